From an optimization exercise on the open Yosys and OpenROAD flow, aimed at small area, a short achievable clock period and few clock cycles; shortcuts taken in it are not production practice. Where RTL was checked, it was by simulation tests only, not by an equivalence proof against the original. Order is by start time. A run may have started before the one above it ended, and the first run may already hold edits. Some runs may be left out. An edit can pass the tests and still lose a function that they never use. The RTL of runs 4, 7 to 12, 21 and 24 was laid out without a check of its function.

**flow/run.sh**
```bash
#!/bin/bash
# synth_recipe.tcl (not shown) runs the flow's synth.tcl, then flattens the netlist and writes it again
# the make line also repeats each setting of config.mk as NAME=value (left out here)
make -C /OpenROAD-flow-scripts/flow DESIGN_CONFIG=/design/flow/config.mk WORK_HOME=/design/flow/orfs CLKGATE_MAP_FILE= SYNTH_SCRIPT=/design/flow/synth_recipe.tcl finish
```
**flow/config.mk**
```make
export PLATFORM = sky130hd
export DESIGN_NAME = TriSolve4x4
export DESIGN_NICKNAME = TriSolve4x4
export VERILOG_FILES = /design/flow/design.v
export SDC_FILE = /design/flow/constraint.sdc
export NUM_CORES = 8
export LEC_CHECK = 0
export CAP_MARGIN = 20
export CORE_MARGIN = 2
export CORE_UTILIZATION = 40
export SLEW_MARGIN = 20
```
**flow/constraint.sdc**
```tcl
create_clock -name core_clock -period 150.0 [get_ports {clk}]
set_input_delay 30.0000 -clock core_clock [delete_from_list [all_inputs] [get_ports {clk}]]
set_output_delay 30.0000 -clock core_clock [all_outputs]
set_load 0.01 [all_outputs]
```
**flow/design.v**
```verilog
`timescale 1ns/1ps
module ForwardSub4x4(
    input              clk,
    input              rst,
    input              start,
    input      [511:0] L_in,  
    input      [127:0] b_in,
    output reg         done,
    output reg [127:0] y_out
);
  reg signed [31:0] L [0:15];
  reg signed [31:0] b [0:3];
  reg signed [31:0] y [0:3];
  reg [1:0] i;
  integer j;
  localparam IDLE  = 3'd0,
             LOAD  = 3'd1,
             CALC  = 3'd2,
             DONE  = 3'd3;
  reg [2:0] state;
  reg signed [31:0] sum;
  integer idx;
  always @(posedge clk) begin
    if(rst) begin
      state <= IDLE;
      done  <= 0;
    end else begin
      case(state)
        IDLE: begin
          done <= 0;
          if(start)
            state <= LOAD;
        end
        LOAD: begin
          for(idx=0; idx<16; idx=idx+1) begin
            if(idx/4 >= idx%4)
              L[idx] <= L_in[idx*32 +: 32];
          end
          for(idx=0; idx<4; idx=idx+1) begin
            b[idx] <= b_in[idx*32 +: 32];
          end
          i <= 0;   
          state <= CALC;
        end
        CALC: begin
          sum = b[i];
          for(j=0; j<3; j=j+1) begin
            if(j < i)
              sum = sum - (L[{i, j[1:0]}] * y[j]);
          end
          if(sum == 32'sh80000000 && L[{i, i}] == -32'sd1)
            y[i] <= 32'sh80000000;
          else if(L[{i, i}] != 0)
            y[i] <= sum / L[{i, i}];
          else
            y[i] <= 0;  
          if(i<3) begin
            i <= i+1;
          end else begin
            state <= DONE;
          end
        end
        DONE: begin
          done <= 1;
          for(idx=0; idx<4; idx=idx+1) begin
            y_out[idx*32 +: 32] <= y[idx];
          end
          if(start) begin
            done  <= 0;
            state <= LOAD;
          end
        end
      endcase
    end
  end
endmodule
`timescale 1ns/1ps
module BackwardSub4x4(
    input              clk,
    input              rst,
    input              start,
    input      [511:0] U_in,
    input      [127:0] y_in,
    output reg         done,
    output reg [127:0] x_out
);
  reg signed [31:0] U [0:15];
  reg signed [31:0] y [0:3];
  reg signed [31:0] x [0:3];
  reg [1:0] i;
  integer j;
  localparam IDLE  = 3'd0,
             LOAD  = 3'd1,
             CALC  = 3'd2,
             DONE  = 3'd3;
  reg [2:0] state;
  reg signed [31:0] sum;
  integer idx;
  always @(posedge clk) begin
    if(rst) begin
      state <= IDLE;
      done <= 0;
    end else begin
      case(state)
        IDLE: begin
          done <= 0;
          if(start)
            state <= LOAD;
        end
        LOAD: begin
          for(idx=0; idx<16; idx=idx+1) begin
            if(idx%4 >= idx/4)
              U[idx] <= U_in[idx*32 +: 32];
          end
          for(idx=0; idx<4; idx=idx+1) begin
            y[idx] <= y_in[idx*32 +: 32];
          end
          i <= 3;  
          state <= CALC;
        end
        CALC: begin
          sum = y[i];
          for(j=3; j>0; j=j-1) begin
            if(j > i)
              sum = sum - (U[{i, j[1:0]}] * x[j]);
          end
          if(sum == 32'sh80000000 && U[{i, i}] == -32'sd1)
            x[i] <= 32'sh80000000;
          else if(U[{i, i}] != 0)
            x[i] <= sum / U[{i, i}];
          else
            x[i] <= 0;  
          if(i>0) begin
            i <= i - 1;
          end else begin
            state <= DONE;
          end
        end
        DONE: begin
          done <= 1;
          for(idx=0; idx<4; idx=idx+1) begin
            x_out[idx*32 +: 32] <= x[idx];
          end
          if(start) begin
            done  <= 0;
            state <= LOAD;
          end
        end
      endcase
    end
  end
endmodule
`timescale 1ns/1ps
module TriSolve4x4(
    input              clk,
    input              rst,
    input              start,
    input      [511:0] L_in,
    input      [511:0] U_in,
    input      [127:0] b_in,
    output reg         done,
    output     [127:0] x_out
);
  wire         fdone;
  wire         bdone;
  wire [127:0] y;
  reg          fdone_q;
  reg          bdone_q;
  ForwardSub4x4 fwd (
    .clk(clk), .rst(rst), .start(start),
    .L_in(L_in), .b_in(b_in),
    .done(fdone), .y_out(y)
  );
  wire bstart = fdone & ~fdone_q;
  BackwardSub4x4 bwd (
    .clk(clk), .rst(rst), .start(bstart),
    .U_in(U_in), .y_in(y),
    .done(bdone), .x_out(x_out)
  );
  always @(posedge clk) begin
    if (rst) begin
      fdone_q <= 1'b0;
      bdone_q <= 1'b0;
      done    <= 1'b0;
    end else begin
      fdone_q <= fdone;
      bdone_q <= bdone;
      if (start)
        done <= 1'b0;
      else if (bdone & ~bdone_q)
        done <= 1'b1;
    end
  end
endmodule
```
==> results.tsv, run 1 <==
stage	metric	value	unit
global_routing	vias in the first global route	172100	
logic_synthesis	top cell type by total area after synthesis	fa_1	
sta	Tcrit/Tclk final	86.74	%
logic_synthesis	Yosys reg bits	1421	
placed_design	hpwl dp	661800	um
clock_tree	CTS tree	built	
worst_setup_path	crit-path max FO	43	
die	Die Width	723.7	um
cells_and_area	nets@finish	28720	
sta	RSZ-0062 raised after global routing	no	
logic_synthesis	Post-synth top flop	edfxtp_1	
worst_setup_path	CP peak stage delay	920	ps
clock_tree	CTS Sinks	1421	
worst_setup_path	Crit. Startpoint	fwd.i[1]$_SDFFCE_PN0P_	
die	I/O pin count	1284	
worst_setup_path	Req. time, crit path	150530	ps
worst_setup_path	R2R Path Start	fwd.i[1]$_SDFFCE_PN0P_	
worst_hold_path	Hold Path Origin	fwd.y_out[35]$_DFFE_PP_	
cells_and_area	post-route insts no fill	29990	
worst_setup_path	kind of critical path	flop to flop	
logic_synthesis	post-synthesis sequential area ratio	20.55	%
placed_design	Cells after DPL	29620	
worst_setup_path	Worst path most repeated cell	o21a_1	
logic_synthesis	async set or reset register ratio after synthesis	0	%
sta	min Tclk post-route	130110	ps
die	row count	264	
logic_synthesis	EDFF count, synth	1412	
worst_setup_path	Crit path max-delay family	compound AO/OA/AOI/OAI gates	
worst_setup_path	Reg2Reg Depth	478	
run_status	outcome	finished clean	
worst_hold_path	Hold Path End	bwd.y[1][3]$_DFFE_PP_	
global_routing	pin count of the biggest net entering global routing	157	
cells_and_area	area grow syn2layout	11.77	%
die	core area	516300	um^2
clock_tree	clock latency on the worst-skew pair	930	ps
worst_setup_path	Worst Path Arrival	130640	ps
worst_hold_path	WHS Path Cells	0	
die	Die Height	723.7	um
die	Die Area	523800	um^2
worst_hold_path	Min-Delay Path Class	flop to flop	
clock_tree	post-CTS resize count	0	
global_routing	gr ovfl total	0	
logic_synthesis	post-synthesis area per instance	9.304	um^2
sta	Slew HR	13.21	%
global_routing	GRT Total Usage	30.89	%
clock_tree	Clock Tree Buf Depth	4	
logic_synthesis	Post-Syn Area	207200	um^2
drt	Via density	5.732	
worst_setup_path	Reg2Reg Capture Point	fwd.y[3][29]$_DFFE_PP_	
drt	wire per inst	27.24	um
clock_tree	clk slew on worst S/H paths	60	ps
drt	routed wire length	817000	um
worst_setup_path	Crit-path slowest cell	a2111oi_0	
cells_and_area	Filler cells	49600	
clock_tree	Post-CTS Setup Bufs	0	
global_routing	initial antenna violation count	79	
sta	fmax	0.007686	GHz
placed_design	# port buffers	899	
drt	Antenna Nets Post-Route	0	
logic_synthesis	top area cells in the synthesized netlist	fa_1 (26%), edfxtp_1 (20%), ha_1 (12%), nand2_1 (6.9%), inv_1 (4.6%)	
job	Max-Cap Viols	0	
sta	Hold Fails Final Rpt	0	
worst_setup_path	Buf/Inv on CP	42	
clock_tree	hold buffers post-CTS	0	
sta	final max-slew violation count	0	
clock_tree	CTS Root Cell	clkbuf_16	
logic_synthesis	Syn Inst Count	22270	
die	Starting Density	40.13	%
worst_setup_path	R2R setup slack	19890	ps
logic_synthesis	Synth top area share	25.51	%
sta	Setup Skew	62.44	ps
sta	post-route setup TNS	0	ps
drt	Residual DRC	0	
logic_synthesis	Syn. warnings	391	
clock_tree	CTS Buf Count	169	
sta	Tightest Pin Transition	1302	ps
clock_tree	CTS H-Tree Depth	4	
global_routing	first-pass GRT wire length	1187000	um
worst_setup_path	CP Capture Type	flop	
cells_and_area	share of post-route cells with drive strength above 1	6.342	%
logic_synthesis	library cells used by synthesis	121	
drt	drt first pass iters	9	
drt	DRC violation total after the first TritonRoute iteration	15620	
placed_design	Routability Congestion	1.010	
sta	Setup violations, final	0	
drt	routed via count	171900	
logic_synthesis	Synth Net Count	28110	
worst_setup_path	Worst setup SP type	flop	
## placed cells by master (no fill, tap or decap), types with 57 or more instances in the layout
master	n
o31ai_1	107
nor2b_1	220
mux2i_1	85
a21boi_0	57
xor2_1	338
fa_1	2640
nor2_1	1232
a211oi_1	96
nand4_1	76
a21oi_1	1004
o21a_1	445
clkbuf_16	169
xnor2_1	753
nor3_1	452
or2_2	105
nand2b_1	146
and2_1	454
a31oi_1	141
mux2_2	283
o21bai_1	61
a21o_1	345
clkdlybuf4s50_1	898
nand2_1	3798
ha_1	2038
or3_1	136
and3_1	72
inv_1	2538
nand3_1	206
edfxtp_1	1412
a22oi_1	124
a222oi_1	116
o21ai_0	648
buf_4	519
diode_2	71
o211ai_1	78
## flip-flops by register name (all words and copies together) (netlist names)
| name | count |
|---|---|
| bwd.y | 128 |
| fwd.b | 128 |
| bwd.x_out | 128 |
| fdone_q | 1 |
| fwd.y | 128 |
| bwd.U | 320 |
| bwd.i | 2 |
| done | 1 |
| fwd.y_out | 128 |
| fwd.done | 1 |
| bwd.done | 1 |
| bwd.x | 128 |
| fwd.i | 2 |
| bwd.state | 2 |
| fwd.L | 320 |
| bdone_q | 1 |
| fwd.state | 2 |
## per-layer routing
metal	wire length, um	GRT usage [%]
met2	353700	47.09
met3	78060	7.556
met1	321300	39.12
met4	63650	20.09
met5	325	0.07327
## Yosys cell counts, drive strengths merged (29+ instances only)
cell type / instances
buf: 238
and3: 72
a211oi: 102
o22ai: 45
o31ai: 111
mux2: 284
edfxtp: 1412
nor2b: 230
or3: 136
a41oi: 32
a21o: 345
a31o: 32
xor2: 346
a221oi: 31
o21a: 445
nor4: 53
o21bai: 62
nor2: 1268
o21ai: 685
mux2i: 87
o2111ai: 33
a31oi: 143
or2: 110
a221o: 31
a21boi: 61
a21oi: 1066
o31a: 30
xnor2: 781
nand3: 207
xnor3: 30
o211ai: 79
nand4: 76
a222oi: 116
a22o: 46
a211o: 29
nor3: 461
and2: 455
fa: 2640
ha: 2047
inv: 2545
nand2: 3799
a22oi: 124
clkbuf: 746
nand2b: 148
nor3b: 35
## metrics by stage
stage                     setup WS [ps]  util [%]  instance area [um^2]  hold WS, ps
after floorplan                   44450         -                207200        400.3
after global placement            23370     43.76                225900        400.7
after global routing              12160     44.83                231500        416.1
final                             19890     44.86                231600        409.0
after CTS                         22570     44.81                231400        411.7
after detailed placement          23150     43.76                225900        404.5
## worst max-delay path by stage
stage                                        end  cells after the start  slack (ps)
final                     fwd.y[3][29]$_DFFE_PP_                    478       19890
after global routing      fwd.y[3][29]$_DFFE_PP_                    487       12160
after CTS                 fwd.y[3][29]$_DFFE_PP_                    479       22570
after detailed placement  fwd.y[2][29]$_DFFE_PP_                    478       23150
after global placement    fwd.y[2][27]$_DFFE_PP_                    476       23370
after floorplan           bwd.x[0][24]$_DFFE_PP_                    526       44450
## logic make-up (layout without fill, tap and decap cells)
group           count (synthesis)  after routing  synth area share (%)
flops                        1421           1421                 20.55
other cells                     0             71                     0
mux                           371            371                 1.966
buf+inv                      3530           4266                 6.519
compound gates               3938           3938                 12.69
simple gates                 7163           7163                 15.29
fa+ha+maj                    4687           4687                 37.87
xor+xnor                     1159           1159                 5.117
## area by class of cell
class / count / area, um^2 / share of cell area [%]
Multi-Input combinational cell: 17320 / 152200 / 65.72
Clock inverter: 97 / 1072 / 0.4630
Clock buffer: 198 / 4338 / 1.873
Antenna cell: 71 / 177.7 / 0.07672
Tap cell: 6916 / 8653 / 3.736
Inverter: 2546 / 9563 / 4.129
Timing Repair Buffer: 1425 / 12990 / 5.610
Sequential cell: 1421 / 42580 / 18.39
Testbench counts, summed over its fixed seeds: cycles 4,800.
Power of run 1 is left out: the tool's default activity adds up to more than one toggle a clock period on the data nets, which glitch-free logic cannot reach.
==> inputs of run 2 (changes only) <==
--- a/flow/design.v
+++ b/flow/design.v
@@ -161,34 +161,187 @@
     output reg         done,
     output     [127:0] x_out
 );
-  wire         fdone;
-  wire         bdone;
-  wire [127:0] y;
-  reg          fdone_q;
-  reg          bdone_q;
-  ForwardSub4x4 fwd (
-    .clk(clk), .rst(rst), .start(start),
-    .L_in(L_in), .b_in(b_in),
-    .done(fdone), .y_out(y)
-  );
-  wire bstart = fdone & ~fdone_q;
-  BackwardSub4x4 bwd (
-    .clk(clk), .rst(rst), .start(bstart),
-    .U_in(U_in), .y_in(y),
-    .done(bdone), .x_out(x_out)
-  );
+  localparam W = 8;      
+  reg  [31:0] slot [0:3];
+  assign x_out = {slot[3], slot[2], slot[1], slot[0]};
+  reg         busy;
+  reg  [4:0]  pc;        
+  reg  [1:0]  ph;        
+  reg  [31:0] op;        
+  reg  [31:0] rr;        
+  reg  [31:0] nq;        
+  reg  [5:0]  sc;        
+  reg         sgn;       
+  reg         wide;      
+  function [5:0] opdec;    
+    input [4:0] p;
+    case (p)
+      5'd0:  opdec = {1'b1, 2'd0, 2'd0, 1'b0};
+      5'd1:  opdec = {1'b0, 2'd1, 2'd0, 1'b0};
+      5'd2:  opdec = {1'b1, 2'd1, 2'd1, 1'b0};
+      5'd3:  opdec = {1'b0, 2'd2, 2'd0, 1'b0};
+      5'd4:  opdec = {1'b0, 2'd2, 2'd1, 1'b0};
+      5'd5:  opdec = {1'b1, 2'd2, 2'd2, 1'b0};
+      5'd6:  opdec = {1'b0, 2'd3, 2'd0, 1'b0};
+      5'd7:  opdec = {1'b0, 2'd3, 2'd1, 1'b0};
+      5'd8:  opdec = {1'b0, 2'd3, 2'd2, 1'b0};
+      5'd9:  opdec = {1'b1, 2'd3, 2'd3, 1'b0};
+      5'd10: opdec = {1'b1, 2'd3, 2'd3, 1'b1};
+      5'd11: opdec = {1'b0, 2'd2, 2'd3, 1'b1};
+      5'd12: opdec = {1'b1, 2'd2, 2'd2, 1'b1};
+      5'd13: opdec = {1'b0, 2'd1, 2'd3, 1'b1};
+      5'd14: opdec = {1'b0, 2'd1, 2'd2, 1'b1};
+      5'd15: opdec = {1'b1, 2'd1, 2'd1, 1'b1};
+      5'd16: opdec = {1'b0, 2'd0, 2'd3, 1'b1};
+      5'd17: opdec = {1'b0, 2'd0, 2'd2, 1'b1};
+      5'd18: opdec = {1'b0, 2'd0, 2'd1, 1'b1};
+      default: opdec = {1'b1, 2'd0, 2'd0, 1'b1};
+    endcase
+  endfunction
+  wire [5:0] cur = opdec(pc);
+  wire       isdiv = cur[5];
+  wire [1:0] ti = cur[4:3];
+  wire [1:0] sj = cur[2:1];
+  wire [4:0] pcn = busy ? pc + 5'd1 : 5'd0;
+  wire [5:0] nxt = opdec(pcn);
+  wire [3:0] widx = {nxt[4:3], nxt[2:1]};
+  wire [31:0] opn = nxt[0] ? U_in[widx*32 +: 32] : L_in[widx*32 +: 32];
+  wire [31:0] acc = slot[ti];
+  wire [31:0] mj  = slot[sj];
+  wire        fits = (&op[31:11]) | ~(|op[31:11]);
+  reg  signed [11:0] digit;
+  reg  signed [31:0] mcand;
+  always @* begin
+    if (fits) begin
+      digit = op[11:0];
+      mcand = mj;
+    end else begin
+      case (ph)
+        2'd0: begin digit = {1'b0, op[10:0]};  mcand = mj; end
+        2'd1: begin digit = {1'b0, op[21:11]}; mcand = {mj[20:0], 11'd0}; end
+        default: begin digit = {{2{op[31]}}, op[31:22]}; mcand = {mj[9:0], 22'd0}; end
+      endcase
+    end
+  end
+  wire signed [31:0] prod = digit * mcand;
+  wire [31:0] macres = acc - prod;
+  wire [31:0] dabs = op[31] ? -op : op;
+  wire        dzero = ~(|op);
+  wire        done1 = (dabs == 32'd1);
+  wire [31:0] negin = (ph == 2'd0) ? acc : nq;
+  wire        negs  = (ph == 2'd0) ? (done1 ? op[31] : acc[31]) : sgn;
+  wire [31:0] negout = negs ? -negin : negin;    
+  function [5:0] blen;
+    input [31:0] v;
+    integer k;
+    begin
+      blen = 0;
+      for (k = 0; k < 32; k = k + 1)
+        if (v[k]) blen = k + 1;
+    end
+  endfunction
+  wire [5:0] bln = blen(negout);
+  wire [5:0] bld = blen(dabs);
+  wire [7:0] rdiff = {2'b0, bln} - {2'b0, bld} + 8'd8;
+  wire [2:0] ngrp = rdiff[7] ? 3'd0 : rdiff[5:3];
+  reg [31:0] rinit, ninit;
+  always @* begin
+    case (ngrp)
+      3'd0: begin rinit = 32'd0; ninit = 32'd0; end
+      3'd1: begin rinit = negout >> 8;  ninit = {negout[7:0], 24'd0}; end
+      3'd2: begin rinit = negout >> 16; ninit = {negout[15:0], 16'd0}; end
+      3'd3: begin rinit = negout >> 24; ninit = {negout[23:0], 8'd0}; end
+      default: begin rinit = 32'd0; ninit = negout; end
+    endcase
+  end
+  reg [W-1:0] nr;
+  reg [31:0]  nn;
+  reg [W:0]   nt;
+  integer s;
+  always @* begin
+    nr = rr[W-1:0];
+    nn = nq;
+    for (s = 0; s < 8; s = s + 1) begin
+      nt = {nr, nn[31]} - {1'b0, op[W-1:0]};
+      if (!nt[W]) nr = nt[W-1:0];
+      else        nr = {nr[W-2:0], nn[31]};
+      nn = {nn[30:0], ~nt[W]};
+    end
+  end
+  wire [31:0] wx = {rr[30:0], nq[31]};
+  wire [32:0] wt = {1'b0, wx} - {1'b0, op};
+  wire        wq = ~wt[32];
+  integer t;
+  wire last_cyc = (!isdiv) ? (fits || ph == 2'd2)
+                 : (ph == 2'd0) ? (dzero || done1) : (ph == 2'd2);
   always @(posedge clk) begin
     if (rst) begin
-      fdone_q <= 1'b0;
-      bdone_q <= 1'b0;
-      done    <= 1'b0;
+      busy <= 1'b0;
+      done <= 1'b0;
+    end else if (!busy) begin
+      if (start) begin
+        busy <= 1'b1;
+        done <= 1'b0;
+      end
+    end else if (last_cyc && pc == 5'd19) begin
+      busy <= 1'b0;
+      done <= 1'b1;
+    end
+  end
+  always @(posedge clk) begin
+    if (!busy) begin
+      if (start) begin
+        pc   <= 5'd0;
+        ph   <= 2'd0;
+        op   <= opn;
+        for (t = 0; t < 4; t = t + 1)
+          slot[t] <= b_in[t*32 +: 32];
+      end
+    end else if (!isdiv) begin
+      slot[ti] <= macres;
+      if (fits || ph == 2'd2) begin
+        ph <= 2'd0;
+        pc <= pcn;
+        op <= opn;
+      end else
+        ph <= ph + 2'd1;
     end else begin
-      fdone_q <= fdone;
-      bdone_q <= bdone;
-      if (start)
-        done <= 1'b0;
-      else if (bdone & ~bdone_q)
-        done <= 1'b1;
+      case (ph)
+        2'd0: begin
+          if (dzero || done1) begin
+            slot[ti] <= dzero ? 32'd0 : negout;
+            pc <= pcn;
+            op <= opn;
+              end else begin
+            op   <= dabs;
+            sgn  <= acc[31] ^ op[31];
+            wide <= |dabs[31:W];
+            rr   <= rinit;
+            nq   <= ninit;
+            sc   <= {ngrp, 3'd0};
+            ph   <= (ngrp == 3'd0) ? 2'd2 : 2'd1;
+          end
+        end
+        2'd1: begin
+          if (!wide) begin
+            rr <= {{(32-W){1'b0}}, nr};
+            nq <= nn;
+            sc <= sc - 6'd8;
+            if (sc == 6'd8) ph <= 2'd2;
+          end else begin
+            rr <= wq ? wt[31:0] : wx;
+            nq <= {nq[30:0], wq};
+            sc <= sc - 6'd1;
+            if (sc == 6'd1) ph <= 2'd2;
+          end
+        end
+        default: begin
+          slot[ti] <= negout;
+          ph <= 2'd0;
+          pc <= pcn;
+          op <= opn;
+          end
+      endcase
     end
   end
 endmodule
==> run 2 against run 1 <==
The flow now stops in I/O pin placement (3_2_place_iop). Synthesized cell count decreased by 76%. Area after synthesis decreased by 79%.
==> results.tsv, run 2 <==
stage	metric	value	unit	change
run_status	Error	[ERROR PPL-0024] Number of IO pins (1284) exceeds maximum number of available positions (1198). Increase the die perimeter from 1327.60um to 1746.24um.		
logic_synthesis	post-synthesis area per instance	7.958	um^2	-14%
run_status	outcome	stopped before the end		
logic_synthesis	Yosys reg bits	245		-83%
logic_synthesis	async set or reset register ratio after synthesis	0	%	unchanged
run_status	Stopped at	I/O pin placement (3_2_place_iop)		
logic_synthesis	Syn Inst Count	5404		-76%
die	Die Width	331.9	um	-54%
die	row count	120		-55%
logic_synthesis	library cells used by synthesis	101		-17%
logic_synthesis	Post-synth top flop	edfxtp_1		
logic_synthesis	Synth Net Count	7025		-75%
die	Starting Density	40.23	%	+0.098 points
die	Die Height	331.9	um	-54%
logic_synthesis	top area cells in the synthesized netlist	edfxtp_1 (17%), fa_1 (13%), a211oi_1 (7.6%), nand2_1 (6.9%), ha_1 (5.6%)		
logic_synthesis	synth cell count leaders	nand2_1 (791), nor2_1 (460), a211oi_1 (433)		
logic_synthesis	EDFF count, synth	238		-83%
logic_synthesis	Post-Syn Area	43010	um^2	-79%
logic_synthesis	Syn. warnings	1		-99.7%
logic_synthesis	Synth top area share	16.62	%	-8.9 points
logic_synthesis	top cell type by total area after synthesis	edfxtp_1		
logic_synthesis	post-synthesis sequential area ratio	16.94	%	-3.6 points
logic_synthesis	top-count cell post-synth	nand2_1		
## run 2: cell families after synthesis
kind of cell	Yosys count	share of synthesized area [%]
AND/OR/NAND/NOR	1898	20.37
multiplexers	287	8.882
adder cells (fa/ha/maj)	466	18.32
XOR/XNOR	196	4.024
AO/OA/AOI/OAI	1508	24.32
buffers and inverters	804	7.142
flip-flops	245	16.94
Testbench counts for the RTL of run 2, summed over its fixed seeds: cycles 12,032.
==> inputs of run 3 (changes only) <==
==> flow/design.v (replaced) <==
`timescale 1ns/1ps
module ForwardSub4x4(
    input              clk,
    input              rst,
    input              start,
    input      [511:0] L_in,  
    input      [127:0] b_in,
    output reg         done,
    output reg [127:0] y_out
);
  reg signed [31:0] L [0:15];
  reg signed [31:0] b [0:3];
  reg signed [31:0] y [0:3];
  reg [1:0] i;
  integer j;
  localparam IDLE  = 3'd0,
             LOAD  = 3'd1,
             CALC  = 3'd2,
             DONE  = 3'd3;
  reg [2:0] state;
  reg signed [31:0] sum;
  integer idx;
  always @(posedge clk) begin
    if(rst) begin
      state <= IDLE;
      done  <= 0;
    end else begin
      case(state)
        IDLE: begin
          done <= 0;
          if(start)
            state <= LOAD;
        end
        LOAD: begin
          for(idx=0; idx<16; idx=idx+1) begin
            if(idx/4 >= idx%4)
              L[idx] <= L_in[idx*32 +: 32];
          end
          for(idx=0; idx<4; idx=idx+1) begin
            b[idx] <= b_in[idx*32 +: 32];
          end
          i <= 0;   
          state <= CALC;
        end
        CALC: begin
          sum = b[i];
          for(j=0; j<3; j=j+1) begin
            if(j < i)
              sum = sum - (L[{i, j[1:0]}] * y[j]);
          end
          if(sum == 32'sh80000000 && L[{i, i}] == -32'sd1)
            y[i] <= 32'sh80000000;
          else if(L[{i, i}] != 0)
            y[i] <= sum / L[{i, i}];
          else
            y[i] <= 0;  
          if(i<3) begin
            i <= i+1;
          end else begin
            state <= DONE;
          end
        end
        DONE: begin
          done <= 1;
          for(idx=0; idx<4; idx=idx+1) begin
            y_out[idx*32 +: 32] <= y[idx];
          end
          if(start) begin
            done  <= 0;
            state <= LOAD;
          end
        end
      endcase
    end
  end
endmodule
`timescale 1ns/1ps
module BackwardSub4x4(
    input              clk,
    input              rst,
    input              start,
    input      [511:0] U_in,
    input      [127:0] y_in,
    output reg         done,
    output reg [127:0] x_out
);
  reg signed [31:0] U [0:15];
  reg signed [31:0] y [0:3];
  reg signed [31:0] x [0:3];
  reg [1:0] i;
  integer j;
  localparam IDLE  = 3'd0,
             LOAD  = 3'd1,
             CALC  = 3'd2,
             DONE  = 3'd3;
  reg [2:0] state;
  reg signed [31:0] sum;
  integer idx;
  always @(posedge clk) begin
    if(rst) begin
      state <= IDLE;
      done <= 0;
    end else begin
      case(state)
        IDLE: begin
          done <= 0;
          if(start)
            state <= LOAD;
        end
        LOAD: begin
          for(idx=0; idx<16; idx=idx+1) begin
            if(idx%4 >= idx/4)
              U[idx] <= U_in[idx*32 +: 32];
          end
          for(idx=0; idx<4; idx=idx+1) begin
            y[idx] <= y_in[idx*32 +: 32];
          end
          i <= 3;  
          state <= CALC;
        end
        CALC: begin
          sum = y[i];
          for(j=3; j>0; j=j-1) begin
            if(j > i)
              sum = sum - (U[{i, j[1:0]}] * x[j]);
          end
          if(sum == 32'sh80000000 && U[{i, i}] == -32'sd1)
            x[i] <= 32'sh80000000;
          else if(U[{i, i}] != 0)
            x[i] <= sum / U[{i, i}];
          else
            x[i] <= 0;  
          if(i>0) begin
            i <= i - 1;
          end else begin
            state <= DONE;
          end
        end
        DONE: begin
          done <= 1;
          for(idx=0; idx<4; idx=idx+1) begin
            x_out[idx*32 +: 32] <= x[idx];
          end
          if(start) begin
            done  <= 0;
            state <= LOAD;
          end
        end
      endcase
    end
  end
endmodule
`timescale 1ns/1ps
module TriSolve4x4(
    input              clk,
    input              rst,
    input              start,
    input      [511:0] L_in,
    input      [511:0] U_in,
    input      [127:0] b_in,
    output reg         done,
    output     [127:0] x_out
);
  localparam W = 8;
  reg  [31:0] slot0, slot1, slot2, slot3;
  assign x_out = {slot3, slot2, slot1, slot0};
  reg  [3:0]  sg;        
  reg  [3:0]  ff;        
  reg  [3:0]  ydn;       
  reg  [3:0]  xdn;       
  reg         busy;
  reg         fix;       
  wire [31:0] mw0  = L_in[(4*1+0)*32 +: 32];
  wire [31:0] mw1  = L_in[(4*2+0)*32 +: 32];
  wire [31:0] mw2  = L_in[(4*3+0)*32 +: 32];
  wire [31:0] mw3  = L_in[(4*2+1)*32 +: 32];
  wire [31:0] mw4  = L_in[(4*3+1)*32 +: 32];
  wire [31:0] mw5  = L_in[(4*3+2)*32 +: 32];
  wire [31:0] mw6  = U_in[(4*2+3)*32 +: 32];
  wire [31:0] mw7  = U_in[(4*1+3)*32 +: 32];
  wire [31:0] mw8  = U_in[(4*1+2)*32 +: 32];
  wire [31:0] mw9  = U_in[(4*0+3)*32 +: 32];
  wire [31:0] mw10 = U_in[(4*0+2)*32 +: 32];
  wire [31:0] mw11 = U_in[(4*0+1)*32 +: 32];
  wire [31:0] dw0 = L_in[(4*0+0)*32 +: 32];
  wire [31:0] dw1 = L_in[(4*1+1)*32 +: 32];
  wire [31:0] dw2 = L_in[(4*2+2)*32 +: 32];
  wire [31:0] dw3 = L_in[(4*3+3)*32 +: 32];
  wire [31:0] dw4 = U_in[(4*3+3)*32 +: 32];
  wire [31:0] dw5 = U_in[(4*2+2)*32 +: 32];
  wire [31:0] dw6 = U_in[(4*1+1)*32 +: 32];
  wire [31:0] dw7 = U_in[(4*0+0)*32 +: 32];
  reg  [11:0] mnx;       
  reg  [7:0]  dnx;       
  wire [31:0] opbn = ({32{mnx[0]}} & mw0) | ({32{mnx[1]}} & mw1) | ({32{mnx[2]}} & mw2)
                   | ({32{mnx[3]}} & mw3) | ({32{mnx[4]}} & mw4) | ({32{mnx[5]}} & mw5)
                   | ({32{mnx[6]}} & mw6) | ({32{mnx[7]}} & mw7) | ({32{mnx[8]}} & mw8)
                   | ({32{mnx[9]}} & mw9) | ({32{mnx[10]}} & mw10) | ({32{mnx[11]}} & mw11);
  wire [31:0] drn  = ({32{dnx[0]}} & dw0) | ({32{dnx[1]}} & dw1) | ({32{dnx[2]}} & dw2)
                   | ({32{dnx[3]}} & dw3) | ({32{dnx[4]}} & dw4) | ({32{dnx[5]}} & dw5)
                   | ({32{dnx[6]}} & dw6) | ({32{dnx[7]}} & dw7);
  reg  [3:0]  mp;        
  reg  [1:0]  ch;        
  reg  [31:0] opb;       
  wire [1:0] mi = (mp == 4'd0) ? 2'd1 : (mp == 4'd1 || mp == 4'd3 || mp == 4'd6) ? 2'd2 :
                  (mp == 4'd2 || mp == 4'd4 || mp == 4'd5) ? 2'd3 :
                  (mp == 4'd7 || mp == 4'd8) ? 2'd1 : 2'd0;
  wire [1:0] mj = (mp <= 4'd2) ? 2'd0 : (mp == 4'd3 || mp == 4'd4 || mp == 4'd11) ? 2'd1 :
                  (mp == 4'd5 || mp == 4'd8 || mp == 4'd10) ? 2'd2 : 2'd3;
  wire       mbwd = (mp >= 4'd6);
  wire       mdone = (mp == 4'd12);
  wire [3:0] rowdone_f = {mp > 4'd5, mp > 4'd3, mp > 4'd0, 1'b1};
  wire [3:0] yrdy = ydn | (ff & rowdone_f);
  wire       srcrdy = mbwd ? xdn[mj] : yrdy[mj];
  function [31:0] sel4;
    input [1:0] k;
    input [31:0] a0, a1, a2, a3;
    sel4 = k[1] ? (k[0] ? a3 : a2) : (k[0] ? a1 : a0);
  endfunction
  reg  [3:0]  dp;        
  reg  [31:0] dr;        
  reg         dbusy;
  reg  [W-1:0] rr;       
  reg  [31:0] nq;        
  reg  [5:0]  sc;        
  reg         qsg;       
  reg         dwide;     
  wire [1:0]  drow = dp[2] ? ~dp[1:0] : dp[1:0];
  wire        dfwd = ~dp[2];
  wire        wstep = dbusy & dwide;
  wire [31:0] sa = sel4(mi, slot0, slot1, slot2, slot3);
  wire [31:0] sb = sel4(mj, slot0, slot1, slot2, slot3);
  wire [31:0] sd = sel4(drow, slot0, slot1, slot2, slot3);
  wire        fits = (&opb[31:11]) | ~(|opb[31:11]);
  reg  [11:0] dg;
  reg  [31:0] mc;
  always @* begin
    if (wstep) begin
      dg = 12'd1;
      mc = dr;
    end else if (fits) begin
      dg = opb[11:0];
      mc = sb;
    end else if (ch == 2'd0) begin
      dg = {1'b0, opb[10:0]};
      mc = sb;
    end else if (ch == 2'd1) begin
      dg = {1'b0, opb[21:11]};
      mc = {sb[20:0], 11'd0};
    end else begin
      dg = {{2{opb[31]}}, opb[31:22]};
      mc = {sb[9:0], 22'd0};
    end
  end
  wire        flip = wstep ? dr[31] : (sg[mj] ^ (mbwd & sg[mi]));
  wire [31:0] wx   = {sd[30:0], nq[31]};
  wire [31:0] acc  = wstep ? wx : sa;
  wire [12:0] dge = {dg, 1'b0};
  reg  [31:0] row0, row1, row2, row3, row4, row5;
  reg  [31:0] negs;
  reg  [31:0] sel;
  reg         one, two, neg;
  reg  [2:0]  bt;
  integer k, b;
  always @* begin
    negs = 32'd0;
    row0 = 0; row1 = 0; row2 = 0; row3 = 0; row4 = 0; row5 = 0;
    for (k = 0; k < 6; k = k + 1) begin
      bt  = dge[2*k +: 3];
      one = bt[1] ^ bt[0];
      two = (bt == 3'b011) | (bt == 3'b100);
      neg = (one | two) & (bt[2] ^ ~flip);
      for (b = 0; b < 32; b = b + 1)
        sel[b] = (one & mc[b]) | (two & (b > 0 ? mc[b-1] : 1'b0));
      sel = (sel ^ {32{neg}}) << (2*k);
      negs[2*k] = neg;
      case (k)
        0: row0 = sel;
        1: row1 = sel;
        2: row2 = sel;
        3: row3 = sel;
        4: row4 = sel;
        default: row5 = sel;
      endcase
    end
  end
  wire [31:0] macres = acc + row0 + row1 + row2 + row3 + row4 + row5 + negs;
  wire        mlast = fits | (ch == 2'd2);
  wire        mfire = busy & ~fix & ~mdone & srcrdy & ~wstep;
  wire        mfin = mfire & mlast;
  wire        d_one  = (dr == 32'd1);
  wire        d_mone = (dr == 32'hffffffff);
  wire        d_zero = (dr == 32'd0);
  wire        dleft  = busy & ~fix & ~dp[3] & ~dbusy;
  wire        prefold = dleft & dfwd & (d_one | d_mone);
  wire [3:0]  lastmac = (dp[2:0] == 3'd1) ? 4'd0 : (dp[2:0] == 3'd2) ? 4'd3 :
                        (dp[2:0] == 3'd3 || dp[2:0] == 3'd4) ? 4'd5 :
                        (dp[2:0] == 3'd5) ? 4'd6 : (dp[2:0] == 3'd6) ? 4'd8 : 4'd11;
  wire        row_ok  = (dp[2:0] == 3'd0) | (mp > lastmac);      
  wire        merge   = mfin & (mp == lastmac) & (dp[2:0] != 3'd0);
  wire        setup   = dleft & ~prefold & (row_ok | merge);
  wire [31:0] nv  = merge ? macres : sd;
  wire        nsg = sg[drow];
  wire [31:0] nneg = -nv;
  wire [31:0] nabs = nv[31] ? nneg : nv;
  wire        nsign = nsg ? nneg[31] : nv[31];
  wire        dnar = dr[31] ? ((&dr[31:W]) & (|dr[W-1:0])) : ~(|dr[31:W]);
  wire [W-1:0] d8 = dr[31] ? -dr[W-1:0] : dr[W-1:0];
  wire [W+1:0] d8x3 = {2'b0, d8} + {1'b0, d8, 1'b0};
  wire [W-1:0] dsm = {1'b0, d8[W-1:1] | {1'b0, d8[W-1:2]} | {2'b0, d8[W-1:3]} | {3'b0, d8[W-1:4]}
                     | {4'b0, d8[W-1:5]} | {5'b0, d8[W-1:6]} | {6'b0, d8[W-1:7]}};
  wire       qzero = dnar & ~(|nabs[31:W]) & ~(|(nabs[W-1:0] & ~dsm));
  wire       grp2 = ~dnar | (|nabs[31:16+W]) | (|(nabs[16 +: W] & ~dsm));
  wire       s_res = d_one | d_mone;                   
  wire       s_zero = d_zero | qzero;                  
  wire       s_div = setup & ~s_res & ~s_zero;
  reg  [W-1:0] sr;
  reg  [31:0]  sn;
  reg  [W+1:0] sx;
  reg  [W+2:0] t1, t2, t3;
  integer s;
  always @* begin
    sr = rr;
    sn = nq;
    for (s = 0; s < 8; s = s + 1) begin
      sx = {sr, sn[31:30]};
      t1 = {1'b0, sx} - {3'b0, dr[W-1:0]};
      t2 = {1'b0, sx} - {2'b0, dr[W-1:0], 1'b0};
      t3 = {1'b0, sx} - {1'b0, dr[W+W+1:W]};
      if (!t3[W+2])      begin sr = t3[W-1:0]; sn = {sn[29:0], 2'd3}; end
      else if (!t2[W+2]) begin sr = t2[W-1:0]; sn = {sn[29:0], 2'd2}; end
      else if (!t1[W+2]) begin sr = t1[W-1:0]; sn = {sn[29:0], 2'd1}; end
      else               begin sr = sx[W-1:0]; sn = {sn[29:0], 2'd0}; end
    end
  end
  wire        wq = ~macres[31];                        
  wire [31:0] qn = dwide ? {nq[30:0], wq} : sn;
  wire        dfin = dbusy & (sc == 6'd1);
  wire [1:0]  fixrow = sg[0] ? 2'd0 : sg[1] ? 2'd1 : sg[2] ? 2'd2 : 2'd3;
  wire [31:0] sf = sel4(fixrow, slot0, slot1, slot2, slot3);
  wire [31:0] dwin = fix ? sf : qn;
  wire        dwneg = fix | qsg;
  wire [31:0] dwv = dwneg ? -dwin : dwin;
  wire        szw = setup & ((s_zero & ~s_res) | (s_div & ~dnar));
  wire        dwr = dfin | fix | szw;
  wire [1:0]  dwrow = fix ? fixrow : drow;
  wire [31:0] dwdata = szw ? 32'd0 : dwv;
  wire [31:0] wrem = wq ? macres : wx;
  wire        dadv = prefold | dfin | (setup & (s_res | s_zero));
  reg [3:0] sg_n;
  always @* begin
    sg_n = sg;
    if (prefold) sg_n[drow] = d_mone;
    if (setup & s_res) sg_n[drow] = nsg ^ d_mone;
    if ((setup & s_zero & ~s_res) | dfin) sg_n[drow] = 1'b0;
    if (fix) sg_n[fixrow] = 1'b0;
  end
  wire all_end = (dadv & (dp == 4'd7)) | fix;
  always @(posedge clk) begin
    if (rst) begin
      busy <= 1'b0;
      done <= 1'b0;
    end else if (!busy) begin
      if (start) begin
        busy <= 1'b1;
        done <= 1'b0;
      end
    end else if (all_end && sg_n == 4'd0) begin
      busy <= 1'b0;
      done <= 1'b1;
    end
  end
  wire        mwr = mfire | wstep;
  wire [1:0]  mwrow = wstep ? drow : mi;
  wire [31:0] mwdata = wstep ? wrem : macres;
  wire [3:0]  dsel = {4{dwr}} & (4'b0001 << dwrow);
  wire [3:0]  msel = {4{mwr}} & (4'b0001 << mwrow) & ~dsel;
  always @(posedge clk) begin
    if (!busy) begin
      if (start) begin
        slot0 <= b_in[31:0];
        slot1 <= b_in[63:32];
        slot2 <= b_in[95:64];
        slot3 <= b_in[127:96];
      end
    end else begin
      if (dsel[0]) slot0 <= dwdata; else if (msel[0]) slot0 <= mwdata;
      if (dsel[1]) slot1 <= dwdata; else if (msel[1]) slot1 <= mwdata;
      if (dsel[2]) slot2 <= dwdata; else if (msel[2]) slot2 <= mwdata;
      if (dsel[3]) slot3 <= dwdata; else if (msel[3]) slot3 <= mwdata;
    end
  end
  always @(posedge clk) begin
    if (!busy) begin
      if (start) begin
        mp    <= 4'd0;
        ch    <= 2'd0;
        opb   <= mw0;
        mnx   <= 12'd2;
        dp    <= 4'd0;
        dr    <= dw0;
        dnx   <= 8'd2;
        sg    <= {3'b0, dw0 == 32'hffffffff};
        ff    <= {3'b0, (dw0[31:1] == 31'd0 && dw0[0]) || (dw0 == 32'hffffffff)};
        ydn   <= 4'd0;
        xdn   <= 4'd0;
        dbusy <= 1'b0;
        fix   <= 1'b0;
      end
    end else begin
      sg <= sg_n;
      if (all_end && sg_n != 4'd0) fix <= 1'b1;
      if (mfire) begin
        if (mlast) begin
          mp  <= mp + 4'd1;
          ch  <= 2'd0;
          opb <= opbn;
          mnx <= {mnx[10:0], 1'b0};
        end else
          ch <= ch + 2'd1;
      end
      if (prefold)
        ff[drow] <= 1'b1;
      if (setup && (s_res || s_zero)) begin
        if (!dfwd) xdn[drow] <= 1'b1;
        else       ydn[drow] <= 1'b1;
      end
      if (s_div) begin
        dbusy <= 1'b1;
        qsg   <= nsign ^ dr[31];
        dwide <= ~dnar;
        if (dnar) begin
          dr[W-1:0]     <= d8;
          dr[2*W+1:W]   <= d8x3;
        end
        rr    <= grp2 ? {W{1'b0}} : nabs[16 +: W];
        nq    <= grp2 ? nabs : {nabs[15:0], 16'd0};
        sc    <= ~dnar ? 6'd32 : (grp2 ? 6'd2 : 6'd1);
      end
      if (dbusy) begin
        nq <= qn;
        rr <= sr;
        sc <= sc - 6'd1;
        if (dfin) begin
          dbusy <= 1'b0;
          if (!dfwd) xdn[drow] <= 1'b1;
          else       ydn[drow] <= 1'b1;
        end
      end
      if (dadv) begin
        dp  <= dp + 4'd1;
        dr  <= drn;
        dnx <= {dnx[6:0], 1'b0};
      end
    end
  end
endmodule
--- a/flow/config.mk
+++ b/flow/config.mk
@@ -6,6 +6,6 @@
 export NUM_CORES = 8
 export LEC_CHECK = 0
 export CAP_MARGIN = 20
-export CORE_MARGIN = 2
-export CORE_UTILIZATION = 40
+export CORE_AREA = 3 3 447 447
+export DIE_AREA = 0 0 450 450
 export SLEW_MARGIN = 20
==> run 3 against run 2 <==
Now clean on timing, DRC and antenna. Area after synthesis increased by 4.8%. Synthesized cell count increased by 2.4%.
==> results.tsv, run 3 <==
stage	metric	value	unit	change
worst_setup_path	R2R setup slack	123680	ps	
cells_and_area	commonest non-fill, non-tap cell in the layout	clkdlybuf4s50_1		
global_routing	GRT Total Usage	28.76	%	
clock_tree	clk slew on worst S/H paths	60	ps	
global_routing	first-pass GRT wire length	412700	um	
worst_setup_path	Req. time, crit path	120000	ps	
logic_synthesis	Syn Inst Count	5534		+2.4%
clock_tree	post-CTS resize count	0		
clock_tree	CTS Root Cell	clkbuf_16		
logic_synthesis	synth cell count leaders	nand2_1 (550), o21ai_0 (432), nor2_1 (350)		
logic_synthesis	Yosys reg bits	288		+18%
sta	fmax	0.03097	GHz	
clock_tree	Clock Tree Buf Depth	3		
clock_tree	CTS Sinks	288		
logic_synthesis	EDFF count, synth	286		+20%
sta	Setup violations, final	0		
worst_setup_path	Crit path max-delay family	buffers and inverters		
worst_setup_path	Worst setup SP type	flop		
die	I/O pin count	1284		
sta	min Tclk post-route	32290	ps	
worst_hold_path	Hold Path Origin	done$_SDFFE_PP0P_		
logic_synthesis	post-synthesis area per instance	8.146	um^2	+2.4%
global_routing	initial antenna violation count	106		
global_routing	gr ovfl total	0		
die	core area	195400	um^2	
cells_and_area	share of post-route cells with drive strength above 1	7.360	%	
drt	met2 wire length	130300	um	
sta	Setup Skew	78.21	ps	
worst_hold_path	WHS Path Cells	2		
sta	Slew HR	16.72	%	
worst_setup_path	Reg2Reg Depth	100		
drt	wire length on met3	35600	um	
drt	Via density	5.949		
drt	Residual DRC	0		
clock_tree	CTS tree	built		
logic_synthesis	library cells used by synthesis	118		+17%
worst_setup_path	crit-path cells	clkdlybuf4s50_1		
cells_and_area	commonest non-fill, non-tap cells in the layout	clkdlybuf4s50_1 (899), nand2_1 (549), o21ai_0 (425), nor2_1 (344), a21oi_1 (333)		
worst_setup_path	crit-path max FO	5		
global_routing	pin count of the biggest net entering global routing	110		
worst_setup_path	Worst Path Arrival	2290	ps	
clock_tree	CTS H-Tree Depth	2		
drt	Metal-1 WL	119800	um	
logic_synthesis	top-count cell post-synth	nand2_1		
global_routing	vias in the first global route	49730		
run_status	outcome	finished clean		
logic_synthesis	top area cells in the synthesized netlist	edfxtp_1 (19%), ha_1 (9.0%), fa_1 (6.8%), o21ai_0 (4.8%), nand2_1 (4.6%)		
drt	wire per inst	34.39	um	
drt	Antenna Nets Post-Route	0		
drt	max layer used	met5		
logic_synthesis	Syn. warnings	1		unchanged
clock_tree	hold buffers post-CTS	0		
sta	final max-slew violation count	0		
drt	drt first pass iters	9		
logic_synthesis	Post-synth top flop	edfxtp_1		
worst_setup_path	Buf/Inv on CP	1		
die	Die Height	450	um	+36%
placed_design	# port buffers	899		
clock_tree	clock latency on the worst-skew pair	650	ps	
worst_hold_path	Min-Delay Path Class	flop to flop		
cells_and_area	area grow syn2layout	30.01	%	
clock_tree	Post-CTS Setup Bufs	0		
die	Starting Density	23.07	%	-17 points
cells_and_area	Filler cells	20900		
worst_setup_path	Reg2Reg Capture Point	slot1[26]$_DFFE_PP_		
worst_setup_path	Crit-path slowest cell	clkdlybuf4s50_1		
logic_synthesis	post-synthesis sequential area ratio	19.14	%	+2.2 points
sta	post-route setup TNS	0	ps	
placed_design	Routability Congestion	1.012		
job	Max-Cap Viols	0		
logic_synthesis	Post-Syn Area	45080	um^2	+4.8%
drt	DRC violation total after the first TritonRoute iteration	7712		
sta	Hold Fails Final Rpt	0		
sta	Tightest Pin Transition	1236	ps	
logic_synthesis	Synth Net Count	7166		+2.0%
worst_setup_path	kind of critical path	flop to primary output		
drt	routed wire length	307700	um	
logic_synthesis	async set or reset register ratio after synthesis	0	%	unchanged
placed_design	hpwl dp	249600	um	
logic_synthesis	top cell type by total area after synthesis	edfxtp_1		
sta	RSZ-0062 raised after global routing	no		
worst_setup_path	CP Capture Type	primary output		
clock_tree	CTS Buf Count	39		
sta	Tcrit/Tclk final	21.53	%	
worst_setup_path	R2R Path Start	dr[13]$_DFFE_PP_		
die	Die Width	450	um	+36%
logic_synthesis	Synth top area share	19.05	%	+2.4 points
worst_hold_path	Hold Path End	done$_SDFFE_PP0P_		
cells_and_area	nets@finish	7879		
drt	routed via count	53240		
die	row count	162		+35%
die	Die Area	202500	um^2	
worst_setup_path	CP peak stage delay	910	ps	
==> run 3: worst max-delay path by stage <==
stage	endpoint	startpoint	cells after the start	slack, ps
final	x_out[73]	slot2[9]$_DFFE_PP_	1	117710
after global routing	x_out[41]	slot1[9]$_DFFE_PP_	1	117690
after CTS	x_out[73]	slot2[9]$_DFFE_PP_	1	117820
after detailed placement	mnx[11]$_SDFFCE_PN0P_	start	5	117360
after global placement	mnx[11]$_SDFFCE_PN0P_	start	5	117390
after floorplan	mnx[10]$_SDFFCE_PN0P_	start	3	115760
==> run 3: per-layer routing <==
layer	vias up	track usage, %
li1	22510	-
met5	-	0
met1	25990	36.34
met4	40	16.97
met2	3875	43.35
met3	824	8.308
==> run 3: final cells by class <==
cell class | instances | area (um^2) | share of cell area [%]
timing repair buffer | 1048 | 10120 | 17.28
sequential | 288 | 8632 | 14.73
inverter | 314 | 1181 | 2.015
multi-input combinational | 4556 | 34000 | 58.00
tap | 2624 | 3283 | 5.602
antenna | 47 | 117.6 | 0.2007
clock inverter | 24 | 257.7 | 0.4398
clock buffer | 47 | 1016 | 1.734
==> run 3: through the flow <==
| stage | worst slack (ps) | utilization, % | std cells | area [um^2] | hold slack, ps |
|---|---|---|---|---|---|
| 4_1_cts | 117820 | 29.93 | 8900 | 58470 | 469.1 |
| 6_report | 117710 | 29.99 | 8948 | 58610 | 475.6 |
| 3_5_place_dp | 117360 | 29.27 | 8829 | 57200 | 460.4 |
| 2_1_floorplan | 115760 | - | 5534 | 45080 | 406.4 |
| 5_1_grt | 117690 | 29.98 | 8935 | 58570 | 496.4 |
| 3_3_place_gp | 117390 | 29.27 | 8828 | 57190 | 447.1 |
==> run 3: logic make-up (layout without fill, tap and decap cells) <==
logic type | count (synthesis) | after routing | share of synthesized area, %
AOI/OAI and AO/OA | 2051 | 2051 | 31.29
and+or+nand+nor | 1523 | 1523 | 16.03
buffers and inverters | 690 | 1433 | 6.009
adders and majority gates | 477 | 477 | 15.77
DFF | 288 | 288 | 19.14
xor gates and xnor gates | 260 | 260 | 5.210
muxes | 245 | 245 | 6.553
other | 0 | 47 | 0
Testbench counts for the RTL of run 3, summed over its fixed seeds: cycles 5,520.
Power of run 3 is left out for the same reason.
==> inputs of run 4 (changes only) <==
--- a/flow/design.v
+++ b/flow/design.v
@@ -190,8 +190,12 @@
   wire [31:0] dw5 = U_in[(4*2+2)*32 +: 32];
   wire [31:0] dw6 = U_in[(4*1+1)*32 +: 32];
   wire [31:0] dw7 = U_in[(4*0+0)*32 +: 32];
-  reg  [11:0] mnx;       
-  reg  [7:0]  dnx;       
+  reg  [3:0]  mp;        
+  reg  [3:0]  dp;        
+  wire [3:0]  mpn = mp + 4'd1;
+  wire [3:0]  dpn = dp + 4'd1;
+  wire [11:0] mnx = 12'd1 << mpn;    
+  wire [7:0]  dnx = 8'd1 << dpn[2:0];   
   wire [31:0] opbn = ({32{mnx[0]}} & mw0) | ({32{mnx[1]}} & mw1) | ({32{mnx[2]}} & mw2)
                    | ({32{mnx[3]}} & mw3) | ({32{mnx[4]}} & mw4) | ({32{mnx[5]}} & mw5)
                    | ({32{mnx[6]}} & mw6) | ({32{mnx[7]}} & mw7) | ({32{mnx[8]}} & mw8)
@@ -199,7 +203,6 @@
   wire [31:0] drn  = ({32{dnx[0]}} & dw0) | ({32{dnx[1]}} & dw1) | ({32{dnx[2]}} & dw2)
                    | ({32{dnx[3]}} & dw3) | ({32{dnx[4]}} & dw4) | ({32{dnx[5]}} & dw5)
                    | ({32{dnx[6]}} & dw6) | ({32{dnx[7]}} & dw7);
-  reg  [3:0]  mp;        
   reg  [1:0]  ch;        
   reg  [31:0] opb;       
   wire [1:0] mi = (mp == 4'd0) ? 2'd1 : (mp == 4'd1 || mp == 4'd3 || mp == 4'd6) ? 2'd2 :
@@ -217,7 +220,6 @@
     input [31:0] a0, a1, a2, a3;
     sel4 = k[1] ? (k[0] ? a3 : a2) : (k[0] ? a1 : a0);
   endfunction
-  reg  [3:0]  dp;        
   reg  [31:0] dr;        
   reg         dbusy;
   reg  [W-1:0] rr;       
@@ -228,9 +230,21 @@
   wire [1:0]  drow = dp[2] ? ~dp[1:0] : dp[1:0];
   wire        dfwd = ~dp[2];
   wire        wstep = dbusy & dwide;
-  wire [31:0] sa = sel4(mi, slot0, slot1, slot2, slot3);
+  wire        dleft  = busy & ~fix & ~dp[3] & ~dbusy;
+  wire        d_one  = (dr == 32'd1);
+  wire        d_mone = (dr == 32'hffffffff);
+  wire        d_zero = (dr == 32'd0);
+  wire        prefold = dleft & dfwd & (d_one | d_mone);
+  wire [3:0]  lastmac = (dp[2:0] == 3'd1) ? 4'd0 : (dp[2:0] == 3'd2) ? 4'd3 :
+                        (dp[2:0] == 3'd3 || dp[2:0] == 3'd4) ? 4'd5 :
+                        (dp[2:0] == 3'd5) ? 4'd6 : (dp[2:0] == 3'd6) ? 4'd8 : 4'd11;
+  wire        row_ok  = (dp[2:0] == 3'd0) | (mp > lastmac);
+  wire        alone   = dleft & ~prefold & row_ok;    
+  wire [1:0]  fixrow = sg[0] ? 2'd0 : sg[1] ? 2'd1 : sg[2] ? 2'd2 : 2'd3;
+  wire [1:0]  ridx = fix ? fixrow : (alone | wstep) ? drow : mi;
+  wire [31:0] sa = sel4(ridx, slot0, slot1, slot2, slot3);
   wire [31:0] sb = sel4(mj, slot0, slot1, slot2, slot3);
-  wire [31:0] sd = sel4(drow, slot0, slot1, slot2, slot3);
+  wire [31:0] sd = sa;
   wire        fits = (&opb[31:11]) | ~(|opb[31:11]);
   reg  [11:0] dg;
   reg  [31:0] mc;
@@ -284,24 +298,36 @@
       endcase
     end
   end
-  wire [31:0] macres = acc + row0 + row1 + row2 + row3 + row4 + row5 + negs;
+  wire [31:0] s1 = acc ^ row0 ^ row1;
+  wire [31:0] c1 = ((acc & row0) | (acc & row1) | (row0 & row1)) << 1;
+  wire [31:0] s2 = row2 ^ row3 ^ row4;
+  wire [31:0] c2 = ((row2 & row3) | (row2 & row4) | (row3 & row4)) << 1;
+  wire [31:0] s3 = s1 ^ c1 ^ s2;
+  wire [31:0] c3 = ((s1 & c1) | (s1 & s2) | (c1 & s2)) << 1;
+  wire [31:0] s4 = c2 ^ row5 ^ negs;
+  wire [31:0] c4 = ((c2 & row5) | (c2 & negs) | (row5 & negs)) << 1;
+  wire [31:0] s5 = s3 ^ c3 ^ s4;
+  wire [31:0] c5 = ((s3 & c3) | (s3 & s4) | (c3 & s4)) << 1;
+  wire [31:0] s6 = s5 ^ c5 ^ c4;
+  wire [31:0] c6 = ((s5 & c5) | (s5 & c4) | (c5 & c4)) << 1;
+  reg  [31:0] macres;
+  reg         rc;
+  integer m;
+  always @* begin
+    rc = 1'b0;
+    for (m = 0; m < 32; m = m + 1) begin
+      macres[m] = s6[m] ^ c6[m] ^ rc;
+      rc = (s6[m] & c6[m]) | (rc & (s6[m] ^ c6[m]));
+    end
+  end
   wire        mlast = fits | (ch == 2'd2);
-  wire        mfire = busy & ~fix & ~mdone & srcrdy & ~wstep;
+  wire        mfire = busy & ~fix & ~mdone & srcrdy & ~wstep & ~alone;
   wire        mfin = mfire & mlast;
-  wire        d_one  = (dr == 32'd1);
-  wire        d_mone = (dr == 32'hffffffff);
-  wire        d_zero = (dr == 32'd0);
-  wire        dleft  = busy & ~fix & ~dp[3] & ~dbusy;
-  wire        prefold = dleft & dfwd & (d_one | d_mone);
-  wire [3:0]  lastmac = (dp[2:0] == 3'd1) ? 4'd0 : (dp[2:0] == 3'd2) ? 4'd3 :
-                        (dp[2:0] == 3'd3 || dp[2:0] == 3'd4) ? 4'd5 :
-                        (dp[2:0] == 3'd5) ? 4'd6 : (dp[2:0] == 3'd6) ? 4'd8 : 4'd11;
-  wire        row_ok  = (dp[2:0] == 3'd0) | (mp > lastmac);      
-  wire        merge   = mfin & (mp == lastmac) & (dp[2:0] != 3'd0);
-  wire        setup   = dleft & ~prefold & (row_ok | merge);
+  wire        merge   = dleft & ~prefold & mfin & (mp == lastmac) & (dp[2:0] != 3'd0);
+  wire        setup   = alone | merge;
   wire [31:0] nv  = merge ? macres : sd;
   wire        nsg = sg[drow];
-  wire [31:0] nneg = -nv;
+  wire [31:0] nneg = ngo;
   wire [31:0] nabs = nv[31] ? nneg : nv;
   wire        nsign = nsg ? nneg[31] : nv[31];
   wire        dnar = dr[31] ? ((&dr[31:W]) & (|dr[W-1:0])) : ~(|dr[31:W]);
@@ -314,6 +340,8 @@
   wire       s_res = d_one | d_mone;                   
   wire       s_zero = d_zero | qzero;                  
   wire       s_div = setup & ~s_res & ~s_zero;
+  wire [31:0] ngi = (dbusy | fix) ? dwin : nv;
+  wire [31:0] ngo = -ngi;
   reg  [W-1:0] sr;
   reg  [31:0]  sn;
   reg  [W+1:0] sx;
@@ -336,11 +364,9 @@
   wire        wq = ~macres[31];                        
   wire [31:0] qn = dwide ? {nq[30:0], wq} : sn;
   wire        dfin = dbusy & (sc == 6'd1);
-  wire [1:0]  fixrow = sg[0] ? 2'd0 : sg[1] ? 2'd1 : sg[2] ? 2'd2 : 2'd3;
-  wire [31:0] sf = sel4(fixrow, slot0, slot1, slot2, slot3);
-  wire [31:0] dwin = fix ? sf : qn;
+  wire [31:0] dwin = fix ? sa : qn;
   wire        dwneg = fix | qsg;
-  wire [31:0] dwv = dwneg ? -dwin : dwin;
+  wire [31:0] dwv = dwneg ? ngo : dwin;
   wire        szw = setup & ((s_zero & ~s_res) | (s_div & ~dnar));
   wire        dwr = dfin | fix | szw;
   wire [1:0]  dwrow = fix ? fixrow : drow;
@@ -396,10 +422,8 @@
         mp    <= 4'd0;
         ch    <= 2'd0;
         opb   <= mw0;
-        mnx   <= 12'd2;
         dp    <= 4'd0;
         dr    <= dw0;
-        dnx   <= 8'd2;
         sg    <= {3'b0, dw0 == 32'hffffffff};
         ff    <= {3'b0, (dw0[31:1] == 31'd0 && dw0[0]) || (dw0 == 32'hffffffff)};
         ydn   <= 4'd0;
@@ -412,10 +436,9 @@
       if (all_end && sg_n != 4'd0) fix <= 1'b1;
       if (mfire) begin
         if (mlast) begin
-          mp  <= mp + 4'd1;
+          mp  <= mpn;
           ch  <= 2'd0;
           opb <= opbn;
-          mnx <= {mnx[10:0], 1'b0};
         end else
           ch <= ch + 2'd1;
       end
@@ -448,9 +471,8 @@
         end
       end
       if (dadv) begin
-        dp  <= dp + 4'd1;
+        dp  <= dpn;
         dr  <= drn;
-        dnx <= {dnx[6:0], 1'b0};
       end
     end
   end
==> flow/flow/run.sh (new file) <==
#!/bin/bash
# The standard layout (standard.sh: the standard flow's synthesis and ORFS flow), except
# that the port buffers are plain buf_1 cells instead of the default choice.
# Every input and output port still gets its own buffer.
set -euo pipefail
bash standard.sh "BUFFER_PORTS_ARGS=-buffer_cell sky130_fd_sc_hd__buf_1" finish > standard_flow.log 2>&1
==> flow/standard.sh (new file) <==
#!/bin/bash
# synth_recipe.tcl (not shown) runs the flow's synth.tcl, then flattens the netlist and writes it again
# the make line also repeats each setting of config.mk as NAME=value (left out here)
make -C /OpenROAD-flow-scripts/flow DESIGN_CONFIG=/design/flow/config.mk WORK_HOME=/design/flow/orfs CLKGATE_MAP_FILE= SYNTH_SCRIPT=/design/flow/synth_recipe.tcl "${@:-finish}"
removed: flow/run.sh
==> run 4 against run 3 <==
Still clean. First-iteration DRC count fell by 15%. Non-clock buffer count rose by 38. Design area down 11%. Critical endpoint is now slot3[25]$_DFFE_PP_.
==> results.tsv, run 4 <==
stage	metric	value	unit	change
worst_setup_path	Worst setup SP type	flop		
worst_setup_path	kind of critical path	flop to flop		
logic_synthesis	post-synthesis area per instance	8.053	um^2	-1.1%
sta	Setup violations, final	0		unchanged
global_routing	gr ovfl total	0		unchanged
logic_synthesis	Post-Syn Area	44000	um^2	-2.4%
logic_synthesis	async set or reset register ratio after synthesis	0	%	unchanged
die	Starting Density	22.52	%	-0.55 points
worst_hold_path	Hold Path Origin	xdn[2]$_SDFFCE_PN0P_		
worst_setup_path	Crit-path slowest cell	a211oi_1		
worst_setup_path	Worst path most repeated cell	a21oi_1		
drt	Residual DRC	0		unchanged
global_routing	GRT Total Usage	29.01	%	+0.26 points
cells_and_area	Filler cells	21610		+3.4%
die	Die Height	450	um	unchanged
worst_hold_path	Min-Delay Path Class	flop to flop		
worst_hold_path	WHS Path Cells	2		unchanged
worst_setup_path	CP peak stage delay	900	ps	about the same
worst_setup_path	crit-path max FO	32		+27
logic_synthesis	Syn Inst Count	5464		-1.3%
cells_and_area	commonest non-fill, non-tap cells in the layout	buf_1 (899), nand2_1 (606), a21oi_1 (420), nor2_1 (406), inv_1 (313)		
logic_synthesis	Yosys reg bits	270		-6.3%
drt	Via density	5.814		-2.3%
worst_setup_path	Critical Path Sink	slot3[25]$_DFFE_PP_		
drt	routed wire length	309000	um	+0.42%
worst_setup_path	Reg2Reg Depth	117		+17%
clock_tree	clock latency on the worst-skew pair	650	ps	about the same
logic_synthesis	multiplexer share of the synthesized area	5.218	%	-1.3 points
logic_synthesis	top area cells in the synthesized netlist	edfxtp_1 (18%), ha_1 (8.6%), fa_1 (8.1%), nand2_1 (5.2%), a21oi_1 (4.9%)		
drt	drt first pass iters	8		-1
cells_and_area	share of post-route cells with drive strength above 1	7.435	%	+0.075 points
worst_setup_path	R2R setup slack	117600	ps	-6080 ps
logic_synthesis	Syn. warnings	1		unchanged
worst_setup_path	Req. time, crit path	150250	ps	+30250 ps
clock_tree	CTS Root Cell	clkbuf_16		
cells_and_area	area occupied by registers	8092	um^2	-6.3%
global_routing	vias in the first global route	48900		-1.7%
drt	wire per inst	34.69	um	+0.87%
worst_setup_path	Reg2Reg Capture Point	slot3[25]$_DFFE_PP_		
run_status	outcome	finished clean		
logic_synthesis	library cells used by synthesis	124		+5.1%
logic_synthesis	top cell type by total area after synthesis	edfxtp_1		
worst_setup_path	CP Capture Type	flop		
sta	Hold Fails Final Rpt	0		unchanged
drt	routed via count	51790		-2.7%
clock_tree	post-CTS resize count	0		unchanged
die	I/O pin count	1284		unchanged
worst_setup_path	Worst Path Arrival	32650	ps	+30360 ps
sta	Setup Skew	51.88	ps	-26.34 ps
drt	Antenna Nets Post-Route	0		unchanged
die	row count	162		unchanged
cells_and_area	Final Util	26.76	%	-3.2 points
sta	RSZ-0062 raised after global routing	no		
clock_tree	CTS Sinks	270		-6.3%
logic_synthesis	Post-synth top flop	edfxtp_1		
placed_design	Routability Congestion	1.047		+3.5%
cells_and_area	area grow syn2layout	18.85	%	
clock_tree	CTS Buf Count	38		-2.6%
logic_synthesis	Post-Synth Adder-Cell Area	16.79	%	+1.0 points
placed_design	# port buffers	899		unchanged
logic_synthesis	Synth Net Count	7102		-0.89%
sta	fmax	0.03086	GHz	-0.35%
sta	Slew HR	16.55	%	-0.17 points
global_routing	pin count of the biggest net entering global routing	86		-22%
clock_tree	hold buffers post-CTS	0		unchanged
worst_setup_path	R2R Path Start	dr[9]$_DFFE_PP_		
die	Die Width	450	um	unchanged
logic_synthesis	Synth top area share	18.29	%	-0.76 points
logic_synthesis	top-count cell post-synth	nand2_1		
sta	Tightest Pin Transition	1241	ps	+4.480 ps
logic_synthesis	synth cell count leaders	nand2_1 (607), a21oi_1 (431), nor2_1 (408)		
placed_design	hpwl dp	250300	um	+0.26%
clock_tree	CTS H-Tree Depth	2		unchanged
die	Die Area	202500	um^2	unchanged
logic_synthesis	post-synthesis sequential area ratio	18.38	%	-0.76 points
drt	DRC violation total after the first TritonRoute iteration	6535		-15%
clock_tree	Clock Tree Buf Depth	3		unchanged
cells_and_area	area occupied by multi-input gates	33540	um^2	-1.3%
sta	post-route setup TNS	0	ps	unchanged
die	core area	195400	um^2	unchanged
placed_design	Cells after DPL	8794		-0.40%
logic_synthesis	largest family of logic cells by synthesized area	compound AO/OA/AOI/OAI gates		
clock_tree	CTS tree	built		
global_routing	initial antenna violation count	110		+3.8%
logic_synthesis	post-synthesis xor/xnor area fraction	5.369	%	+0.16 points
cells_and_area	commonest non-fill, non-tap cell in the layout	buf_1		
logic_synthesis	post-synthesis compound-gate area fraction	31.68	%	+0.39 points
sta	min Tclk post-route	32400	ps	+112.0 ps
clock_tree	Post-CTS Setup Bufs	0		unchanged
cells_and_area	post-route insts no fill	8908		-0.45%
cells_and_area	nets@finish	7850		-0.37%
logic_synthesis	post-synthesis simple-gate area fraction	16.35	%	+0.32 points
clock_tree	clk slew on worst S/H paths	60	ps	about the same
worst_setup_path	Crit. Startpoint	dr[9]$_DFFE_PP_		
sta	Tcrit/Tclk final	21.60	%	+0.075 points
global_routing	first-pass GRT wire length	411600	um	-0.28%
logic_synthesis	EDFF count, synth	268		-6.3%
sta	final max-slew violation count	0		unchanged
job	Max-Cap Viols	0		unchanged
==> run 4: cell families after synthesis <==
logic type | after synthesis
adders and majority gates | 483
xor gates and xnor gates | 265
and+or+nand+nor | 1558
muxes | 220
buffers and inverters | 698
AOI/OAI and AO/OA | 1970
DFF | 270
==> run 4: critical path: cells and delay by family, from the launching register on <==
kind            cells  cell delay (ps)
compound gates     62            17480
mux                 2              540
xor+xnor            1              170
simple gates       33             7450
flops               1              320
buf+inv            10             2380
fa+ha+maj           9             3440
==> run 4: metal layers <==
layer  vias up  global-route usage (%)  routed length [um]
met4        74                   18.21               23610
met1     25360                   34.72              117400
li1      21940                       -                   -
met3       838                   10.48               36250
met5         -                       0                 429
met2      3583                   44.02              131300
==> run 4: stage by stage <==
step	hold WS (ps)	area [um^2]	setup slack (ps)
3_3_place_gp	555.3	50870	117860
6_report	573.2	52300	117600
5_1_grt	617.9	52230	115840
4_1_cts	576.8	52160	118080
2_1_floorplan	406.4	44000	117640
3_5_place_dp	562.9	50870	117830
==> run 4: final cells by class <==
class,count,share of cell area [%]
tap,2624,6.278
inverter,320,2.311
clock buffer,40,1.873
multi-input combinational,4496,64.14
clock inverter,29,0.5886
antenna,43,0.2058
sequential,270,15.47
timing repair buffer,1086,9.132
==> run 4: worst min path at each step <==
stage	slack [ps]	endpoint
after floorplan	410	fix$_DFFE_PP_
after global placement	560	xdn[2]$_SDFFCE_PN0P_
after detailed placement	560	ydn[1]$_SDFFCE_PN0P_
after CTS	580	ydn[1]$_SDFFCE_PN0P_
after global routing	620	xdn[3]$_SDFFCE_PN0P_
final	570	xdn[2]$_SDFFCE_PN0P_
Power of run 4 is left out for the same reason.
==> inputs of run 5 (changes only) <==
--- a/flow/design.v
+++ b/flow/design.v
@@ -335,10 +335,9 @@
   wire [W+1:0] d8x3 = {2'b0, d8} + {1'b0, d8, 1'b0};
   wire [W-1:0] dsm = {1'b0, d8[W-1:1] | {1'b0, d8[W-1:2]} | {2'b0, d8[W-1:3]} | {3'b0, d8[W-1:4]}
                      | {4'b0, d8[W-1:5]} | {5'b0, d8[W-1:6]} | {6'b0, d8[W-1:7]}};
-  wire       qzero = dnar & ~(|nabs[31:W]) & ~(|(nabs[W-1:0] & ~dsm));
   wire       grp2 = ~dnar | (|nabs[31:16+W]) | (|(nabs[16 +: W] & ~dsm));
   wire       s_res = d_one | d_mone;                   
-  wire       s_zero = d_zero | qzero;                  
+  wire       s_zero = d_zero;                          
   wire       s_div = setup & ~s_res & ~s_zero;
   wire [31:0] ngi = (dbusy | fix) ? dwin : nv;
   wire [31:0] ngo = -ngi;
--- a/flow/config.mk
+++ b/flow/config.mk
@@ -5,6 +5,7 @@
 export SDC_FILE = /design/flow/constraint.sdc
 export NUM_CORES = 8
 export LEC_CHECK = 0
+export ABC_AREA = 1
 export CAP_MARGIN = 20
 export CORE_AREA = 3 3 447 447
 export DIE_AREA = 0 0 450 450
==> run 5 against run 4 <==
Sequential cell count did not move. Worst setup slack improved by 410 ps. Largest cell class unchanged. Design area decreased by 3.9%. Highest routed layer unchanged. Wire length fell by 7.1%. Non-clock buffer count down 39. Critical path depth fell by 109. Clock skew down 11 ps. Critical path type is now input pin to flop. Worst hold slack got worse by 78 ps.
==> results.tsv, run 5 <==
stage	metric	value	unit	change
worst_setup_path	Crit-path slowest cell	a21oi_1		
drt	Residual DRC	0		unchanged
sta	RSZ-0062 raised after global routing	no		
clock_tree	Clock Tree Buf Depth	3		unchanged
logic_synthesis	EDFF count, synth	268		unchanged
global_routing	vias in the first global route	48310		-1.2%
logic_synthesis	top-count cell post-synth	nand2_1		
clock_tree	CTS Buf Count	37		-2.6%
cells_and_area	area occupied by multi-input gates	30490	um^2	-9.1%
clock_tree	clk slew on worst S/H paths	60	ps	about the same
drt	DRC violation total after the first TritonRoute iteration	6679		+2.2%
clock_tree	CTS tree	built		
clock_tree	CTS Sinks	270		unchanged
worst_setup_path	kind of critical path	input pin to flop		
sta	Setup violations, final	0		unchanged
worst_hold_path	WHS Path Cells	2		unchanged
sta	Tcrit/Tclk final	21.33	%	-0.27 points
worst_hold_path	Min-Delay Path Class	flop to flop		
clock_tree	Post-CTS Setup Bufs	0		unchanged
worst_setup_path	Worst setup SP type	input pin		
drt	drt first pass iters	6		-2
global_routing	first-pass GRT wire length	386300	um	-6.1%
cells_and_area	commonest non-fill, non-tap cell in the layout	nand2_1		
logic_synthesis	Post-Syn Area	42260	um^2	-4.0%
logic_synthesis	post-synthesis sequential area ratio	19.14	%	+0.76 points
drt	Antenna Nets Post-Route	0		unchanged
sta	Setup Skew	41.08	ps	-10.80 ps
placed_design	# port buffers	899		unchanged
job	Max-Cap Viols	0		unchanged
worst_setup_path	CP Capture Type	flop		
global_routing	GRT Total Usage	26.96	%	-2.1 points
cells_and_area	area grow syn2layout	18.97	%	about the same
worst_setup_path	Worst Path Arrival	32330	ps	-320 ps
worst_setup_path	Req. time, crit path	150340	ps	+90 ps
sta	Hold Slack	495.7	ps	-77.51 ps
sta	min Tclk post-route	32000	ps	-409.0 ps
global_routing	gr ovfl total	0		unchanged
logic_synthesis	top cell type by total area after synthesis	edfxtp_1		
worst_setup_path	Crit path max-delay family	compound AO/OA/AOI/OAI gates		
sta	post-route setup TNS	0	ps	unchanged
placed_design	pre-CTS setup slack	117370	ps	-463.0 ps
logic_synthesis	synth cell count leaders	nand2_1 (1255), inv_1 (674), a21oi_1 (450)		
placed_design	Routability Congestion	1.034		-1.2%
cells_and_area	commonest non-fill, non-tap cells in the layout	nand2_1 (1253), buf_1 (899), inv_1 (667), a21oi_1 (445), o21ai_0 (389)		
worst_setup_path	Buf/Inv on CP	1		-9
sta	Hold Fails Final Rpt	0		unchanged
die	Starting Density	21.63	%	-0.89 points
cells_and_area	area occupied by registers	8092	um^2	unchanged
drt	routed via count	50940		-1.6%
clock_tree	clock latency on the worst-skew pair	640	ps	about the same
placed_design	hpwl dp	235100	um	-6.1%
logic_synthesis	Syn. warnings	1		unchanged
global_routing	met3 usage	8.378	%	-2.1 points
drt	routed wire length	286900	um	-7.1%
global_routing	initial antenna violation count	77		-30%
clock_tree	post-CTS resize count	0		unchanged
sta	setup ws final	118010	ps	+409.0 ps
logic_synthesis	async set or reset register ratio after synthesis	0	%	unchanged
worst_setup_path	CP peak stage delay	620	ps	-280 ps
sta	Slew HR	14.63	%	-1.9 points
cells_and_area	share of post-route cells with drive strength above 1	5.659	%	-1.8 points
sta	fmax	0.03126	GHz	+1.3%
die	Die Width	450	um	unchanged
global_routing	GR Util met1	33.58	%	-1.1 points
global_routing	met2 Use GR	40.20	%	-3.8 points
worst_setup_path	WP depth	8		-93%
logic_synthesis	Post-synth top flop	edfxtp_1		
die	I/O pin count	1284		unchanged
die	row count	162		unchanged
drt	Via density	5.414		-6.9%
logic_synthesis	Synth top area share	19.04	%	+0.75 points
cells_and_area	nets@finish	8362		+6.5%
worst_setup_path	crit-path max FO	1		-97%
worst_setup_path	crit-path cells	buf_1, a22o_1, a21oi_1, o2111ai_1, a221oi_1, a21oi_1, o21ai_0, o21ai_0		
clock_tree	hold buffers post-CTS	0		unchanged
logic_synthesis	top area cells in the synthesized netlist	edfxtp_1 (19%), nand2_1 (11%), ha_1 (9.1%), fa_1 (8.5%), inv_1 (6.0%)		
run_status	outcome	finished clean		
die	Die Height	450	um	unchanged
logic_synthesis	Syn Inst Count	5970		+9.3%
global_routing	Top Usage Layer GRT	met2		
logic_synthesis	post-synthesis area per instance	7.079	um^2	-12%
sta	Tightest Pin Transition	1267	ps	+26.45 ps
die	core area	195400	um^2	unchanged
clock_tree	CTS H-Tree Depth	2		unchanged
cells_and_area	Filler cells	21970		+1.7%
logic_synthesis	Yosys reg bits	270		unchanged
clock_tree	CTS Root Cell	clkbuf_16		
die	Die Area	202500	um^2	unchanged
logic_synthesis	library cells used by synthesis	77		-38%
drt	wire per inst	30.50	um	-12%
worst_setup_path	Reg2Reg Depth	83		-29%
sta	final max-slew violation count	0		unchanged
global_routing	pin count of the biggest net entering global routing	102		+19%
logic_synthesis	Synth Net Count	7610		+7.2%
## run 5: changes by cell type after synthesis, sizes merged, moves of 103 or more
cell,delta
nand2,+672
a22oi,-103
nand3,+221
o22ai,+116
mux2i,-147
o21ai,+133
inv,+379
a21o,-133
## run 5: worst min-delay path, stage by stage (launching register included)
cell	delay, ps
dfxtp_1	320
nand2_1	70
a21oi_1	60
## run 5: logic make-up (layout without fill, tap and decap cells)
| family | after synthesis | after routing | synth area share, % |
|---|---|---|---|
| flip-flops | 270 | 270 | 19.14 |
| adder cells (fa/ha/maj) | 485 | 485 | 17.54 |
| AND/OR/NAND/NOR | 2180 | 2180 | 22.18 |
| other | 0 | 35 | 0 |
| multiplexers | 7 | 7 | 0.1658 |
| XOR/XNOR | 308 | 308 | 6.383 |
| AO/OA/AOI/OAI | 1681 | 1681 | 25.18 |
| buffers and inverters | 1039 | 1819 | 9.415 |
## run 5: through the flow
step | area, um^2 | instances | utilization [%]
CTS | 50160 | 9371 | 25.67
detailed placement | 48980 | 9304 | 25.07
floorplan | 42260 | 5970 | -
global route | 50240 | 9394 | 25.71
finish | 50280 | 9409 | 25.73
global placement | 48980 | 9304 | 25.07
## run 5: layout make-up
cell class	instances	share of cell area, %
Antenna cell	35	0.1742
Clock buffer	45	1.901
Clock inverter	22	0.4529
Inverter	705	5.288
Multi-Input combinational cell	4661	60.64
Sequential cell	270	16.09
Tap cell	2624	6.530
Timing Repair Buffer	1047	8.921
## run 5: path summary, 6_finish.rpt
path                            start                 to  slack [ps]
hold reg to reg     done$_SDFFE_PP0P_  done$_SDFFE_PP0P_         500
setup reg to reg  mp[0]$_SDFFCE_PN0P_   nq[13]$_DFFE_PP_      126410
hold / removal      done$_SDFFE_PP0P_  done$_SDFFE_PP0P_         500
setup / recovery              U_in[4]    dr[4]$_DFFE_PP_      118010
## run 5: routing by layer
metal,part of all wire (%),wire (um),up-vias
met5,0.066,190,-
met4,7.4,21240,30
met3,12,33200,712
met2,42,121200,3374
met1,39,111100,24540
li1,-,-,22280
Testbench counts for the RTL of run 5, summed over its fixed seeds: cycles 5,520.
Power of run 5 is left out for the same reason.
==> inputs of run 6 (changes only) <==
--- a/flow/config.mk
+++ b/flow/config.mk
@@ -7,6 +7,6 @@
 export LEC_CHECK = 0
 export ABC_AREA = 1
 export CAP_MARGIN = 20
-export CORE_AREA = 3 3 447 447
-export DIE_AREA = 0 0 450 450
+export CORE_AREA = 3 3 997 77
+export DIE_AREA = 0 0 1000 80
 export SLEW_MARGIN = 20
==> run 6 against run 5 <==
The run now fails in global routing (5_1_grt). Synthesized cell count stayed put. Area after synthesis is the same.
==> results.tsv, run 6 <==
stage	metric	value	unit	change
clock_tree	CTS Root Cell	clkbuf_16		
logic_synthesis	library cells used by synthesis	77		unchanged
clock_tree	CTS Sinks	270		unchanged
die	I/O pin count	1284		unchanged
run_status	outcome	stopped before the end		
run_status	Stopped at	global routing (5_1_grt)		
global_routing	first-pass GRT wire length	409900	um	
die	Die Height	80	um	-82%
clock_tree	CTS Buf Count	21		-43%
global_routing	vias in the first global route	54400		
global_routing	GRT Total Usage	72.33	%	
global_routing	gr ovfl total	486		
logic_synthesis	async set or reset register ratio after synthesis	0	%	unchanged
logic_synthesis	top-count cell post-synth	nand2_1		
clock_tree	hold buffers post-CTS	0		unchanged
die	Starting Density	60.14	%	+39 points
global_routing	pin count of the biggest net entering global routing	121		
die	Die Width	1000	um	+120%
logic_synthesis	Synth Net Count	7610		unchanged
logic_synthesis	top area cells in the synthesized netlist	edfxtp_1 (19%), nand2_1 (11%), ha_1 (9.1%), fa_1 (8.5%), inv_1 (6.0%)		
placed_design	# port buffers	899		unchanged
logic_synthesis	Synth top area share	19.04	%	unchanged
logic_synthesis	EDFF count, synth	268		unchanged
logic_synthesis	Syn. warnings	1		unchanged
logic_synthesis	Syn Inst Count	5970		unchanged
clock_tree	Post-CTS Setup Bufs	0		unchanged
run_status	Error	[ERROR GRT-0116] Global routing finished with congestion. Check the congestion regions in the DRC Viewer.		
placed_design	Routability Congestion	1.468		+42%
logic_synthesis	synth cell count leaders	nand2_1 (1255), inv_1 (674), a21oi_1 (450)		
clock_tree	CTS H-Tree Depth	1		-1
logic_synthesis	post-synthesis area per instance	7.079	um^2	unchanged
logic_synthesis	post-synthesis sequential area ratio	19.14	%	unchanged
placed_design	hpwl dp	229000	um	-2.6%
die	row count	26		-84%
logic_synthesis	Post-Syn Area	42260	um^2	unchanged
clock_tree	post-CTS resize count	0		unchanged
clock_tree	Clock Tree Buf Depth	3		unchanged
logic_synthesis	Post-synth top flop	edfxtp_1		
logic_synthesis	Yosys reg bits	270		unchanged
logic_synthesis	top cell type by total area after synthesis	edfxtp_1		
## run 6: through the flow
step / util (%) / hold slack (ps) / instances / area, um^2 / setup WS (ps)
after detailed placement: 67.21 / 467.8 / 7713 / 47230 / 117670
after CTS: 68.15 / 479.8 / 7750 / 47890 / 118330
after global placement: 67.18 / 457.1 / 7713 / 47210 / 117670
after floorplan: - / 483.9 / 5970 / 42260 / 117890
## run 6: logic make-up after synthesis
| logic type | Yosys count | synth area share [%] |
|---|---|---|
| multiplexers | 7 | 0.1658 |
| adder cells (fa/ha/maj) | 485 | 17.54 |
| flip-flops | 270 | 19.14 |
| XOR/XNOR | 308 | 6.383 |
| buffers and inverters | 1039 | 9.415 |
| AO/OA/AOI/OAI | 1681 | 25.18 |
| AND/OR/NAND/NOR | 2180 | 22.18 |
## run 6: how the worst max path moves through the flow
stage / start / endpoint / slack (ps) / depth (start not counted)
global placement: L_in[149] / opb[21]$_DFFE_PP_ / 117670 / 9
detailed placement: L_in[149] / opb[21]$_DFFE_PP_ / 117670 / 9
floorplan: start / slot0[0]$_DFFE_PP_ / 117890 / 2
CTS: L_in[149] / opb[21]$_DFFE_PP_ / 118330 / 9
## run 6: routing by layer
metal,global-route usage [%],overflow
met5,59.06,16
met4,36.20,14
met3,68.35,244
met2,78.61,41
met1,83.50,171
==> inputs of run 7 (changes only) <==
--- a/flow/design.v
+++ b/flow/design.v
@@ -194,8 +194,8 @@
   reg  [3:0]  dp;        
   wire [3:0]  mpn = mp + 4'd1;
   wire [3:0]  dpn = dp + 4'd1;
-  wire [11:0] mnx = 12'd1 << mpn;    
-  wire [7:0]  dnx = 8'd1 << dpn[2:0];   
+  wire [11:0] mnx = busy ? (12'd1 << mpn) : 12'd1;
+  wire [7:0]  dnx = busy ? (8'd1 << dpn[2:0]) : 8'd1;
   wire [31:0] opbn = ({32{mnx[0]}} & mw0) | ({32{mnx[1]}} & mw1) | ({32{mnx[2]}} & mw2)
                    | ({32{mnx[3]}} & mw3) | ({32{mnx[4]}} & mw4) | ({32{mnx[5]}} & mw5)
                    | ({32{mnx[6]}} & mw6) | ({32{mnx[7]}} & mw7) | ({32{mnx[8]}} & mw8)
@@ -310,16 +310,7 @@
   wire [31:0] c5 = ((s3 & c3) | (s3 & s4) | (c3 & s4)) << 1;
   wire [31:0] s6 = s5 ^ c5 ^ c4;
   wire [31:0] c6 = ((s5 & c5) | (s5 & c4) | (c5 & c4)) << 1;
-  reg  [31:0] macres;
-  reg         rc;
-  integer m;
-  always @* begin
-    rc = 1'b0;
-    for (m = 0; m < 32; m = m + 1) begin
-      macres[m] = s6[m] ^ c6[m] ^ rc;
-      rc = (s6[m] & c6[m]) | (rc & (s6[m] ^ c6[m]));
-    end
-  end
+  wire [31:0] macres = s6 + c6;
   wire        mlast = fits | (ch == 2'd2);
   wire        mfire = busy & ~fix & ~mdone & srcrdy & ~wstep & ~alone;
   wire        mfin = mfire & mlast;
@@ -335,25 +326,31 @@
   wire [W+1:0] d8x3 = {2'b0, d8} + {1'b0, d8, 1'b0};
   wire [W-1:0] dsm = {1'b0, d8[W-1:1] | {1'b0, d8[W-1:2]} | {2'b0, d8[W-1:3]} | {3'b0, d8[W-1:4]}
                      | {4'b0, d8[W-1:5]} | {5'b0, d8[W-1:6]} | {6'b0, d8[W-1:7]}};
-  wire       grp2 = ~dnar | (|nabs[31:16+W]) | (|(nabs[16 +: W] & ~dsm));
+  wire       c_a = dnar & ~(|nabs[31:12+W]) & ~(|(nabs[12 +: W] & ~dsm));
+  wire       c_b = dnar & ~c_a & ~(|(nabs[31:28] & ~dsm[3:0]));
   wire       s_res = d_one | d_mone;                   
   wire       s_zero = d_zero;                          
   wire       s_div = setup & ~s_res & ~s_zero;
-  wire [31:0] ngi = (dbusy | fix) ? dwin : nv;
-  wire [31:0] ngo = -ngi;
-  reg  [W-1:0] sr;
-  reg  [31:0]  sn;
+  wire       s_fin = s_div & c_a;                     
+  wire [31:0] ngo = -nv;
+  wire [W-1:0] ci_r = dbusy ? rr : (c_a ? nabs[12 +: W] : {4'b0, nabs[31:28]});
+  wire [31:0]  ci_n = dbusy ? nq : (c_a ? {nabs[11:0], 20'd0} : {nabs[27:0], 4'd0});
+  reg  [W-1:0] sr, r6;
+  reg  [31:0]  sn, n6;
   reg  [W+1:0] sx;
   reg  [W+2:0] t1, t2, t3;
   integer s;
   always @* begin
-    sr = rr;
-    sn = nq;
+    sr = ci_r;
+    sn = ci_n;
+    r6 = 0;
+    n6 = 0;
     for (s = 0; s < 8; s = s + 1) begin
+      if (s == 6) begin r6 = sr; n6 = sn; end
       sx = {sr, sn[31:30]};
-      t1 = {1'b0, sx} - {3'b0, dr[W-1:0]};
-      t2 = {1'b0, sx} - {2'b0, dr[W-1:0], 1'b0};
-      t3 = {1'b0, sx} - {1'b0, dr[W+W+1:W]};
+      t1 = {1'b0, sx} - {3'b0, d8};
+      t2 = {1'b0, sx} - {2'b0, d8, 1'b0};
+      t3 = {1'b0, sx} - {1'b0, d8x3};
       if (!t3[W+2])      begin sr = t3[W-1:0]; sn = {sn[29:0], 2'd3}; end
       else if (!t2[W+2]) begin sr = t2[W-1:0]; sn = {sn[29:0], 2'd2}; end
       else if (!t1[W+2]) begin sr = t1[W-1:0]; sn = {sn[29:0], 2'd1}; end
@@ -363,21 +360,22 @@
   wire        wq = ~macres[31];                        
   wire [31:0] qn = dwide ? {nq[30:0], wq} : sn;
   wire        dfin = dbusy & (sc == 6'd1);
-  wire [31:0] dwin = fix ? sa : qn;
-  wire        dwneg = fix | qsg;
-  wire [31:0] dwv = dwneg ? ngo : dwin;
+  wire [31:0] dwin = fix ? sa : dbusy ? qn : n6;
+  wire        dwneg = fix | (dbusy ? qsg : (nsign ^ dr[31]));
+  wire [31:0] dwo = -dwin;
+  wire [31:0] dwv = dwneg ? dwo : dwin;
   wire        szw = setup & ((s_zero & ~s_res) | (s_div & ~dnar));
-  wire        dwr = dfin | fix | szw;
+  wire        dwr = dfin | fix | szw | s_fin;
   wire [1:0]  dwrow = fix ? fixrow : drow;
   wire [31:0] dwdata = szw ? 32'd0 : dwv;
   wire [31:0] wrem = wq ? macres : wx;
-  wire        dadv = prefold | dfin | (setup & (s_res | s_zero));
+  wire        dadv = prefold | dfin | (setup & (s_res | s_zero)) | s_fin;
   reg [3:0] sg_n;
   always @* begin
     sg_n = sg;
     if (prefold) sg_n[drow] = d_mone;
     if (setup & s_res) sg_n[drow] = nsg ^ d_mone;
-    if ((setup & s_zero & ~s_res) | dfin) sg_n[drow] = 1'b0;
+    if ((setup & s_zero & ~s_res) | dfin | s_fin) sg_n[drow] = 1'b0;
     if (fix) sg_n[fixrow] = 1'b0;
   end
   wire all_end = (dadv & (dp == 4'd7)) | fix;
@@ -417,12 +415,12 @@
   end
   always @(posedge clk) begin
     if (!busy) begin
+      opb <= opbn;
+      dr  <= drn;
       if (start) begin
         mp    <= 4'd0;
         ch    <= 2'd0;
-        opb   <= mw0;
         dp    <= 4'd0;
-        dr    <= dw0;
         sg    <= {3'b0, dw0 == 32'hffffffff};
         ff    <= {3'b0, (dw0[31:1] == 31'd0 && dw0[0]) || (dw0 == 32'hffffffff)};
         ydn   <= 4'd0;
@@ -443,21 +441,17 @@
       end
       if (prefold)
         ff[drow] <= 1'b1;
-      if (setup && (s_res || s_zero)) begin
+      if (setup && (s_res || s_zero || s_fin)) begin
         if (!dfwd) xdn[drow] <= 1'b1;
         else       ydn[drow] <= 1'b1;
       end
-      if (s_div) begin
+      if (s_div && !c_a) begin
         dbusy <= 1'b1;
         qsg   <= nsign ^ dr[31];
         dwide <= ~dnar;
-        if (dnar) begin
-          dr[W-1:0]     <= d8;
-          dr[2*W+1:W]   <= d8x3;
-        end
-        rr    <= grp2 ? {W{1'b0}} : nabs[16 +: W];
-        nq    <= grp2 ? nabs : {nabs[15:0], 16'd0};
-        sc    <= ~dnar ? 6'd32 : (grp2 ? 6'd2 : 6'd1);
+        rr    <= c_b ? r6 : {W{1'b0}};
+        nq    <= c_b ? n6 : nabs;
+        sc    <= ~dnar ? 6'd32 : (c_b ? 6'd1 : 6'd2);
       end
       if (dbusy) begin
         nq <= qn;
--- a/flow/config.mk
+++ b/flow/config.mk
@@ -7,6 +7,6 @@
 export LEC_CHECK = 0
 export ABC_AREA = 1
 export CAP_MARGIN = 20
-export CORE_AREA = 3 3 997 77
-export DIE_AREA = 0 0 1000 80
+export CORE_AREA = 3 3 447 447
+export DIE_AREA = 0 0 450 450
 export SLEW_MARGIN = 20
==> run 7 against run 6 <==
Now clean on timing, DRC and antenna. Synthesized cell count is 15% higher. Area after synthesis is 7.7% higher.
==> results.tsv, run 7 <==
stage	metric	value	unit	change
sta	final max-slew violation count	0		
worst_setup_path	Crit-path slowest cell	o21ai_0		
worst_setup_path	Worst Path Arrival	39110	ps	
job	Max-Cap Viols	0		
sta	Tcrit/Tclk final	25.85	%	
logic_synthesis	top-count cell post-synth	nand2_1		
drt	wire per inst	33.03	um	
worst_setup_path	kind of critical path	flop to flop		
drt	routed via count	56080		
logic_synthesis	Post-synth top flop	edfxtp_1		
worst_setup_path	Worst setup SP type	flop		
clock_tree	post-CTS resize count	0		unchanged
logic_synthesis	post-synthesis sequential area ratio	17.77	%	-1.4 points
sta	post-route setup TNS	0	ps	
cells_and_area	area occupied by multi-input gates	32580	um^2	
logic_synthesis	top area cells in the synthesized netlist	edfxtp_1 (18%), nand2_1 (14%), ha_1 (9.0%), inv_1 (7.4%), nand3_1 (6.9%)		
global_routing	gr ovfl total	0		
cells_and_area	area grow syn2layout	17.10	%	
sta	Setup violations, final	0		
logic_synthesis	post-synthesis compound-gate area fraction	19.89	%	-5.3 points
clock_tree	CTS Root Cell	clkbuf_16		
global_routing	initial antenna violation count	139		
clock_tree	Clock Tree Buf Depth	3		unchanged
cells_and_area	Final Util	27.28	%	
logic_synthesis	EDFF count, synth	268		unchanged
sta	RSZ-0062 raised after global routing	no		
die	Die Area	202500	um^2	
drt	routed wire length	341500	um	
logic_synthesis	library cells used by synthesis	78		+1.3%
clock_tree	hold buffers post-CTS	0		unchanged
cells_and_area	share of post-route cells with drive strength above 1	5.855	%	
logic_synthesis	async set or reset register ratio after synthesis	0	%	unchanged
drt	Residual DRC	0		
sta	fmax	0.02579	GHz	
clock_tree	CTS Sinks	270		unchanged
logic_synthesis	post-synthesis area per instance	6.623	um^2	-6.4%
logic_synthesis	Syn Inst Count	6872		+15%
logic_synthesis	Synth Net Count	8505		+12%
clock_tree	clk slew on worst S/H paths	70	ps	
die	Die Width	450	um	-55%
cells_and_area	Filler cells	22300		
logic_synthesis	largest family of logic cells by synthesized area	simple AND/OR/NAND/NOR gates		
sta	Tightest Pin Transition	1180	ps	
die	Starting Density	23.29	%	-37 points
worst_setup_path	Worst path most repeated cell	nand2_1		
global_routing	GRT Total Usage	32.22	%	
worst_setup_path	Req. time, crit path	150330	ps	
sta	Hold Fails Final Rpt	0		
cells_and_area	final instance area	53300	um^2	
placed_design	Cell Area, Placed	51880	um^2	+9.9%
run_status	outcome	finished clean		
logic_synthesis	top cell type by total area after synthesis	edfxtp_1		
logic_synthesis	post-synthesis xor/xnor area fraction	6.023	%	-0.36 points
global_routing	vias in the first global route	52540		
logic_synthesis	multiplexer share of the synthesized area	0.1100	%	-0.056 points
placed_design	Routability Congestion	1.088		-26%
worst_setup_path	CP Capture Type	flop		
clock_tree	Post-CTS Setup Bufs	0		unchanged
worst_setup_path	crit-path max FO	85		
drt	DRC violation total after the first TritonRoute iteration	7083		
logic_synthesis	synth cell count leaders	nand2_1 (1653), inv_1 (900), nand3_1 (630)		
drt	Antenna Nets Post-Route	0		
die	core area	195400	um^2	
cells_and_area	commonest non-fill, non-tap cell in the layout	nand2_1		
placed_design	pre-CTS setup slack	112290	ps	-5378 ps
global_routing	pin count of the biggest net entering global routing	107		
placed_design	hpwl dp	287800	um	+26%
cells_and_area	nets@finish	9240		
clock_tree	CTS H-Tree Depth	2		+1
die	Die Height	450	um	+460%
global_routing	first-pass GRT wire length	450400	um	
placed_design	# port buffers	899		unchanged
cells_and_area	commonest non-fill, non-tap cells in the layout	nand2_1 (1651), buf_1 (899), inv_1 (895), nand3_1 (625), a21oi_1 (438)		
clock_tree	clock latency on the worst-skew pair	590	ps	
worst_hold_path	Min-Delay Path Class	flop to flop		
sta	Slew HR	20.77	%	
logic_synthesis	Post-Synth Adder-Cell Area	15.65	%	-1.9 points
die	I/O pin count	1284		unchanged
sta	min Tclk post-route	38780	ps	
die	row count	162		+520%
drt	Via density	5.425		
logic_synthesis	Synth top area share	17.68	%	-1.4 points
logic_synthesis	Yosys reg bits	270		unchanged
cells_and_area	area occupied by registers	8088	um^2	
logic_synthesis	post-synthesis simple-gate area fraction	29.30	%	+7.1 points
clock_tree	CTS tree	built		
logic_synthesis	Syn. warnings	1		unchanged
clock_tree	CTS Buf Count	36		+71%
drt	drt first pass iters	9		
logic_synthesis	Post-Syn Area	45510	um^2	+7.7%
worst_setup_path	CP peak stage delay	790	ps	
sta	Setup Skew	41.93	ps	
sta	setup ws final	111220	ps	
==> run 7: stage by stage <==
stage               hold slack [ps]  instances
floorplan                     409.5       6872
global placement              546.3      10190
detailed placement            550.3      10190
CTS                           560.0      10260
global route                  558.4      10290
finish                        546.6      10340
==> run 7: cell type report <==
cell class / count / share of cell area (%)
multi-input cells: 5316 / 61.12
flip-flops and latches: 270 / 15.17
repair buffers: 1033 / 8.226
inverters: 950 / 6.716
well taps: 2624 / 6.160
clock buffers: 44 / 1.784
clock inverters: 22 / 0.4507
diodes: 78 / 0.3662
==> run 7: cell families after synthesis <==
kind of cell             count (synthesis)
AO/OA/AOI/OAI                         1474
XOR/XNOR                               313
adder cells (fa/ha/maj)                478
buffers and inverters                 1286
flip-flops                             270
multiplexers                             5
AND/OR/NAND/NOR                       3046
==> run 7: worst paths after layout <==
check	startpoint	endpoint	slack [ps]	cells past startpoint
min	done$_SDFFE_PP0P_	done$_SDFFE_PP0P_	550	2
max	dp[2]$_SDFFCE_PN0P_	slot1[14]$_DFFE_PP_	111220	167
max reg2reg	dp[2]$_SDFFCE_PN0P_	slot1[14]$_DFFE_PP_	111220	167
min reg2reg	done$_SDFFE_PP0P_	done$_SDFFE_PP0P_	550	2
==> run 7: critical path: cells and delay by family (launching register included) <==
kind                       cells  cell delay, ps
AOI/OAI and AO/OA             51           13630
xor gates and xnor gates       1             290
adders and majority gates     16            6520
buffers and inverters         18            2560
DFF                            1             720
muxes                          3            1860
and+or+nand+nor               78           12720
==> run 7: per-layer routing <==
layer	part of all wire (%)	vias to the layer above	track usage (%)
met3	11	737	9.832
li1	-	24810	-
met4	8.6	52	22.77
met2	42	3293	47.92
met1	39	27190	39.49
met5	0.091	-	0
Power of run 7 is left out for the same reason.
==> inputs of run 8 (changes only) <==
--- a/flow/design.v
+++ b/flow/design.v
@@ -310,7 +310,16 @@
   wire [31:0] c5 = ((s3 & c3) | (s3 & s4) | (c3 & s4)) << 1;
   wire [31:0] s6 = s5 ^ c5 ^ c4;
   wire [31:0] c6 = ((s5 & c5) | (s5 & c4) | (c5 & c4)) << 1;
-  wire [31:0] macres = s6 + c6;
+  reg  [31:0] macres;
+  reg         rc;
+  integer m;
+  always @* begin
+    rc = 1'b0;
+    for (m = 0; m < 32; m = m + 1) begin
+      macres[m] = s6[m] ^ c6[m] ^ rc;
+      rc = (s6[m] & c6[m]) | (rc & (s6[m] ^ c6[m]));
+    end
+  end
   wire        mlast = fits | (ch == 2'd2);
   wire        mfire = busy & ~fix & ~mdone & srcrdy & ~wstep & ~alone;
   wire        mfin = mfire & mlast;
@@ -326,27 +335,21 @@
   wire [W+1:0] d8x3 = {2'b0, d8} + {1'b0, d8, 1'b0};
   wire [W-1:0] dsm = {1'b0, d8[W-1:1] | {1'b0, d8[W-1:2]} | {2'b0, d8[W-1:3]} | {3'b0, d8[W-1:4]}
                      | {4'b0, d8[W-1:5]} | {5'b0, d8[W-1:6]} | {6'b0, d8[W-1:7]}};
-  wire       c_a = dnar & ~(|nabs[31:12+W]) & ~(|(nabs[12 +: W] & ~dsm));
-  wire       c_b = dnar & ~c_a & ~(|(nabs[31:28] & ~dsm[3:0]));
+  wire       grp2 = ~dnar | (|nabs[31:16+W]) | (|(nabs[16 +: W] & ~dsm));
   wire       s_res = d_one | d_mone;                   
   wire       s_zero = d_zero;                          
   wire       s_div = setup & ~s_res & ~s_zero;
-  wire       s_fin = s_div & c_a;                     
-  wire [31:0] ngo = -nv;
-  wire [W-1:0] ci_r = dbusy ? rr : (c_a ? nabs[12 +: W] : {4'b0, nabs[31:28]});
-  wire [31:0]  ci_n = dbusy ? nq : (c_a ? {nabs[11:0], 20'd0} : {nabs[27:0], 4'd0});
-  reg  [W-1:0] sr, r6;
-  reg  [31:0]  sn, n6;
+  wire [31:0] ngi = (dbusy | fix) ? dwin : nv;
+  wire [31:0] ngo = -ngi;
+  reg  [W-1:0] sr;
+  reg  [31:0]  sn;
   reg  [W+1:0] sx;
   reg  [W+2:0] t1, t2, t3;
   integer s;
   always @* begin
-    sr = ci_r;
-    sn = ci_n;
-    r6 = 0;
-    n6 = 0;
+    sr = rr;
+    sn = nq;
     for (s = 0; s < 8; s = s + 1) begin
-      if (s == 6) begin r6 = sr; n6 = sn; end
       sx = {sr, sn[31:30]};
       t1 = {1'b0, sx} - {3'b0, d8};
       t2 = {1'b0, sx} - {2'b0, d8, 1'b0};
@@ -360,22 +363,21 @@
   wire        wq = ~macres[31];                        
   wire [31:0] qn = dwide ? {nq[30:0], wq} : sn;
   wire        dfin = dbusy & (sc == 6'd1);
-  wire [31:0] dwin = fix ? sa : dbusy ? qn : n6;
-  wire        dwneg = fix | (dbusy ? qsg : (nsign ^ dr[31]));
-  wire [31:0] dwo = -dwin;
-  wire [31:0] dwv = dwneg ? dwo : dwin;
+  wire [31:0] dwin = fix ? sa : qn;
+  wire        dwneg = fix | qsg;
+  wire [31:0] dwv = dwneg ? ngo : dwin;
   wire        szw = setup & ((s_zero & ~s_res) | (s_div & ~dnar));
-  wire        dwr = dfin | fix | szw | s_fin;
+  wire        dwr = dfin | fix | szw;
   wire [1:0]  dwrow = fix ? fixrow : drow;
   wire [31:0] dwdata = szw ? 32'd0 : dwv;
   wire [31:0] wrem = wq ? macres : wx;
-  wire        dadv = prefold | dfin | (setup & (s_res | s_zero)) | s_fin;
+  wire        dadv = prefold | dfin | (setup & (s_res | s_zero));
   reg [3:0] sg_n;
   always @* begin
     sg_n = sg;
     if (prefold) sg_n[drow] = d_mone;
     if (setup & s_res) sg_n[drow] = nsg ^ d_mone;
-    if ((setup & s_zero & ~s_res) | dfin | s_fin) sg_n[drow] = 1'b0;
+    if ((setup & s_zero & ~s_res) | dfin) sg_n[drow] = 1'b0;
     if (fix) sg_n[fixrow] = 1'b0;
   end
   wire all_end = (dadv & (dp == 4'd7)) | fix;
@@ -441,17 +443,17 @@
       end
       if (prefold)
         ff[drow] <= 1'b1;
-      if (setup && (s_res || s_zero || s_fin)) begin
+      if (setup && (s_res || s_zero)) begin
         if (!dfwd) xdn[drow] <= 1'b1;
         else       ydn[drow] <= 1'b1;
       end
-      if (s_div && !c_a) begin
+      if (s_div) begin
         dbusy <= 1'b1;
         qsg   <= nsign ^ dr[31];
         dwide <= ~dnar;
-        rr    <= c_b ? r6 : {W{1'b0}};
-        nq    <= c_b ? n6 : nabs;
-        sc    <= ~dnar ? 6'd32 : (c_b ? 6'd1 : 6'd2);
+        rr    <= grp2 ? {W{1'b0}} : nabs[16 +: W];
+        nq    <= grp2 ? nabs : {nabs[15:0], 16'd0};
+        sc    <= ~dnar ? 6'd32 : (grp2 ? 6'd2 : 6'd1);
       end
       if (dbusy) begin
         nq <= qn;
==> run 8 against run 7 <==
Still clean on timing, DRC and antenna. Via count shrank 11%. Worst setup slack gained 7000 ps. Worst hold slack lost 6.3 ps. Non-clock buffer count grew 16. Global-route usage shrank 6.3 points. Sequential share of layout area grew 0.83 points. Clock skew grew 4.3 ps. Utilization shrank 1.4 points. First-iteration DRC count shrank 18%. Register-to-register slack gained 12000 ps. Critical path depth shrank 160. Critical path type is now input pin to flop. Highest routed layer unchanged.
==> results.tsv, run 8 <==
stage	metric	value	unit	change
worst_setup_path	Worst setup SP type	input pin		
drt	Via density	5.247		-3.3%
clock_tree	CTS H-Tree Depth	2		unchanged
clock_tree	CTS tree	built		
logic_synthesis	top cell type by total area after synthesis	edfxtp_1		
drt	drt first pass iters	9		unchanged
worst_setup_path	Crit-path slowest cell	nor4_1		
clock_tree	Post-CTS Setup Bufs	0		unchanged
sta	Tightest Pin Transition	1311	ps	+130.9 ps
clock_tree	CTS Buf Count	35		-2.8%
logic_synthesis	Yosys reg bits	270		unchanged
logic_synthesis	Syn. warnings	1		unchanged
clock_tree	post-CTS resize count	0		unchanged
die	Die Width	450	um	unchanged
die	Starting Density	21.95	%	-1.3 points
clock_tree	CTS Root Cell	clkbuf_16		
logic_synthesis	EDFF count, synth	268		unchanged
global_routing	GRT Total Usage	25.90	%	-6.3 points
clock_tree	clock latency on the worst-skew pair	610	ps	+20 ps
placed_design	hpwl dp	229900	um	-20%
drt	DRC violation total after the first TritonRoute iteration	5786		-18%
worst_setup_path	CP Capture Type	flop		
logic_synthesis	post-synthesis xor/xnor area fraction	6.327	%	+0.30 points
logic_synthesis	Synth Net Count	7673		-9.8%
sta	final max-slew violation count	0		unchanged
logic_synthesis	Post-Syn Area	42890	um^2	-5.8%
clock_tree	CTS Sinks	270		unchanged
logic_synthesis	Syn Inst Count	6069		-12%
logic_synthesis	async set or reset register ratio after synthesis	0	%	unchanged
logic_synthesis	Post-Synth Adder-Cell Area	16.23	%	+0.58 points
clock_tree	Clock Tree Buf Depth	3		unchanged
die	Die Height	450	um	unchanged
worst_setup_path	crit-path cells	buf_1, nand4_1, nor4_1, nand2_1, nand2_1, a41oi_1, a31oi_1		
sta	min Tclk post-route	31790	ps	-6993 ps
die	core area	195400	um^2	unchanged
cells_and_area	area occupied by registers	8088	um^2	unchanged
drt	Residual DRC	0		unchanged
global_routing	vias in the first global route	47190		-10%
worst_setup_path	kind of critical path	input pin to flop		
placed_design	Routability Congestion	1.077		-1.0%
sta	Setup violations, final	0		unchanged
logic_synthesis	post-synthesis compound-gate area fraction	23.69	%	+3.8 points
logic_synthesis	synth cell count leaders	nand2_1 (1090), inv_1 (790), o21ai_0 (530)		
clock_tree	clk slew on worst S/H paths	60	ps	about the same
drt	Antenna Nets Post-Route	0		unchanged
cells_and_area	share of post-route cells with drive strength above 1	7.792	%	+1.9 points
sta	Hold Fails Final Rpt	0		unchanged
placed_design	# port buffers	899		unchanged
worst_setup_path	Req. time, crit path	150400	ps	+70 ps
drt	routed via count	49780		-11%
worst_setup_path	Worst path most repeated cell	nand2_1		
cells_and_area	nets@finish	8420		-8.9%
logic_synthesis	multiplexer share of the synthesized area	0.1634	%	+0.053 points
sta	Slew HR	11.65	%	-9.1 points
sta	Setup Skew	46.26	ps	+4.330 ps
logic_synthesis	Synth top area share	18.76	%	+1.1 points
worst_hold_path	Min-Delay Path Class	flop to flop		
sta	post-route setup TNS	0	ps	unchanged
global_routing	first-pass GRT wire length	373100	um	-17%
cells_and_area	area occupied by multi-input gates	30390	um^2	-6.7%
clock_tree	hold buffers post-CTS	0		unchanged
worst_setup_path	crit-path max FO	3		-96%
die	Die Area	202500	um^2	unchanged
worst_setup_path	Worst Path Arrival	32190	ps	-6920 ps
logic_synthesis	post-synthesis simple-gate area fraction	23.70	%	-5.6 points
global_routing	pin count of the biggest net entering global routing	97		-9.3%
global_routing	gr ovfl total	0		unchanged
logic_synthesis	post-synthesis area per instance	7.067	um^2	+6.7%
logic_synthesis	top-count cell post-synth	nand2_1		
global_routing	initial antenna violation count	53		-62%
cells_and_area	area grow syn2layout	17.84	%	
run_status	outcome	finished clean		
logic_synthesis	Post-synth top flop	edfxtp_1		
logic_synthesis	library cells used by synthesis	89		+14%
drt	wire per inst	28.99	um	-12%
logic_synthesis	top area cells in the synthesized netlist	edfxtp_1 (19%), nand2_1 (9.5%), fa_1 (8.4%), ha_1 (7.9%), inv_1 (6.9%)		
die	row count	162		unchanged
die	I/O pin count	1284		unchanged
cells_and_area	Filler cells	22010		-1.3%
drt	routed wire length	275100	um	-19%
job	Max-Cap Viols	0		unchanged
logic_synthesis	largest family of logic cells by synthesized area	simple AND/OR/NAND/NOR gates		
worst_setup_path	CP peak stage delay	490	ps	-300 ps
logic_synthesis	post-synthesis sequential area ratio	18.86	%	+1.1 points
sta	Tcrit/Tclk final	21.19	%	-4.7 points
cells_and_area	commonest non-fill, non-tap cells in the layout	nand2_1 (1088), buf_1 (899), inv_1 (788), o21ai_0 (520), a21oi_1 (406)		
cells_and_area	commonest non-fill, non-tap cell in the layout	nand2_1		
sta	RSZ-0062 raised after global routing	no		
sta	fmax	0.03146	GHz	+22%
==> run 8: changes by cell type after synthesis, sizes merged, moves of 43 or more <==
| cell | previous run | this run |
|---|---|---|
| buf | 110 | 67 |
| clkbuf | 219 | 271 |
| ha | 326 | 270 |
| inv | 933 | 815 |
| nand2 | 1701 | 1213 |
| nand3 | 658 | 387 |
| o211ai | 91 | 44 |
| o21ai | 387 | 582 |
| o22ai | 169 | 215 |
| xnor2 | 91 | 153 |
| xor2 | 222 | 156 |
==> run 8: area by class of cell <==
class / instances / area share, %
flip-flops and latches: 270 / 16.00
repair buffers: 1049 / 8.905
multi-input cells: 4632 / 60.13
inverters: 828 / 6.271
clock buffers: 45 / 1.807
well taps: 2624 / 6.496
clock inverters: 16 / 0.2698
diodes: 24 / 0.1188
==> run 8: through the flow <==
stage	utilization, %	cell area (um^2)	cells	setup WS (ps)	hold slack [ps]
2_1_floorplan	-	42890	6069	117880	406.4
3_5_place_dp	25.29	49410	9402	117700	517.7
5_1_grt	25.85	50510	9475	118290	542.2
6_report	25.87	50540	9488	118210	540.4
4_1_cts	25.83	50460	9463	118300	527.7
3_3_place_gp	25.29	49410	9401	117680	506.7
==> run 8: logic make-up (layout without fill, tap and decap cells) <==
group / after synthesis / count (layout)
AOI/OAI and AO/OA: 1665 / 1665
buffers and inverters: 1167 / 1938
muxes: 7 / 7
adders and majority gates: 449 / 449
xor gates and xnor gates: 309 / 309
other: 0 / 24
and+or+nand+nor: 2202 / 2202
DFF: 270 / 270
==> run 8: final timing paths <==
path / cells past startpoint / end / slack (ps) / from
max reg2reg: 141 / nq[14]$_DFFE_PP_ / 123420 / dr[0]$_DFFE_PP_
max: 7 / ff[0]$_DFFE_PP_ / 118210 / L_in[29]
min reg2reg: 2 / done$_SDFFE_PP0P_ / 540 / done$_SDFFE_PP0P_
min: 2 / done$_SDFFE_PP0P_ / 540 / done$_SDFFE_PP0P_
==> run 8: critical path: cells and delay by family <==
family	cells	cell delay [ps]
and+or+nand+nor	4	1150
buffers and inverters	1	340
AOI/OAI and AO/OA	2	680
==> run 8: metal layers <==
metal	GRT usage, %	share of wire, %	routed length (um)	vias to the layer above
met4	13.44	6.2	17050	10
met2	42.75	46	126900	2998
met1	32.19	39	107400	23970
li1	-	-	-	22300
met5	0	0.026	72	-
met3	4.571	8.6	23690	508
Power of run 8 is left out for the same reason.
==> inputs of run 9 (changes only) <==
--- a/flow/config.mk
+++ b/flow/config.mk
@@ -9,4 +9,5 @@
 export CAP_MARGIN = 20
 export CORE_AREA = 3 3 447 447
 export DIE_AREA = 0 0 450 450
+export GPL_TIMING_DRIVEN = 0
 export SLEW_MARGIN = 20
==> run 9 against run 8 <==
Design area is 2.0% higher. Global-route usage is 3.5 points higher. Register-to-register slack lost 110 ps. Critical path type unchanged. Highest routed layer unchanged.
==> results.tsv, run 9 <==
stage	metric	value	unit	change
logic_synthesis	library cells used by synthesis	89		unchanged
global_routing	gr ovfl total	0		unchanged
worst_hold_path	Min-Delay Path Class	flop to flop		
logic_synthesis	Post-synth top flop	edfxtp_1		
logic_synthesis	Post-Synth Adder-Cell Area	16.23	%	unchanged
drt	wire per inst	32.38	um	+12%
logic_synthesis	Syn Inst Count	6069		unchanged
drt	Antenna Nets Post-Route	0		unchanged
cells_and_area	Filler cells	22040		+0.14%
logic_synthesis	post-synthesis sequential area ratio	18.86	%	unchanged
worst_setup_path	Worst Path Arrival	31790	ps	-400 ps
clock_tree	Clock Tree Buf Depth	3		unchanged
clock_tree	CTS H-Tree Depth	2		unchanged
drt	drt first pass iters	8		-1
cells_and_area	nets@finish	8639		+2.6%
clock_tree	CTS Buf Count	38		+8.6%
logic_synthesis	post-synthesis xor/xnor area fraction	6.327	%	unchanged
sta	fmax	0.03169	GHz	+0.73%
logic_synthesis	top area cells in the synthesized netlist	edfxtp_1 (19%), nand2_1 (9.5%), fa_1 (8.4%), ha_1 (7.9%), inv_1 (6.9%)		
clock_tree	hold buffers post-CTS	0		unchanged
sta	Hold Fails Final Rpt	0		unchanged
clock_tree	CTS Root Cell	clkbuf_16		
sta	Tcrit/Tclk final	21.04	%	-0.15 points
sta	min Tclk post-route	31560	ps	-231.0 ps
clock_tree	CTS Sinks	270		unchanged
clock_tree	clock latency on the worst-skew pair	620	ps	about the same
clock_tree	clk slew on worst S/H paths	60	ps	about the same
placed_design	# port buffers	899		unchanged
sta	Slew HR	14.49	%	+2.8 points
logic_synthesis	EDFF count, synth	268		unchanged
die	core area	195400	um^2	unchanged
worst_setup_path	crit-path max FO	1		-2
die	Die Width	450	um	unchanged
sta	Setup violations, final	0		unchanged
logic_synthesis	top-count cell post-synth	nand2_1		
logic_synthesis	Synth top area share	18.76	%	unchanged
logic_synthesis	top cell type by total area after synthesis	edfxtp_1		
logic_synthesis	post-synthesis simple-gate area fraction	23.70	%	unchanged
logic_synthesis	multiplexer share of the synthesized area	0.1634	%	unchanged
global_routing	first-pass GRT wire length	414700	um	+11%
clock_tree	CTS tree	built		
sta	Setup Skew	50.59	ps	+4.326 ps
die	Die Height	450	um	unchanged
drt	Residual DRC	0		unchanged
worst_setup_path	CP Capture Type	flop		
drt	DRC violation total after the first TritonRoute iteration	6626		+15%
die	Die Area	202500	um^2	unchanged
global_routing	initial antenna violation count	83		+57%
logic_synthesis	Syn. warnings	1		unchanged
drt	Via density	5.365		+2.3%
sta	RSZ-0062 raised after global routing	no		
worst_setup_path	R2R setup slack	123310	ps	-110 ps
logic_synthesis	largest family of logic cells by synthesized area	simple AND/OR/NAND/NOR gates		
worst_setup_path	Worst setup SP type	input pin		
global_routing	pin count of the biggest net entering global routing	33		-66%
die	Starting Density	21.95	%	unchanged
worst_setup_path	Req. time, crit path	150240	ps	-160 ps
sta	final max-slew violation count	0		unchanged
job	Max-Cap Viols	0		unchanged
cells_and_area	commonest non-fill, non-tap cell in the layout	nand2_1		
logic_synthesis	Synth Net Count	7673		unchanged
global_routing	vias in the first global route	49310		+4.5%
logic_synthesis	Yosys reg bits	270		unchanged
run_status	outcome	finished clean		
clock_tree	Post-CTS Setup Bufs	0		unchanged
logic_synthesis	async set or reset register ratio after synthesis	0	%	unchanged
global_routing	GRT Total Usage	29.44	%	+3.5 points
cells_and_area	area grow syn2layout	20.20	%	
drt	routed via count	52080		+4.6%
cells_and_area	commonest non-fill, non-tap cells in the layout	nand2_1 (1089), buf_1 (941), inv_1 (788), o21ai_0 (519), a21oi_1 (408)		
logic_synthesis	synth cell count leaders	nand2_1 (1090), inv_1 (790), o21ai_0 (530)		
placed_design	hpwl dp	275100	um	+20%
sta	Tightest Pin Transition	1269	ps	-42.14 ps
drt	routed wire length	314300	um	+14%
logic_synthesis	post-synthesis area per instance	7.067	um^2	unchanged
die	I/O pin count	1284		unchanged
logic_synthesis	post-synthesis compound-gate area fraction	23.69	%	unchanged
placed_design	Routability Congestion	1.093		+1.5%
logic_synthesis	Post-Syn Area	42890	um^2	unchanged
sta	post-route setup TNS	0	ps	unchanged
die	row count	162		unchanged
cells_and_area	share of post-route cells with drive strength above 1	6.343	%	-1.4 points
clock_tree	post-CTS resize count	0		unchanged
worst_setup_path	kind of critical path	input pin to flop		
[run 9: layout make-up]
cell class                 count  area (um^2)  area share [%]
clock buffer                  44        973.4           1.888
sequential                   270         8088           15.69
tap                         2624         3283           6.368
multi-input combinational   4632        30260           58.69
clock inverter                24        371.6          0.7208
buffer                       339         1577           3.058
timing repair buffer         926         3787           7.347
inverter                     828         3162           6.133
antenna                       21        52.55          0.1019
[run 9: cell families after synthesis]
logic type                 Yosys count
AOI/OAI and AO/OA                 1665
xor gates and xnor gates           309
adders and majority gates          449
buffers and inverters             1167
DFF                                270
muxes                                7
and+or+nand+nor                   2202
[run 9: through the flow]
stage / instance area [um^2] / setup WS, ps / cells / utilization [%] / hold WS (ps)
2_1_floorplan: 42890 / 117880 / 6069 / - / 406.4
3_3_place_gp: 49550 / 115110 / 9592 / 25.36 / 421.5
3_5_place_dp: 50130 / 117830 / 9619 / 25.65 / 425.4
4_1_cts: 51470 / 118440 / 9687 / 26.34 / 449.2
5_1_grt: 51520 / 118430 / 9694 / 26.37 / 472.2
6_report: 51550 / 118440 / 9708 / 26.38 / 452.6
[run 9: path summary, 6_finish.rpt]
check / startpoint / end / cells after the start
max reg2reg: dr[0]$_DFFE_PP_ / nq[28]$_DFFE_PP_ / 148
max: U_in[45] / opb[13]$_DFFE_PP_ / 4
min: busy$_SDFF_PP0_ / fix$_DFFE_PP_ / 0
min reg2reg: busy$_SDFF_PP0_ / fix$_DFFE_PP_ / 0
[run 9: metal layers]
metal	part of all wire (%)	routed length, um	GRT usage, %	up-vias
li1	-	-	-	22740
met2	46	146000	49.25	3230
met3	8.5	26870	5.807	636
met4	6.0	18970	14.34	44
met1	39	122200	36.04	25430
met5	0.088	277	0	-
[run 9: critical path, stage by stage]
cell and delay [ps]:
buf_1 100, a22o_1 430, a2111oi_0 970, nand3_1 270
Power of run 9 is left out for the same reason.
==> inputs of run 10 (changes only) <==
--- a/flow/config.mk
+++ b/flow/config.mk
@@ -8,6 +8,6 @@
 export ABC_AREA = 1
 export CAP_MARGIN = 20
 export CORE_AREA = 3 3 447 447
+export CTS_BUF_LIST = sky130_fd_sc_hd__clkbuf_8 sky130_fd_sc_hd__clkbuf_4
 export DIE_AREA = 0 0 450 450
-export GPL_TIMING_DRIVEN = 0
 export SLEW_MARGIN = 20
==> run 10 against run 9 <==
Still clean. Sequential share of layout area grew 0.33 points. Clock skew rose by 7.6 ps. Final cell count decreased by 2.0%. Fmax down 0.24%. Critical endpoint is now x_out[80]. Highest routed layer unchanged.
==> results.tsv, run 10 <==
stage	metric	value	unit	change
run_status	outcome	finished clean		
worst_setup_path	Reg2Reg Capture Point	nq[14]$_DFFE_PP_		
sta	Tcrit/Tclk final	21.09	%	+0.051 points
worst_setup_path	Reg2Reg Depth	141		-4.7%
clock_tree	clock latency on the worst-skew pair	730	ps	+110 ps
logic_synthesis	post-synthesis area per instance	7.067	um^2	unchanged
die	Die Area	202500	um^2	unchanged
clock_tree	Clock Tree Buf Depth	3		unchanged
logic_synthesis	Yosys reg bits	270		unchanged
drt	routed via count	49820		-4.3%
sta	fmax	0.03161	GHz	-0.24%
global_routing	pin count of the biggest net entering global routing	97		+190%
global_routing	initial antenna violation count	58		-30%
drt	wire per inst	28.98	um	-10%
cells_and_area	share of post-route cells with drive strength above 1	8.271	%	+1.9 points
logic_synthesis	EDFF count, synth	268		unchanged
sta	post-route setup TNS	0	ps	unchanged
cells_and_area	commonest non-fill, non-tap cells in the layout	nand2_1 (1088), buf_1 (899), inv_1 (788), o21ai_0 (519), a21oi_1 (406)		
logic_synthesis	library cells used by synthesis	89		unchanged
global_routing	gr ovfl total	0		unchanged
logic_synthesis	async set or reset register ratio after synthesis	0	%	unchanged
die	I/O pin count	1284		unchanged
global_routing	GRT Total Usage	25.97	%	-3.5 points
global_routing	vias in the first global route	47270		-4.1%
worst_setup_path	R2R setup slack	123560	ps	+250 ps
placed_design	# port buffers	899		unchanged
cells_and_area	nets@finish	8434		-2.4%
die	Die Height	450	um	unchanged
logic_synthesis	top-count cell post-synth	nand2_1		
clock_tree	post-CTS resize count	0		unchanged
logic_synthesis	Synth top area share	18.76	%	unchanged
worst_setup_path	WP depth	1		-3
sta	min Tclk post-route	31630	ps	+76.00 ps
die	core area	195400	um^2	unchanged
drt	DRC violation total after the first TritonRoute iteration	5697		-14%
logic_synthesis	top area cells in the synthesized netlist	edfxtp_1 (19%), nand2_1 (9.5%), fa_1 (8.4%), ha_1 (7.9%), inv_1 (6.9%)		
worst_setup_path	Req. time, crit path	120000	ps	-30240 ps
drt	routed wire length	275800	um	-12%
sta	Hold Fails Final Rpt	0		unchanged
sta	final max-slew violation count	0		unchanged
clock_tree	clk slew on worst S/H paths	60	ps	about the same
worst_hold_path	WHS Path Cells	2		+2
drt	Antenna Nets Post-Route	0		unchanged
sta	Setup Skew	58.14	ps	+7.550 ps
die	Die Width	450	um	unchanged
clock_tree	CTS Sinks	270		unchanged
worst_setup_path	Buf/Inv on CP	1		unchanged
worst_setup_path	CP Capture Type	primary output		
logic_synthesis	Synth Net Count	7673		unchanged
clock_tree	hold buffers post-CTS	0		unchanged
clock_tree	CTS Root Cell	clkbuf_8		
clock_tree	CTS H-Tree Depth	2		unchanged
cells_and_area	area grow syn2layout	17.72	%	
drt	drt first pass iters	6		-2
worst_setup_path	Crit-path slowest cell	buf_1		
drt	Via density	5.236		-2.4%
worst_setup_path	R2R Path Start	dr[0]$_DFFE_PP_		
sta	Setup violations, final	0		unchanged
global_routing	first-pass GRT wire length	374100	um	-9.8%
logic_synthesis	Syn Inst Count	6069		unchanged
logic_synthesis	Syn. warnings	1		unchanged
worst_setup_path	crit-path max FO	3		+2
worst_setup_path	crit-path cells	buf_1		
sta	Slew HR	14.53	%	+0.037 points
logic_synthesis	synth cell count leaders	nand2_1 (1090), inv_1 (790), o21ai_0 (530)		
die	row count	162		unchanged
logic_synthesis	Post-Syn Area	42890	um^2	unchanged
sta	RSZ-0062 raised after global routing	no		
worst_setup_path	Worst Path Arrival	1630	ps	-30160 ps
logic_synthesis	post-synthesis sequential area ratio	18.86	%	unchanged
worst_setup_path	Crit path max-delay family	buffers and inverters		
logic_synthesis	top cell type by total area after synthesis	edfxtp_1		
worst_setup_path	Worst setup SP type	flop		
cells_and_area	commonest non-fill, non-tap cell in the layout	nand2_1		
placed_design	hpwl dp	229900	um	-16%
worst_setup_path	kind of critical path	flop to primary output		
worst_setup_path	CP peak stage delay	490	ps	-480 ps
die	Starting Density	21.95	%	unchanged
logic_synthesis	Post-synth top flop	edfxtp_1		
placed_design	Routability Congestion	1.077		-1.5%
job	Max-Cap Viols	0		unchanged
clock_tree	Post-CTS Setup Bufs	0		unchanged
clock_tree	CTS Buf Count	49		+29%
worst_setup_path	Critical Path Sink	x_out[80]		
sta	Tightest Pin Transition	1282	ps	+12.86 ps
clock_tree	CTS tree	built		
worst_hold_path	Min-Delay Path Class	flop to flop		
worst_setup_path	Crit. Startpoint	slot2[16]$_DFFE_PP_		
drt	Residual DRC	0		unchanged
-- run 10: tightest hold or removal path: stages (launching register included) --
cell and delay, ps:
dfxtp_1 350, nand2_1 80, a21oi_1 60
-- run 10: logic make-up (layout without fill, tap and decap cells) --
| family | Yosys count | count (layout) | synth area share (%) |
|---|---|---|---|
| and+or+nand+nor | 2202 | 2202 | 23.70 |
| AOI/OAI and AO/OA | 1665 | 1665 | 23.69 |
| buffers and inverters | 1167 | 1965 | 11.03 |
| adders and majority gates | 449 | 449 | 16.23 |
| xor gates and xnor gates | 309 | 309 | 6.328 |
| DFF | 270 | 270 | 18.86 |
| muxes | 7 | 7 | 0.1634 |
| other | 0 | 24 | 0 |
-- run 10: final cells by class --
| type | count | area (um^2) |
|---|---|---|
| Sequential cell | 270 | 8088 |
| Inverter | 828 | 3169 |
| Clock inverter | 31 | 264.0 |
| Antenna cell | 24 | 60.06 |
| Fill cell | 22020 | 144900 |
| Clock buffer | 57 | 734.5 |
| Multi-Input combinational cell | 4632 | 30390 |
| Timing Repair Buffer | 1049 | 4501 |
| Tap cell | 2624 | 3283 |
-- run 10: worst min-delay path by stage --
stage,from,to
floorplan,busy$_SDFF_PP0_,fix$_DFFE_PP_
global placement,done$_SDFFE_PP0P_,done$_SDFFE_PP0P_
detailed placement,done$_SDFFE_PP0P_,done$_SDFFE_PP0P_
CTS,done$_SDFFE_PP0P_,done$_SDFFE_PP0P_
global route,done$_SDFFE_PP0P_,done$_SDFFE_PP0P_
finish,done$_SDFFE_PP0P_,done$_SDFFE_PP0P_
-- run 10: metrics by stage --
stage / area, um^2 / util [%] / setup WS [ps] / hold slack (ps) / instances
finish: 50490 / 25.84 / 118370 / 538.6 / 9515
global route: 50460 / 25.82 / 118300 / 540.1 / 9504
CTS: 50410 / 25.80 / 118360 / 525.5 / 9490
detailed placement: 49410 / 25.29 / 117700 / 517.7 / 9402
global placement: 49410 / 25.29 / 117680 / 506.7 / 9401
floorplan: 42890 / - / 117880 / 406.4 / 6069
-- run 10: per-layer routing --
layer	global-route usage, %	part of all wire, %
met1	32.19	39
met4	12.91	5.9
met5	0	0.045
met3	4.865	8.8
met2	43.04	46
Power of run 10 is left out for the same reason.
==> inputs of run 11 (changes only) <==
--- a/flow/design.v
+++ b/flow/design.v
@@ -213,7 +213,8 @@
   wire       mbwd = (mp >= 4'd6);
   wire       mdone = (mp == 4'd12);
   wire [3:0] rowdone_f = {mp > 4'd5, mp > 4'd3, mp > 4'd0, 1'b1};
-  wire [3:0] yrdy = ydn | (ff & rowdone_f);
+  wire       fold0 = prefold & (dp[2:0] == 3'd0);
+  wire [3:0] yrdy = ydn | (ff & rowdone_f) | {3'b0, fold0};
   wire       srcrdy = mbwd ? xdn[mj] : yrdy[mj];
   function [31:0] sel4;
     input [1:0] k;
@@ -266,7 +267,8 @@
       mc = {sb[9:0], 22'd0};
     end
   end
-  wire        flip = wstep ? dr[31] : (sg[mj] ^ (mbwd & sg[mi]));
+  wire [3:0]  sgx = sg | {3'b0, fold0 & d_mone};
+  wire        flip = wstep ? dr[31] : (sgx[mj] ^ (mbwd & sg[mi]));
   wire [31:0] wx   = {sd[30:0], nq[31]};
   wire [31:0] acc  = wstep ? wx : sa;
   wire [12:0] dge = {dg, 1'b0};
@@ -400,19 +402,24 @@
   wire [31:0] mwdata = wstep ? wrem : macres;
   wire [3:0]  dsel = {4{dwr}} & (4'b0001 << dwrow);
   wire [3:0]  msel = {4{mwr}} & (4'b0001 << mwrow) & ~dsel;
+  reg first;
   always @(posedge clk) begin
+    first <= ~busy & start;
     if (!busy) begin
       if (start) begin
         slot0 <= b_in[31:0];
         slot1 <= b_in[63:32];
-        slot2 <= b_in[95:64];
-        slot3 <= b_in[127:96];
       end
     end else begin
       if (dsel[0]) slot0 <= dwdata; else if (msel[0]) slot0 <= mwdata;
       if (dsel[1]) slot1 <= dwdata; else if (msel[1]) slot1 <= mwdata;
-      if (dsel[2]) slot2 <= dwdata; else if (msel[2]) slot2 <= mwdata;
-      if (dsel[3]) slot3 <= dwdata; else if (msel[3]) slot3 <= mwdata;
+      if (first) begin
+        slot2 <= b_in[95:64];
+        slot3 <= b_in[127:96];
+      end else begin
+        if (dsel[2]) slot2 <= dwdata; else if (msel[2]) slot2 <= mwdata;
+        if (dsel[3]) slot3 <= dwdata; else if (msel[3]) slot3 <= mwdata;
+      end
     end
   end
   always @(posedge clk) begin
@@ -423,8 +430,8 @@
         mp    <= 4'd0;
         ch    <= 2'd0;
         dp    <= 4'd0;
-        sg    <= {3'b0, dw0 == 32'hffffffff};
-        ff    <= {3'b0, (dw0[31:1] == 31'd0 && dw0[0]) || (dw0 == 32'hffffffff)};
+        sg    <= 4'd0;
+        ff    <= 4'd0;
         ydn   <= 4'd0;
         xdn   <= 4'd0;
         dbusy <= 1'b0;
==> run 11 against run 10 <==
Still clean on timing, DRC and antenna. Utilization up 0.12 points. Non-clock buffer count up 11. Wire length up 6.5%. Register-to-register slack about the same. Design area up 0.45%. Sequential share of layout area about the same. Worst hold slack worse by 63 ps. Count of clock-buffer cells in the layout up 8. Via count up 3.4%. Critical path depth up 6. First-iteration DRC count up 11%. Worst setup slack worse by 1100 ps. Critical path type is now input pin to flop. Critical endpoint is now opb[23]$_DFFE_PP_. Largest cell class unchanged.
==> results.tsv, run 11 <==
stage	metric	value	unit	change
sta	post-route setup TNS	0	ps	unchanged
logic_synthesis	EDFF count, synth	268		unchanged
placed_design	# port buffers	899		unchanged
logic_synthesis	Post-Syn Area	42710	um^2	-0.42%
global_routing	first-pass GRT wire length	392200	um	+4.8%
logic_synthesis	Syn. warnings	1		unchanged
die	Starting Density	21.86	%	-0.092 points
worst_setup_path	Req. time, crit path	150330	ps	+30330 ps
logic_synthesis	multiplexer share of the synthesized area	0.1435	%	-0.020 points
logic_synthesis	Syn Inst Count	6234		+2.7%
placed_design	Routability Congestion	1.064		-1.2%
global_routing	met3 usage	7.767	%	+2.9 points
logic_synthesis	library cells used by synthesis	77		-13%
drt	drt first pass iters	8		+2
run_status	outcome	finished clean		
logic_synthesis	post-synthesis xor/xnor area fraction	6.091	%	-0.24 points
placed_design	hpwl dp	243700	um	+6.0%
clock_tree	Clock Tree Buf Depth	3		unchanged
global_routing	gr ovfl total	0		unchanged
logic_synthesis	post-synthesis sequential area ratio	18.98	%	+0.13 points
drt	wire per inst	30.21	um	+4.2%
job	Max-Cap Viols	0		unchanged
clock_tree	hold buffers post-CTS	0		unchanged
logic_synthesis	Post-Synth Adder-Cell Area	16.21	%	-0.019 points
sta	Setup Skew	25.64	ps	-32.49 ps
logic_synthesis	top-count cell post-synth	nand2_1		
global_routing	met2 Use GR	41.14	%	-1.9 points
sta	final max-slew violation count	0		unchanged
logic_synthesis	Yosys reg bits	271		+0.37%
cells_and_area	nets@finish	8617		+2.2%
die	Die Area	202500	um^2	unchanged
clock_tree	CTS tree	built		
clock_tree	CTS Sinks	271		+0.37%
worst_setup_path	Worst setup SP type	input pin		
worst_setup_path	crit-path max FO	1		-2
drt	Via density	5.296		+1.2%
logic_synthesis	largest family of logic cells by synthesized area	simple AND/OR/NAND/NOR gates		
sta	fmax	0.03053	GHz	-3.4%
sta	min Tclk post-route	32760	ps	+1124 ps
logic_synthesis	top area cells in the synthesized netlist	edfxtp_1 (19%), nand2_1 (13%), fa_1 (8.4%), ha_1 (7.8%), inv_1 (7.2%)		
logic_synthesis	Post-synth top flop	edfxtp_1		
die	core area	195400	um^2	unchanged
sta	Slew HR	14.99	%	+0.46 points
die	I/O pin count	1284		unchanged
logic_synthesis	synth cell count leaders	nand2_1 (1435), inv_1 (817), nand3_1 (469)		
cells_and_area	final instance area	50710	um^2	+0.45%
logic_synthesis	Synth top area share	18.84	%	+0.079 points
global_routing	Top Usage Layer GRT	met2		
worst_hold_path	Min-Delay Path Class	flop to flop		
global_routing	initial antenna violation count	89		+53%
sta	Setup violations, final	0		unchanged
cells_and_area	area grow syn2layout	18.74	%	
die	Die Height	450	um	unchanged
clock_tree	clk slew on worst S/H paths	60	ps	about the same
logic_synthesis	Synth Net Count	7835		+2.1%
drt	routed via count	51490		+3.4%
placed_design	Cell Area, Placed	49480	um^2	+0.14%
drt	Antenna Nets Post-Route	0		unchanged
worst_setup_path	CP Capture Type	flop		
global_routing	pin count of the biggest net entering global routing	87		-10%
worst_setup_path	Worst Path Arrival	33090	ps	+31460 ps
cells_and_area	post-route insts no fill	9722		+2.2%
global_routing	GRT Total Usage	27.56	%	+1.6 points
cells_and_area	commonest non-fill, non-tap cells in the layout	nand2_1 (1433), buf_1 (899), inv_1 (807), nand3_1 (466), a21oi_1 (375)		
logic_synthesis	post-synthesis area per instance	6.851	um^2	-3.1%
die	row count	162		unchanged
logic_synthesis	async set or reset register ratio after synthesis	0	%	unchanged
clock_tree	CTS Root Cell	clkbuf_8		
global_routing	GR Util met1	35.05	%	+2.9 points
logic_synthesis	top cell type by total area after synthesis	edfxtp_1		
drt	DRC violation total after the first TritonRoute iteration	6299		+11%
clock_tree	Post-CTS Setup Bufs	0		unchanged
global_routing	vias in the first global route	47770		+1.1%
clock_tree	clock latency on the worst-skew pair	690	ps	-40 ps
logic_synthesis	post-synthesis simple-gate area fraction	26.77	%	+3.1 points
worst_setup_path	kind of critical path	input pin to flop		
placed_design	Cells after DPL	9582		+1.9%
cells_and_area	commonest non-fill, non-tap cell in the layout	nand2_1		
sta	RSZ-0062 raised after global routing	no		
worst_hold_path	WHS Path Cells	2		unchanged
sta	Hold Fails Final Rpt	0		unchanged
cells_and_area	share of post-route cells with drive strength above 1	7.358	%	-0.91 points
drt	routed wire length	293700	um	+6.5%
worst_setup_path	Reg2Reg Depth	142		+0.71%
drt	Residual DRC	0		unchanged
die	Die Width	450	um	unchanged
sta	Tcrit/Tclk final	21.84	%	+0.75 points
clock_tree	CTS H-Tree Depth	2		unchanged
clock_tree	post-CTS resize count	0		unchanged
logic_synthesis	post-synthesis compound-gate area fraction	20.94	%	-2.7 points
clock_tree	CTS Buf Count	53		+8.2%
sta	Tightest Pin Transition	1272	ps	-10.08 ps
==> run 11: cell types whose count changed after synthesis, sizes merged, moves of 34 or more <==
cell / change
nor2: -44
nand3: +112
a21oi: -36
nand2: +304
o21ai: -194
inv: +34
==> run 11: final timing paths <==
kind	start	to	slack (ps)
hold reg to reg	done$_SDFFE_PP0P_	done$_SDFFE_PP0P_	480
setup / recovery	L_in[279]	opb[23]$_DFFE_PP_	117240
hold / removal	done$_SDFFE_PP0P_	done$_SDFFE_PP0P_	480
setup reg to reg	dr[31]$_DFFE_PP_	rr[6]$_DFFE_PP_	123550
==> run 11: kinds of logic (layout without fill, tap and decap cells) <==
group | count (synthesis) | count (layout)
compound gates | 1434 | 1434
xor+xnor | 297 | 297
fa+ha+maj | 446 | 446
buf+inv | 1192 | 2012
flops | 271 | 271
mux | 6 | 6
other cells | 0 | 44
simple gates | 2588 | 2588
==> run 11: final cells by class <==
class                   count  area (um^2)
fillers                 21960       144700
multi-input cells        4771        30300
diodes                     44        110.1
inverters                 859         3239
clock buffers              65        825.8
flip-flops and latches    271         8110
clock inverters            28        260.3
repair buffers           1060         4583
well taps                2624         3283
==> run 11: metal layers <==
layer,routed length (um),vias to the layer above
li1,-,22750
met1,117900,24790
met2,123800,3278
met3,30560,636
met4,21120,38
met5,279,-
==> run 11: per-stage QoR <==
step           utilization (%)  setup slack [ps]  hold slack [ps]
2_1_floorplan                -            117900            482.0
3_3_place_gp             25.32            116560            459.0
3_5_place_dp             25.32            116620            462.8
4_1_cts                  25.88            117330            479.1
5_1_grt                  25.92            117420            523.4
6_report                 25.95            117240            476.1
==> run 11: worst max-delay path, stage by stage <==
cell,delay [ps]
buf_1,70
nand3_1,60
o21ai_0,180
a2111oi_2,800
o221ai_1,540
a2111oi_1,1130
nand3_1,290
Power of run 11 is left out for the same reason.
==> inputs of run 12 (changes only) <==
--- a/flow/design.v
+++ b/flow/design.v
@@ -194,8 +194,8 @@
   reg  [3:0]  dp;        
   wire [3:0]  mpn = mp + 4'd1;
   wire [3:0]  dpn = dp + 4'd1;
-  wire [11:0] mnx = busy ? (12'd1 << mpn) : 12'd1;
-  wire [7:0]  dnx = busy ? (8'd1 << dpn[2:0]) : 8'd1;
+  reg  [11:0] mnx;
+  reg  [7:0]  dnx;
   wire [31:0] opbn = ({32{mnx[0]}} & mw0) | ({32{mnx[1]}} & mw1) | ({32{mnx[2]}} & mw2)
                    | ({32{mnx[3]}} & mw3) | ({32{mnx[4]}} & mw4) | ({32{mnx[5]}} & mw5)
                    | ({32{mnx[6]}} & mw6) | ({32{mnx[7]}} & mw7) | ({32{mnx[8]}} & mw8)
@@ -427,6 +427,10 @@
       opb <= opbn;
       dr  <= drn;
       if (start) begin
+        mnx <= 12'd2;
+        dnx <= 8'd2;
+      end
+      if (start) begin
         mp    <= 4'd0;
         ch    <= 2'd0;
         dp    <= 4'd0;
@@ -445,6 +449,7 @@
           mp  <= mpn;
           ch  <= 2'd0;
           opb <= opbn;
+          mnx <= {mnx[10:0], 1'b0};
         end else
           ch <= ch + 2'd1;
       end
@@ -475,7 +480,16 @@
       if (dadv) begin
         dp  <= dpn;
         dr  <= drn;
+        dnx <= {dnx[6:0], 1'b0};
+      end
+      if (all_end && sg_n == 4'd0) begin
+        mnx <= 12'd1;
+        dnx <= 8'd1;
       end
     end
+    if (rst) begin
+      mnx <= 12'd1;
+      dnx <= 8'd1;
+    end
   end
 endmodule
==> run 12 against run 11 <==
Fmax rose by 0.82%. Utilization fell by 0.73 points. Count of clock-buffer cells in the layout rose by 2. Clock skew rose by 19 ps. Via count fell by 4.6%. Global-route usage fell by 0.65 points. Sequential cell count rose by 20. Non-clock buffer count fell by 23. Wire length fell by 3.0%. Design area fell by 2.8%.
==> results.tsv, run 12 <==
stage	metric	value	unit	change
sta	Tcrit/Tclk final	21.66	%	-0.18 points
global_routing	met2 Use GR	44.40	%	+3.3 points
die	I/O pin count	1284		unchanged
logic_synthesis	top-count cell post-synth	nand2_1		
clock_tree	Post-CTS Setup Bufs	0		unchanged
drt	routed wire length	284800	um	-3.0%
cells_and_area	commonest non-fill, non-tap cell in the layout	nand2_1		
clock_tree	CTS Buf Count	54		+1.9%
worst_setup_path	R2R Path Start	dr[0]$_DFFE_PP_		
sta	min Tclk post-route	32490	ps	-267.0 ps
worst_setup_path	WP depth	6		-1
clock_tree	hold buffers post-CTS	0		unchanged
logic_synthesis	post-synthesis area per instance	6.995	um^2	+2.1%
logic_synthesis	post-synthesis sequential area ratio	20.45	%	+1.5 points
worst_setup_path	Buf/Inv on CP	1		unchanged
cells_and_area	nets@finish	8297		-3.7%
clock_tree	CTS Root Cell	clkbuf_8		
global_routing	GRT Total Usage	26.90	%	-0.65 points
clock_tree	CTS H-Tree Depth	2		unchanged
sta	final max-slew violation count	0		unchanged
logic_synthesis	Post-synth top flop	edfxtp_1		
die	core area	195400	um^2	unchanged
worst_setup_path	Crit path max-delay family	compound AO/OA/AOI/OAI gates		
worst_setup_path	R2R setup slack	124660	ps	+1110 ps
drt	Via density	5.227		-1.3%
logic_synthesis	async set or reset register ratio after synthesis	0	%	unchanged
logic_synthesis	Synth Net Count	7546		-3.7%
logic_synthesis	Syn. warnings	1		unchanged
global_routing	met3 usage	4.524	%	-3.2 points
clock_tree	post-CTS resize count	0		unchanged
placed_design	hpwl dp	240300	um	-1.4%
drt	DRC violation total after the first TritonRoute iteration	5686		-9.7%
drt	Residual DRC	0		unchanged
die	row count	162		unchanged
logic_synthesis	library cells used by synthesis	73		-5.2%
sta	Slew HR	17.23	%	+2.2 points
global_routing	vias in the first global route	45980		-3.7%
die	Die Height	450	um	unchanged
global_routing	first-pass GRT wire length	382900	um	-2.4%
worst_setup_path	crit-path max FO	1		unchanged
global_routing	gr ovfl total	0		unchanged
worst_setup_path	Worst setup SP type	input pin		
global_routing	GR Util met1	33.97	%	-1.1 points
logic_synthesis	Syn Inst Count	5949		-4.6%
global_routing	pin count of the biggest net entering global routing	74		-15%
run_status	outcome	finished clean		
sta	Hold Fails Final Rpt	0		unchanged
cells_and_area	post-route insts no fill	9398		-3.3%
sta	RSZ-0062 raised after global routing	no		
worst_hold_path	Min-Delay Path Class	flop to flop		
global_routing	initial antenna violation count	88		-1.1%
logic_synthesis	Post-Syn Area	41610	um^2	-2.6%
job	Max-Cap Viols	0		unchanged
die	Die Width	450	um	unchanged
clock_tree	Clock Tree Buf Depth	3		unchanged
placed_design	Cells after DPL	9268		-3.3%
sta	fmax	0.03078	GHz	+0.82%
drt	wire per inst	30.31	um	+0.32%
cells_and_area	area occupied by registers	8526	um^2	+5.1%
sta	Setup violations, final	0		unchanged
worst_setup_path	Worst Path Arrival	32730	ps	-360 ps
clock_tree	CTS Sinks	291		+7.4%
sta	Tightest Pin Transition	1229	ps	-43.36 ps
cells_and_area	area grow syn2layout	18.46	%	
logic_synthesis	Synth top area share	19.34	%	+0.50 points
cells_and_area	share of post-route cells with drive strength above 1	6.527	%	-0.83 points
logic_synthesis	EDFF count, synth	268		unchanged
sta	Setup Skew	44.46	ps	+18.81 ps
placed_design	pre-CTS setup slack	117010	ps	+397.0 ps
die	Die Area	202500	um^2	unchanged
cells_and_area	area occupied by multi-input gates	29540	um^2	-2.5%
logic_synthesis	Yosys reg bits	291		+7.4%
drt	routed via count	49120		-4.6%
logic_synthesis	top cell type by total area after synthesis	edfxtp_1		
worst_setup_path	Req. time, crit path	150240	ps	-90 ps
worst_setup_path	Reg2Reg Capture Point	nq[10]$_DFFE_PP_		
worst_setup_path	Critical Path Sink	opb[2]$_DFFE_PP_		
clock_tree	clk slew on worst S/H paths	60	ps	about the same
clock_tree	CTS tree	built		
cells_and_area	commonest non-fill, non-tap cells in the layout	nand2_1 (1416), buf_1 (899), inv_1 (593), o21ai_0 (443), nor2_1 (395)		
cells_and_area	Filler cells	22160		+0.92%
worst_setup_path	CP Capture Type	flop		
worst_setup_path	kind of critical path	input pin to flop		
worst_setup_path	crit-path cells	buf_1, a22o_1, a221oi_1, nand4_1, a221oi_1, nand4_1		
drt	drt first pass iters	7		-1
drt	Antenna Nets Post-Route	0		unchanged
logic_synthesis	top area cells in the synthesized netlist	edfxtp_1 (19%), nand2_1 (13%), fa_1 (8.6%), ha_1 (7.9%), o21ai_0 (5.4%)		
worst_setup_path	CP peak stage delay	960	ps	-170 ps
worst_setup_path	Reg2Reg Depth	131		-7.7%
sta	setup ws final	117510	ps	+267.0 ps
logic_synthesis	synth cell count leaders	nand2_1 (1419), inv_1 (594), o21ai_0 (448)		
global_routing	Top Usage Layer GRT	met2		
clock_tree	clock latency on the worst-skew pair	710	ps	+20 ps
placed_design	Routability Congestion	1.060		-0.39%
worst_setup_path	Crit-path slowest cell	a221oi_1		
die	Starting Density	21.30	%	-0.56 points
worst_setup_path	Crit. Startpoint	L_in[386]		
placed_design	# port buffers	899		unchanged
sta	post-route setup TNS	0	ps	unchanged
==> run 12: cell count changes after synthesis, sizes merged, moves of 20 or more <==
cell,change
a211oi,-22
o21ai,+96
a221oi,+95
dfxtp,+20
a32oi,-26
a22o,+64
a21oi,-20
nand3,-119
nor2,+37
a31oi,-29
a311oi,-22
nand2,-45
inv,-228
==> run 12: worst min path at each step <==
stage | cells after the start | to | slack, ps | from
after floorplan | 0 | fix$_DFFE_PP_ | 410 | busy$_SDFF_PP0_
after global placement | 2 | dnx[7]$_SDFFE_PP0P_ | 460 | dnx[7]$_SDFFE_PP0P_
after detailed placement | 2 | dnx[7]$_SDFFE_PP0P_ | 470 | dnx[7]$_SDFFE_PP0P_
after CTS | 2 | dnx[7]$_SDFFE_PP0P_ | 480 | dnx[7]$_SDFFE_PP0P_
after global routing | 2 | dnx[7]$_SDFFE_PP0P_ | 520 | dnx[7]$_SDFFE_PP0P_
final | 2 | dnx[7]$_SDFFE_PP0P_ | 470 | dnx[7]$_SDFFE_PP0P_
==> run 12: layer usage <==
metal,vias to the layer above,share of wire (%)
met1,23730,40
met3,463,8.2
li1,21970,-
met4,26,5.9
met5,-,0.061
met2,2935,46
==> run 12: logic make-up (layout without fill, tap and decap cells) <==
kind of cell / Yosys count / count (layout) / share of synthesized area (%)
and+or+nand+nor: 2435 / 2435 / 24.96
AOI/OAI and AO/OA: 1508 / 1508 / 22.66
buffers and inverters: 975 / 1767 / 9.084
adders and majority gates: 442 / 442 / 16.52
DFF: 291 / 291 / 20.45
xor gates and xnor gates: 290 / 290 / 6.140
muxes: 8 / 8 / 0.1955
other: 0 / 33 / 0
==> run 12: through the flow <==
step | hold WS [ps] | utilization [%] | area [um^2]
finish | 471.0 | 25.23 | 49290
CTS | 475.7 | 25.18 | 49210
detailed placement | 465.5 | 24.64 | 48140
floorplan | 406.4 | - | 41610
global placement | 458.3 | 24.63 | 48130
global route | 519.3 | 25.20 | 49250
==> run 12: cell type report <==
| cell class | instances | area share (%) |
|---|---|---|
| inverter | 633 | 4.828 |
| sequential | 291 | 17.30 |
| antenna | 33 | 0.1675 |
| multi-input combinational | 4683 | 59.93 |
| clock inverter | 30 | 0.4594 |
| clock buffer | 67 | 1.706 |
| timing repair buffer | 1037 | 8.948 |
| tap | 2624 | 6.661 |
==> run 12: worst min-delay path, delay by kind of cell, from the launching register on <==
family             cells  cell delay, ps
DFF                    1             310
AOI/OAI and AO/OA      1              60
and+or+nand+nor        1              60
Power of run 12 is left out for the same reason.
==> inputs of run 13 (changes only) <==
--- a/flow/design.v
+++ b/flow/design.v
@@ -165,9 +165,6 @@
   reg  [31:0] slot0, slot1, slot2, slot3;
   assign x_out = {slot3, slot2, slot1, slot0};
   reg  [3:0]  sg;        
-  reg  [3:0]  ff;        
-  reg  [3:0]  ydn;       
-  reg  [3:0]  xdn;       
   reg         busy;
   reg         fix;       
   wire [31:0] mw0  = L_in[(4*1+0)*32 +: 32];
@@ -214,7 +211,9 @@
   wire       mdone = (mp == 4'd12);
   wire [3:0] rowdone_f = {mp > 4'd5, mp > 4'd3, mp > 4'd0, 1'b1};
   wire       fold0 = prefold & (dp[2:0] == 3'd0);
-  wire [3:0] yrdy = ydn | (ff & rowdone_f) | {3'b0, fold0};
+  wire [3:0] ddone = {dp > 4'd3, dp > 4'd2, dp > 4'd1, dp > 4'd0};
+  wire [3:0] yrdy = (ddone & rowdone_f) | {3'b0, fold0};
+  wire [3:0] xdn  = {dp > 4'd4, dp > 4'd5, dp > 4'd6, dp > 4'd7};
   wire       srcrdy = mbwd ? xdn[mj] : yrdy[mj];
   function [31:0] sel4;
     input [1:0] k;
@@ -435,9 +434,6 @@
         ch    <= 2'd0;
         dp    <= 4'd0;
         sg    <= 4'd0;
-        ff    <= 4'd0;
-        ydn   <= 4'd0;
-        xdn   <= 4'd0;
         dbusy <= 1'b0;
         fix   <= 1'b0;
       end
@@ -453,12 +449,6 @@
         end else
           ch <= ch + 2'd1;
       end
-      if (prefold)
-        ff[drow] <= 1'b1;
-      if (setup && (s_res || s_zero)) begin
-        if (!dfwd) xdn[drow] <= 1'b1;
-        else       ydn[drow] <= 1'b1;
-      end
       if (s_div) begin
         dbusy <= 1'b1;
         qsg   <= nsign ^ dr[31];
@@ -471,11 +461,8 @@
         nq <= qn;
         rr <= sr;
         sc <= sc - 6'd1;
-        if (dfin) begin
+        if (dfin)
           dbusy <= 1'b0;
-          if (!dfwd) xdn[drow] <= 1'b1;
-          else       ydn[drow] <= 1'b1;
-        end
       end
       if (dadv) begin
         dp  <= dpn;
==> run 13 against run 12 <==
Fmax fell by 0.23%. Largest cell class unchanged. Sequential share of layout area fell by 0.76 points. Count of clock-buffer cells in the layout did not move. Critical path type unchanged. Non-clock buffer count rose by 12. Global-route usage fell by 0.094 points.
==> results.tsv, run 13 <==
stage	metric	value	unit	change
run_status	outcome	finished clean		
die	Die Area	202500	um^2	unchanged
drt	Via density	5.206		-0.39%
clock_tree	CTS H-Tree Depth	2		unchanged
clock_tree	CTS Buf Count	56		+3.7%
sta	min Tclk post-route	32560	ps	+74.00 ps
logic_synthesis	post-synthesis area per instance	6.926	um^2	-0.99%
cells_and_area	nets@finish	8376		+0.95%
worst_setup_path	kind of critical path	input pin to flop		
cells_and_area	area occupied by registers	8164	um^2	-4.2%
clock_tree	CTS Root Cell	clkbuf_8		
sta	final max-slew violation count	0		unchanged
sta	Setup violations, final	0		unchanged
worst_setup_path	Crit path max-delay family	compound AO/OA/AOI/OAI gates		
cells_and_area	area occupied by multi-input gates	29830	um^2	+0.97%
worst_setup_path	Buf/Inv on CP	1		unchanged
job	Max-Cap Viols	0		unchanged
drt	Antenna Nets Post-Route	0		unchanged
sta	Slew HR	5.097	%	-12 points
logic_synthesis	async set or reset register ratio after synthesis	0	%	unchanged
die	core area	195400	um^2	unchanged
die	Die Width	450	um	unchanged
global_routing	gr ovfl total	0		unchanged
drt	routed via count	49240		+0.24%
worst_setup_path	CP Capture Type	flop		
worst_hold_path	Min-Delay Path Class	flop to flop		
logic_synthesis	Yosys reg bits	279		-4.1%
cells_and_area	Final Util	25.26	%	+0.035 points
logic_synthesis	EDFF count, synth	256		-4.5%
die	Starting Density	21.30	%	about the same
logic_synthesis	Synth Net Count	7608		+0.82%
cells_and_area	share of post-route cells with drive strength above 1	7.247	%	+0.72 points
global_routing	first-pass GRT wire length	380900	um	-0.51%
clock_tree	post-CTS resize count	0		unchanged
logic_synthesis	Syn. warnings	1		unchanged
sta	Hold Slack	489.6	ps	+18.70 ps
die	I/O pin count	1284		unchanged
drt	wire per inst	30.10	um	-0.69%
logic_synthesis	synth cell count leaders	nand2_1 (1662), inv_1 (595), nand3_1 (403)		
logic_synthesis	Syn Inst Count	6010		+1.0%
worst_setup_path	CP peak stage delay	870	ps	-90 ps
sta	RSZ-0062 raised after global routing	no		
sta	Tightest Pin Transition	1424	ps	+194.9 ps
clock_tree	hold buffers post-CTS	0		unchanged
placed_design	pre-CTS setup slack	116960	ps	-55.00 ps
worst_setup_path	crit-path max FO	1		unchanged
global_routing	pin count of the biggest net entering global routing	86		+16%
sta	Tcrit/Tclk final	21.71	%	+0.049 points
cells_and_area	area grow syn2layout	18.59	%	
worst_setup_path	Worst setup SP type	input pin		
clock_tree	clk slew on worst S/H paths	60	ps	about the same
worst_setup_path	crit-path cells	buf_1, nand2_1, nand4_1, a221oi_1, nand3_1, a221oi_1, nand3_1		
global_routing	initial antenna violation count	82		-6.8%
drt	routed wire length	284600	um	about the same
worst_setup_path	Req. time, crit path	150290	ps	+50 ps
logic_synthesis	post-synthesis sequential area ratio	19.58	%	-0.87 points
placed_design	# port buffers	899		unchanged
clock_tree	Clock Tree Buf Depth	3		unchanged
clock_tree	CTS tree	built		
cells_and_area	commonest non-fill, non-tap cell in the layout	nand2_1		
sta	setup ws final	117440	ps	-74.00 ps
sta	post-route setup TNS	0	ps	unchanged
placed_design	hpwl dp	240200	um	about the same
cells_and_area	commonest non-fill, non-tap cells in the layout	nand2_1 (1659), buf_1 (899), inv_1 (591), nand3_1 (403), o21ai_0 (348)		
logic_synthesis	top cell type by total area after synthesis	edfxtp_1		
logic_synthesis	Post-synth top flop	edfxtp_1		
cells_and_area	Filler cells	22120		-0.16%
drt	Residual DRC	0		unchanged
logic_synthesis	Post-Syn Area	41620	um^2	about the same
die	row count	162		unchanged
drt	DRC violation total after the first TritonRoute iteration	5691		+0.088%
sta	Setup Skew	122.2	ps	+77.73 ps
logic_synthesis	top-count cell post-synth	nand2_1		
clock_tree	CTS Sinks	279		-4.1%
die	Die Height	450	um	unchanged
logic_synthesis	top area cells in the synthesized netlist	edfxtp_1 (18%), nand2_1 (15%), fa_1 (8.6%), ha_1 (7.9%), inv_1 (5.4%)		
clock_tree	clock latency on the worst-skew pair	760	ps	+50 ps
logic_synthesis	Synth top area share	18.47	%	-0.87 points
clock_tree	Post-CTS Setup Bufs	0		unchanged
sta	Hold Fails Final Rpt	0		unchanged
worst_setup_path	Worst Path Arrival	32860	ps	+130 ps
placed_design	Routability Congestion	1.139		+7.5%
global_routing	GRT Total Usage	26.81	%	-0.094 points
logic_synthesis	library cells used by synthesis	75		+2.7%
sta	fmax	0.03071	GHz	-0.23%
drt	drt first pass iters	7		unchanged
worst_setup_path	Crit-path slowest cell	a221oi_1		
global_routing	vias in the first global route	46360		+0.83%
## run 13: cell count changes in the layout (fill, tap and decap cells not counted), sizes merged, moves of 11 or more
cell | before | now
nand2 | 1472 | 1745
diode | 33 | 16
o21ai | 484 | 392
xnor2 | 146 | 128
edfxtp | 268 | 256
a22o | 134 | 93
nand3 | 380 | 434
xor2 | 144 | 162
nand4 | 76 | 88
nor3 | 25 | 36
nor2 | 415 | 292
a32o | 13 | 1
buf | 1037 | 1049
## run 13: metrics by stage
step | area, um^2 | cells
floorplan | 41620 | 6010
global placement | 48130 | 9342
detailed placement | 48140 | 9343
CTS | 49310 | 9440
global route | 49340 | 9447
finish | 49360 | 9457
## run 13: cell type report
cell class | count | area share (%)
well taps | 2624 | 6.651
diodes | 16 | 0.08111
inverters | 629 | 4.824
repair buffers | 1049 | 9.113
clock inverters | 30 | 0.6286
clock buffers | 67 | 1.729
multi-input cells | 4763 | 60.43
flip-flops and latches | 279 | 16.54
## run 13: path summary, 6_finish.rpt
check,startpoint,slack [ps],depth (start not counted),endpoint
hold / removal,dnx[6]$_SDFFE_PP0P_,490,2,dnx[6]$_SDFFE_PP0P_
setup / recovery,L_in[314],117440,7,opb[26]$_DFFE_PP_
hold reg to reg,dnx[6]$_SDFFE_PP0P_,490,2,dnx[6]$_SDFFE_PP0P_
setup reg to reg,dr[0]$_DFFE_PP_,124240,124,nq[28]$_DFFE_PP_
## run 13: cell families after synthesis
logic type / Yosys count / synth area share, %
fa+ha+maj: 443 / 16.55
flops: 279 / 19.58
simple gates: 2667 / 28.11
compound gates: 1357 / 20.26
mux: 6 / 0.1443
buf+inv: 968 / 9.244
xor+xnor: 290 / 6.120
## run 13: routing by layer
metal	GRT usage (%)	vias up	wire, um
li1	-	22040	-
met1	32.77	23560	109200
met2	44.31	3061	130400
met3	4.995	553	25400
met4	14.72	22	19370
met5	0.5445	-	301
## run 13: worst min-delay path: stages, from the launching register on
cell     delay, ps
dfxtp_1        320
nand2_1         60
a21oi_1         50
Testbench counts for the RTL of run 13, summed over its fixed seeds: cycles 5,520.
Power of run 13 is left out for the same reason.
==> inputs of run 14 (changes only) <==
--- a/flow/config.mk
+++ b/flow/config.mk
@@ -10,4 +10,5 @@
 export CORE_AREA = 3 3 447 447
 export CTS_BUF_LIST = sky130_fd_sc_hd__clkbuf_8 sky130_fd_sc_hd__clkbuf_4
 export DIE_AREA = 0 0 450 450
+export PLACE_DENSITY = 0.85
 export SLEW_MARGIN = 20
==> run 14 against run 13 <==
Highest routed layer unchanged. Global-route usage is 2.9 points lower. Wire length fell by 10%. Design area down 0.38%. Worst hold slack worse by 16 ps. Sequential share of layout area up 0.060 points. Still clean. Worst setup slack improved by 480 ps. Die area unchanged. First-iteration DRC count increased by 27%.
==> results.tsv, run 14 <==
stage	metric	value	unit	change
worst_setup_path	R2R setup slack	125220	ps	+980 ps
logic_synthesis	top-count cell post-synth	nand2_1		
die	Die Width	450	um	unchanged
worst_setup_path	Crit path max-delay family	compound AO/OA/AOI/OAI gates		
placed_design	Routability Congestion	1.082		-5.0%
logic_synthesis	top cell type by total area after synthesis	edfxtp_1		
global_routing	initial antenna violation count	74		-9.8%
clock_tree	Clock Tree Buf Depth	3		unchanged
logic_synthesis	library cells used by synthesis	75		unchanged
worst_setup_path	Reg2Reg Capture Point	nq[27]$_DFFE_PP_		
job	Max-Cap Viols	0		unchanged
logic_synthesis	async set or reset register ratio after synthesis	0	%	unchanged
drt	drt first pass iters	9		+2
logic_synthesis	post-synthesis area per instance	6.926	um^2	unchanged
cells_and_area	commonest non-fill, non-tap cells in the layout	nand2_1 (1659), buf_1 (898), inv_1 (591), nand3_1 (403), o21ai_0 (349)		
worst_setup_path	CP Capture Type	flop		
sta	RSZ-0062 raised after global routing	no		
global_routing	gr ovfl total	0		unchanged
sta	Setup violations, final	0		unchanged
die	Die Height	450	um	unchanged
global_routing	vias in the first global route	44440		-4.1%
sta	Hold Fails Final Rpt	0		unchanged
clock_tree	CTS Buf Count	50		-11%
sta	Slew HR	18.21	%	+13 points
die	Starting Density	21.30	%	unchanged
clock_tree	hold buffers post-CTS	0		unchanged
sta	Setup Skew	82.02	ps	-40.17 ps
drt	DRC violation total after the first TritonRoute iteration	7222		+27%
worst_setup_path	Crit-path slowest cell	a221oi_1		
worst_setup_path	Req. time, crit path	150280	ps	about the same
cells_and_area	Final Util	25.17	%	-0.095 points
run_status	outcome	finished clean		
clock_tree	post-CTS resize count	0		unchanged
sta	final max-slew violation count	0		unchanged
logic_synthesis	Synth Net Count	7608		unchanged
clock_tree	CTS Root Cell	clkbuf_8		
worst_setup_path	Reg2Reg Depth	127		+2.4%
sta	Tcrit/Tclk final	21.39	%	-0.32 points
worst_setup_path	crit-path cells	buf_1, a22o_1, a221oi_1, nand4_1, a221oi_2, buf_4, nand4_1		
cells_and_area	nets@finish	8357		-0.23%
logic_synthesis	Syn Inst Count	6010		unchanged
clock_tree	clk slew on worst S/H paths	60	ps	about the same
sta	fmax	0.03117	GHz	+1.5%
drt	Antenna Nets Post-Route	0		unchanged
cells_and_area	area grow syn2layout	18.15	%	
worst_setup_path	Worst Path Arrival	32360	ps	-500 ps
worst_hold_path	Min-Delay Path Class	flop to flop		
worst_setup_path	Worst setup SP type	input pin		
worst_setup_path	crit-path max FO	1		unchanged
clock_tree	CTS tree	built		
die	row count	162		unchanged
clock_tree	clock latency on the worst-skew pair	750	ps	about the same
logic_synthesis	Post-synth top flop	edfxtp_1		
die	core area	195400	um^2	unchanged
worst_setup_path	R2R Path Start	dr[0]$_DFFE_PP_		
cells_and_area	share of post-route cells with drive strength above 1	6.904	%	-0.34 points
global_routing	GRT Total Usage	23.92	%	-2.9 points
worst_setup_path	kind of critical path	input pin to flop		
drt	Via density	5.223		+0.33%
logic_synthesis	synth cell count leaders	nand2_1 (1662), inv_1 (595), nand3_1 (403)		
worst_hold_path	Hold Path End	dnx[7]$_SDFFE_PP0P_		
global_routing	first-pass GRT wire length	344500	um	-9.6%
logic_synthesis	Syn. warnings	1		unchanged
drt	routed wire length	255400	um	-10%
worst_setup_path	CP peak stage delay	740	ps	-130 ps
logic_synthesis	Synth top area share	18.47	%	unchanged
logic_synthesis	EDFF count, synth	256		unchanged
placed_design	# port buffers	899		unchanged
logic_synthesis	top area cells in the synthesized netlist	edfxtp_1 (18%), nand2_1 (15%), fa_1 (8.6%), ha_1 (7.9%), inv_1 (5.4%)		
drt	Residual DRC	0		unchanged
clock_tree	CTS Sinks	279		unchanged
worst_hold_path	Hold Path Origin	dnx[7]$_SDFFE_PP0P_		
worst_setup_path	Buf/Inv on CP	2		+1
clock_tree	Post-CTS Setup Bufs	0		unchanged
logic_synthesis	post-synthesis sequential area ratio	19.58	%	unchanged
sta	post-route setup TNS	0	ps	unchanged
cells_and_area	commonest non-fill, non-tap cell in the layout	nand2_1		
clock_tree	CTS H-Tree Depth	2		unchanged
drt	routed via count	49340		+0.22%
placed_design	hpwl dp	213400	um	-11%
drt	wire per inst	27.03	um	-10%
die	I/O pin count	1284		unchanged
sta	min Tclk post-route	32080	ps	-480.0 ps
worst_hold_path	WHS Path Cells	2		unchanged
die	Die Area	202500	um^2	unchanged
sta	Tightest Pin Transition	1227	ps	-196.7 ps
worst_setup_path	Worst path most repeated cell	nand4_1		
logic_synthesis	Post-Syn Area	41620	um^2	unchanged
global_routing	pin count of the biggest net entering global routing	110		+28%
logic_synthesis	Yosys reg bits	279		unchanged
-- run 14: cell count changes in the layout (fill, tap and decap cells not counted), moves of 3 or more --
| cell | delta |
|---|---|
| buf_16 | +4 |
| buf_4 | -18 |
| bufinv_16 | -3 |
| clkbuf_8 | -6 |
| diode_2 | +14 |
-- run 14: worst max-delay path by stage --
stage / cells after the start / end / startpoint / slack [ps]
floorplan: 2 / slot0[0]$_DFFE_PP_ / start / 117890
global placement: 7 / opb[7]$_DFFE_PP_ / L_in[391] / 117110
detailed placement: 6 / opb[23]$_DFFE_PP_ / L_in[151] / 117290
CTS: 6 / opb[23]$_DFFE_PP_ / L_in[151] / 118080
global route: 7 / opb[15]$_DFFE_PP_ / L_in[143] / 117980
finish: 7 / opb[15]$_DFFE_PP_ / L_in[143] / 117920
-- run 14: logic make-up after synthesis --
family / after synthesis / synth area share [%]
AO/OA/AOI/OAI: 1357 / 20.26
XOR/XNOR: 290 / 6.120
adder cells (fa/ha/maj): 443 / 16.55
buffers and inverters: 968 / 9.244
flip-flops: 279 / 19.58
multiplexers: 6 / 0.1443
AND/OR/NAND/NOR: 2667 / 28.11
-- run 14: area by class of cell --
class | instances | area (um^2)
fillers | 21730 | 146200
multi-input cells | 4763 | 29810
flip-flops and latches | 279 | 8163
repair buffers | 1036 | 4479
well taps | 2624 | 3283
inverters | 629 | 2381
clock buffers | 60 | 763.2
clock inverters | 26 | 224.0
diodes | 30 | 75.07
-- run 14: tightest hold or removal path: cells and delay by family, from the launching register on --
family | cells | cell delay [ps]
AOI/OAI and AO/OA | 1 | 60
DFF | 1 | 310
and+or+nand+nor | 1 | 60
-- run 14: stage by stage --
step / cells / setup slack [ps] / area [um^2] / hold WS (ps)
finish: 9447 / 117920 / 49180 / 474.1
global route: 9432 / 117980 / 49140 / 495.9
CTS: 9413 / 118080 / 49010 / 475.4
detailed placement: 9327 / 117290 / 48030 / 466.3
global placement: 9325 / 117110 / 47990 / 455.7
floorplan: 6010 / 117890 / 41620 / 406.4
-- run 14: per-layer routing --
metal	global-route usage (%)	vias up	share of wire (%)
met4	15.45	40	8.1
met1	28.00	22860	35
met3	7.850	647	13
met5	0.5919	-	0.17
met2	37.41	3780	43
li1	-	22010	-
Power of run 14 is left out for the same reason.
==> inputs of run 15 (changes only) <==
--- a/flow/config.mk
+++ b/flow/config.mk
@@ -10,5 +10,5 @@
 export CORE_AREA = 3 3 447 447
 export CTS_BUF_LIST = sky130_fd_sc_hd__clkbuf_8 sky130_fd_sc_hd__clkbuf_4
 export DIE_AREA = 0 0 450 450
-export PLACE_DENSITY = 0.85
+export PLACE_DENSITY = 0.95
 export SLEW_MARGIN = 20
==> run 15 against run 14 <==
Synthesized cell count unchanged. Register-to-register slack got worse by 860 ps. Critical path depth decreased by 1. Design area increased by 0.48%. Utilization increased by 0.12 points. Sequential share of layout area decreased by 0.072 points. Worst hold slack improved by 14 ps. Sequential cell count unchanged. Die area unchanged. Clock skew increased by 26 ps. Wire length increased by 2.0%. Critical path type unchanged. Critical endpoint is now opb[23]$_DFFE_PP_. Largest cell class unchanged.
==> results.tsv, run 15 <==
stage	metric	value	unit	change
logic_synthesis	async set or reset register ratio after synthesis	0	%	unchanged
die	row count	162		unchanged
worst_setup_path	Worst setup SP type	input pin		
logic_synthesis	Synth Net Count	7608		unchanged
cells_and_area	commonest non-fill, non-tap cells in the layout	nand2_1 (1659), buf_1 (899), inv_1 (591), nand3_1 (403), o21ai_0 (348)		
die	Starting Density	21.30	%	unchanged
worst_setup_path	crit-path cells	buf_1, a22o_1, a221oi_1, nand4_1, a221oi_1, nand4_1		
drt	wire per inst	27.51	um	+1.7%
clock_tree	CTS H-Tree Depth	2		unchanged
sta	Setup violations, final	0		unchanged
cells_and_area	Final Util	25.29	%	+0.12 points
die	Die Width	450	um	unchanged
die	Die Height	450	um	unchanged
logic_synthesis	Yosys reg bits	279		unchanged
worst_setup_path	Crit-path slowest cell	nand4_1		
logic_synthesis	Syn Inst Count	6010		unchanged
drt	drt first pass iters	12		+3
placed_design	Routability Congestion	1.103		+1.9%
sta	Tightest Pin Transition	1314	ps	+86.63 ps
worst_setup_path	Req. time, crit path	150290	ps	about the same
drt	Via density	5.329		+2.0%
logic_synthesis	post-synthesis sequential area ratio	19.58	%	unchanged
job	Max-Cap Viols	0		unchanged
logic_synthesis	library cells used by synthesis	75		unchanged
clock_tree	CTS tree	built		
placed_design	# port buffers	899		unchanged
logic_synthesis	top-count cell post-synth	nand2_1		
worst_setup_path	Worst Path Arrival	32810	ps	+450 ps
clock_tree	post-CTS resize count	0		unchanged
sta	Setup Skew	108.4	ps	+26.38 ps
sta	Hold Slack	488.0	ps	+13.89 ps
clock_tree	clock latency on the worst-skew pair	790	ps	+40 ps
sta	final max-slew violation count	0		unchanged
logic_synthesis	Post-synth top flop	edfxtp_1		
logic_synthesis	EDFF count, synth	256		unchanged
clock_tree	CTS Sinks	279		unchanged
sta	RSZ-0062 raised after global routing	no		
run_status	outcome	finished clean		
clock_tree	CTS Root Cell	clkbuf_8		
cells_and_area	commonest non-fill, non-tap cell in the layout	nand2_1		
sta	setup ws final	117480	ps	-439.0 ps
placed_design	hpwl dp	214700	um	+0.63%
clock_tree	CTS Buf Count	53		+6.0%
sta	post-route setup TNS	0	ps	unchanged
worst_setup_path	crit-path max FO	1		unchanged
clock_tree	Post-CTS Setup Bufs	0		unchanged
worst_hold_path	WHS Path Cells	2		unchanged
clock_tree	hold buffers post-CTS	0		unchanged
sta	fmax	0.03075	GHz	-1.3%
worst_setup_path	Reg2Reg Depth	121		-4.7%
sta	Slew HR	11.51	%	-6.7 points
worst_setup_path	CP Capture Type	flop		
clock_tree	clk slew on worst S/H paths	70	ps	about the same
drt	routed wire length	260500	um	+2.0%
cells_and_area	area grow syn2layout	18.72	%	
logic_synthesis	synth cell count leaders	nand2_1 (1662), inv_1 (595), nand3_1 (403)		
global_routing	vias in the first global route	45540		+2.5%
sta	Hold Fails Final Rpt	0		unchanged
die	Die Area	202500	um^2	unchanged
logic_synthesis	Syn. warnings	1		unchanged
drt	routed via count	50480		+2.3%
drt	Residual DRC	0		unchanged
die	core area	195400	um^2	unchanged
global_routing	GRT Total Usage	24.31	%	+0.38 points
logic_synthesis	post-synthesis area per instance	6.926	um^2	unchanged
sta	Tcrit/Tclk final	21.68	%	+0.29 points
logic_synthesis	top area cells in the synthesized netlist	edfxtp_1 (18%), nand2_1 (15%), fa_1 (8.6%), ha_1 (7.9%), inv_1 (5.4%)		
clock_tree	Clock Tree Buf Depth	3		unchanged
logic_synthesis	Post-Syn Area	41620	um^2	unchanged
worst_setup_path	kind of critical path	input pin to flop		
placed_design	pre-CTS setup slack	116640	ps	-649.0 ps
global_routing	gr ovfl total	0		unchanged
sta	min Tclk post-route	32520	ps	+439.0 ps
global_routing	pin count of the biggest net entering global routing	108		-1.8%
cells_and_area	share of post-route cells with drive strength above 1	7.160	%	+0.26 points
logic_synthesis	top cell type by total area after synthesis	edfxtp_1		
cells_and_area	Filler cells	21610		-0.53%
drt	Antenna Nets Post-Route	0		unchanged
worst_hold_path	Min-Delay Path Class	flop to flop		
worst_setup_path	CP peak stage delay	760	ps	+20 ps
drt	DRC violation total after the first TritonRoute iteration	7825		+8.3%
global_routing	first-pass GRT wire length	350200	um	+1.7%
logic_synthesis	Synth top area share	18.47	%	unchanged
global_routing	initial antenna violation count	82		+11%
die	I/O pin count	1284		unchanged
cells_and_area	nets@finish	8358		+0.012%
==> run 15: cell counts after synthesis <==
No cell type changed its count.
==> run 15: cell families (layout without fill, tap and decap cells) <==
| family | after synthesis | in the layout | share of synthesized area (%) |
|---|---|---|---|
| flops | 279 | 279 | 19.58 |
| fa+ha+maj | 443 | 443 | 16.55 |
| buf+inv | 968 | 1760 | 9.244 |
| xor+xnor | 290 | 290 | 6.120 |
| simple gates | 2667 | 2667 | 28.11 |
| other cells | 0 | 46 | 0 |
| compound gates | 1357 | 1357 | 20.26 |
| mux | 6 | 6 | 0.1443 |
==> run 15: path summary, 6_finish.rpt <==
path / from / to / slack (ps)
setup / recovery: L_in[279] / opb[23]$_DFFE_PP_ / 117480
hold / removal: dnx[5]$_SDFFE_PP0P_ / dnx[5]$_SDFFE_PP0P_ / 490
setup reg to reg: dr[0]$_DFFE_PP_ / nq[8]$_DFFE_PP_ / 124360
hold reg to reg: dnx[5]$_SDFFE_PP0P_ / dnx[5]$_SDFFE_PP0P_ / 490
==> run 15: layer usage <==
metal / track usage, % / part of all wire [%] / vias to the layer above
li1: - / - / 22050
met1: 27.90 / 35 / 23380
met2: 37.41 / 43 / 4143
met3: 8.593 / 13 / 870
met4: 17.57 / 9.2 / 34
met5: 0.02367 / 0.095 / -
==> run 15: metrics by stage <==
step / area, um^2 / instances
after floorplan: 41620 / 6010
after global placement: 47990 / 9324
after detailed placement: 47990 / 9325
after CTS: 49170 / 9422
after global routing: 49350 / 9448
final: 49410 / 9472
==> run 15: final cells by class <==
type	instances	area [um^2]	area share (%)
multi-input cells	4763	29820	60.35
flip-flops and latches	279	8167	16.53
repair buffers	1034	4466	9.037
well taps	2624	3283	6.644
inverters	629	2381	4.819
clock buffers	60	782.0	1.583
clock inverters	37	399.1	0.8078
diodes	46	115.1	0.2330
==> run 15: worst max-delay path, delay by kind of cell <==
kind	cells	cell delay (ps)
buf+inv	1	100
simple gates	2	1210
compound gates	3	1470
Power of run 15 is left out for the same reason.
==> inputs of run 16 (changes only) <==
--- a/flow/config.mk
+++ b/flow/config.mk
@@ -10,5 +10,6 @@
 export CORE_AREA = 3 3 447 447
 export CTS_BUF_LIST = sky130_fd_sc_hd__clkbuf_8 sky130_fd_sc_hd__clkbuf_4
 export DIE_AREA = 0 0 450 450
-export PLACE_DENSITY = 0.95
+export GPL_TIMING_DRIVEN = 0
+export PLACE_DENSITY = 0.85
 export SLEW_MARGIN = 20
==> run 16 against run 15 <==
Largest cell class unchanged. Highest routed layer unchanged. Critical path depth is the same. First-iteration DRC count decreased by 17%. Non-clock buffer count grew 218. Utilization grew 0.32 points. Worst setup slack improved by 67 ps. Register-to-register slack lost 460 ps. Synthesized cell count stayed put. Sequential share of layout area fell by 0.25 points. Clock skew is 21 ps lower.
==> results.tsv, run 16 <==
stage	metric	value	unit	change
worst_setup_path	crit-path cells	buf_1, a22o_1, a221oi_1, nand4_1, a221oi_1, nand4_1		
global_routing	initial antenna violation count	119		+45%
clock_tree	Clock Tree Buf Depth	3		unchanged
sta	post-route setup TNS	0	ps	unchanged
clock_tree	Post-CTS Setup Bufs	0		unchanged
drt	Antenna Nets Post-Route	0		unchanged
worst_setup_path	Worst setup SP type	input pin		
drt	drt first pass iters	8		-4
logic_synthesis	top-count cell post-synth	nand2_1		
die	Die Height	450	um	unchanged
cells_and_area	final instance area	50050	um^2	+1.3%
sta	Hold Fails Final Rpt	0		unchanged
drt	wire per inst	30.61	um	+11%
sta	fmax	0.03081	GHz	+0.21%
logic_synthesis	Syn. warnings	1		unchanged
die	Die Area	202500	um^2	unchanged
placed_design	hpwl dp	258000	um	+20%
worst_setup_path	CP peak stage delay	730	ps	-30 ps
global_routing	GRT Total Usage	27.90	%	+3.6 points
worst_setup_path	kind of critical path	input pin to flop		
placed_design	# port buffers	899		unchanged
worst_setup_path	CP Capture Type	flop		
sta	final max-slew violation count	0		unchanged
logic_synthesis	Synth Net Count	7608		unchanged
clock_tree	hold buffers post-CTS	0		unchanged
logic_synthesis	top area cells in the synthesized netlist	edfxtp_1 (18%), nand2_1 (15%), fa_1 (8.6%), ha_1 (7.9%), inv_1 (5.4%)		
logic_synthesis	synth cell count leaders	nand2_1 (1662), inv_1 (595), nand3_1 (403)		
sta	Setup Skew	87.17	ps	-21.23 ps
cells_and_area	nets@finish	8577		+2.6%
clock_tree	CTS Root Cell	clkbuf_8		
logic_synthesis	top cell type by total area after synthesis	edfxtp_1		
worst_hold_path	Min-Delay Path Class	flop to flop		
cells_and_area	post-route insts no fill	9707		+2.5%
sta	Slew HR	8.770	%	-2.7 points
worst_setup_path	Worst Path Arrival	32740	ps	-70 ps
drt	routed via count	51340		+1.7%
job	Max-Cap Viols	0		unchanged
worst_setup_path	Crit-path slowest cell	a221oi_1		
clock_tree	post-CTS resize count	0		unchanged
cells_and_area	Final Util	25.61	%	+0.32 points
die	core area	195400	um^2	unchanged
worst_setup_path	crit-path max FO	1		unchanged
global_routing	pin count of the biggest net entering global routing	47		-56%
placed_design	Cells after DPL	9546		+2.4%
logic_synthesis	Post-synth top flop	edfxtp_1		
placed_design	Cell Area, Placed	48660	um^2	+1.4%
run_status	outcome	finished clean		
logic_synthesis	async set or reset register ratio after synthesis	0	%	unchanged
clock_tree	CTS Sinks	279		unchanged
drt	DRC violation total after the first TritonRoute iteration	6511		-17%
drt	Residual DRC	0		unchanged
die	Starting Density	21.30	%	unchanged
drt	Via density	5.289		-0.76%
logic_synthesis	EDFF count, synth	256		unchanged
logic_synthesis	Syn Inst Count	6010		unchanged
logic_synthesis	Yosys reg bits	279		unchanged
sta	RSZ-0062 raised after global routing	no		
clock_tree	CTS tree	built		
global_routing	gr ovfl total	0		unchanged
global_routing	first-pass GRT wire length	392700	um	+12%
cells_and_area	Filler cells	22150		+2.5%
cells_and_area	commonest non-fill, non-tap cells in the layout	nand2_1 (1661), buf_1 (930), inv_1 (593), nand3_1 (403), a21oi_1 (347)		
cells_and_area	area grow syn2layout	20.24	%	
cells_and_area	area occupied by multi-input gates	29760	um^2	-0.20%
clock_tree	CTS Buf Count	54		+1.9%
cells_and_area	area occupied by registers	8148	um^2	-0.23%
sta	min Tclk post-route	32460	ps	-67.00 ps
cells_and_area	share of post-route cells with drive strength above 1	5.355	%	-1.8 points
worst_setup_path	Req. time, crit path	150280	ps	about the same
logic_synthesis	post-synthesis sequential area ratio	19.58	%	unchanged
logic_synthesis	post-synthesis area per instance	6.926	um^2	unchanged
die	I/O pin count	1284		unchanged
logic_synthesis	Post-Syn Area	41620	um^2	unchanged
worst_setup_path	R2R setup slack	123900	ps	-460 ps
logic_synthesis	library cells used by synthesis	75		unchanged
logic_synthesis	Synth top area share	18.47	%	unchanged
sta	Tightest Pin Transition	1354	ps	+40.63 ps
die	Die Width	450	um	unchanged
global_routing	vias in the first global route	47560		+4.4%
clock_tree	CTS H-Tree Depth	2		unchanged
sta	Setup violations, final	0		unchanged
die	row count	162		unchanged
sta	Tcrit/Tclk final	21.64	%	-0.045 points
clock_tree	clock latency on the worst-skew pair	780	ps	about the same
cells_and_area	commonest non-fill, non-tap cell in the layout	nand2_1		
drt	routed wire length	297100	um	+14%
placed_design	Routability Congestion	1.066		-3.3%
clock_tree	clk slew on worst S/H paths	60	ps	about the same
==> run 16: cell counts after synthesis <==
Identical to the previous run, type by type.
==> run 16: metrics by stage <==
stage / setup WS, ps / hold WS (ps)
CTS: 117650 / 429.4
global route: 117770 / 439.8
global placement: 115540 / 414.0
detailed placement: 116900 / 415.0
floorplan: 117890 / 406.4
finish: 117540 / 434.2
==> run 16: critical path, delay by kind of cell <==
family	cells	cell delay (ps)
AO/OA/AOI/OAI	3	1500
buffers and inverters	1	70
AND/OR/NAND/NOR	2	1150
==> run 16: final timing paths <==
path                                       from                 to  cells after the start
worst max-delay path                  L_in[151]  opb[23]$_DFFE_PP_                      6
worst min-delay path            busy$_SDFF_PP0_      fix$_DFFE_PP_                      0
worst max register to register  dr[0]$_DFFE_PP_   nq[27]$_DFFE_PP_                    123
worst min register to register  busy$_SDFF_PP0_      fix$_DFFE_PP_                      0
==> run 16: layout make-up <==
type | count | share of cell area [%]
multi-input cells | 4763 | 59.47
flip-flops and latches | 279 | 16.28
repair buffers | 913 | 7.253
well taps | 2624 | 6.560
inverters | 629 | 4.753
plain buffers | 339 | 2.963
clock buffers | 61 | 1.590
clock inverters | 38 | 0.8300
diodes | 61 | 0.3050
==> run 16: routing by layer <==
metal / wire, um / GRT usage [%] / share of wire [%]
met3: 30970 / 7.246 / 10
met4: 24380 / 19.06 / 8.2
met5: 411 / 0 / 0.14
met1: 109200 / 32.72 / 37
met2: 132200 / 44.58 / 44
==> run 16: logic make-up after synthesis <==
kind of cell    Yosys count  synth area share, %
xor+xnor                290                6.120
buf+inv                 968                9.244
flops                   279                19.58
fa+ha+maj               443                16.55
simple gates           2667                28.11
compound gates         1357                20.26
mux                       6               0.1443
Power of run 16 is left out for the same reason.
==> inputs of run 17 (changes only) <==
==> flow/flow/run.sh (replaced) <==
#!/bin/bash
# The standard layout (standard.sh: the standard flow's synthesis and ORFS flow) with two
# changes to how it is made:
#  - the port buffers are plain buf_1 cells instead of the default choice
#    (every input and output port still gets its own buffer);
#  - before pin placement, flow/pins.tcl groups the input pins that feed the
#    same register bit, so that each bit's input multiplexer stays local.
set -euo pipefail
bash standard.sh "BUFFER_PORTS_ARGS=-buffer_cell sky130_fd_sc_hd__buf_1" \
  "PRE_IO_PLACEMENT_TCL=$PWD/flow/pins.tcl" finish > standard_flow.log 2>&1
==> flow/flow/pins.tcl (new file) <==
for {set b 0} {$b < 32} {incr b} {
  set pins {}
  foreach w {4 8 12 9 13 14 0 5 10 15} { lappend pins "L_in\[[expr {$w*32+$b}]\]" }
  foreach w {11 7 6 3 2 1} { lappend pins "U_in\[[expr {$w*32+$b}]\]" }
  foreach w {15 10 5 0} { lappend pins "U_in\[[expr {$w*32+$b}]\]" }
  foreach k {0 1 2 3} { lappend pins "b_in\[[expr {$k*32+$b}]\]" }
  set_io_pin_constraint -group -order -pin_names $pins
}
--- a/flow/config.mk
+++ b/flow/config.mk
@@ -10,6 +10,5 @@
 export CORE_AREA = 3 3 447 447
 export CTS_BUF_LIST = sky130_fd_sc_hd__clkbuf_8 sky130_fd_sc_hd__clkbuf_4
 export DIE_AREA = 0 0 450 450
-export GPL_TIMING_DRIVEN = 0
 export PLACE_DENSITY = 0.85
 export SLEW_MARGIN = 20
==> run 17 against run 16 <==
Via count shrank 1.2%. Wire length is 15% lower. Register-to-register slack improved by 1200 ps. Sequential share of layout area rose by 0.32 points. Highest routed layer unchanged. Design area decreased by 1.6%. Worst setup slack gained 250 ps. Area after synthesis unchanged. Synthesized cell count is the same.
==> results.tsv, run 17 <==
stage	metric	value	unit	change
run_status	outcome	finished clean		
clock_tree	Post-CTS Setup Bufs	0		unchanged
clock_tree	CTS Sinks	279		unchanged
drt	routed via count	50720		-1.2%
logic_synthesis	library cells used by synthesis	75		unchanged
drt	wire per inst	26.79	um	-12%
logic_synthesis	top area cells in the synthesized netlist	edfxtp_1 (18%), nand2_1 (15%), fa_1 (8.6%), ha_1 (7.9%), inv_1 (5.4%)		
logic_synthesis	Post-Syn Area	41620	um^2	unchanged
clock_tree	clock latency on the worst-skew pair	710	ps	-70 ps
global_routing	pin count of the biggest net entering global routing	92		+96%
placed_design	hpwl dp	203700	um	-21%
sta	RSZ-0062 raised after global routing	no		
die	Starting Density	21.30	%	unchanged
worst_setup_path	Crit path max-delay family	buffers and inverters		
clock_tree	CTS H-Tree Depth	2		unchanged
worst_setup_path	crit-path max FO	3		+2
logic_synthesis	Post-synth top flop	edfxtp_1		
worst_setup_path	Crit-path slowest cell	buf_1		
drt	drt first pass iters	8		unchanged
die	core area	195400	um^2	unchanged
logic_synthesis	EDFF count, synth	256		unchanged
logic_synthesis	top cell type by total area after synthesis	edfxtp_1		
drt	DRC violation total after the first TritonRoute iteration	7594		+17%
die	Die Width	450	um	unchanged
logic_synthesis	async set or reset register ratio after synthesis	0	%	unchanged
placed_design	pre-CTS setup slack	117880	ps	+983.0 ps
clock_tree	CTS Buf Count	52		-3.7%
sta	Slew HR	19.48	%	+11 points
logic_synthesis	Syn. warnings	1		unchanged
clock_tree	Clock Tree Buf Depth	3		unchanged
clock_tree	CTS Root Cell	clkbuf_8		
sta	setup ws final	117790	ps	+247.0 ps
cells_and_area	commonest non-fill, non-tap cells in the layout	nand2_1 (1658), buf_1 (899), inv_1 (592), nand3_1 (403), a21oi_1 (347)		
sta	final max-slew violation count	0		unchanged
worst_hold_path	Min-Delay Path Class	flop to flop		
worst_setup_path	Buf/Inv on CP	1		unchanged
placed_design	# port buffers	899		unchanged
die	I/O pin count	1284		unchanged
job	Max-Cap Viols	0		unchanged
clock_tree	clk slew on worst S/H paths	60	ps	about the same
clock_tree	post-CTS resize count	0		unchanged
drt	Residual DRC	0		unchanged
logic_synthesis	Syn Inst Count	6010		unchanged
worst_setup_path	Req. time, crit path	120000	ps	-30280 ps
global_routing	gr ovfl total	0		unchanged
logic_synthesis	post-synthesis sequential area ratio	19.58	%	unchanged
drt	Antenna Nets Post-Route	0		unchanged
cells_and_area	area grow syn2layout	18.31	%	
die	row count	162		unchanged
worst_setup_path	R2R setup slack	125110	ps	+1210 ps
clock_tree	hold buffers post-CTS	0		unchanged
placed_design	Routability Congestion	1.100		+3.1%
clock_tree	CTS tree	built		
worst_setup_path	Worst setup SP type	flop		
worst_setup_path	CP peak stage delay	930	ps	+200 ps
cells_and_area	commonest non-fill, non-tap cell in the layout	nand2_1		
sta	post-route setup TNS	0	ps	unchanged
global_routing	initial antenna violation count	60		-50%
cells_and_area	share of post-route cells with drive strength above 1	7.120	%	+1.8 points
global_routing	vias in the first global route	45390		-4.6%
logic_synthesis	synth cell count leaders	nand2_1 (1662), inv_1 (595), nand3_1 (403)		
worst_setup_path	crit-path cells	buf_1		
logic_synthesis	post-synthesis area per instance	6.926	um^2	unchanged
global_routing	first-pass GRT wire length	340800	um	-13%
cells_and_area	nets@finish	8355		-2.6%
logic_synthesis	top-count cell post-synth	nand2_1		
sta	Tightest Pin Transition	1213	ps	-141.5 ps
worst_setup_path	kind of critical path	flop to primary output		
sta	fmax	0.03105	GHz	+0.77%
sta	Setup violations, final	0		unchanged
drt	routed wire length	253300	um	-15%
global_routing	GRT Total Usage	23.53	%	-4.4 points
worst_setup_path	CP Capture Type	primary output		
die	Die Height	450	um	unchanged
logic_synthesis	Synth Net Count	7608		unchanged
die	Die Area	202500	um^2	unchanged
logic_synthesis	Synth top area share	18.47	%	unchanged
sta	Setup Skew	57.41	ps	-29.77 ps
sta	Tcrit/Tclk final	21.47	%	-0.16 points
sta	min Tclk post-route	32210	ps	-247.0 ps
worst_setup_path	Worst Path Arrival	2210	ps	-30530 ps
drt	Via density	5.364		+1.4%
logic_synthesis	Yosys reg bits	279		unchanged
sta	Hold Fails Final Rpt	0		unchanged
run 17: cell counts after synthesis:
No cell type changed its count.
run 17: final cells by class:
class | count | area [um^2]
Multi-Input combinational cell | 4763 | 29820
Inverter | 629 | 2381
Tap cell | 2624 | 3283
Antenna cell | 34 | 85.08
Timing Repair Buffer | 1032 | 4390
Clock inverter | 23 | 225.2
Fill cell | 21690 | 146200
Sequential cell | 279 | 8177
Clock buffer | 72 | 884.6
run 17: routing by layer:
metal,share of wire [%],global-route usage (%),routed length [um],vias to the layer above
met5,0.031,0.4735,78,-
met4,11,20.21,27780,8
met3,19,13.93,47320,1110
met2,38,32.24,96610,4432
met1,32,25.52,81560,23140
li1,-,-,-,22030
run 17: worst paths after layout:
kind | cells past startpoint | to | from
max | 1 | x_out[99] | slot3[3]$_DFFE_PP_
min | 2 | mnx[9]$_SDFFE_PP0P_ | mnx[8]$_SDFFE_PP0P_
max reg2reg | 125 | nq[7]$_DFFE_PP_ | dr[0]$_DFFE_PP_
min reg2reg | 2 | mnx[9]$_SDFFE_PP0P_ | mnx[8]$_SDFFE_PP0P_
run 17: logic make-up (layout without fill, tap and decap cells):
group	after synthesis	after routing	synth area share, %
AO/OA/AOI/OAI	1357	1357	20.26
XOR/XNOR	290	290	6.120
adder cells (fa/ha/maj)	443	443	16.55
buffers and inverters	968	1756	9.244
flip-flops	279	279	19.58
multiplexers	6	6	0.1443
other	0	34	0
AND/OR/NAND/NOR	2667	2667	28.11
run 17: worst min-delay path: cells and delay by family, from the launching register on:
family	cells	cell delay, ps
flip-flops	1	310
AND/OR/NAND/NOR	1	50
AO/OA/AOI/OAI	1	60
run 17: metrics by stage:
stage          utilization, %  cells  instance area (um^2)  hold slack (ps)
6_report                25.20   9456                 49240            466.9
3_5_place_dp            24.58   9326                 48030            453.9
4_1_cts                 25.15   9421                 49140            462.4
5_1_grt                 25.19   9445                 49220            487.7
3_3_place_gp            24.56   9324                 48000            447.9
2_1_floorplan               -   6010                 41620            406.4
Power of run 17 is left out for the same reason.
==> inputs of run 18 (changes only) <==
--- a/flow/design.v
+++ b/flow/design.v
@@ -191,8 +191,10 @@
   reg  [3:0]  dp;        
   wire [3:0]  mpn = mp + 4'd1;
   wire [3:0]  dpn = dp + 4'd1;
-  reg  [11:0] mnx;
-  reg  [7:0]  dnx;
+  reg  [11:0] mnr;
+  reg  [7:0]  dnr;
+  wire [11:0] mnx = busy ? mnr : 12'd1;
+  wire [7:0]  dnx = busy ? dnr : 8'd1;
   wire [31:0] opbn = ({32{mnx[0]}} & mw0) | ({32{mnx[1]}} & mw1) | ({32{mnx[2]}} & mw2)
                    | ({32{mnx[3]}} & mw3) | ({32{mnx[4]}} & mw4) | ({32{mnx[5]}} & mw5)
                    | ({32{mnx[6]}} & mw6) | ({32{mnx[7]}} & mw7) | ({32{mnx[8]}} & mw8)
@@ -425,10 +427,8 @@
     if (!busy) begin
       opb <= opbn;
       dr  <= drn;
-      if (start) begin
-        mnx <= 12'd2;
-        dnx <= 8'd2;
-      end
+      mnr <= 12'd2;
+      dnr <= 8'd2;
       if (start) begin
         mp    <= 4'd0;
         ch    <= 2'd0;
@@ -445,7 +445,7 @@
           mp  <= mpn;
           ch  <= 2'd0;
           opb <= opbn;
-          mnx <= {mnx[10:0], 1'b0};
+          mnr <= {mnr[10:0], 1'b0};
         end else
           ch <= ch + 2'd1;
       end
@@ -467,16 +467,8 @@
       if (dadv) begin
         dp  <= dpn;
         dr  <= drn;
-        dnx <= {dnx[6:0], 1'b0};
-      end
-      if (all_end && sg_n == 4'd0) begin
-        mnx <= 12'd1;
-        dnx <= 8'd1;
+        dnr <= {dnr[6:0], 1'b0};
       end
     end
-    if (rst) begin
-      mnx <= 12'd1;
-      dnx <= 8'd1;
-    end
   end
 endmodule
==> flow/flow/run.sh (replaced) <==
#!/bin/bash
# The standard layout (standard.sh: the standard flow's synthesis and ORFS flow) with two
# changes to how it is made:
#  - the port buffers are plain buf_1 cells instead of the default choice
#    (every input and output port still gets its own buffer);
#  - before pin placement, flow/pins.tcl groups, bit by bit, the input pins
#    that feed the same register bit and the output pins of that bit, so that
#    each bit's input multiplexer and output wires stay local.
set -euo pipefail
bash standard.sh "BUFFER_PORTS_ARGS=-buffer_cell sky130_fd_sc_hd__buf_1" \
  "PRE_IO_PLACEMENT_TCL=$PWD/flow/pins.tcl" finish > standard_flow.log 2>&1
--- a/flow/flow/pins.tcl
+++ b/flow/flow/pins.tcl
@@ -4,5 +4,6 @@
   foreach w {11 7 6 3 2 1} { lappend pins "U_in\[[expr {$w*32+$b}]\]" }
   foreach w {15 10 5 0} { lappend pins "U_in\[[expr {$w*32+$b}]\]" }
   foreach k {0 1 2 3} { lappend pins "b_in\[[expr {$k*32+$b}]\]" }
+  foreach k {0 1 2 3} { lappend pins "x_out\[[expr {$k*32+$b}]\]" }
   set_io_pin_constraint -group -order -pin_names $pins
 }
==> run 18 against run 17 <==
Synthesized cell count up 0.47%. Critical path depth unchanged. Sequential cell count decreased by 2. Worst setup slack improved by 780 ps. Register-to-register slack got worse by 400 ps. Critical endpoint is now x_out[60].
==> results.tsv, run 18 <==
stage	metric	value	unit	change
run_status	outcome	finished clean		
sta	final max-slew violation count	0		unchanged
logic_synthesis	Post-Syn Area	42000	um^2	+0.91%
placed_design	hpwl dp	166800	um	-18%
drt	DRC violation total after the first TritonRoute iteration	6987		-8.0%
drt	routed wire length	216400	um	-15%
cells_and_area	post-route insts no fill	9492		+0.38%
cells_and_area	share of post-route cells with drive strength above 1	7.675	%	+0.56 points
logic_synthesis	EDFF count, synth	256		unchanged
sta	Tightest Pin Transition	1306	ps	+92.87 ps
worst_setup_path	WP depth	1		unchanged
sta	post-route setup TNS	0	ps	unchanged
worst_hold_path	Min-Delay Path Class	flop to flop		
worst_setup_path	CP Capture Type	primary output		
drt	Antenna Nets Post-Route	0		unchanged
logic_synthesis	post-synthesis sequential area ratio	19.30	%	-0.27 points
sta	Setup violations, final	0		unchanged
drt	Via density	5.231		-2.5%
logic_synthesis	synth cell count leaders	nand2_1 (1685), inv_1 (653), nand3_1 (401)		
worst_setup_path	crit-path cells	buf_1		
die	I/O pin count	1284		unchanged
placed_design	# port buffers	899		unchanged
drt	wire per inst	22.79	um	-15%
logic_synthesis	library cells used by synthesis	80		+6.7%
global_routing	GRT Total Usage	20.22	%	-3.3 points
worst_setup_path	crit-path max FO	3		unchanged
logic_synthesis	Syn. warnings	1		unchanged
worst_hold_path	WHS Path Cells	2		unchanged
die	Die Height	450	um	unchanged
drt	Residual DRC	0		unchanged
clock_tree	CTS Sinks	277		-0.72%
clock_tree	Post-CTS Setup Bufs	0		unchanged
sta	min Tclk post-route	31420	ps	-785.0 ps
clock_tree	CTS Root Cell	clkbuf_8		
global_routing	first-pass GRT wire length	305500	um	-10%
worst_setup_path	Reg2Reg Depth	115		-8.0%
clock_tree	clk slew on worst S/H paths	90	ps	+30 ps
cells_and_area	nets@finish	8411		+0.67%
worst_setup_path	Crit path max-delay family	flip-flops		
clock_tree	clock latency on the worst-skew pair	720	ps	about the same
placed_design	Routability Congestion	1.029		-6.5%
cells_and_area	commonest non-fill, non-tap cell in the layout	nand2_1		
clock_tree	CTS Buf Count	50		-3.8%
worst_setup_path	Worst Path Arrival	1430	ps	-780 ps
clock_tree	Clock Tree Buf Depth	3		unchanged
die	Starting Density	21.49	%	+0.19 points
sta	Setup Skew	30.31	ps	-27.09 ps
die	row count	162		unchanged
cells_and_area	Final Util	25.36	%	+0.16 points
global_routing	pin count of the biggest net entering global routing	65		-29%
global_routing	initial antenna violation count	20		-67%
logic_synthesis	async set or reset register ratio after synthesis	0	%	unchanged
logic_synthesis	top area cells in the synthesized netlist	edfxtp_1 (18%), nand2_1 (15%), fa_1 (8.5%), ha_1 (7.9%), inv_1 (5.8%)		
drt	routed via count	49650		-2.1%
cells_and_area	commonest non-fill, non-tap cells in the layout	nand2_1 (1681), buf_1 (899), inv_1 (627), nand3_1 (400), a21oi_1 (343)		
sta	Slew HR	12.96	%	-6.5 points
sta	Tcrit/Tclk final	20.95	%	-0.52 points
clock_tree	post-CTS resize count	0		unchanged
logic_synthesis	Post-synth top flop	edfxtp_1		
clock_tree	hold buffers post-CTS	0		unchanged
sta	Hold Fails Final Rpt	0		unchanged
clock_tree	CTS H-Tree Depth	2		unchanged
clock_tree	CTS tree	built		
worst_setup_path	Buf/Inv on CP	1		unchanged
sta	fmax	0.03182	GHz	+2.5%
logic_synthesis	Yosys reg bits	277		-0.72%
global_routing	vias in the first global route	46080		+1.5%
logic_synthesis	top cell type by total area after synthesis	edfxtp_1		
logic_synthesis	Synth top area share	18.30	%	-0.17 points
logic_synthesis	post-synthesis area per instance	6.956	um^2	+0.44%
logic_synthesis	Synth Net Count	7636		+0.37%
logic_synthesis	Syn Inst Count	6038		+0.47%
placed_design	Cells after DPL	9383		+0.61%
sta	RSZ-0062 raised after global routing	no		
logic_synthesis	top-count cell post-synth	nand2_1		
cells_and_area	area grow syn2layout	18.00	%	
worst_setup_path	Crit-path slowest cell	edfxtp_1		
worst_setup_path	CP peak stage delay	410	ps	-520 ps
global_routing	gr ovfl total	0		unchanged
worst_setup_path	Worst setup SP type	flop		
die	Die Area	202500	um^2	unchanged
job	Max-Cap Viols	0		unchanged
worst_setup_path	Req. time, crit path	120000	ps	about the same
drt	drt first pass iters	7		-1
die	core area	195400	um^2	unchanged
worst_setup_path	kind of critical path	flop to primary output		
die	Die Width	450	um	unchanged
run 18: logic make-up after synthesis:
group | after synthesis | synth area share, %
DFF | 277 | 19.30
adders and majority gates | 443 | 16.40
xor gates and xnor gates | 297 | 6.193
buffers and inverters | 1020 | 9.756
AOI/OAI and AO/OA | 1313 | 19.82
and+or+nand+nor | 2682 | 28.38
muxes | 6 | 0.1430
run 18: per-stage QoR:
stage / worst slack, ps / hold WS [ps] / instance area [um^2]
after floorplan: 117890 / 429.1 / 42000
after global placement: 117920 / 453.4 / 48470
after detailed placement: 117900 / 457.1 / 48470
after CTS: 118520 / 472.9 / 49510
after global routing: 118460 / 492.1 / 49540
final: 118580 / 472.4 / 49560
run 18: area by class of cell:
cell class | instances | area (um^2)
Fill cell | 21590 | 145800
Timing Repair Buffer | 1050 | 4508
Clock buffer | 60 | 763.2
Tap cell | 2624 | 3283
Sequential cell | 277 | 8117
Inverter | 693 | 2631
Multi-Input combinational cell | 4741 | 29950
Antenna cell | 15 | 37.54
Clock inverter | 32 | 271.5
run 18: final timing paths:
check / from / to / slack [ps]
min reg2reg: mnr[1]$_SDFFE_PN1P_ / mnr[1]$_SDFFE_PN1P_ / 470
max reg2reg: dr[0]$_DFFE_PP_ / nq[14]$_DFFE_PP_ / 124710
min: mnr[1]$_SDFFE_PN1P_ / mnr[1]$_SDFFE_PN1P_ / 470
max: slot1[28]$_DFFE_PP_ / x_out[60] / 118580
run 18: routing by layer:
layer / up-vias / GRT usage, % / wire, um
met3: 995 / 5.289 / 27050
li1: 22150 / - / -
met5: - / 0 / 75
met4: 12 / 19.34 / 25780
met1: 22630 / 22.76 / 71780
met2: 3862 / 30.90 / 91680
Testbench counts for the RTL of run 18, summed over its fixed seeds: cycles 5,520.
Power of run 18 is left out for the same reason.
==> inputs of run 19 (changes only) <==
--- a/flow/config.mk
+++ b/flow/config.mk
@@ -10,5 +10,4 @@
 export CORE_AREA = 3 3 447 447
 export CTS_BUF_LIST = sky130_fd_sc_hd__clkbuf_8 sky130_fd_sc_hd__clkbuf_4
 export DIE_AREA = 0 0 450 450
-export PLACE_DENSITY = 0.85
 export SLEW_MARGIN = 20
==> run 19 against run 18 <==
Still clean on timing, DRC and antenna. Wire length is 9.5% higher. Register-to-register slack worse by 1100 ps. Utilization is 0.060 points higher. Highest routed layer unchanged.
==> results.tsv, run 19 <==
stage	metric	value	unit	change
run_status	outcome	finished clean		
clock_tree	clock latency on the worst-skew pair	740	ps	+20 ps
sta	Slew HR	20.10	%	+7.1 points
cells_and_area	area grow syn2layout	18.28	%	
sta	Tcrit/Tclk final	21.04	%	+0.090 points
logic_synthesis	synth cell count leaders	nand2_1 (1685), inv_1 (653), nand3_1 (401)		
worst_setup_path	Crit-path slowest cell	nand4_1		
worst_setup_path	Worst path most repeated cell	a221oi_1		
die	Die Height	450	um	unchanged
sta	post-route setup TNS	0	ps	unchanged
sta	Tightest Pin Transition	1186	ps	-119.5 ps
worst_setup_path	Buf/Inv on CP	1		unchanged
clock_tree	CTS Sinks	277		unchanged
global_routing	first-pass GRT wire length	328700	um	+7.6%
placed_design	Routability Congestion	1.034		+0.53%
worst_setup_path	R2R Path Start	dr[0]$_DFFE_PP_		
sta	Hold Fails Final Rpt	0		unchanged
worst_hold_path	Hold Path Origin	mnr[1]$_SDFFE_PN1P_		
logic_synthesis	Syn. warnings	1		unchanged
logic_synthesis	post-synthesis area per instance	6.956	um^2	unchanged
global_routing	GRT Total Usage	22.08	%	+1.9 points
sta	Setup violations, final	0		unchanged
worst_hold_path	Min-Delay Path Class	flop to flop		
die	Die Width	450	um	unchanged
logic_synthesis	Synth Net Count	7636		unchanged
clock_tree	post-CTS resize count	0		unchanged
logic_synthesis	multiplexer share of the synthesized area	0.1430	%	unchanged
drt	Antenna Nets Post-Route	0		unchanged
global_routing	gr ovfl total	0		unchanged
logic_synthesis	Post-synth top flop	edfxtp_1		
logic_synthesis	library cells used by synthesis	80		unchanged
die	core area	195400	um^2	unchanged
logic_synthesis	top-count cell post-synth	nand2_1		
clock_tree	CTS H-Tree Depth	2		unchanged
global_routing	vias in the first global route	46840		+1.6%
clock_tree	CTS Buf Count	52		+4.0%
worst_setup_path	CP Capture Type	flop		
logic_synthesis	largest family of logic cells by synthesized area	simple AND/OR/NAND/NOR gates		
cells_and_area	commonest non-fill, non-tap cell in the layout	nand2_1		
sta	RSZ-0062 raised after global routing	no		
drt	wire per inst	24.93	um	+9.4%
worst_setup_path	R2R setup slack	123580	ps	-1130 ps
job	Max-Cap Viols	0		unchanged
worst_setup_path	Crit path max-delay family	compound AO/OA/AOI/OAI gates		
logic_synthesis	post-synthesis xor/xnor area fraction	6.193	%	unchanged
cells_and_area	nets@finish	8418		+0.083%
worst_setup_path	kind of critical path	input pin to flop		
worst_hold_path	WHS Path Cells	2		unchanged
logic_synthesis	Synth top area share	18.30	%	unchanged
sta	Setup Skew	53.85	ps	+23.54 ps
clock_tree	Post-CTS Setup Bufs	0		unchanged
drt	Via density	5.211		-0.38%
worst_setup_path	Worst Path Arrival	31760	ps	+30330 ps
worst_setup_path	CP peak stage delay	670	ps	+260 ps
global_routing	pin count of the biggest net entering global routing	61		-6.2%
logic_synthesis	top area cells in the synthesized netlist	edfxtp_1 (18%), nand2_1 (15%), fa_1 (8.5%), ha_1 (7.9%), inv_1 (5.8%)		
clock_tree	CTS tree	built		
worst_setup_path	Worst setup SP type	input pin		
logic_synthesis	post-synthesis sequential area ratio	19.30	%	unchanged
sta	fmax	0.03169	GHz	-0.43%
cells_and_area	share of post-route cells with drive strength above 1	7.955	%	+0.28 points
cells_and_area	Filler cells	21830		+1.1%
worst_setup_path	crit-path cells	buf_1, a22o_1, a221oi_1, nand2_1, a221o_1, a221oi_1, nand4_1		
logic_synthesis	Post-Syn Area	42000	um^2	unchanged
drt	drt first pass iters	8		+1
worst_setup_path	Reg2Reg Capture Point	rr[6]$_DFFE_PP_		
logic_synthesis	async set or reset register ratio after synthesis	0	%	unchanged
sta	final max-slew violation count	0		unchanged
placed_design	hpwl dp	182100	um	+9.1%
cells_and_area	commonest non-fill, non-tap cells in the layout	nand2_1 (1679), buf_1 (899), inv_1 (630), nand3_1 (400), a21oi_1 (342)		
drt	routed wire length	236800	um	+9.5%
logic_synthesis	EDFF count, synth	256		unchanged
drt	DRC violation total after the first TritonRoute iteration	5502		-21%
die	I/O pin count	1284		unchanged
die	Die Area	202500	um^2	unchanged
logic_synthesis	Post-Synth Adder-Cell Area	16.40	%	unchanged
global_routing	initial antenna violation count	13		-35%
logic_synthesis	top cell type by total area after synthesis	edfxtp_1		
worst_setup_path	crit-path max FO	1		-2
logic_synthesis	Syn Inst Count	6038		unchanged
clock_tree	Clock Tree Buf Depth	3		unchanged
worst_hold_path	Hold Path End	mnr[1]$_SDFFE_PN1P_		
worst_setup_path	Req. time, crit path	150200	ps	+30200 ps
worst_setup_path	Reg2Reg Depth	117		+1.7%
clock_tree	CTS Root Cell	clkbuf_8		
drt	Residual DRC	0		unchanged
placed_design	# port buffers	899		unchanged
logic_synthesis	post-synthesis compound-gate area fraction	19.82	%	unchanged
logic_synthesis	post-synthesis simple-gate area fraction	28.38	%	unchanged
die	row count	162		unchanged
die	Starting Density	21.49	%	unchanged
clock_tree	clk slew on worst S/H paths	60	ps	-30 ps
sta	min Tclk post-route	31560	ps	+135.0 ps
logic_synthesis	Yosys reg bits	277		unchanged
drt	routed via count	49510		-0.28%
clock_tree	hold buffers post-CTS	0		unchanged
==> run 19: cell counts after synthesis <==
Identical to the previous run, type by type.
==> run 19: area by class of cell <==
cell class | count | area [um^2] | area share, %
antenna | 13 | 32.53 | 0.06549
tap | 2624 | 3283 | 6.609
clock buffer | 73 | 923.4 | 1.859
multi-input combinational | 4741 | 29960 | 60.30
timing repair buffer | 1055 | 4546 | 9.150
inverter | 693 | 2631 | 5.297
clock inverter | 25 | 188.9 | 0.3803
sequential | 277 | 8117 | 16.34
==> run 19: metal layers <==
layer	wire length (um)	GRT usage (%)	vias up
li1	-	-	22160
met1	84540	25.06	23510
met2	106400	35.81	3133
met3	21920	4.410	704
met4	23860	18.35	8
met5	70	0	-
==> run 19: cell families after synthesis <==
group,count (synthesis)
adder cells (fa/ha/maj),443
AO/OA/AOI/OAI,1313
multiplexers,6
flip-flops,277
AND/OR/NAND/NOR,2682
XOR/XNOR,297
buffers and inverters,1020
==> run 19: worst reg2reg max path, delay by kind of cell (launching register included) <==
family	cells	cell delay, ps
compound gates	43	11130
xor+xnor	1	690
simple gates	56	8770
flops	1	320
fa+ha+maj	10	3930
buf+inv	7	1430
==> run 19: through the flow <==
stage | hold WS, ps | utilization (%) | worst slack, ps | std cells | instance area, um^2
2_1_floorplan | 429.1 | - | 117890 | 6038 | 42000
3_3_place_gp | 452.6 | 24.82 | 117870 | 9387 | 48510
3_5_place_dp | 457.3 | 24.84 | 117880 | 9390 | 48530
4_1_cts | 471.7 | 25.40 | 118510 | 9488 | 49640
5_1_grt | 487.4 | 25.42 | 118530 | 9495 | 49660
6_report | 472.0 | 25.42 | 118440 | 9501 | 49680
==> run 19: worst max path at each step <==
stage	to	depth (start not counted)	start	slack, ps
global placement	opb[24]$_DFFE_PP_	7	L_in[152]	117870
finish	opb[24]$_DFFE_PP_	7	L_in[152]	118440
detailed placement	opb[24]$_DFFE_PP_	7	L_in[152]	117880
floorplan	slot0[0]$_DFFE_PP_	2	start	117890
global route	x_out[28]	1	slot0[28]$_DFFE_PP_	118530
CTS	x_out[127]	1	slot3[31]$_DFFE_PP_	118510
Power of run 19 is left out for the same reason.
==> inputs of run 20 (changes only) <==
--- a/flow/config.mk
+++ b/flow/config.mk
@@ -10,4 +10,5 @@
 export CORE_AREA = 3 3 447 447
 export CTS_BUF_LIST = sky130_fd_sc_hd__clkbuf_8 sky130_fd_sc_hd__clkbuf_4
 export DIE_AREA = 0 0 450 450
+export PLACE_DENSITY = 0.7
 export SLEW_MARGIN = 20
==> run 20 against run 19 <==
Critical path depth shrank 6. Critical endpoint is now x_out[28]. Count of clock-buffer cells in the layout shrank 11. Design area shrank 0.14%. Sequential cell count is the same. Utilization is essentially flat. Clock skew shrank 17 ps. Fmax grew 0.37%. First-iteration DRC count grew 8.9%. Sequential share of layout area is essentially flat. Final cell count is essentially flat. Worst hold slack lost 1.5 ps. Still clean on timing, DRC and antenna. Via count shrank 1.4%.
==> results.tsv, run 20 <==
stage	metric	value	unit	change
logic_synthesis	top cell type by total area after synthesis	edfxtp_1		
sta	Tightest Pin Transition	1206	ps	+19.77 ps
logic_synthesis	async set or reset register ratio after synthesis	0	%	unchanged
sta	Tcrit/Tclk final	20.96	%	-0.078 points
worst_setup_path	Worst setup SP type	flop		
sta	min Tclk post-route	31440	ps	-117.0 ps
drt	routed wire length	219900	um	-7.2%
global_routing	initial antenna violation count	17		+4
cells_and_area	share of post-route cells with drive strength above 1	7.730	%	-0.22 points
clock_tree	Post-CTS Setup Bufs	0		unchanged
global_routing	gr ovfl total	0		unchanged
worst_setup_path	CP Capture Type	primary output		
logic_synthesis	EDFF count, synth	256		unchanged
clock_tree	hold buffers post-CTS	0		unchanged
logic_synthesis	Synth top area share	18.30	%	unchanged
logic_synthesis	Syn. warnings	1		unchanged
worst_setup_path	CP peak stage delay	450	ps	-220 ps
sta	Setup Skew	36.85	ps	-17.00 ps
clock_tree	post-CTS resize count	0		unchanged
sta	Slew HR	19.61	%	-0.48 points
cells_and_area	commonest non-fill, non-tap cells in the layout	nand2_1 (1682), buf_1 (899), inv_1 (628), nand3_1 (400), a21oi_1 (343)		
drt	Antenna Nets Post-Route	0		unchanged
clock_tree	Clock Tree Buf Depth	3		unchanged
drt	Via density	5.142		-1.3%
die	row count	162		unchanged
logic_synthesis	Syn Inst Count	6038		unchanged
worst_setup_path	Buf/Inv on CP	1		unchanged
clock_tree	CTS Sinks	277		unchanged
sta	Setup violations, final	0		unchanged
worst_setup_path	Crit-path slowest cell	edfxtp_1		
logic_synthesis	library cells used by synthesis	80		unchanged
clock_tree	CTS Root Cell	clkbuf_8		
clock_tree	clock latency on the worst-skew pair	720	ps	-20 ps
cells_and_area	commonest non-fill, non-tap cell in the layout	nand2_1		
cells_and_area	area grow syn2layout	18.11	%	
placed_design	hpwl dp	172400	um	-5.3%
die	Die Height	450	um	unchanged
global_routing	GRT Total Usage	20.51	%	-1.6 points
clock_tree	clk slew on worst S/H paths	90	ps	+30 ps
worst_hold_path	Min-Delay Path Class	flop to flop		
sta	post-route setup TNS	0	ps	unchanged
logic_synthesis	top-count cell post-synth	nand2_1		
logic_synthesis	Synth Net Count	7636		unchanged
logic_synthesis	post-synthesis sequential area ratio	19.30	%	unchanged
die	Die Width	450	um	unchanged
drt	drt first pass iters	6		-2
die	I/O pin count	1284		unchanged
sta	RSZ-0062 raised after global routing	no		
logic_synthesis	Post-Syn Area	42000	um^2	unchanged
die	Die Area	202500	um^2	unchanged
logic_synthesis	synth cell count leaders	nand2_1 (1685), inv_1 (653), nand3_1 (401)		
logic_synthesis	Yosys reg bits	277		unchanged
drt	Residual DRC	0		unchanged
drt	wire per inst	23.15	um	-7.1%
sta	Hold Fails Final Rpt	0		unchanged
logic_synthesis	Post-synth top flop	edfxtp_1		
placed_design	Routability Congestion	1.040		+0.52%
job	Max-Cap Viols	0		unchanged
clock_tree	CTS Buf Count	49		-5.8%
clock_tree	CTS H-Tree Depth	2		unchanged
global_routing	pin count of the biggest net entering global routing	63		+3.3%
worst_setup_path	Req. time, crit path	120000	ps	-30200 ps
placed_design	pre-CTS setup slack	117930	ps	+55.00 ps
sta	final max-slew violation count	0		unchanged
sta	fmax	0.03180	GHz	+0.37%
cells_and_area	Final Util	25.39	%	-0.035 points
global_routing	first-pass GRT wire length	308100	um	-6.3%
worst_setup_path	crit-path cells	buf_1		
cells_and_area	final instance area	49610	um^2	-0.14%
drt	routed via count	48830		-1.4%
worst_setup_path	Crit path max-delay family	flip-flops		
worst_setup_path	kind of critical path	flop to primary output		
logic_synthesis	post-synthesis area per instance	6.956	um^2	unchanged
run_status	outcome	finished clean		
clock_tree	CTS tree	built		
die	Starting Density	21.49	%	unchanged
drt	DRC violation total after the first TritonRoute iteration	5991		+8.9%
placed_design	# port buffers	899		unchanged
sta	setup ws final	118560	ps	+117.0 ps
cells_and_area	nets@finish	8414		-0.048%
die	core area	195400	um^2	unchanged
logic_synthesis	top area cells in the synthesized netlist	edfxtp_1 (18%), nand2_1 (15%), fa_1 (8.5%), ha_1 (7.9%), inv_1 (5.8%)		
worst_setup_path	crit-path max FO	3		+2
worst_setup_path	Worst Path Arrival	1440	ps	-30320 ps
global_routing	vias in the first global route	44870		-4.2%
placed_design	Cell Area, Placed	48530	um^2	about the same
## run 20: cell counts after synthesis
No cell type changed its count.
## run 20: layer usage
layer | global-route usage (%) | share of wire, % | up-vias
met5 | 0 | 0.026 | -
met4 | 19.36 | 11 | 8
met3 | 3.803 | 10 | 734
met2 | 31.79 | 43 | 3262
met1 | 23.77 | 35 | 22680
li1 | - | - | 22150
## run 20: logic make-up (layout without fill, tap and decap cells)
group                    after synthesis  count (layout)  synth area share [%]
flip-flops                           277             277                 19.30
adder cells (fa/ha/maj)              443             443                 16.40
XOR/XNOR                             297             297                 6.193
multiplexers                           6               6                0.1430
buffers and inverters               1020            1838                 9.756
AND/OR/NAND/NOR                     2682            2682                 28.38
AO/OA/AOI/OAI                       1313            1313                 19.82
other                                  0              17                     0
## run 20: stage by stage
step | instances | hold WS (ps)
3_3_place_gp | 9387 | 453.2
4_1_cts | 9479 | 471.4
6_report | 9497 | 470.5
5_1_grt | 9492 | 501.6
3_5_place_dp | 9388 | 457.5
2_1_floorplan | 6038 | 429.1
## run 20: final cells by class
| class | instances | area, um^2 |
|---|---|---|
| fill | 22060 | 145800 |
| multi-input combinational | 4741 | 29960 |
| sequential | 277 | 8117 |
| timing repair buffer | 1054 | 4551 |
| tap | 2624 | 3283 |
| inverter | 693 | 2631 |
| clock buffer | 62 | 797.0 |
| clock inverter | 29 | 231.5 |
| antenna | 17 | 42.54 |
## run 20: path summary, 6_finish.rpt
| check | start | to | slack [ps] | cells after the start |
|---|---|---|---|---|
| min reg2reg | mnr[1]$_SDFFE_PN1P_ | mnr[1]$_SDFFE_PN1P_ | 470 | 2 |
| max | slot0[28]$_DFFE_PP_ | x_out[28] | 118560 | 1 |
| min | mnr[1]$_SDFFE_PN1P_ | mnr[1]$_SDFFE_PN1P_ | 470 | 2 |
| max reg2reg | dr[0]$_DFFE_PP_ | rr[1]$_DFFE_PP_ | 124960 | 119 |
Power of run 20 is left out for the same reason.
==> inputs of run 21 (changes only) <==
--- a/flow/design.v
+++ b/flow/design.v
@@ -209,6 +209,11 @@
                   (mp == 4'd7 || mp == 4'd8) ? 2'd1 : 2'd0;
   wire [1:0] mj = (mp <= 4'd2) ? 2'd0 : (mp == 4'd3 || mp == 4'd4 || mp == 4'd11) ? 2'd1 :
                   (mp == 4'd5 || mp == 4'd8 || mp == 4'd10) ? 2'd2 : 2'd3;
+  wire [1:0] min = (mpn == 4'd0) ? 2'd1 : (mpn == 4'd1 || mpn == 4'd3 || mpn == 4'd6) ? 2'd2 :
+                   (mpn == 4'd2 || mpn == 4'd4 || mpn == 4'd5) ? 2'd3 :
+                   (mpn == 4'd7 || mpn == 4'd8) ? 2'd1 : 2'd0;
+  wire [1:0] mjn = (mpn <= 4'd2) ? 2'd0 : (mpn == 4'd3 || mpn == 4'd4 || mpn == 4'd11) ? 2'd1 :
+                   (mpn == 4'd5 || mpn == 4'd8 || mpn == 4'd10) ? 2'd2 : 2'd3;
   wire       mbwd = (mp >= 4'd6);
   wire       mdone = (mp == 4'd12);
   wire [3:0] rowdone_f = {mp > 4'd5, mp > 4'd3, mp > 4'd0, 1'b1};
@@ -243,10 +248,11 @@
   wire        row_ok  = (dp[2:0] == 3'd0) | (mp > lastmac);
   wire        alone   = dleft & ~prefold & row_ok;    
   wire [1:0]  fixrow = sg[0] ? 2'd0 : sg[1] ? 2'd1 : sg[2] ? 2'd2 : 2'd3;
-  wire [1:0]  ridx = fix ? fixrow : (alone | wstep) ? drow : mi;
-  wire [31:0] sa = sel4(ridx, slot0, slot1, slot2, slot3);
-  wire [31:0] sb = sel4(mj, slot0, slot1, slot2, slot3);
-  wire [31:0] sd = sa;
+  wire [1:0]  didx = fix ? fixrow : drow;
+  reg  [3:0]  mio, mjo;     
+  wire [31:0] sa = ({32{mio[0]}} & slot0) | ({32{mio[1]}} & slot1) | ({32{mio[2]}} & slot2) | ({32{mio[3]}} & slot3);
+  wire [31:0] sb = ({32{mjo[0]}} & slot0) | ({32{mjo[1]}} & slot1) | ({32{mjo[2]}} & slot2) | ({32{mjo[3]}} & slot3);
+  wire [31:0] sd = sel4(didx, slot0, slot1, slot2, slot3);
   wire        fits = (&opb[31:11]) | ~(|opb[31:11]);
   reg  [11:0] dg;
   reg  [31:0] mc;
@@ -254,13 +260,13 @@
     if (wstep) begin
       dg = 12'd1;
       mc = dr;
-    end else if (fits) begin
+    end else if (ch == 2'd0) begin
       dg = opb[11:0];
       mc = sb;
-    end else if (ch == 2'd0) begin
+    end else if (ch == 2'd1) begin
       dg = {1'b0, opb[10:0]};
       mc = sb;
-    end else if (ch == 2'd1) begin
+    end else if (ch == 2'd2) begin
       dg = {1'b0, opb[21:11]};
       mc = {sb[20:0], 11'd0};
     end else begin
@@ -313,74 +319,90 @@
   wire [31:0] c5 = ((s3 & c3) | (s3 & s4) | (c3 & s4)) << 1;
   wire [31:0] s6 = s5 ^ c5 ^ c4;
   wire [31:0] c6 = ((s5 & c5) | (s5 & c4) | (c5 & c4)) << 1;
-  reg  [31:0] macres;
-  reg         rc;
-  integer m;
-  always @* begin
-    rc = 1'b0;
-    for (m = 0; m < 32; m = m + 1) begin
-      macres[m] = s6[m] ^ c6[m] ^ rc;
-      rc = (s6[m] & c6[m]) | (rc & (s6[m] ^ c6[m]));
-    end
-  end
-  wire        mlast = fits | (ch == 2'd2);
+  wire [31:0] macres = s6 + c6;
+  wire        mlast = (ch == 2'd0) ? fits : (ch == 2'd3);
+  wire        mreal = (ch != 2'd0) | fits;      
   wire        mfire = busy & ~fix & ~mdone & srcrdy & ~wstep & ~alone;
   wire        mfin = mfire & mlast;
   wire        merge   = dleft & ~prefold & mfin & (mp == lastmac) & (dp[2:0] != 3'd0);
   wire        setup   = alone | merge;
   wire [31:0] nv  = merge ? macres : sd;
   wire        nsg = sg[drow];
-  wire [31:0] nneg = ngo;
-  wire [31:0] nabs = nv[31] ? nneg : nv;
-  wire        nsign = nsg ? nneg[31] : nv[31];
+  wire        ones = nv[31];
+  wire [31:0] mag = nv ^ {32{nv[31]}};
+  wire        nvmin = nv[31] & ~(|nv[30:0]);
+  wire        nsign = nsg ? (nvmin | ~nv[31]) : nv[31];
+  wire        qsnow = nsign ^ dr[31];
   wire        dnar = dr[31] ? ((&dr[31:W]) & (|dr[W-1:0])) : ~(|dr[31:W]);
   wire [W-1:0] d8 = dr[31] ? -dr[W-1:0] : dr[W-1:0];
   wire [W+1:0] d8x3 = {2'b0, d8} + {1'b0, d8, 1'b0};
   wire [W-1:0] dsm = {1'b0, d8[W-1:1] | {1'b0, d8[W-1:2]} | {2'b0, d8[W-1:3]} | {3'b0, d8[W-1:4]}
                      | {4'b0, d8[W-1:5]} | {5'b0, d8[W-1:6]} | {6'b0, d8[W-1:7]}};
-  wire       grp2 = ~dnar | (|nabs[31:16+W]) | (|(nabs[16 +: W] & ~dsm));
+  wire       c_a = dnar & ~(|mag[31:12+W]) & ~(|(mag[12 +: W] & ~dsm));
+  wire       c_b = dnar & ~c_a & ~(|(mag[31:28] & ~dsm[3:0]));
   wire       s_res = d_one | d_mone;                   
   wire       s_zero = d_zero;                          
   wire       s_div = setup & ~s_res & ~s_zero;
-  wire [31:0] ngi = (dbusy | fix) ? dwin : nv;
-  wire [31:0] ngo = -ngi;
-  reg  [W-1:0] sr;
-  reg  [31:0]  sn;
-  reg  [W+1:0] sx;
-  reg  [W+2:0] t1, t2, t3;
+  wire       s_fin = s_div & c_a;                      
+  wire       wset  = s_div & ~dnar;                    
+  function [W+32-1:0] r4step;    
+    input [W-1:0] r;
+    input [31:0]  n;
+    input [W-1:0] d;
+    input [W+1:0] d3;
+    reg [W+1:0] x;
+    reg [W+2:0] t1, t2, t3;
+    begin
+      x  = {r, n[31:30]};
+      t1 = {1'b0, x} - {3'b0, d};
+      t2 = {1'b0, x} - {2'b0, d, 1'b0};
+      t3 = {1'b0, x} - {1'b0, d3};
+      if (!t3[W+2])      r4step = {t3[W-1:0], n[29:0], 2'd3};
+      else if (!t2[W+2]) r4step = {t2[W-1:0], n[29:0], 2'd2};
+      else if (!t1[W+2]) r4step = {t1[W-1:0], n[29:0], 2'd1};
+      else               r4step = {x[W-1:0],  n[29:0], 2'd0};
+    end
+  endfunction
+  wire [W+31:0] pa1 = r4step(rr, nq, d8, d8x3);
+  wire [W+31:0] pa2 = r4step(pa1[W+31:32], pa1[31:0], d8, d8x3);
+  wire [W-1:0] ci_r = dbusy ? pa2[W+31:32] : (c_a ? mag[12 +: W] : {4'b0, mag[31:28]});
+  wire [31:0]  ci_n = dbusy ? pa2[31:0] : (c_a ? {mag[11:0], 20'd0} : {mag[27:0], 4'd0});
+  reg  [W-1:0] r6;
+  reg  [31:0]  n6;
+  reg  [W+31:0] st;
   integer s;
   always @* begin
-    sr = rr;
-    sn = nq;
-    for (s = 0; s < 8; s = s + 1) begin
-      sx = {sr, sn[31:30]};
-      t1 = {1'b0, sx} - {3'b0, d8};
-      t2 = {1'b0, sx} - {2'b0, d8, 1'b0};
-      t3 = {1'b0, sx} - {1'b0, d8x3};
-      if (!t3[W+2])      begin sr = t3[W-1:0]; sn = {sn[29:0], 2'd3}; end
-      else if (!t2[W+2]) begin sr = t2[W-1:0]; sn = {sn[29:0], 2'd2}; end
-      else if (!t1[W+2]) begin sr = t1[W-1:0]; sn = {sn[29:0], 2'd1}; end
-      else               begin sr = sx[W-1:0]; sn = {sn[29:0], 2'd0}; end
-    end
+    st = {ci_r, ci_n};
+    for (s = 0; s < 6; s = s + 1)
+      st = r4step(st[W+31:32], st[31:0], d8, d8x3);
+    r6 = st[W+31:32];
+    n6 = st[31:0];
   end
+  wire [W-1:0] sr = r6;
+  wire [31:0]  sn = n6;
   wire        wq = ~macres[31];                        
   wire [31:0] qn = dwide ? {nq[30:0], wq} : sn;
   wire        dfin = dbusy & (sc == 6'd1);
-  wire [31:0] dwin = fix ? sa : qn;
-  wire        dwneg = fix | qsg;
-  wire [31:0] dwv = dwneg ? ngo : dwin;
+  reg         ones_r;
+  wire [W-1:0] dm1 = d8 - 1'b1;
+  wire        c6f = ones & (r6 == dm1);
+  wire        c8f = ones_r & ~dwide & (sr == dm1);
+  wire [31:0] dwin = fix ? sd : dbusy ? qn : wset ? mag : n6;
+  wire        dwx  = fix | (dbusy ? qsg : ~wset & qsnow);
+  wire        dwc  = fix | (dbusy ? (qsg ^ c8f) : wset ? ones : (qsnow ^ c6f));
+  wire [31:0] dwv  = (dwin ^ {32{dwx}}) + {31'd0, dwc};
   wire        szw = setup & ((s_zero & ~s_res) | (s_div & ~dnar));
-  wire        dwr = dfin | fix | szw;
+  wire        dwr = dfin | fix | szw | s_fin;
   wire [1:0]  dwrow = fix ? fixrow : drow;
   wire [31:0] dwdata = szw ? 32'd0 : dwv;
   wire [31:0] wrem = wq ? macres : wx;
-  wire        dadv = prefold | dfin | (setup & (s_res | s_zero));
+  wire        dadv = prefold | dfin | (setup & (s_res | s_zero)) | s_fin;
   reg [3:0] sg_n;
   always @* begin
     sg_n = sg;
     if (prefold) sg_n[drow] = d_mone;
     if (setup & s_res) sg_n[drow] = nsg ^ d_mone;
-    if ((setup & s_zero & ~s_res) | dfin) sg_n[drow] = 1'b0;
+    if ((setup & s_zero & ~s_res) | dfin | s_fin) sg_n[drow] = 1'b0;
     if (fix) sg_n[fixrow] = 1'b0;
   end
   wire all_end = (dadv & (dp == 4'd7)) | fix;
@@ -398,7 +420,7 @@
       done <= 1'b1;
     end
   end
-  wire        mwr = mfire | wstep;
+  wire        mwr = (mfire & mreal) | wstep;
   wire [1:0]  mwrow = wstep ? drow : mi;
   wire [31:0] mwdata = wstep ? wrem : macres;
   wire [3:0]  dsel = {4{dwr}} & (4'b0001 << dwrow);
@@ -431,6 +453,8 @@
       dnr <= 8'd2;
       if (start) begin
         mp    <= 4'd0;
+        mio   <= 4'b0010;
+        mjo   <= 4'b0001;
         ch    <= 2'd0;
         dp    <= 4'd0;
         sg    <= 4'd0;
@@ -443,19 +467,22 @@
       if (mfire) begin
         if (mlast) begin
           mp  <= mpn;
+          mio <= 4'b0001 << min;
+          mjo <= 4'b0001 << mjn;
           ch  <= 2'd0;
           opb <= opbn;
           mnr <= {mnr[10:0], 1'b0};
         end else
           ch <= ch + 2'd1;
       end
-      if (s_div) begin
-        dbusy <= 1'b1;
-        qsg   <= nsign ^ dr[31];
-        dwide <= ~dnar;
-        rr    <= grp2 ? {W{1'b0}} : nabs[16 +: W];
-        nq    <= grp2 ? nabs : {nabs[15:0], 16'd0};
-        sc    <= ~dnar ? 6'd32 : (grp2 ? 6'd2 : 6'd1);
+      if (s_div && !c_a) begin
+        dbusy  <= 1'b1;
+        qsg    <= qsnow;
+        ones_r <= ones;
+        dwide  <= ~dnar;
+        rr     <= c_b ? r6 : {W{1'b0}};
+        nq     <= ~dnar ? dwv : c_b ? n6 : mag;
+        sc     <= ~dnar ? 6'd32 : (c_b ? 6'd1 : 6'd2);
       end
       if (dbusy) begin
         nq <= qn;
--- a/flow/config.mk
+++ b/flow/config.mk
@@ -10,5 +10,5 @@
 export CORE_AREA = 3 3 447 447
 export CTS_BUF_LIST = sky130_fd_sc_hd__clkbuf_8 sky130_fd_sc_hd__clkbuf_4
 export DIE_AREA = 0 0 450 450
-export PLACE_DENSITY = 0.7
+export PLACE_DENSITY = 0.85
 export SLEW_MARGIN = 20
==> run 21 against run 20 <==
Via count is 11% higher. Fmax fell by 3.2%. Clock skew is 22 ps higher. Die area did not move. Non-clock buffer count shrank 5. Final cell count is 4.7% higher. Utilization up 1.4 points. Global-route usage increased by 2.7 points. Critical endpoint is now slot1[26]$_DFFE_PP_. Largest cell class unchanged.
==> results.tsv, run 21 <==
stage	metric	value	unit	change
logic_synthesis	async set or reset register ratio after synthesis	0	%	unchanged
global_routing	initial antenna violation count	17		unchanged
logic_synthesis	EDFF count, synth	265		+3.5%
drt	DRC violation total after the first TritonRoute iteration	7101		+19%
worst_setup_path	Crit-path slowest cell	clkinv_1		
clock_tree	CTS tree	built		
clock_tree	clk slew on worst S/H paths	70	ps	-20 ps
logic_synthesis	post-synthesis area per instance	6.831	um^2	-1.8%
die	Starting Density	22.59	%	+1.1 points
die	Die Width	450	um	unchanged
drt	drt first pass iters	7		+1
global_routing	first-pass GRT wire length	346400	um	+12%
cells_and_area	area grow syn2layout	18.38	%	
cells_and_area	Filler cells	21690		-1.7%
clock_tree	post-CTS resize count	0		unchanged
clock_tree	CTS Sinks	286		+3.2%
sta	min Tclk post-route	32500	ps	+1054 ps
sta	Setup violations, final	0		unchanged
die	I/O pin count	1284		unchanged
drt	Antenna Nets Post-Route	0		unchanged
logic_synthesis	Syn Inst Count	6463		+7.0%
placed_design	Routability Congestion	1.097		+5.5%
logic_synthesis	top cell type by total area after synthesis	edfxtp_1		
global_routing	gr ovfl total	0		unchanged
clock_tree	CTS H-Tree Depth	2		unchanged
worst_setup_path	CP peak stage delay	890	ps	+440 ps
cells_and_area	nets@finish	8888		+5.6%
sta	fmax	0.03077	GHz	-3.2%
worst_hold_path	Min-Delay Path Class	flop to flop		
logic_synthesis	Synth top area share	18.02	%	-0.28 points
logic_synthesis	library cells used by synthesis	69		-14%
cells_and_area	share of post-route cells with drive strength above 1	6.152	%	-1.6 points
die	Die Height	450	um	unchanged
logic_synthesis	Yosys reg bits	286		+3.2%
clock_tree	hold buffers post-CTS	0		unchanged
logic_synthesis	Post-Syn Area	44150	um^2	+5.1%
sta	Tightest Pin Transition	1266	ps	+60.12 ps
worst_setup_path	Worst path most repeated cell	nand2_1		
worst_setup_path	CP Capture Type	flop		
logic_synthesis	top area cells in the synthesized netlist	edfxtp_1 (18%), nand2_1 (15%), ha_1 (9.2%), fa_1 (6.9%), inv_1 (6.4%)		
worst_setup_path	Worst setup SP type	flop		
drt	routed via count	54230		+11%
die	core area	195400	um^2	unchanged
sta	Hold Fails Final Rpt	0		unchanged
sta	Tcrit/Tclk final	21.66	%	+0.70 points
logic_synthesis	Synth Net Count	8095		+6.0%
logic_synthesis	top-count cell post-synth	nand2_1		
worst_setup_path	Worst Path Arrival	33100	ps	+31660 ps
global_routing	vias in the first global route	50010		+11%
drt	Residual DRC	0		unchanged
drt	routed wire length	247900	um	+13%
clock_tree	Clock Tree Buf Depth	3		unchanged
clock_tree	Post-CTS Setup Bufs	0		unchanged
drt	Via density	5.456		+6.1%
cells_and_area	commonest non-fill, non-tap cells in the layout	nand2_1 (1782), buf_1 (899), inv_1 (729), a21oi_1 (444), nand3_1 (334)		
die	Die Area	202500	um^2	unchanged
run_status	outcome	finished clean		
clock_tree	CTS Buf Count	51		+4.1%
die	row count	162		unchanged
logic_synthesis	Post-synth top flop	edfxtp_1		
worst_setup_path	kind of critical path	flop to flop		
sta	Setup Skew	59.21	ps	+22.35 ps
global_routing	pin count of the biggest net entering global routing	121		+92%
logic_synthesis	synth cell count leaders	nand2_1 (1784), inv_1 (752), a21oi_1 (450)		
drt	wire per inst	24.95	um	+7.7%
cells_and_area	Final Util	26.75	%	+1.4 points
cells_and_area	commonest non-fill, non-tap cell in the layout	nand2_1		
sta	post-route setup TNS	0	ps	unchanged
clock_tree	clock latency on the worst-skew pair	780	ps	+60 ps
sta	Slew HR	15.08	%	-4.5 points
job	Max-Cap Viols	0		unchanged
clock_tree	CTS Root Cell	clkbuf_8		
global_routing	GRT Total Usage	23.20	%	+2.7 points
worst_setup_path	crit-path max FO	34		+31
placed_design	# port buffers	899		unchanged
logic_synthesis	Syn. warnings	1		unchanged
sta	RSZ-0062 raised after global routing	no		
sta	final max-slew violation count	0		unchanged
worst_setup_path	Req. time, crit path	150610	ps	+30610 ps
logic_synthesis	post-synthesis sequential area ratio	18.98	%	-0.33 points
placed_design	hpwl dp	192100	um	+11%
[run 21: routing by layer]
metal | wire length, um | up-vias | share of wire, % | global-route usage (%)
li1 | - | 23740 | - | -
met1 | 84350 | 24830 | 34 | 26.00
met2 | 102500 | 4428 | 41 | 34.50
met3 | 29200 | 1226 | 12 | 6.282
met4 | 31910 | 4 | 13 | 24.14
met5 | 23 | - | 0.0093 | 0.1184
[run 21: kinds of logic (layout without fill, tap and decap cells)]
group	count (synthesis)	in the layout	share of synthesized area, %
AO/OA/AOI/OAI	1512	1512	21.68
XOR/XNOR	359	359	7.156
adder cells (fa/ha/maj)	477	477	16.10
buffers and inverters	1108	1944	9.630
flip-flops	286	286	18.98
multiplexers	16	16	0.3628
other	0	16	0
AND/OR/NAND/NOR	2705	2705	26.09
[run 21: cell type report]
type	count	area, um^2	share of cell area (%)
repair buffers	1049	4508	8.626
flip-flops and latches	286	8388	16.05
clock buffers	59	780.7	1.494
inverters	799	3012	5.763
diodes	16	40.04	0.07661
well taps	2624	3283	6.282
clock inverters	37	509.2	0.9744
multi-input cells	5069	31740	60.74
[run 21: stage by stage]
stage                     worst slack [ps]  std cells  cell area, um^2  hold slack [ps]
after floorplan                     117890       6463            44150            409.5
final                               117500       9939            52260            474.2
after global routing                116020       9928            52240            480.9
after global placement              117910       9822            50880            443.6
after CTS                           118360       9918            52170            464.9
after detailed placement            117880       9822            50880            453.5
[run 21: path summary, 6_finish.rpt]
path / from / endpoint / slack (ps) / depth (start not counted)
setup / recovery: ch[0]$_SDFFCE_PP0P_ / slot1[26]$_DFFE_PP_ / 117500 / 139
hold / removal: mnr[1]$_SDFFE_PN1P_ / mnr[1]$_SDFFE_PN1P_ / 470 / 2
setup reg to reg: ch[0]$_SDFFCE_PP0P_ / slot1[26]$_DFFE_PP_ / 117500 / 139
hold reg to reg: mnr[1]$_SDFFE_PN1P_ / mnr[1]$_SDFFE_PN1P_ / 470 / 2
[run 21: critical path, delay by kind of cell (launching register included)]
| kind | cells | cell delay, ps |
|---|---|---|
| XOR/XNOR | 2 | 770 |
| AND/OR/NAND/NOR | 70 | 10250 |
| buffers and inverters | 17 | 4100 |
| multiplexers | 3 | 1930 |
| AO/OA/AOI/OAI | 32 | 8970 |
| adder cells (fa/ha/maj) | 15 | 5740 |
| flip-flops | 1 | 410 |
Power of run 21 is left out for the same reason.
==> inputs of run 22 (changes only) <==
--- a/flow/design.v
+++ b/flow/design.v
@@ -209,11 +209,6 @@
                   (mp == 4'd7 || mp == 4'd8) ? 2'd1 : 2'd0;
   wire [1:0] mj = (mp <= 4'd2) ? 2'd0 : (mp == 4'd3 || mp == 4'd4 || mp == 4'd11) ? 2'd1 :
                   (mp == 4'd5 || mp == 4'd8 || mp == 4'd10) ? 2'd2 : 2'd3;
-  wire [1:0] min = (mpn == 4'd0) ? 2'd1 : (mpn == 4'd1 || mpn == 4'd3 || mpn == 4'd6) ? 2'd2 :
-                   (mpn == 4'd2 || mpn == 4'd4 || mpn == 4'd5) ? 2'd3 :
-                   (mpn == 4'd7 || mpn == 4'd8) ? 2'd1 : 2'd0;
-  wire [1:0] mjn = (mpn <= 4'd2) ? 2'd0 : (mpn == 4'd3 || mpn == 4'd4 || mpn == 4'd11) ? 2'd1 :
-                   (mpn == 4'd5 || mpn == 4'd8 || mpn == 4'd10) ? 2'd2 : 2'd3;
   wire       mbwd = (mp >= 4'd6);
   wire       mdone = (mp == 4'd12);
   wire [3:0] rowdone_f = {mp > 4'd5, mp > 4'd3, mp > 4'd0, 1'b1};
@@ -249,9 +244,8 @@
   wire        alone   = dleft & ~prefold & row_ok;    
   wire [1:0]  fixrow = sg[0] ? 2'd0 : sg[1] ? 2'd1 : sg[2] ? 2'd2 : 2'd3;
   wire [1:0]  didx = fix ? fixrow : drow;
-  reg  [3:0]  mio, mjo;     
-  wire [31:0] sa = ({32{mio[0]}} & slot0) | ({32{mio[1]}} & slot1) | ({32{mio[2]}} & slot2) | ({32{mio[3]}} & slot3);
-  wire [31:0] sb = ({32{mjo[0]}} & slot0) | ({32{mjo[1]}} & slot1) | ({32{mjo[2]}} & slot2) | ({32{mjo[3]}} & slot3);
+  wire [31:0] sa = sel4(mi, slot0, slot1, slot2, slot3);
+  wire [31:0] sb = sel4(mj, slot0, slot1, slot2, slot3);
   wire [31:0] sd = sel4(didx, slot0, slot1, slot2, slot3);
   wire        fits = (&opb[31:11]) | ~(|opb[31:11]);
   reg  [11:0] dg;
@@ -260,13 +254,13 @@
     if (wstep) begin
       dg = 12'd1;
       mc = dr;
-    end else if (ch == 2'd0) begin
+    end else if (fits) begin
       dg = opb[11:0];
       mc = sb;
-    end else if (ch == 2'd1) begin
+    end else if (ch == 2'd0) begin
       dg = {1'b0, opb[10:0]};
       mc = sb;
-    end else if (ch == 2'd2) begin
+    end else if (ch == 2'd1) begin
       dg = {1'b0, opb[21:11]};
       mc = {sb[20:0], 11'd0};
     end else begin
@@ -320,8 +314,7 @@
   wire [31:0] s6 = s5 ^ c5 ^ c4;
   wire [31:0] c6 = ((s5 & c5) | (s5 & c4) | (c5 & c4)) << 1;
   wire [31:0] macres = s6 + c6;
-  wire        mlast = (ch == 2'd0) ? fits : (ch == 2'd3);
-  wire        mreal = (ch != 2'd0) | fits;      
+  wire        mlast = fits | (ch == 2'd2);
   wire        mfire = busy & ~fix & ~mdone & srcrdy & ~wstep & ~alone;
   wire        mfin = mfire & mlast;
   wire        merge   = dleft & ~prefold & mfin & (mp == lastmac) & (dp[2:0] != 3'd0);
@@ -420,7 +413,7 @@
       done <= 1'b1;
     end
   end
-  wire        mwr = (mfire & mreal) | wstep;
+  wire        mwr = mfire | wstep;
   wire [1:0]  mwrow = wstep ? drow : mi;
   wire [31:0] mwdata = wstep ? wrem : macres;
   wire [3:0]  dsel = {4{dwr}} & (4'b0001 << dwrow);
@@ -453,8 +446,6 @@
       dnr <= 8'd2;
       if (start) begin
         mp    <= 4'd0;
-        mio   <= 4'b0010;
-        mjo   <= 4'b0001;
         ch    <= 2'd0;
         dp    <= 4'd0;
         sg    <= 4'd0;
@@ -467,8 +458,6 @@
       if (mfire) begin
         if (mlast) begin
           mp  <= mpn;
-          mio <= 4'b0001 << min;
-          mjo <= 4'b0001 << mjn;
           ch  <= 2'd0;
           opb <= opbn;
           mnr <= {mnr[10:0], 1'b0};
==> run 22 against run 21 <==
Critical endpoint is now slot1[30]$_DFFE_PP_. Non-clock buffer count shrank 11. Count of clock-buffer cells in the layout shrank 3. Utilization is essentially flat. Worst setup slack gained 350 ps. Sequential share of layout area shrank 0.48 points. Worst hold slack lost 7.1 ps. Synthesized cell count grew 4.3%. Via count grew 1.4%. Register-to-register slack gained 350 ps. Wire length is essentially flat. Fmax grew 1.1%. Largest cell class unchanged.
==> results.tsv, run 22 <==
stage	metric	value	unit	change
clock_tree	post-CTS resize count	0		unchanged
worst_setup_path	Crit path max-delay family	simple AND/OR/NAND/NOR gates		
logic_synthesis	library cells used by synthesis	72		+4.3%
cells_and_area	nets@finish	9116		+2.6%
die	row count	162		unchanged
clock_tree	Clock Tree Buf Depth	3		unchanged
clock_tree	hold buffers post-CTS	0		unchanged
logic_synthesis	post-synthesis simple-gate area fraction	28.69	%	+2.6 points
worst_setup_path	CP Capture Type	flop		
cells_and_area	post-route insts no fill	10160		+2.2%
job	Max-Cap Viols	0		unchanged
logic_synthesis	post-synthesis compound-gate area fraction	20.40	%	-1.3 points
worst_setup_path	Crit. Startpoint	mp[1]$_SDFFCE_PN0P_		
placed_design	hpwl dp	192500	um	+0.21%
clock_tree	CTS Buf Count	48		-5.9%
sta	Slew HR	11.91	%	-3.2 points
clock_tree	CTS Sinks	278		-2.8%
worst_setup_path	R2R setup slack	117850	ps	+350 ps
placed_design	# port buffers	899		unchanged
logic_synthesis	Synth Net Count	8364		+3.3%
sta	Hold Fails Final Rpt	0		unchanged
logic_synthesis	Post-Syn Area	44600	um^2	+1.0%
drt	wire per inst	24.42	um	-2.1%
drt	DRC violation total after the first TritonRoute iteration	7786		+9.6%
logic_synthesis	Yosys reg bits	278		-2.8%
clock_tree	CTS tree	built		
logic_synthesis	top-count cell post-synth	nand2_1		
logic_synthesis	EDFF count, synth	257		-3.0%
logic_synthesis	Post-synth top flop	edfxtp_1		
worst_setup_path	Worst Path Arrival	32760	ps	-340 ps
global_routing	gr ovfl total	0		unchanged
worst_hold_path	Hold Path End	mnr[1]$_SDFFE_PN1P_		
worst_setup_path	Crit-path slowest cell	nand2_2		
worst_setup_path	R2R Path Start	mp[1]$_SDFFCE_PN0P_		
die	Starting Density	22.83	%	+0.23 points
worst_hold_path	Hold Path Origin	mnr[1]$_SDFFE_PN1P_		
global_routing	pin count of the biggest net entering global routing	67		-45%
cells_and_area	share of post-route cells with drive strength above 1	5.550	%	-0.60 points
run_status	outcome	finished clean		
sta	Setup Skew	54.82	ps	-4.386 ps
sta	post-route setup TNS	0	ps	unchanged
global_routing	GRT Total Usage	23.09	%	-0.11 points
sta	Setup violations, final	0		unchanged
die	I/O pin count	1284		unchanged
drt	Residual DRC	0		unchanged
logic_synthesis	Post-Synth Adder-Cell Area	15.74	%	-0.36 points
logic_synthesis	async set or reset register ratio after synthesis	0	%	unchanged
logic_synthesis	top area cells in the synthesized netlist	edfxtp_1 (17%), nand2_1 (16%), ha_1 (8.9%), fa_1 (6.8%), inv_1 (6.2%)		
sta	Tcrit/Tclk final	21.43	%	-0.23 points
logic_synthesis	largest family of logic cells by synthesized area	simple AND/OR/NAND/NOR gates		
die	Die Width	450	um	unchanged
drt	routed via count	55010		+1.4%
placed_design	Routability Congestion	1.133		+3.3%
logic_synthesis	synth cell count leaders	nand2_1 (1897), inv_1 (740), a21oi_1 (477)		
worst_setup_path	Worst path most repeated cell	nand2_1		
logic_synthesis	Syn Inst Count	6739		+4.3%
worst_hold_path	WHS Path Cells	2		unchanged
logic_synthesis	post-synthesis xor/xnor area fraction	7.223	%	+0.067 points
clock_tree	clk slew on worst S/H paths	70	ps	about the same
placed_design	Cells after DPL	10060		+2.4%
logic_synthesis	post-synthesis area per instance	6.619	um^2	-3.1%
logic_synthesis	Synth top area share	17.30	%	-0.72 points
logic_synthesis	post-synthesis sequential area ratio	18.24	%	-0.73 points
worst_setup_path	Reg2Reg Capture Point	slot1[30]$_DFFE_PP_		
worst_setup_path	Buf/Inv on CP	12		-5
drt	drt first pass iters	8		+1
worst_setup_path	CP peak stage delay	780	ps	-110 ps
worst_setup_path	Req. time, crit path	150610	ps	about the same
logic_synthesis	multiplexer share of the synthesized area	0.08976	%	-0.27 points
sta	fmax	0.03111	GHz	+1.1%
die	Die Height	450	um	unchanged
die	core area	195400	um^2	unchanged
sta	final max-slew violation count	0		unchanged
worst_setup_path	Worst setup SP type	flop		
drt	routed wire length	248100	um	about the same
clock_tree	clock latency on the worst-skew pair	760	ps	-20 ps
logic_synthesis	top cell type by total area after synthesis	edfxtp_1		
clock_tree	CTS H-Tree Depth	2		unchanged
global_routing	first-pass GRT wire length	344100	um	-0.68%
drt	Via density	5.414		-0.77%
global_routing	initial antenna violation count	12		-5
worst_hold_path	Min-Delay Path Class	flop to flop		
global_routing	vias in the first global route	49190		-1.6%
worst_setup_path	Reg2Reg Depth	147		+5.8%
sta	RSZ-0062 raised after global routing	no		
cells_and_area	area grow syn2layout	17.32	%	
sta	Tightest Pin Transition	1312	ps	+46.58 ps
worst_setup_path	kind of critical path	flop to flop		
sta	min Tclk post-route	32150	ps	-350.0 ps
drt	Antenna Nets Post-Route	0		unchanged
cells_and_area	commonest non-fill, non-tap cells in the layout	nand2_1 (1893), buf_1 (899), inv_1 (715), a21oi_1 (471), nand3_1 (452)		
clock_tree	CTS Root Cell	clkbuf_8		
logic_synthesis	Syn. warnings	1		unchanged
worst_setup_path	crit-path max FO	42		+24%
die	Die Area	202500	um^2	unchanged
cells_and_area	commonest non-fill, non-tap cell in the layout	nand2_1		
clock_tree	Post-CTS Setup Bufs	0		unchanged
-- run 22: how the worst max path moves through the flow --
stage	end	slack, ps	cells after the start
final	slot1[30]$_DFFE_PP_	117850	147
after global routing	slot1[10]$_DFFE_PP_	115910	136
after CTS	x_out[104]	118240	1
after detailed placement	opb[14]$_DFFE_PP_	117970	7
after global placement	opb[14]$_DFFE_PP_	117970	7
after floorplan	slot0[0]$_DFFE_PP_	117890	2
-- run 22: final cells by class --
class | instances | area, um^2
tap | 2624 | 3283
clock inverter | 34 | 432.9
sequential | 278 | 8149
inverter | 780 | 2948
antenna | 6 | 15.01
timing repair buffer | 1038 | 4448
fill | 21590 | 143100
clock buffer | 56 | 726.9
multi-input combinational | 5345 | 32330
-- run 22: tightest hold or removal path: cells and delay by family (launching register included) --
kind | cells | cell delay (ps)
flip-flops | 1 | 310
AND/OR/NAND/NOR | 2 | 110
-- run 22: metal layers --
metal,GRT usage [%],vias up,wire [um]
li1,-,24380,-
met1,25.82,25000,81880
met2,33.96,4426,100800
met3,7.110,1193,33080
met4,23.63,6,32310
met5,0,-,40
-- run 22: cells by family after synthesis --
kind of cell,after synthesis
flops,278
compound gates,1486
buf+inv,1116
mux,4
fa+ha+maj,470
xor+xnor,367
simple gates,3018
-- run 22: per-stage QoR --
| step | util [%] | setup WS (ps) | instance area, um^2 | hold slack, ps |
|---|---|---|---|---|
| after floorplan | - | 117890 | 44600 | 418.7 |
| after global placement | 26.15 | 117970 | 51090 | 443.1 |
| after detailed placement | 26.15 | 117970 | 51090 | 459.2 |
| after CTS | 26.74 | 118240 | 52250 | 468.2 |
| after global routing | 26.78 | 115910 | 52320 | 489.8 |
| final | 26.78 | 117850 | 52330 | 467.1 |
Testbench counts for the RTL of run 22, summed over its fixed seeds: cycles 4,672.
Power of run 22 is left out for the same reason.
==> inputs of run 23 (changes only) <==
--- a/flow/design.v
+++ b/flow/design.v
@@ -209,6 +209,11 @@
                   (mp == 4'd7 || mp == 4'd8) ? 2'd1 : 2'd0;
   wire [1:0] mj = (mp <= 4'd2) ? 2'd0 : (mp == 4'd3 || mp == 4'd4 || mp == 4'd11) ? 2'd1 :
                   (mp == 4'd5 || mp == 4'd8 || mp == 4'd10) ? 2'd2 : 2'd3;
+  wire [1:0] min = (mpn == 4'd0) ? 2'd1 : (mpn == 4'd1 || mpn == 4'd3 || mpn == 4'd6) ? 2'd2 :
+                   (mpn == 4'd2 || mpn == 4'd4 || mpn == 4'd5) ? 2'd3 :
+                   (mpn == 4'd7 || mpn == 4'd8) ? 2'd1 : 2'd0;
+  wire [1:0] mjn = (mpn <= 4'd2) ? 2'd0 : (mpn == 4'd3 || mpn == 4'd4 || mpn == 4'd11) ? 2'd1 :
+                   (mpn == 4'd5 || mpn == 4'd8 || mpn == 4'd10) ? 2'd2 : 2'd3;
   wire       mbwd = (mp >= 4'd6);
   wire       mdone = (mp == 4'd12);
   wire [3:0] rowdone_f = {mp > 4'd5, mp > 4'd3, mp > 4'd0, 1'b1};
@@ -244,23 +249,21 @@
   wire        alone   = dleft & ~prefold & row_ok;    
   wire [1:0]  fixrow = sg[0] ? 2'd0 : sg[1] ? 2'd1 : sg[2] ? 2'd2 : 2'd3;
   wire [1:0]  didx = fix ? fixrow : drow;
-  wire [31:0] sa = sel4(mi, slot0, slot1, slot2, slot3);
-  wire [31:0] sb = sel4(mj, slot0, slot1, slot2, slot3);
+  reg  [3:0]  mio, mjo;     
+  wire [31:0] sa = ({32{mio[0]}} & slot0) | ({32{mio[1]}} & slot1) | ({32{mio[2]}} & slot2) | ({32{mio[3]}} & slot3);
+  wire [31:0] sb = ({32{mjo[0]}} & slot0) | ({32{mjo[1]}} & slot1) | ({32{mjo[2]}} & slot2) | ({32{mjo[3]}} & slot3);
   wire [31:0] sd = sel4(didx, slot0, slot1, slot2, slot3);
   wire        fits = (&opb[31:11]) | ~(|opb[31:11]);
   reg  [11:0] dg;
   reg  [31:0] mc;
   always @* begin
-    if (wstep) begin
-      dg = 12'd1;
-      mc = dr;
-    end else if (fits) begin
+    if (ch == 2'd0) begin
       dg = opb[11:0];
       mc = sb;
-    end else if (ch == 2'd0) begin
+    end else if (ch == 2'd1) begin
       dg = {1'b0, opb[10:0]};
       mc = sb;
-    end else if (ch == 2'd1) begin
+    end else if (ch == 2'd2) begin
       dg = {1'b0, opb[21:11]};
       mc = {sb[20:0], 11'd0};
     end else begin
@@ -269,9 +272,20 @@
     end
   end
   wire [3:0]  sgx = sg | {3'b0, fold0 & d_mone};
-  wire        flip = wstep ? dr[31] : (sgx[mj] ^ (mbwd & sg[mi]));
+  wire        flip = sgx[mj] ^ (mbwd & sg[mi]);
+  wire [31:0] acc  = sa;
   wire [31:0] wx   = {sd[30:0], nq[31]};
-  wire [31:0] acc  = wstep ? wx : sa;
+  wire [31:0] wy   = dr ^ {32{~dr[31]}};
+  reg  [31:0] wt;          
+  reg         wc;
+  integer w;
+  always @* begin
+    wc = ~dr[31];
+    for (w = 0; w < 32; w = w + 1) begin
+      wt[w] = wx[w] ^ wy[w] ^ wc;
+      wc = (wx[w] & wy[w]) | (wc & (wx[w] ^ wy[w]));
+    end
+  end
   wire [12:0] dge = {dg, 1'b0};
   reg  [31:0] row0, row1, row2, row3, row4, row5;
   reg  [31:0] negs;
@@ -314,7 +328,8 @@
   wire [31:0] s6 = s5 ^ c5 ^ c4;
   wire [31:0] c6 = ((s5 & c5) | (s5 & c4) | (c5 & c4)) << 1;
   wire [31:0] macres = s6 + c6;
-  wire        mlast = fits | (ch == 2'd2);
+  wire        mlast = (ch == 2'd0) ? fits : (ch == 2'd3);
+  wire        mreal = (ch != 2'd0) | fits;      
   wire        mfire = busy & ~fix & ~mdone & srcrdy & ~wstep & ~alone;
   wire        mfin = mfire & mlast;
   wire        merge   = dleft & ~prefold & mfin & (mp == lastmac) & (dp[2:0] != 3'd0);
@@ -373,7 +388,7 @@
   end
   wire [W-1:0] sr = r6;
   wire [31:0]  sn = n6;
-  wire        wq = ~macres[31];                        
+  wire        wq = ~wt[31];                            
   wire [31:0] qn = dwide ? {nq[30:0], wq} : sn;
   wire        dfin = dbusy & (sc == 6'd1);
   reg         ones_r;
@@ -388,7 +403,7 @@
   wire        dwr = dfin | fix | szw | s_fin;
   wire [1:0]  dwrow = fix ? fixrow : drow;
   wire [31:0] dwdata = szw ? 32'd0 : dwv;
-  wire [31:0] wrem = wq ? macres : wx;
+  wire [31:0] wrem = wq ? wt : wx;
   wire        dadv = prefold | dfin | (setup & (s_res | s_zero)) | s_fin;
   reg [3:0] sg_n;
   always @* begin
@@ -413,7 +428,7 @@
       done <= 1'b1;
     end
   end
-  wire        mwr = mfire | wstep;
+  wire        mwr = (mfire & mreal) | wstep;
   wire [1:0]  mwrow = wstep ? drow : mi;
   wire [31:0] mwdata = wstep ? wrem : macres;
   wire [3:0]  dsel = {4{dwr}} & (4'b0001 << dwrow);
@@ -446,6 +461,8 @@
       dnr <= 8'd2;
       if (start) begin
         mp    <= 4'd0;
+        mio   <= 4'b0010;
+        mjo   <= 4'b0001;
         ch    <= 2'd0;
         dp    <= 4'd0;
         sg    <= 4'd0;
@@ -458,6 +475,8 @@
       if (mfire) begin
         if (mlast) begin
           mp  <= mpn;
+          mio <= 4'b0001 << min;
+          mjo <= 4'b0001 << mjn;
           ch  <= 2'd0;
           opb <= opbn;
           mnr <= {mnr[10:0], 1'b0};
==> run 23 against run 22 <==
Final cell count shrank 1.9%. Synthesized cell count shrank 3.8%. Sequential cell count grew 8. Design area grew 0.40%. Fmax grew 1.1%. Highest routed layer unchanged. Still clean on timing, DRC and antenna.
==> results.tsv, run 23 <==
stage	metric	value	unit	change
worst_setup_path	Worst Path Arrival	1810	ps	-30950 ps
die	core area	195400	um^2	unchanged
global_routing	met2 Use GR	34.13	%	+0.17 points
sta	Setup Skew	83.59	ps	+28.77 ps
worst_setup_path	Worst setup SP type	flop		
clock_tree	Clock Tree Buf Depth	3		unchanged
logic_synthesis	Synth Net Count	8148		-2.6%
sta	Tcrit/Tclk final	21.21	%	-0.22 points
placed_design	pre-CTS setup slack	117960	ps	-9.000 ps
drt	drt first pass iters	10		+2
logic_synthesis	synth cell count leaders	nand2_1 (1677), inv_1 (814), a21oi_1 (467)		
placed_design	# port buffers	899		unchanged
sta	min Tclk post-route	31810	ps	-335.0 ps
drt	routed wire length	250300	um	+0.87%
logic_synthesis	async set or reset register ratio after synthesis	0	%	unchanged
logic_synthesis	Post-Syn Area	44830	um^2	+0.51%
logic_synthesis	multiplexer share of the synthesized area	0.08931	%	-0.00046 points
worst_setup_path	Buf/Inv on CP	1		-11
die	Die Area	202500	um^2	unchanged
worst_setup_path	crit-path cells	buf_1		
worst_setup_path	CP Capture Type	primary output		
clock_tree	CTS Buf Count	53		+10%
global_routing	GR Util met1	26.69	%	+0.87 points
worst_setup_path	Reg2Reg Capture Point	slot0[30]$_DFFE_PP_		
placed_design	Routability Congestion	1.089		-3.9%
worst_setup_path	Critical Path Sink	x_out[114]		
drt	Residual DRC	0		unchanged
sta	post-route setup TNS	0	ps	unchanged
logic_synthesis	Yosys reg bits	286		+2.9%
global_routing	gr ovfl total	0		unchanged
logic_synthesis	post-synthesis area per instance	6.915	um^2	+4.5%
sta	Tightest Pin Transition	1273	ps	-39.80 ps
job	Max-Cap Viols	0		unchanged
clock_tree	CTS Sinks	286		+2.9%
sta	Slew HR	14.54	%	+2.6 points
logic_synthesis	Syn Inst Count	6483		-3.8%
die	Starting Density	22.94	%	+0.12 points
die	I/O pin count	1284		unchanged
clock_tree	clock latency on the worst-skew pair	800	ps	+40 ps
worst_setup_path	kind of critical path	flop to primary output		
worst_setup_path	Crit-path slowest cell	edfxtp_1		
worst_setup_path	Reg2Reg Depth	148		+0.68%
global_routing	GRT Total Usage	23.13	%	+0.034 points
logic_synthesis	top cell type by total area after synthesis	edfxtp_1		
drt	wire per inst	25.12	um	+2.9%
die	Die Width	450	um	unchanged
logic_synthesis	Post-synth top flop	edfxtp_1		
clock_tree	Post-CTS Setup Bufs	0		unchanged
clock_tree	CTS tree	built		
logic_synthesis	EDFF count, synth	265		+3.1%
logic_synthesis	library cells used by synthesis	80		+11%
cells_and_area	area grow syn2layout	17.20	%	
global_routing	pin count of the biggest net entering global routing	79		+18%
die	Die Height	450	um	unchanged
worst_setup_path	crit-path max FO	4		-90%
clock_tree	CTS H-Tree Depth	2		unchanged
worst_setup_path	Req. time, crit path	120000	ps	-30610 ps
worst_setup_path	R2R setup slack	118840	ps	+990 ps
cells_and_area	final instance area	52540	um^2	+0.40%
run_status	outcome	finished clean		
global_routing	initial antenna violation count	56		+44
drt	DRC violation total after the first TritonRoute iteration	8014		+2.9%
cells_and_area	commonest non-fill, non-tap cell in the layout	nand2_1		
worst_setup_path	R2R Path Start	ch[0]$_SDFFCE_PP0P_		
cells_and_area	share of post-route cells with drive strength above 1	5.400	%	-0.15 points
sta	final max-slew violation count	0		unchanged
logic_synthesis	post-synthesis xor/xnor area fraction	7.778	%	+0.55 points
worst_hold_path	Min-Delay Path Class	flop to flop		
clock_tree	CTS Root Cell	clkbuf_8		
logic_synthesis	post-synthesis simple-gate area fraction	25.02	%	-3.7 points
sta	RSZ-0062 raised after global routing	no		
placed_design	hpwl dp	196300	um	+2.0%
cells_and_area	nets@finish	8919		-2.2%
die	row count	162		unchanged
logic_synthesis	post-synthesis compound-gate area fraction	21.01	%	+0.61 points
worst_setup_path	Crit path max-delay family	flip-flops		
placed_design	Cell Area, Placed	51180	um^2	+0.18%
logic_synthesis	Synth top area share	17.75	%	+0.45 points
drt	routed via count	54310		-1.3%
sta	Hold Fails Final Rpt	0		unchanged
cells_and_area	commonest non-fill, non-tap cells in the layout	nand2_1 (1676), buf_1 (899), inv_1 (791), a21oi_1 (462), nand3_1 (333)		
drt	Antenna Nets Post-Route	0		unchanged
global_routing	vias in the first global route	48530		-1.3%
worst_setup_path	CP peak stage delay	570	ps	-210 ps
clock_tree	clk slew on worst S/H paths	70	ps	about the same
logic_synthesis	top area cells in the synthesized netlist	edfxtp_1 (18%), nand2_1 (14%), ha_1 (9.2%), fa_1 (8.1%), inv_1 (6.8%)		
logic_synthesis	top-count cell post-synth	nand2_1		
sta	setup ws final	118190	ps	+335.0 ps
clock_tree	post-CTS resize count	0		unchanged
logic_synthesis	Syn. warnings	1		unchanged
sta	fmax	0.03143	GHz	+1.1%
worst_setup_path	Crit. Startpoint	slot3[18]$_DFFE_PP_		
global_routing	met3 usage	9.724	%	+2.6 points
worst_setup_path	WP depth	1		-99%
logic_synthesis	post-synthesis sequential area ratio	18.69	%	+0.44 points
global_routing	first-pass GRT wire length	341100	um	-0.88%
clock_tree	hold buffers post-CTS	0		unchanged
logic_synthesis	Post-Synth Adder-Cell Area	17.28	%	+1.5 points
global_routing	Top Usage Layer GRT	met2		
drt	Via density	5.451		+0.69%
sta	Hold Slack	470.5	ps	+3.423 ps
sta	Setup violations, final	0		unchanged
logic_synthesis	largest family of logic cells by synthesized area	simple AND/OR/NAND/NOR gates		
-- run 23: cell types whose count changed in the layout (fill, tap and decap cells not counted), moves of 17 or more --
cell and delta:
nor2_1 -42, nand2_1 -217, fa_1 +30, a221oi_1 +24
buf_4 -17, diode_2 +38, o221ai_1 +27, or2_2 -21
inv_1 +76, o22ai_1 +38, o21ai_0 -49, xnor2_1 +26
nand3_1 -119
-- run 23: logic make-up (layout without fill, tap and decap cells) --
| logic type | count (synthesis) | after routing |
|---|---|---|
| and+or+nand+nor | 2635 | 2635 |
| AOI/OAI and AO/OA | 1506 | 1506 |
| buffers and inverters | 1148 | 1961 |
| adders and majority gates | 510 | 510 |
| xor gates and xnor gates | 394 | 394 |
| DFF | 286 | 286 |
| muxes | 4 | 4 |
| other | 0 | 44 |
-- run 23: how the worst min path moves through the flow --
stage | cells past startpoint | to | slack, ps | start
global placement | 2 | done$_SDFFE_PP0P_ | 450 | done$_SDFFE_PP0P_
floorplan | 2 | mnr[1]$_SDFFE_PN1P_ | 440 | mnr[1]$_SDFFE_PN1P_
detailed placement | 2 | mnr[1]$_SDFFE_PN1P_ | 460 | mnr[1]$_SDFFE_PN1P_
global route | 2 | dnr[7]$_SDFFE_PN0P_ | 490 | dnr[7]$_SDFFE_PN0P_
finish | 2 | mnr[1]$_SDFFE_PN1P_ | 470 | mnr[1]$_SDFFE_PN1P_
CTS | 2 | mnr[1]$_SDFFE_PN1P_ | 470 | mnr[1]$_SDFFE_PN1P_
-- run 23: layout make-up --
class,instances,area [um^2]
Fill cell,21410,142900
Multi-Input combinational cell,5049,32080
Sequential cell,286,8387
Timing Repair Buffer,1017,4260
Tap cell,2624,3283
Inverter,847,3189
Clock buffer,72,903.4
Clock inverter,25,327.8
Antenna cell,44,110.1
-- run 23: per-layer routing --
metal | wire, um | vias up
met1 | 84160 | 25050
met2 | 105200 | 4501
li1 | - | 23720
met3 | 38970 | 1024
met4 | 21560 | 24
met5 | 319 | -
-- run 23: stage by stage --
stage / utilization [%] / instances
floorplan: - / 6483
global placement: 26.19 / 9823
detailed placement: 26.19 / 9823
CTS: 26.82 / 9920
global route: 26.86 / 9938
finish: 26.89 / 9964
Testbench counts for the RTL of run 23, summed over its fixed seeds: cycles 4,672.
Power of run 23 is left out for the same reason.
==> inputs of run 24 (changes only) <==
--- a/flow/design.v
+++ b/flow/design.v
@@ -398,7 +398,9 @@
   wire [31:0] dwin = fix ? sd : dbusy ? qn : wset ? mag : n6;
   wire        dwx  = fix | (dbusy ? qsg : ~wset & qsnow);
   wire        dwc  = fix | (dbusy ? (qsg ^ c8f) : wset ? ones : (qsnow ^ c6f));
-  wire [31:0] dwv  = (dwin ^ {32{dwx}}) + {31'd0, dwc};
+  wire [31:0] dwx1 = dwin ^ {32{dwx}};
+  wire [31:0] dwx2 = dwx1 + 32'd1;
+  wire [31:0] dwv  = dwc ? dwx2 : dwx1;
   wire        szw = setup & ((s_zero & ~s_res) | (s_div & ~dnar));
   wire        dwr = dfin | fix | szw | s_fin;
   wire [1:0]  dwrow = fix ? fixrow : drow;
==> run 24 against run 23 <==
Critical endpoint is now slot0[21]$_DFFE_PP_. Area after synthesis grew 1.8%. Critical path depth increased by 125. Global-route usage up 1.6 points. Critical path type is now flop to flop. Final cell count increased by 1.5%. Die area unchanged. Utilization grew 0.41 points. Design area increased by 1.5%. Clock skew is 32 ps lower. Fmax down 1.7%. Sequential share of layout area fell by 0.24 points. Via count increased by 0.35%. Worst hold slack lost 9.0 ps.
==> results.tsv, run 24 <==
stage	metric	value	unit	change
global_routing	initial antenna violation count	16		-71%
run_status	outcome	finished clean		
cells_and_area	commonest non-fill, non-tap cells in the layout	nand2_1 (1811), buf_1 (899), inv_1 (812), a21oi_1 (441), nor2_1 (329)		
placed_design	# port buffers	899		unchanged
logic_synthesis	async set or reset register ratio after synthesis	0	%	unchanged
worst_setup_path	CP Capture Type	flop		
sta	post-route setup TNS	0	ps	unchanged
logic_synthesis	post-synthesis sequential area ratio	18.35	%	-0.34 points
sta	Hold Slack	461.6	ps	-8.971 ps
worst_setup_path	Worst setup SP type	flop		
clock_tree	post-CTS resize count	0		unchanged
worst_setup_path	CP peak stage delay	1030	ps	+460 ps
cells_and_area	nets@finish	9104		+2.1%
logic_synthesis	synth cell count leaders	nand2_1 (1813), inv_1 (834), a21oi_1 (447)		
logic_synthesis	Synth Net Count	8319		+2.1%
drt	routed wire length	266300	um	+6.4%
drt	Via density	5.387		-1.2%
sta	min Tclk post-route	32360	ps	+551.0 ps
worst_setup_path	kind of critical path	flop to flop		
sta	Tcrit/Tclk final	21.58	%	+0.37 points
clock_tree	Clock Tree Buf Depth	3		unchanged
drt	wire per inst	26.32	um	+4.8%
sta	Setup violations, final	0		unchanged
drt	routed via count	54500		+0.35%
cells_and_area	post-route insts no fill	10120		+1.5%
worst_setup_path	Crit-path slowest cell	o21ai_0		
sta	Tightest Pin Transition	1308	ps	+35.49 ps
die	row count	162		unchanged
logic_synthesis	EDFF count, synth	265		unchanged
global_routing	pin count of the biggest net entering global routing	69		-13%
die	Die Height	450	um	unchanged
logic_synthesis	Post-synth top flop	edfxtp_1		
logic_synthesis	library cells used by synthesis	76		-5.0%
logic_synthesis	Syn. warnings	1		unchanged
die	core area	195400	um^2	unchanged
sta	RSZ-0062 raised after global routing	no		
clock_tree	CTS Buf Count	51		-3.8%
drt	DRC violation total after the first TritonRoute iteration	7665		-4.4%
logic_synthesis	Synth top area share	17.43	%	-0.32 points
die	Die Width	450	um	unchanged
worst_setup_path	crit-path max FO	37		+33
cells_and_area	share of post-route cells with drive strength above 1	5.680	%	+0.28 points
logic_synthesis	top area cells in the synthesized netlist	edfxtp_1 (17%), nand2_1 (15%), ha_1 (9.0%), fa_1 (8.0%), inv_1 (6.9%)		
die	I/O pin count	1284		unchanged
worst_setup_path	Worst Path Arrival	32850	ps	+31040 ps
worst_setup_path	Worst path most repeated cell	nand2_1		
clock_tree	CTS tree	built		
logic_synthesis	top-count cell post-synth	nand2_1		
cells_and_area	commonest non-fill, non-tap cell in the layout	nand2_1		
worst_setup_path	Req. time, crit path	150490	ps	+30490 ps
die	Die Area	202500	um^2	unchanged
drt	drt first pass iters	8		-2
placed_design	Cells after DPL	10010		+1.9%
sta	Hold Fails Final Rpt	0		unchanged
worst_setup_path	Crit path max-delay family	compound AO/OA/AOI/OAI gates		
global_routing	GRT Total Usage	24.70	%	+1.6 points
sta	Slew HR	12.79	%	-1.8 points
worst_setup_path	Buf/Inv on CP	14		+13
clock_tree	Post-CTS Setup Bufs	0		unchanged
drt	Residual DRC	0		unchanged
clock_tree	CTS Sinks	286		unchanged
logic_synthesis	Yosys reg bits	286		unchanged
job	Max-Cap Viols	0		unchanged
die	Starting Density	23.37	%	+0.42 points
placed_design	Routability Congestion	1.065		-2.2%
sta	Setup Skew	51.58	ps	-32.01 ps
logic_synthesis	top cell type by total area after synthesis	edfxtp_1		
clock_tree	clk slew on worst S/H paths	70	ps	about the same
sta	fmax	0.03090	GHz	-1.7%
logic_synthesis	Post-Syn Area	45660	um^2	+1.8%
worst_hold_path	Min-Delay Path Class	flop to flop		
clock_tree	clock latency on the worst-skew pair	750	ps	-50 ps
global_routing	vias in the first global route	50260		+3.6%
clock_tree	hold buffers post-CTS	0		unchanged
drt	Antenna Nets Post-Route	0		unchanged
clock_tree	CTS Root Cell	clkbuf_8		
logic_synthesis	post-synthesis area per instance	6.861	um^2	-0.78%
placed_design	hpwl dp	209300	um	+6.6%
clock_tree	CTS H-Tree Depth	2		unchanged
logic_synthesis	Syn Inst Count	6655		+2.7%
sta	final max-slew violation count	0		unchanged
global_routing	first-pass GRT wire length	363600	um	+6.6%
cells_and_area	area grow syn2layout	16.81	%	
global_routing	gr ovfl total	0		unchanged
==> run 24: cell types whose count changed after synthesis, moves of 18 or more <==
cell,before,now
nand2_1,1677,1813
nand3_1,334,295
clkbuf_1,199,161
a221oi_1,127,154
buf_1,27,52
o21ai_0,264,239
o22ai_1,269,291
a21oi_1,467,447
inv_1,814,834
nand4_1,116,134
==> run 24: through the flow <==
step / worst slack [ps] / instance area [um^2] / utilization (%)
after floorplan: 117890 / 45660 / -
after global placement: 118020 / 52040 / 26.63
after detailed placement: 118010 / 52050 / 26.64
after CTS: 118240 / 53230 / 27.24
after global routing: 116400 / 53320 / 27.29
final: 117640 / 53330 / 27.30
==> run 24: cell type report <==
type | instances | area (um^2)
Fill cell | 21670 | 142100
Multi-Input combinational cell | 5181 | 32670
Sequential cell | 286 | 8383
Timing Repair Buffer | 1045 | 4491
Inverter | 875 | 3301
Tap cell | 2624 | 3283
Clock buffer | 59 | 787.0
Clock inverter | 36 | 395.4
Antenna cell | 12 | 30.03
==> run 24: tightest hold or removal path: stages (launching register included) <==
cell and delay, ps:
dfxtp_1 310, o21ai_0 60, nand2_1 50
==> run 24: per-layer routing <==
metal	vias up	global-route usage [%]	wire length, um
li1	24230	-	-
met1	25400	29.10	95660
met2	3928	37.58	112200
met3	933	6.301	30300
met4	12	20.80	28020
met5	-	0	91
==> run 24: kinds of logic (layout without fill, tap and decap cells) <==
family | after synthesis | count (layout) | synth area share, %
fa+ha+maj | 509 | 509 | 16.94
mux | 5 | 5 | 0.1124
other cells | 0 | 12 | 0
simple gates | 2774 | 2774 | 25.80
compound gates | 1502 | 1502 | 20.74
flops | 286 | 286 | 18.35
xor+xnor | 391 | 391 | 7.566
buf+inv | 1188 | 2015 | 10.50
==> run 24: final timing paths <==
check                                    startpoint             endpoint  slack (ps)  cells past startpoint
worst max-delay path            ch[0]$_SDFFCE_PP0P_  slot0[21]$_DFFE_PP_      117640                    126
worst min-delay path            mnr[1]$_SDFFE_PN1P_  mnr[1]$_SDFFE_PN1P_         460                      2
worst max register to register  ch[0]$_SDFFCE_PP0P_  slot0[21]$_DFFE_PP_      117640                    126
worst min register to register  mnr[1]$_SDFFE_PN1P_  mnr[1]$_SDFFE_PN1P_         460                      2
Power of run 24 is left out for the same reason.

-- what the ideal ports hide --
Ports are ideal in the flow. The routed layouts listed here were re-timed in OpenROAD.
Step 1: set_driving_cell puts a clkbuf_16 on clk and a buf_2 on each other input, an assumption about the parent block.
Step 2 adds t to the input delays and takes it off the output delays; t is the mean of the earliest and latest rising clock arrival at the registers after step 1. Input paths then give back, and output paths get back, about the clock's delay inside the block.
Three values: ideal, step 1, step 2; two values: the first two.
run	shift t [ns]	setup WS [ns]	worst setup path after step 2
run 1	1.031	19.888 / 19.888 / 19.888	register to register
run 3	0.685	117.708 / 117.636 / 117.221	input to register
run 4	0.712	117.596 / 117.596 / 117.596	register to register
run 5	0.712	118.005 / 118.068 / 117.356	input to register
run 7	0.634	111.218 / 111.218 / 111.218	register to register
run 8	0.663	118.211 / 118.256 / 117.593	input to register
run 9	0.665	118.442 / 118.471 / 117.823	input to register
run 10	0.776	118.366 / 118.294 / 117.667	input to register
run 11	0.756	117.242 / 117.300 / 116.544	input to register
run 12	0.766	117.509 / 117.532 / 116.767	input to register
run 13	0.766	117.435 / 117.474 / 116.708	input to register
run 14	0.786	117.915 / 117.977 / 117.190	input to register
run 15	0.829	117.476 / 117.547 / 116.718	input to register
run 16	0.830	117.543 / 117.556 / 116.726	input to register
run 17	0.732	117.790 / 117.736 / 117.749	input to register
run 18	0.761	118.575 / 118.520 / 117.868	input to register
run 19	0.772	118.440 / 118.473 / 117.701	input to register
run 20	0.750	118.557 / 118.505 / 117.851	input to register
run 21	0.807	117.503 / 117.503 / 117.503	register to register
run 22	0.786	117.853 / 117.853 / 117.853	register to register
run 23	0.826	118.188 / 118.123 / 117.582	input to register
run 24	0.773	117.637 / 117.637 / 117.637	register to register
After both steps every run listed still meets setup and hold. For run 16, which loses most, drivers alone change the setup slack by +0.013 ns; drivers and shift together by -0.817 ns.
